Context: an optimization exercise on an open-source flow, tuned for small area, a short achievable clock period and few clock cycles. The choices shown serve that exercise and are no tape-out recipe.
At most, simulation tests tie the RTL to the original design; equivalence was not proved.
Runs are listed by start time; runs that overlapped did not see each other's results, and the first one shown may already differ from the original design.
Some runs may be left out. An edit can pass the tests and still lose a function that they never use.
For runs 3 to 5, 7, 9 and 15, only the layout was checked, not whether the RTL still works.

--- flow/config.mk ---
export PLATFORM = sky130hd
export DESIGN_NAME = mat_trans
export DESIGN_NICKNAME = mat_trans
export VERILOG_FILES = /design/flow/design.v
export SDC_FILE = /design/flow/constraint.sdc
export NUM_CORES = 4
export LEC_CHECK = 0
export CAP_MARGIN = 20
export CORE_MARGIN = 2
export CORE_UTILIZATION = 40
export PLACE_DENSITY = 0.6
export SLEW_MARGIN = 20
--- flow/constraint.sdc ---
create_clock -name core_clock -period 6.0 [get_ports {clk}]
set_input_delay 1.2000 -clock core_clock [delete_from_list [all_inputs] [get_ports {clk}]]
set_output_delay 1.2000 -clock core_clock [all_outputs]
set_load 0.01 [all_outputs]
--- flow/design.v ---
module spram (
    input clk,
    input en,
    input wire [31:0] din,
    output wire [31:0] dout
);
reg [31:0] w [0:7];
integer i;
always @(posedge clk) begin
    if (en) begin
        for (i = 0; i < 7; i = i + 1) w[i] <= w[i+1];
        w[7] <= din;
    end
end
assign dout = w[0];
endmodule
module mat_trans (
    input clk,
    input rstn,
    input in_req,
    input in_vld,
    input out_ack,
    input wire [31:0] in_data,
    output in_ack,
    output reg out_req,
    output reg out_vld,
    output reg [31:0] out_data
);
reg vq;
reg [31:0] dq;
always @(posedge clk or negedge rstn) begin
    if (!rstn) vq <= 1'b0;
    else vq <= in_vld;
end
always @(posedge clk) dq <= in_data;
reg in_ack_q;
reg fr_on;           
reg fr_in;           
reg fr_out;          
reg st_full;         
reg mode;
reg [6:0] c;         
reg o_on;            
reg [6:0] o_n;       
reg in_done;         
reg [5:0] icnt;      
reg [7:0] sel;       
assign in_ack = in_ack_q;
wire in_grant  = in_req & in_ack_q;
wire out_grant = out_req & out_ack;
wire [6:0] lead = o_n - c;
wire can_ld = mode ? (lead[6:3] == 4'd0) : ((lead == 7'd0) | (o_n[2:0] == 3'd0));
wire ld     = o_on & fr_on & fr_out & can_ld;
wire ld_g   = out_grant & fr_on & fr_out & (c == 7'd0);
wire c0     = (c == 7'd0);
wire fstep  = c0 ? (!in_grant & fr_out & o_on & (lead != 7'd0) & !ld)
                 : ((lead != 7'd0) | ld);
wire step   = fr_on & (fr_in ? vq : fstep);
wire fr_last = step & (c == 7'd63);
reg fr_on_n, fr_in_n, fr_out_n, st_full_n, mode_n, pend_n, in_done_n;
reg [6:0] c_n;
always @(*) begin
    fr_on_n = fr_on; fr_in_n = fr_in; fr_out_n = fr_out;
    st_full_n = st_full; mode_n = mode; c_n = c; in_done_n = in_done;
    if (ld && o_n == 7'd63) fr_out_n = 1'b0;
    if (step) c_n = c + 7'd1;
    if (fr_last) fr_on_n = 1'b0;
    if (in_vld && icnt == 6'd63) in_done_n = 1'b1;
    if ((fr_last | !fr_on) & (st_full | in_grant)) begin
        fr_on_n = 1'b1;
        fr_in_n = in_grant;
        fr_out_n = st_full;
        st_full_n = in_grant;
        mode_n = ~mode;
        c_n = 7'd0;
    end else if (in_grant) begin
        fr_in_n = 1'b1;
        st_full_n = 1'b1;
    end
    if (in_grant) in_done_n = 1'b0;
    pend_n = in_grant ? 1'b1 : (out_grant ? 1'b0 : out_req);
end
wire [2:0] sidx = mode_n ? c_n[2:0] : c_n[5:3];
always @(posedge clk or negedge rstn) begin
    if (!rstn) begin
        fr_on <= 1'b0; fr_in <= 1'b0; fr_out <= 1'b0; st_full <= 1'b0;
        mode <= 1'b0; c <= 7'd0; out_req <= 1'b0; in_ack_q <= 1'b0;
        o_on <= 1'b0; o_n <= 7'd0; out_vld <= 1'b0; sel <= 8'd1;
        in_done <= 1'b0; icnt <= 6'd0;
    end else begin
        fr_on <= fr_on_n; fr_in <= fr_in_n; fr_out <= fr_out_n;
        st_full <= st_full_n; mode <= mode_n; c <= c_n;
        in_done <= in_done_n;
        out_req <= pend_n;
        in_ack_q <= !pend_n & (!fr_on_n | (fr_in_n ? in_done_n : c_n == 7'd0));
        sel <= 8'd1 << sidx;
        out_vld <= ld | ld_g;
        if (in_grant) icnt <= 6'd0;
        else if (in_vld) icnt <= icnt + 6'd1;
        if (out_grant) begin
            o_on <= 1'b1; o_n <= {6'd0, ld_g};
        end else if (ld) begin
            o_n <= o_n + 7'd1;
            if (o_n == 7'd63) o_on <= 1'b0;
        end
    end
end
wire [31:0] head [0:7];
genvar k;
generate for (k = 0; k < 8; k = k + 1) begin : g_ch
    spram u_ch (.clk(clk), .en(step & sel[k]), .din(dq), .dout(head[k]));
end endgenerate
wire [2:0] osel = mode ? o_n[2:0] : o_n[5:3];
always @(posedge clk) out_data <= head[osel];
endmodule
--- flow/run.sh ---
#!/bin/bash
# synth_recipe.tcl (not shown) runs the flow's synth.tcl, then flattens the netlist and writes it again
# the make line also repeats each setting of config.mk as NAME=value (left out here)
make -C /OpenROAD-flow-scripts/flow DESIGN_CONFIG=/design/flow/config.mk WORK_HOME=/design/flow/orfs CLKGATE_MAP_FILE= SYNTH_SCRIPT=/design/flow/synth_recipe.tcl finish
==> impl_metrics.env, run 1 <==
export IMPL_ys_dominant_reg_cell="edfxtp_1"
export IMPL_timing_rr_end="g_ch[6].u_ch.w[7][14]$_DFFE_PP_"
export IMPL_firstDrtPassIters=5
export IMPL_initial_core_util=0.4029
export IMPL_max_slew_margin_rel=0.2487
export IMPL_min_from="g_ch[3].u_ch.w[1][19]$_DFFE_PP_"
export IMPL_drt_iter0_markers=2810
export IMPL_netlist_instances=2847
export IMPL_wl_per_cell_um=19.00
export IMPL_r2r_slack_ns=1.98
export IMPL_nFillCells=13570
export IMPL_syn2layout_area_growth_pct=15.94
export IMPL_maxSlewViolCount=0
export IMPL_grt_max_degree=97
export IMPL_yosysWarnings=3
export IMPL_grt_pass1_vias=25200
export IMPL_synthTopCellsByArea="edfxtp_1 (91%), dfxtp_1 (1.9%), dfrtp_1 (1.4%)"
export IMPL_drc_errors=0
export IMPL_ys_seq_area_frac=0.9452
export IMPL_io_pins=72
export IMPL_cts_tree="built"
export IMPL_nets=3182
export IMPL_ctsHtreeMaxLevel=4
export IMPL_status="complete, no violations"
export IMPL_min_to="g_ch[3].u_ch.w[0][19]$_DFFE_PP_"
export IMPL_reg2reg_from="c[2]$_DFF_PN0_"
export IMPL_cts_hold_buffers=0
export IMPL_crit_path_start_kind="input port"
export IMPL_cts_root_buf="clkbuf_16"
export IMPL_tns_ns=0
export IMPL_antenna_found_initial=7
export IMPL_skew_ns=0.02607
export IMPL_die_area_um2=171900
export IMPL_ys_ff_latch=2151
export IMPL_grt_pass1_wl_mm=156.8
export IMPL_worstPathRequired_ns=6.47
export IMPL_clk_pin_slew_ns=0.06
export IMPL_reg2reg_depth=9
export IMPL_ant_nets=0
export IMPL_hold_viol_final=0
export IMPL_finalSetupViolations=0
export IMPL_cts_max_path_buffers=3
export IMPL_synthesis_area_um2=67450
export IMPL_synth_distinct_cells=69
export IMPL_vias=25700
export IMPL_io_buffer_count=71
export IMPL_hp_class="flip-flop to flip-flop"
export IMPL_synthArstFlopShare=0.01813
export IMPL_wl_mm=104.8
export IMPL_cts_buffers=201
export IMPL_clock_latency_ns=0.81
export IMPL_yosysTopAreaCell="edfxtp_1"
export IMPL_drive_gt1_frac=0.1116
export IMPL_syn_nets=2895
export IMPL_maxCapViolCount=0
export IMPL_syn_area_per_cell_um2=23.69
export IMPL_tightestPinTransition_ns=1.123
export IMPL_cts_setup_buffers=0
export IMPL_fp_coreArea_um2=167400
export IMPL_dp_hpwl_mm=58.60
export IMPL_synth_edf_count=2048
export IMPL_synth_top_area_share=0.9117
export IMPL_worstPathMaxFanout=51
export IMPL_placementRows=150
export IMPL_cts_sinks=2151
export IMPL_fp_dieW_um=414.7
export IMPL_grt_usage=0.1214
export IMPL_period_needed_ns=4.080
export IMPL_hold_path_depth=0
export IMPL_die_y_um=414.7
export IMPL_critPathKind="input port to flip-flop"
export IMPL_gp_congestion=0.7950
export IMPL_period_share=0.6801
export IMPL_grt_overflow=0
export IMPL_critical_path_arrival_ns=4.55
export IMPL_cts_resized=0
export IMPL_clock_fmax_ghz=0.2451
export IMPL_critPathCaptureType="flip-flop"
export IMPL_rsz0062_at_grt="false"
export IMPL_vias_per_cell=4.660
-- placed cells by master (no fill, tap or decap), types with 6 or more instances in the layout --
master           count
a21oi_1             41
a22oi_1              8
a2bb2oi_1            6
a31oi_1              8
and2_4               9
buf_12              30
buf_4               30
bufinv_16           23
clkbuf_1            44
clkbuf_16          204
clkbuf_8             6
clkdlybuf4s50_1     70
clkinv_1            49
clkinv_2            28
clkinvlp_4           6
dfrtp_1             38
dfxtp_1             64
edfxtp_1          2048
ha_1                11
inv_1               16
inv_6                8
mux2i_1              9
nand2_1            211
nand3_1            105
nand4_1             12
nor2_1              47
nor3_1              12
o211ai_1             6
o21ai_0             34
o22ai_1             11
xnor2_1             15
-- cells in the mapped netlist, types with 15 or more instances --
library cell,count
a21oi_1,41
clkbuf_1,37
dfrtp_1,38
dfxtp_1,64
edfxtp_1,2048
inv_1,16
nand2_1,211
nand3_1,105
nor2_1,47
o21ai_0,34
xnor2_1,15
-- worst max-delay path by stage --
stage               slack, ns  cells past startpoint                         endpoint            from
global placement         1.10                      8  g_ch[6].u_ch.w[7][10]$_DFFE_PP_          in_req
floorplan                0.06                      6   g_ch[0].u_ch.w[0][0]$_DFFE_PP_          in_req
finish                   1.92                      8  g_ch[6].u_ch.w[7][14]$_DFFE_PP_          in_req
detailed placement       1.14                      8  g_ch[6].u_ch.w[7][21]$_DFFE_PP_          in_req
CTS                      1.99                      9  g_ch[6].u_ch.w[7][21]$_DFFE_PP_  c[2]$_DFF_PN0_
global route             1.74                      9   g_ch[6].u_ch.w[2][3]$_DFFE_PP_  c[2]$_DFF_PN0_
-- final cells by class --
type | count | area, um2 | area share
Sequential cell | 2151 | 63760 | 0.8153
Inverter | 16 | 60.06 | 0.0007680
Antenna cell | 5 | 12.51 | 0.0001600
Multi-Input combinational cell | 633 | 3520 | 0.04501
Clock inverter | 120 | 1212 | 0.01550
Tap cell | 2204 | 2758 | 0.03526
Clock buffer | 254 | 5353 | 0.06844
Timing Repair Buffer | 131 | 1531 | 0.01958
-- worst max-delay path, cell delays in order --
cell	delay [ns]
clkdlybuf4s50_1	0.41
and2_0	0.39
a211o_1	0.32
a21o_1	0.20
and2_4	0.18
a211oi_4	0.56
and2_4	0.87
buf_12	0.34
-- stage by stage --
stage | cells | area, um2 | util | setup slack (ns) | hold WS (ns)
after floorplan | 2847 | 67450 | - | 0.05716 | 0.4003
after CTS | 5509 | 78190 | 0.4671 | 1.988 | 0.3968
after detailed placement | 5135 | 71630 | 0.4278 | 1.137 | 0.4045
after global routing | 5510 | 78190 | 0.4671 | 1.739 | 0.4072
after global placement | 5135 | 71630 | 0.4278 | 1.103 | 0.4000
final | 5514 | 78200 | 0.4671 | 1.920 | 0.4024
-- logic make-up after synthesis --
kind of cell,count (synthesis),synth area share
buffers and inverters,63,0.003524
adders and majority gates,11,0.002040
xor gates and xnor gates,18,0.002337
AOI/OAI and AO/OA,156,0.01547
and+or+nand+nor,435,0.02946
DFF,2151,0.9452
muxes,13,0.001966
-- state kept, by name, summed over array words and instances, names as in the netlist --
signal,count
out_data,32
g_ch.u_ch.w,2048
st_full,1
o_on,1
fr_in,1
in_done,1
out_req,1
sel,8
o_n,7
dq,32
vq,1
icnt,6
out_vld,1
c,7
fr_on,1
in_ack_q,1
fr_out,1
mode,1
-- routing by layer --
layer | share of wire | vias to the layer above | global-route usage
met3 | 0.047 | 195 | 0.02594
met4 | 0.027 | 0 | 0.04380
met5 | 0 | - | 0
li1 | - | 11860 | -
met1 | 0.45 | 13050 | 0.1693
met2 | 0.48 | 598 | 0.1896
Testbench counts, summed over its fixed seeds: cycles 21,800.
Power of run 1 is not shown: the default activity estimate is doubtful for this run.
==> run 2: changes to the inputs <==
==> flow/design.v (replaced) <==
module spram (
    input clk,
    input en,
    input wire [31:0] din,
    output wire [31:0] dout
);
reg [31:0] w [0:7];
integer i;
always @(posedge clk) begin
    if (en) begin
        for (i = 0; i < 7; i = i + 1) w[i] <= w[i+1];
        w[7] <= din;
    end
end
assign dout = w[0];
endmodule
module mat_trans (
    input clk,
    input rstn,
    input in_req,
    input in_vld,
    input out_ack,
    input wire [31:0] in_data,
    output in_ack,
    output reg out_req,
    output reg out_vld,
    output reg [31:0] out_data
);
reg in_ack_q;
reg fr_on;           
reg fr_in;           
reg fr_out;          
reg st_full;         
reg mode;
reg [6:0] c;         
reg o_on;            
reg [6:0] o_n;       
reg can_q;           
reg fl_q;            
reg [7:0] en_in;     
reg [7:0] en_fl;     
assign in_ack = in_ack_q;
wire in_grant  = in_req & in_ack_q;
wire out_grant = out_req & out_ack;
wire c_is0     = (c == 7'd0);
wire ld      = o_on & fr_on & fr_out & can_q;
wire ld_g    = out_grant & fr_on & fr_out & c_is0 & !o_on;
wire step    = (in_vld & fr_in) | fl_q;
wire fr_last = step & (c == 7'd63);
reg fr_on_n, fr_in_n, fr_out_n, st_full_n, mode_n, pend_n, o_on_n, fl_n, can_n;
reg [6:0] c_n, o_n_n, lead_n;
reg [7:0] sel_n;
always @(*) begin
    fr_on_n = fr_on; fr_in_n = fr_in; fr_out_n = fr_out;
    st_full_n = st_full; mode_n = mode; c_n = c;
    if (ld && o_n == 7'd63) fr_out_n = 1'b0;
    if (step) c_n = c + 7'd1;
    if (fr_last) fr_on_n = 1'b0;
    if ((fr_last | !fr_on) & (st_full | in_grant)) begin
        fr_on_n = 1'b1;
        fr_in_n = in_grant;
        fr_out_n = st_full;
        st_full_n = in_grant;
        mode_n = ~mode;
        c_n = 7'd0;
    end else if (in_grant) begin
        fr_in_n = 1'b1;
        st_full_n = 1'b1;
    end
    pend_n = in_grant ? 1'b1 : (out_grant ? 1'b0 : out_req);
    o_on_n = o_on; o_n_n = o_n;
    if (out_grant) begin
        o_on_n = 1'b1; o_n_n = {6'd0, ld_g};
    end else if (ld) begin
        o_n_n = o_n + 7'd1;
        if (o_n == 7'd63) o_on_n = 1'b0;
    end
    fl_n = fr_on_n & !fr_in_n &
           ((c_n != 7'd0) | (o_on_n & fr_out_n & (mode_n ? (o_n_n[6:3] != 4'd0) : (o_n_n != 7'd0))));
    lead_n = o_n_n - c_n;
    can_n = mode_n ? (lead_n[6:3] == 4'd0) : ((lead_n == 7'd0) | (o_n_n[2:0] == 3'd0));
    sel_n = 8'd1 << (mode_n ? c_n[2:0] : c_n[5:3]);
end
always @(posedge clk or negedge rstn) begin
    if (!rstn) begin
        fr_on <= 1'b0; fr_in <= 1'b0; fr_out <= 1'b0; st_full <= 1'b0;
        mode <= 1'b0; c <= 7'd0; out_req <= 1'b0; in_ack_q <= 1'b0;
        o_on <= 1'b0; o_n <= 7'd0; out_vld <= 1'b0; can_q <= 1'b0;
        fl_q <= 1'b0; en_in <= 8'd0; en_fl <= 8'd0;
    end else begin
        fr_on <= fr_on_n; fr_in <= fr_in_n; fr_out <= fr_out_n;
        st_full <= st_full_n; mode <= mode_n; c <= c_n;
        out_req <= pend_n;
        in_ack_q <= !pend_n & (!fr_on_n | (!fr_in_n & (c_n == 7'd0) & !fl_n));
        o_on <= o_on_n; o_n <= o_n_n; can_q <= can_n;
        out_vld <= ld | ld_g;
        fl_q <= fl_n;
        en_in <= (fr_on_n & fr_in_n) ? sel_n : 8'd0;
        en_fl <= fl_n ? sel_n : 8'd0;
    end
end
wire [31:0] head [0:7];
genvar k;
generate for (k = 0; k < 8; k = k + 1) begin : g_ch
    spram u_ch (.clk(clk), .en((in_vld & en_in[k]) | en_fl[k]), .din(in_data), .dout(head[k]));
end endgenerate
wire [2:0] osel = mode ? o_n[2:0] : o_n[5:3];
always @(posedge clk) out_data <= head[osel];
endmodule
==> impl_metrics.env, run 2 <==
export IMPL_status="complete, no violations"
export IMPL_rsz0062_at_grt="false"
export IMPL_cts_hold_buffers=0
export IMPL_placementRows=149
export IMPL_clk_pin_slew_ns=0.06
export IMPL_ant_nets=0
export IMPL_nets=3047
export IMPL_synth_top_area_share=0.9231
export IMPL_yosys_area_share_simple=0.01933
export IMPL_synthTopCellsByArea="edfxtp_1 (92%), dfrtp_1 (1.5%), dfxtp_1 (0.96%)"
export IMPL_wl_mm=97.84
export IMPL_synthTopCellsByCount="edfxtp_1 (2048), nand2_1 (149), nor2_1 (61)"
export IMPL_maxSlewViolCount=0
export IMPL_syn2layout_area_growth_pct=15.44
export IMPL_tightestPinTransition_ns=1.076
export IMPL_drt_iter0_markers=1955
export IMPL_clock_fmax_ghz=0.2343
export IMPL_drive_gt1_frac=0.1137
export IMPL_biggestRegsByFlops="g_ch.u_ch.w x2048, out_data x32"
export IMPL_maxCapViolCount=0
export IMPL_finalSetupViolations=0
export IMPL_hold_viol_final=0
export IMPL_cts_sinks=2121
export IMPL_grt_pass1_vias=25310
export IMPL_crit_chain="clkdlybuf4s50_1 -> buf_4 -> a21oi_1 -> buf_4 -> nor3_1 -> a21boi_2 -> nand2b_1 -> ha_1 -> nor2b_1 -> o21a_1 -> or4_1 -> a32oi_1 -> or3b_2 -> o311ai_2"
export IMPL_ys_dominant_reg_cell="edfxtp_1"
export IMPL_cts_buffers=195
export IMPL_ctsHtreeMaxLevel=4
export IMPL_worstPathRequired_ns=6.70
export IMPL_synth_compound_area_frac=0.02299
export IMPL_final_cells=5356
export IMPL_fp_coreArea_um2=165200
export IMPL_synth_edf_count=2048
export IMPL_firstDrtPassIters=6
export IMPL_critPathKind="input port to flip-flop"
export IMPL_die_area_um2=169800
export IMPL_grt_pass1_wl_mm=150.2
export IMPL_pre_cts_slack_ns=0.9828
export IMPL_critPathCaptureType="flip-flop"
export IMPL_vias=24790
export IMPL_ys_ff_latch=2121
export IMPL_largest_reg_flops=2048
export IMPL_fp_dieW_um=412.1
export IMPL_period_share=0.7112
export IMPL_cts_max_path_buffers=3
export IMPL_worst_path_max_delay_cell="clkdlybuf4s50_1"
export IMPL_muxShareOfSynthArea=0.001765
export IMPL_syn_area_per_cell_um2=24.38
export IMPL_yosysWarnings=3
export IMPL_skew_ns=0.02953
export IMPL_dp_hpwl_mm=50.22
export IMPL_worstPathMaxFanout=12
export IMPL_hp_class="flip-flop to flip-flop"
export IMPL_dp_cells=4990
export IMPL_period_needed_ns=4.267
export IMPL_setup_ws_ns=1.733
export IMPL_drc_errors=0
export IMPL_io_pins=72
export IMPL_grt_usage=0.1158
export IMPL_wl_per_cell_um=18.27
export IMPL_cts_setup_buffers=0
export IMPL_cts_resized=0
export IMPL_ys_seq_area_frac=0.9481
export IMPL_cts_tree="built"
export IMPL_netlist_instances=2733
export IMPL_antenna_found_initial=5
export IMPL_synth_fa_ha_area_frac=0.001690
export IMPL_synth_most_common_cell="edfxtp_1"
export IMPL_crit_top_cell="buf_4"
export IMPL_synth_top_family_by_area="compound AO/OA/AOI/OAI gates"
export IMPL_grt_overflow=0
export IMPL_gp_congestion=0.7259
export IMPL_vias_per_cell=4.628
export IMPL_grt_max_degree=145
export IMPL_crit_path_start_kind="input port"
export IMPL_synth_distinct_cells=75
export IMPL_io_buffer_count=71
export IMPL_synthesis_area_um2=66620
export IMPL_clock_latency_ns=0.80
export IMPL_yosys_area_share_xor_xnor=0.001972
export IMPL_max_slew_margin_rel=0.2825
export IMPL_syn_nets=2779
export IMPL_initial_core_util=0.4033
export IMPL_final_common_cell="edfxtp_1"
export IMPL_die_y_um=412.1
export IMPL_insertedDiodeCount=0
export IMPL_mostFrequentLayoutCells="edfxtp_1 (2048), clkbuf_16 (199), nand2_1 (149)"
export IMPL_synthArstFlopShare=0.01933
export IMPL_yosysTopAreaCell="edfxtp_1"
export IMPL_cts_root_buf="clkbuf_16"
export IMPL_critical_path_arrival_ns=4.97
export IMPL_critical_path_max_stage_delay_ns=0.50
export IMPL_largest_register="g_ch.u_ch.w"
run 2: cell count changes after synthesis, moves of 9 or more:
cell and change:
a21o_1 +9, a21oi_1 +14, a22oi_1 +17, a31oi_1 +9, buf_2 +12, clkbuf_1 -9, dfxtp_1 -32, nand2_1 -62
nand3_1 -61, nand4_1 -10, nor2_1 +14, o21ai_0 -13
run 2: worst paths after layout:
kind	startpoint	end	slack [ns]	cells after the start
setup / recovery	in_vld	can_q$_DFF_PN0_	1.73	14
hold / removal	g_ch[7].u_ch.w[5][16]$_DFFE_PP_	g_ch[7].u_ch.w[4][16]$_DFFE_PP_	0.39	0
setup reg to reg	in_ack_q$_DFF_PN0_	can_q$_DFF_PN0_	2.24	11
hold reg to reg	g_ch[7].u_ch.w[5][16]$_DFFE_PP_	g_ch[7].u_ch.w[4][16]$_DFFE_PP_	0.39	0
max in group asynchronous	rstn	c[3]$_DFF_PN0_	4.88	1
min in group asynchronous	rstn	in_ack_q$_DFF_PN0_	0.53	1
run 2: routing by layer:
layer / share of wire / GRT usage / vias up / wire length (um)
li1: - / - / 11470 / -
met1: 0.47 / 0.1626 / 12610 / 45940
met2: 0.46 / 0.1790 / 507 / 45210
met3: 0.045 / 0.02693 / 193 / 4440
met4: 0.023 / 0.03945 / 6 / 2212
met5: 0.00035 / 0 / - / 34
run 2: worst max-delay path, delay by kind of cell:
kind                       cells  cell delay (ns)
and+or+nand+nor                5             1.65
buffers and inverters          3             0.92
adders and majority gates      1             0.27
AOI/OAI and AO/OA              5             0.90
run 2: area by class of cell:
type | instances | area, um2
clock buffer | 266 | 5351
fill | 13380 | 88270
inverter | 13 | 48.80
tap | 2189 | 2739
multi-input combinational | 547 | 3287
timing repair buffer | 123 | 1456
clock inverter | 97 | 860.8
sequential | 2121 | 63170
run 2: cells by family (layout without fill, tap and decap cells):
family | Yosys count | after routing
compound gates | 218 | 218
xor+xnor | 15 | 15
fa+ha+maj | 9 | 9
buf+inv | 65 | 499
flops | 2121 | 2121
mux | 11 | 11
simple gates | 294 | 294
run 2: metrics by stage:
| step | hold WS, ns | util | TNS [ns] | area [um2] |
|---|---|---|---|---|
| floorplan | 0.4003 | - | -569.39 | 66630 |
| global placement | 0.4000 | 0.4275 | 0 | 70610 |
| detailed placement | 0.4045 | 0.4275 | 0 | 70610 |
| CTS | 0.4024 | 0.4651 | 0 | 76830 |
| global route | 0.4107 | 0.4656 | 0 | 76910 |
| finish | 0.3945 | 0.4656 | 0 | 76910 |
Testbench counts for the RTL of run 2, summed over its fixed seeds: cycles 21,640.
Power of run 2 is not shown: the default activity estimate is doubtful for this run.
==> run 3: changes to the inputs <==
==> flow/design.v (replaced) <==
module spram (
    input clk,
    input en,
    input wire [31:0] din,
    output wire [31:0] dout
);
reg [31:0] w [0:7];
integer i;
always @(posedge clk) begin
    if (en) begin
        for (i = 0; i < 7; i = i + 1) w[i] <= w[i+1];
        w[7] <= din;
    end
end
assign dout = w[0];
endmodule
module mat_trans (
    input clk,
    input rstn,
    input in_req,
    input in_vld,
    input out_ack,
    input wire [31:0] in_data,
    output in_ack,
    output reg out_req,
    output reg out_vld,
    output reg [31:0] out_data
);
reg in_ack_q;
reg fr_on;           
reg fr_in;           
reg fr_out;          
reg st_full;         
reg mode;
reg [5:0] c;         
reg c0_q, c63_q;     
reg o_on;            
reg [5:0] o_n;       
reg [3:0] lead;      
reg can_q;           
reg fl_q;            
reg [7:0] en_in;     
reg [7:0] en_fl;     
reg [7:0] osel;      
assign in_ack = in_ack_q;
wire in_grant  = in_req & in_ack_q;
wire out_grant = out_req & out_ack;
wire ld      = o_on & fr_on & fr_out & can_q;
wire ld_g    = out_grant & fr_on & fr_out & c0_q & !o_on;
wire step    = (in_vld & fr_in) | fl_q;
wire fr_last = step & c63_q;
wire open    = (fr_last | !fr_on) & (st_full | in_grant);
wire o_last  = (o_n == 6'd63);
reg fr_on_n, fr_in_n, fr_out_n, st_full_n, mode_n, pend_n, o_on_n, fl_n, can_n;
reg c0_n, c63_n;
reg [5:0] c_n, o_n_n;
reg [3:0] lead_n;
always @(*) begin
    fr_on_n   = open | (fr_on & !fr_last);
    fr_in_n   = open ? in_grant : (fr_in | in_grant);
    fr_out_n  = open ? st_full : (fr_out & !(ld & o_last));
    st_full_n = open ? in_grant : (st_full | in_grant);
    mode_n    = mode ^ open;
    c_n       = open ? 6'd0 : (step ? c + 6'd1 : c);
    c0_n      = open | (c0_q & !step);
    c63_n     = !open & (step ? (c == 6'd62) : c63_q);
    pend_n    = in_grant | (out_req & !out_grant);
    o_on_n = o_on; o_n_n = o_n;
    if (out_grant) begin
        o_on_n = 1'b1; o_n_n = {5'd0, ld_g};
    end else if (ld) begin
        o_n_n = o_n + 6'd1;
        if (o_last) o_on_n = 1'b0;
    end
    if (open | out_grant) lead_n = {3'd0, ld_g};
    else lead_n = lead + {3'd0, ld} - {3'd0, step};
    can_n = mode_n ? !lead_n[3] : ((lead_n == 4'd0) | (o_n_n[2:0] == 3'd0));
    fl_n = fr_on_n & !fr_in_n &
           ((fl_q & !open) | (o_on_n & fr_out_n & (mode_n ? lead_n[3] : (lead_n != 4'd0))));
end
always @(posedge clk or negedge rstn) begin
    if (!rstn) begin
        fr_on <= 1'b0; fr_in <= 1'b0; fr_out <= 1'b0; st_full <= 1'b0;
        mode <= 1'b0; c <= 6'd0; c0_q <= 1'b1; c63_q <= 1'b0;
        out_req <= 1'b0; in_ack_q <= 1'b0;
        o_on <= 1'b0; o_n <= 6'd0; lead <= 4'd0; out_vld <= 1'b0; can_q <= 1'b0;
        fl_q <= 1'b0; en_in <= 8'd0; en_fl <= 8'd0; osel <= 8'd1;
    end else begin
        fr_on <= fr_on_n; fr_in <= fr_in_n; fr_out <= fr_out_n;
        st_full <= st_full_n; mode <= mode_n; c <= c_n;
        c0_q <= c0_n; c63_q <= c63_n;
        out_req <= pend_n;
        in_ack_q <= !pend_n & (!fr_on_n | (!fr_in_n & c0_n & !fl_n));
        o_on <= o_on_n; o_n <= o_n_n; lead <= lead_n; can_q <= can_n;
        out_vld <= ld | ld_g;
        fl_q <= fl_n;
        en_in <= (fr_on_n & fr_in_n) ? (8'd1 << (mode_n ? c_n[2:0] : c_n[5:3])) : 8'd0;
        en_fl <= fl_n ? (8'd1 << (mode_n ? c_n[2:0] : c_n[5:3])) : 8'd0;
        osel <= 8'd1 << (mode_n ? o_n_n[2:0] : o_n_n[5:3]);
    end
end
wire [31:0] head [0:7];
genvar k;
generate for (k = 0; k < 8; k = k + 1) begin : g_ch
    spram u_ch (.clk(clk), .en((in_vld & en_in[k]) | en_fl[k]), .din(in_data), .dout(head[k]));
end endgenerate
reg [31:0] omux;
integer j;
always @(*) begin
    omux = 32'd0;
    for (j = 0; j < 8; j = j + 1) omux = omux | (head[j] & {32{osel[j]}});
end
always @(posedge clk) out_data <= omux;
endmodule
--- a/flow/config.mk
+++ b/flow/config.mk
@@ -10,3 +10,4 @@
 export CORE_UTILIZATION = 40
 export PLACE_DENSITY = 0.6
+export SETUP_SLACK_MARGIN = 3.5
 export SLEW_MARGIN = 20
==> impl_metrics.env, run 3 <==
export IMPL_status="complete, no violations"
export IMPL_drc_errors=0
export IMPL_clk_pin_slew_ns=0.06
export IMPL_ctsHtreeMaxLevel=4
export IMPL_tightestPinTransition_ns=1.159
export IMPL_critPathKind="input port to flip-flop"
export IMPL_critical_path_arrival_ns=3.40
export IMPL_crit_end="en_fl[1]$_DFF_PN0_"
export IMPL_dp_hpwl_mm=52.22
export IMPL_syn_nets=2549
export IMPL_vias=23920
export IMPL_maxCapViolCount=0
export IMPL_firstDrtPassIters=5
export IMPL_reg2reg_depth=11
export IMPL_r2r_slack_ns=3.32
export IMPL_clock_fmax_ghz=0.3665
export IMPL_period_share=0.4548
export IMPL_wl_mm=99.97
export IMPL_yosysWarnings=3
export IMPL_synth_top_area_share=0.9324
export IMPL_largest_reg_flops=2048
export IMPL_clock_latency_ns=0.80
export IMPL_crit_path_start_kind="input port"
export IMPL_io_buffer_count=71
export IMPL_die_area_um2=168100
export IMPL_skew_ns=0.03250
export IMPL_fp_coreArea_um2=164400
export IMPL_syn_area_per_cell_um2=26.33
export IMPL_placementRows=149
export IMPL_wl_per_cell_um=19.43
export IMPL_synth_edf_count=2048
export IMPL_grt_usage=0.1188
export IMPL_hp_class="flip-flop to flip-flop"
export IMPL_ys_dominant_reg_cell="edfxtp_1"
export IMPL_regArea_um2=63530
export IMPL_timing_rr_end="en_fl[1]$_DFF_PN0_"
export IMPL_cts_hold_buffers=0
export IMPL_cts_max_path_buffers=3
export IMPL_largest_register="g_ch.u_ch.w"
export IMPL_synthTopCellsByCount="edfxtp_1 (2048), a22oi_1 (128), dfrtp_1 (51)"
export IMPL_maxSlewViolCount=0
export IMPL_cp_startpoint="in_vld"
export IMPL_period_needed_ns=2.729
export IMPL_ys_ff_latch=2133
export IMPL_final_common_cell="edfxtp_1"
export IMPL_gp_congestion=0.7881
export IMPL_rsz0062_at_grt="true"
export IMPL_io_pins=72
export IMPL_tns_ns=0
export IMPL_syn2layout_area_growth_pct=15.57
export IMPL_synthTopCellsByArea="edfxtp_1 (93%), dfrtp_1 (1.9%), a22oi_1 (1.5%)"
export IMPL_worstPathRequired_ns=6.67
export IMPL_ys_seq_area_frac=0.9623
export IMPL_mostFrequentLayoutCells="edfxtp_1 (2048), clkbuf_16 (196), a22oi_1 (128)"
export IMPL_grt_pass1_wl_mm=151.0
export IMPL_finalSetupViolations=0
export IMPL_hold_viol_final=0
export IMPL_netlist_instances=2505
export IMPL_critPathCaptureType="flip-flop"
export IMPL_synthesis_area_um2=65950
export IMPL_multi_input_area_um2=2497
export IMPL_nFillCells=13170
export IMPL_biggestRegsByFlops="g_ch.u_ch.w x2048, out_data x32"
export IMPL_grt_max_degree=162
export IMPL_antenna_found_initial=7
export IMPL_fp_dieW_um=410.1
export IMPL_cts_buffers=192
export IMPL_ant_nets=0
export IMPL_reg2reg_from="o_on$_DFF_PN0_"
export IMPL_cts_root_buf="clkbuf_16"
export IMPL_worstPathMaxFanout=4
export IMPL_die_y_um=410.1
export IMPL_vias_per_cell=4.649
export IMPL_grt_overflow=0
export IMPL_synthArstFlopShare=0.02485
export IMPL_drt_iter0_markers=2441
export IMPL_yosysTopAreaCell="edfxtp_1"
export IMPL_initial_core_util=0.4011
export IMPL_synth_most_common_cell="edfxtp_1"
export IMPL_cts_tree="built"
export IMPL_min_from="g_ch[3].u_ch.w[3][1]$_DFFE_PP_"
export IMPL_max_slew_margin_rel=0.2276
export IMPL_nets=2837
export IMPL_grt_pass1_vias=24600
export IMPL_synth_distinct_cells=56
export IMPL_drive_gt1_frac=0.1419
export IMPL_cts_sinks=2133
[run 3: worst min-delay path by stage]
stage / endpoint / depth (start not counted)
after global placement: g_ch[2].u_ch.w[5][18]$_DFFE_PP_ / 0
after global routing: g_ch[0].u_ch.w[6][10]$_DFFE_PP_ / 0
final: g_ch[3].u_ch.w[2][1]$_DFFE_PP_ / 0
after CTS: g_ch[2].u_ch.w[6][15]$_DFFE_PP_ / 0
after floorplan: g_ch[0].u_ch.w[0][0]$_DFFE_PP_ / 0
after detailed placement: g_ch[0].u_ch.w[2][13]$_DFFE_PP_ / 0
[run 3: critical path: stages]
cell,delay [ns]
buf_12,0.11
a21oi_4,0.18
xnor2_2,0.14
ha_2,0.22
fa_2,0.45
nor2_2,0.12
a21o_1,0.13
a22oi_2,0.06
a21o_1,0.20
a41oi_4,0.31
clkbuf_16,0.21
nor3_2,0.05
[run 3: cells by family (layout without fill, tap and decap cells)]
logic type               Yosys count  count (layout)  share of synthesized area
buffers and inverters             39             486                   0.002485
adder cells (fa/ha/maj)            7               7                   0.001442
AND/OR/NAND/NOR                  133             133                    0.01091
multiplexers                       5               5                  0.0007968
XOR/XNOR                          11              11                   0.001745
flip-flops                      2133            2133                     0.9623
other                              0               4                          0
AO/OA/AOI/OAI                    177             177                    0.02032
[run 3: per-layer routing]
layer  GRT usage  share of wire  vias up
li1            -              -    10790
met1      0.1639           0.44    12380
met2      0.1848           0.48      538
met3     0.02567          0.050      213
met4     0.04779          0.028        4
met5           0        0.00024        -
[run 3: through the flow]
step | cell area [um2] | utilization | hold WS [ns] | std cells | setup WS (ns)
final | 76230 | 0.4636 | 0.3922 | 5145 | 3.271
after floorplan | 66020 | - | 0.4003 | 2505 | 2.555
after global placement | 69810 | 0.4245 | 0.4002 | 4765 | 1.250
after CTS | 76100 | 0.4628 | 0.3882 | 5133 | 3.357
after global routing | 76220 | 0.4635 | 0.3946 | 5141 | 3.262
after detailed placement | 69810 | 0.4245 | 0.4045 | 4765 | 1.069
[run 3: cell type report]
| class | count | area share |
|---|---|---|
| timing repair buffer | 123 | 0.01761 |
| inverter | 10 | 0.0004924 |
| sequential | 2133 | 0.8334 |
| multi-input combinational | 333 | 0.03276 |
| clock inverter | 97 | 0.01160 |
| antenna | 4 | 0.0001313 |
| tap | 2189 | 0.03593 |
| clock buffer | 256 | 0.06807 |
[run 3: repair_timing]
item                                    in CTS  in global routing
gates cloned                                 0                  1
setup buffers                               15                  7
pin swaps                                    5                 10
endpoints found under the setup margin    1787                 27
resized for setup                          215                  6
Power of run 3 is not shown: the default activity estimate is doubtful for this run.
==> run 4: changes to the inputs <==
--- a/flow/config.mk
+++ b/flow/config.mk
@@ -6,8 +6,9 @@
 export NUM_CORES = 4
 export LEC_CHECK = 0
+export ABC_CLOCK_PERIOD_IN_PS = 2500
 export CAP_MARGIN = 20
 export CORE_MARGIN = 2
-export CORE_UTILIZATION = 40
-export PLACE_DENSITY = 0.6
+export CORE_UTILIZATION = 65
+export PLACE_DENSITY = 0.75
 export SETUP_SLACK_MARGIN = 3.5
 export SLEW_MARGIN = 20
==> impl_metrics.env, run 4 <==
export IMPL_status="complete, no violations"
export IMPL_syn2layout_area_growth_pct=13.41
export IMPL_drt_iter0_markers=3048
export IMPL_ys_dominant_reg_cell="edfxtp_1"
export IMPL_grt_overflow=0
export IMPL_fp_coreArea_um2=100300
export IMPL_critPathKind="input port to flip-flop"
export IMPL_crit_chain="buf_12 -> a21oi_4 -> xnor2_2 -> ha_2 -> fa_1 -> nor2_2 -> a21o_1 -> a22oi_2 -> a21o_1 -> a41oi_4 -> buf_12 -> nor3_1"
export IMPL_vias_per_cell=5.821
export IMPL_synth_edf_count=2048
export IMPL_synthesis_area_um2=65950
export IMPL_clock_latency_ns=0.77
export IMPL_final_common_cell="edfxtp_1"
export IMPL_initial_core_util=0.6576
export IMPL_insertedDiodeCount=0
export IMPL_period_share=0.4474
export IMPL_nets=2836
export IMPL_setup_ws_ns=3.315
export IMPL_grt_usage=0.2300
export IMPL_pre_cts_slack_ns=1.189
export IMPL_nFillCells=4974
export IMPL_ant_nets=0
export IMPL_worstPathMaxFanout=9
export IMPL_rsz0062_at_grt="true"
export IMPL_die_y_um=322.5
export IMPL_wl_per_cell_um=27.14
export IMPL_finalSetupViolations=0
export IMPL_wl_mm=116.7
export IMPL_hp_class="flip-flop to flip-flop"
export IMPL_die_area_um2=104000
export IMPL_worstPathRequired_ns=6.68
export IMPL_grt_pass1_wl_mm=170.8
export IMPL_crit_path_start_kind="input port"
export IMPL_netlist_instances=2505
export IMPL_synth_distinct_cells=56
export IMPL_cts_buffers=186
export IMPL_ys_seq_area_frac=0.9623
export IMPL_synthArstFlopShare=0.02485
export IMPL_biggestRegsByFlops="g_ch.u_ch.w x2048, out_data x32"
export IMPL_tns_ns=0
export IMPL_gp_congestion=0.8071
export IMPL_cts_tree="built"
export IMPL_tightestPinTransition_ns=1.155
export IMPL_grt_pass1_vias=25800
export IMPL_regArea_um2=63500
export IMPL_maxCapViolCount=0
export IMPL_cts_max_path_buffers=3
export IMPL_clk_pin_slew_ns=0.06
export IMPL_clock_fmax_ghz=0.3725
export IMPL_yosysWarnings=3
export IMPL_io_buffer_count=71
export IMPL_critical_path_arrival_ns=3.36
export IMPL_synth_top_area_share=0.9324
export IMPL_largest_register="g_ch.u_ch.w"
export IMPL_maxSlewViolCount=0
export IMPL_drc_errors=0
export IMPL_period_needed_ns=2.685
export IMPL_largest_reg_flops=2048
export IMPL_cts_root_buf="clkbuf_16"
export IMPL_ys_ff_latch=2133
export IMPL_antenna_found_initial=7
export IMPL_worst_path_max_delay_cell="fa_1"
export IMPL_critPathCaptureType="flip-flop"
export IMPL_skew_ns=0.03200
export IMPL_synthTopCellsByArea="edfxtp_1 (93%), dfrtp_1 (1.9%), a22oi_1 (1.5%)"
export IMPL_dp_hpwl_mm=53.12
export IMPL_firstDrtPassIters=7
export IMPL_synthTopCellsByCount="edfxtp_1 (2048), a22oi_1 (128), dfrtp_1 (51)"
export IMPL_syn_area_per_cell_um2=26.33
export IMPL_synth_most_common_cell="edfxtp_1"
export IMPL_syn_nets=2549
export IMPL_cts_sinks=2133
export IMPL_multi_input_area_um2=2472
export IMPL_ctsHtreeMaxLevel=4
export IMPL_io_pins=72
export IMPL_fp_dieW_um=322.5
export IMPL_vias=25040
export IMPL_yosysTopAreaCell="edfxtp_1"
export IMPL_placementRows=116
export IMPL_grt_max_degree=137
export IMPL_critical_path_max_stage_delay_ns=0.52
export IMPL_hold_viol_final=0
export IMPL_mostFrequentLayoutCells="edfxtp_1 (2048), clkbuf_16 (189), a22oi_1 (128)"
export IMPL_max_slew_margin_rel=0.2301
export IMPL_drive_gt1_frac=0.1351
-- run 4: cell counts after synthesis --
Identical to the previous run, type by type.
-- run 4: logic make-up after synthesis --
group	after synthesis	synth area share
DFF	2133	0.9623
buffers and inverters	39	0.002485
AOI/OAI and AO/OA	177	0.02032
adders and majority gates	7	0.001442
muxes	5	0.0007968
and+or+nand+nor	133	0.01091
xor gates and xnor gates	11	0.001745
-- run 4: timing repair --
| item | in CTS | in global routing |
|---|---|---|
| buffers inserted | 16 | 6 |
| resized for setup | 187 | 6 |
| cloned | 0 | 2 |
| endpoints found under the setup margin | 2050 | 172 |
| pin swaps | 4 | 3 |
| hold buffers | 0 | 0 |
-- run 4: worst max-delay path, delay by kind of cell --
family,cells,cell delay (ns)
AOI/OAI and AO/OA,5,0.81
adders and majority gates,2,0.72
buffers and inverters,2,0.28
and+or+nand+nor,2,0.26
xor gates and xnor gates,1,0.09
-- run 4: final timing paths --
kind                                            startpoint                              end  slack, ns  cells after the start
max in group asynchronous                             rstn                osel[2]$_DFF_PN0_       4.95                      2
setup / recovery                                    in_vld               en_fl[6]$_DFF_PN0_       3.32                     12
min in group asynchronous                             rstn                   c[5]$_DFF_PN0_       0.55                      2
hold / removal             g_ch[0].u_ch.w[2][25]$_DFFE_PP_  g_ch[0].u_ch.w[1][25]$_DFFE_PP_       0.40                      0
setup reg to reg                            o_on$_DFF_PN0_               en_fl[6]$_DFF_PN0_       3.37                     11
hold reg to reg            g_ch[0].u_ch.w[2][25]$_DFFE_PP_  g_ch[0].u_ch.w[1][25]$_DFFE_PP_       0.40                      0
-- run 4: layer usage --
metal	part of all wire	GRT usage	vias up
met5	0.00046	0	-
met4	0.026	0.07435	8
met3	0.071	0.04539	209
met2	0.51	0.3707	1089
met1	0.39	0.3254	12960
li1	-	-	10770
-- run 4: final cells by class --
type,instances,share of cell area
sequential,2133,0.8490
inverter,10,0.0005018
timing repair buffer,126,0.01658
clock buffer,238,0.06609
multi-input combinational,335,0.03305
tap,1357,0.02270
clock inverter,103,0.01211
-- run 4: per-stage QoR --
stage | instances | hold WS [ns] | cell area (um2) | utilization
floorplan | 2505 | 0.4003 | 66020 | -
finish | 4302 | 0.4007 | 74800 | 0.7458
global placement | 3936 | 0.4001 | 68720 | 0.6852
detailed placement | 3936 | 0.4045 | 68720 | 0.6852
global route | 4302 | 0.4084 | 74800 | 0.7458
CTS | 4293 | 0.4017 | 74690 | 0.7447
Power of run 4 is not shown: the default activity estimate is doubtful for this run.
==> run 5: changes to the inputs <==
--- a/flow/config.mk
+++ b/flow/config.mk
@@ -9,6 +9,7 @@
 export CAP_MARGIN = 20
 export CORE_MARGIN = 2
-export CORE_UTILIZATION = 65
-export PLACE_DENSITY = 0.75
+export CORE_UTILIZATION = 75
+export CTS_CLUSTER_SIZE = 30
+export PLACE_DENSITY = 0.85
 export SETUP_SLACK_MARGIN = 3.5
 export SLEW_MARGIN = 20
==> impl_metrics.env, run 5 <==
export IMPL_status="aborted with a tool error"
export IMPL_lastStage="clock tree synthesis (4_1_cts)"
export IMPL_toolErrorMsg="[ERROR DPL-0033] detailed placement checks failed during check placement."
export IMPL_cts_hold_buffers=0
export IMPL_synth_distinct_cells=56
export IMPL_ys_ff_latch=2133
export IMPL_synthesis_area_um2=65950
export IMPL_syn_area_per_cell_um2=26.33
export IMPL_io_buffer_count=71
export IMPL_synth_compound_area_frac=0.02032
export IMPL_syn_nets=2549
export IMPL_yosysWarnings=3
export IMPL_synthTopCellsByCount="edfxtp_1 (2048), a22oi_1 (128), dfrtp_1 (51)"
export IMPL_yosys_area_share_simple=0.01091
export IMPL_synth_top_area_share=0.9324
export IMPL_yosys_area_share_xor_xnor=0.001745
export IMPL_cts_setup_buffers=25
export IMPL_cts_resized=207
export IMPL_ctsHtreeMaxLevel=4
export IMPL_synth_edf_count=2048
export IMPL_cts_max_path_buffers=3
export IMPL_io_pins=72
export IMPL_synth_top_family_by_area="compound AO/OA/AOI/OAI gates"
export IMPL_synthArstFlopShare=0.02485
export IMPL_muxShareOfSynthArea=0.0007968
export IMPL_ys_seq_area_frac=0.9623
export IMPL_gp_congestion=0.8306
export IMPL_fp_dieW_um=300.5
export IMPL_dp_hpwl_mm=55.08
export IMPL_placementRows=108
export IMPL_yosysTopAreaCell="edfxtp_1"
export IMPL_die_y_um=300.5
export IMPL_synth_fa_ha_area_frac=0.001442
export IMPL_ys_dominant_reg_cell="edfxtp_1"
export IMPL_synth_most_common_cell="edfxtp_1"
export IMPL_netlist_instances=2505
export IMPL_synthTopCellsByArea="edfxtp_1 (93%), dfrtp_1 (1.9%), a22oi_1 (1.5%)"
export IMPL_initial_core_util=0.7579
export IMPL_cts_buffers=185
export IMPL_cts_root_buf="clkbuf_16"
export IMPL_cts_sinks=2133
[run 5: cell counts after synthesis]
Identical to the previous run, type by type.
[run 5: worst max path at each step]
| stage | start | end | slack, ns | cells past startpoint |
|---|---|---|---|---|
| floorplan | in_vld | g_ch[0].u_ch.w[0][0]$_DFFE_PP_ | 2.56 | 2 |
| global placement | in_vld | en_fl[0]$_DFF_PN0_ | 1.42 | 11 |
| detailed placement | in_vld | en_fl[0]$_DFF_PN0_ | 1.10 | 11 |
[run 5: metrics by stage]
| stage | worst slack (ns) | util | std cells | cell area (um2) |
|---|---|---|---|---|
| after global placement | 1.419 | 0.7867 | 3729 | 68460 |
| after floorplan | 2.555 | - | 2505 | 66020 |
| after detailed placement | 1.105 | 0.7867 | 3729 | 68460 |
[run 5: logic make-up after synthesis]
| kind of cell | Yosys count |
|---|---|
| AOI/OAI and AO/OA | 177 |
| xor gates and xnor gates | 11 |
| adders and majority gates | 7 |
| buffers and inverters | 39 |
| DFF | 2133 |
| muxes | 5 |
| and+or+nand+nor | 133 |
==> run 6: changes to the inputs <==
==> flow/design.v (replaced) <==
module spram (
    input clk,
    input en,
    input hold,
    input wire [31:0] din,
    output wire [31:0] dout
);
reg [31:0] w [0:7];
integer i;
always @(posedge clk) begin
    for (i = 0; i < 7; i = i + 1)
        w[i] <= (w[i+1] & {32{en}}) | (w[i] & {32{hold}});
    w[7] <= (din & {32{en}}) | (w[7] & {32{hold}});
end
assign dout = w[0];
endmodule
module mat_trans (
    input clk,
    input rstn,
    input in_req,
    input in_vld,
    input out_ack,
    input wire [31:0] in_data,
    output in_ack,
    output reg out_req,
    output reg out_vld,
    output reg [31:0] out_data
);
reg in_ack_q;
reg fr_on;           
reg fr_in;           
reg fr_out;          
reg st_full;         
reg mode;
reg [5:0] c;         
reg c0_q, c63_q;     
reg [7:0] sel;       
reg o_on;            
reg [5:0] o_n;       
reg [7:0] osel;      
reg [7:0] lt;        
reg can_q;           
reg fl_q;            
reg [7:0] en_in;     
reg [7:0] en_fl;     
reg [7:0] hd_in;     
reg [7:0] hd_fl;     
assign in_ack = in_ack_q;
wire in_grant  = in_req & in_ack_q;
wire out_grant = out_req & out_ack;
wire ld      = o_on & fr_on & fr_out & can_q;
wire ld_g    = out_grant & fr_on & fr_out & c0_q & !o_on;
wire step    = (in_vld & fr_in) | fl_q;
wire fr_last = step & c63_q;
wire open    = (fr_last | !fr_on) & (st_full | in_grant);
wire o_last  = (o_n == 6'd63);
wire [7:0] sel_inc  = (mode | (c[2:0] == 3'd7)) ? {sel[6:0], sel[7]} : sel;
wire [7:0] osel_inc = (mode | (o_n[2:0] == 3'd7)) ? {osel[6:0], osel[7]} : osel;
wire c62 = (c == 6'd62);
wire fr_on_n   = open | (fr_on & !fr_last);
wire fr_in_n   = open ? in_grant : (fr_in | in_grant);
wire fr_out_n  = open ? st_full : (fr_out & !(ld & o_last));
wire st_full_n = open ? in_grant : (st_full | in_grant);
wire mode_n    = mode ^ open;
wire [5:0] c_n = open ? 6'd0 : (step ? c + 6'd1 : c);
wire c0_n      = open | (c0_q & !step);
wire c63_n     = !open & (step ? c62 : c63_q);
wire [7:0] sel_n = open ? 8'd1 : (step ? sel_inc : sel);
wire pend_n    = in_grant | (out_req & !out_grant);
wire o_on_n    = out_grant | (o_on & !(ld & o_last));
wire [5:0] o_n_n = out_grant ? {5'd0, ld_g} : (ld ? o_n + 6'd1 : o_n);
wire [7:0] osel_n = open ? 8'd1 :
                    out_grant ? ((ld_g & mode) ? 8'd2 : 8'd1) :
                    ld ? osel_inc : osel;
wire on_low0_n = out_grant ? !ld_g : (ld ? (o_n[2:0] == 3'd7) : (o_n[2:0] == 3'd0));
wire [7:0] lt_n = (open | out_grant) ? {7'd0, ld_g} :
                  (ld & !step) ? {lt[6:0], 1'b1} :
                  (step & !ld) ? {1'b0, lt[7:1]} : lt;
wire can_n = mode_n ? !lt_n[7] : (!lt_n[0] | on_low0_n);
wire fl_n = fr_on_n & !fr_in_n &
            ((fl_q & !open) | (o_on_n & fr_out_n & (mode_n ? lt_n[7] : lt_n[0])));
always @(posedge clk or negedge rstn) begin
    if (!rstn) begin
        fr_on <= 1'b0; fr_in <= 1'b0; fr_out <= 1'b0; st_full <= 1'b0;
        mode <= 1'b0; c <= 6'd0; c0_q <= 1'b1; c63_q <= 1'b0; sel <= 8'd1;
        out_req <= 1'b0; in_ack_q <= 1'b0;
        o_on <= 1'b0; o_n <= 6'd0; osel <= 8'd1; lt <= 8'd0; can_q <= 1'b0;
        out_vld <= 1'b0; fl_q <= 1'b0; en_in <= 8'd0; en_fl <= 8'd0;
        hd_in <= 8'hff; hd_fl <= 8'hff;
    end else begin
        fr_on <= fr_on_n; fr_in <= fr_in_n; fr_out <= fr_out_n;
        st_full <= st_full_n; mode <= mode_n; c <= c_n;
        c0_q <= c0_n; c63_q <= c63_n; sel <= sel_n;
        out_req <= pend_n;
        in_ack_q <= !pend_n & (!fr_on_n | (!fr_in_n & c0_n & !fl_n));
        o_on <= o_on_n; o_n <= o_n_n; osel <= osel_n; lt <= lt_n; can_q <= can_n;
        out_vld <= ld | ld_g;
        fl_q <= fl_n;
        en_in <= sel_n & {8{fr_on_n & fr_in_n}};
        en_fl <= sel_n & {8{fl_n}};
        hd_in <= ~(sel_n & {8{fr_on_n & fr_in_n}});
        hd_fl <= ~(sel_n & {8{fl_n}});
    end
end
wire [31:0] head [0:7];
genvar k;
generate for (k = 0; k < 8; k = k + 1) begin : g_ch
    spram u_ch (.clk(clk), .en((in_vld & en_in[k]) | en_fl[k]),
                .hold((!in_vld | hd_in[k]) & hd_fl[k]), .din(in_data), .dout(head[k]));
end endgenerate
reg [31:0] omux;
integer j;
always @(*) begin
    omux = 32'd0;
    for (j = 0; j < 8; j = j + 1) omux = omux | (head[j] & {32{osel[j]}});
end
always @(posedge clk) out_data <= omux;
endmodule
--- a/flow/config.mk
+++ b/flow/config.mk
@@ -9,7 +9,8 @@
 export CAP_MARGIN = 20
 export CORE_MARGIN = 2
-export CORE_UTILIZATION = 75
-export CTS_CLUSTER_SIZE = 30
-export PLACE_DENSITY = 0.85
+export CORE_UTILIZATION = 65
+export CTS_CLUSTER_DIAMETER = 80
+export CTS_CLUSTER_SIZE = 25
+export PLACE_DENSITY = 0.75
 export SETUP_SLACK_MARGIN = 3.5
 export SLEW_MARGIN = 20
==> impl_metrics.env, run 6 <==
export IMPL_status="complete, no violations"
export IMPL_critical_path_max_stage_delay_ns=0.29
export IMPL_synthesis_area_um2=66110
export IMPL_critPathCaptureType="flip-flop"
export IMPL_wl_mm=130.9
export IMPL_ctsHtreeMaxLevel=3
export IMPL_wl_per_cell_um=21.10
export IMPL_syn2layout_area_growth_pct=5.963
export IMPL_grt_overflow=0
export IMPL_routed_wl_met2_mm=55.25
export IMPL_io_buffer_count=71
export IMPL_ys_ff_latch=2161
export IMPL_grt_pass1_wl_mm=206.1
export IMPL_period_share=0.4177
export IMPL_vias_per_cell=6.348
export IMPL_synthTopCellsByArea="dfxtp_1 (63%), a22o_1 (27%), clkbuf_1 (2.6%)"
export IMPL_clock_latency_ns=0.70
export IMPL_placementRows=116
export IMPL_cts_root_buf="clkbuf_16"
export IMPL_cts_max_path_buffers=3
export IMPL_syn_nets=5166
export IMPL_dp_hpwl_mm=73.26
export IMPL_drt_iter0_markers=3206
export IMPL_final_util=0.6975
export IMPL_cts_sinks=2161
export IMPL_antenna_found_initial=7
export IMPL_grt_usage=0.2449
export IMPL_synth_distinct_cells=51
export IMPL_largest_reg_flops=2048
export IMPL_synthArstFlopShare=0.03748
export IMPL_drive_gt1_frac=0.05840
export IMPL_synth_top_area_share=0.6298
export IMPL_maxSlewViolCount=0
export IMPL_biggestRegsByFlops="g_ch.u_ch.w x2048, out_data x32"
export IMPL_crit_family="compound AO/OA/AOI/OAI gates"
export IMPL_synth_edf_count=0
export IMPL_mostFrequentLayoutCells="dfxtp_1 (2059), a22o_1 (2048), a22oi_1 (129)"
export IMPL_worst_path_max_delay_cell="xnor2_4"
export IMPL_maxCapViolCount=0
export IMPL_critPathKind="input port to flip-flop"
export IMPL_yosysWarnings=3
export IMPL_crit_chain="buf_4 -> buf_8 -> a21o_4 -> xnor2_4 -> a21o_1 -> a211oi_4 -> o31ai_4 -> buf_12 -> inv_4 -> nand2_1"
export IMPL_top_layer="met5"
export IMPL_clock_fmax_ghz=0.3991
export IMPL_cts_tree="built"
export IMPL_final_common_cell="dfxtp_1"
export IMPL_cts_buffers=96
export IMPL_rsz0062_at_grt="true"
export IMPL_skew_ns=0.02035
export IMPL_drc_errors=0
export IMPL_hold_viol_final=0
export IMPL_io_pins=72
export IMPL_die_area_um2=104300
export IMPL_grt_max_degree=217
export IMPL_largest_register="g_ch.u_ch.w"
export IMPL_insertedDiodeCount=0
export IMPL_met1_length_mm=67.31
export IMPL_grt_pass1_vias=36130
export IMPL_ys_dominant_reg_cell="dfxtp_1"
export IMPL_dr_wl_met3_mm=5.869
export IMPL_syn_area_per_cell_um2=12.90
export IMPL_tightestPinTransition_ns=1.136
export IMPL_tns_ns=0
export IMPL_vias=39370
export IMPL_ant_nets=0
export IMPL_fp_coreArea_um2=100400
export IMPL_netlist_instances=5123
export IMPL_gp_congestion=0.7879
export IMPL_critPathBufInv=4
export IMPL_cts_hold_buffers=0
export IMPL_fp_dieW_um=322.9
export IMPL_worstPathMaxFanout=12
export IMPL_clk_pin_slew_ns=0.10
export IMPL_hp_class="flip-flop to flip-flop"
export IMPL_synth_most_common_cell="dfxtp_1"
export IMPL_critical_path_arrival_ns=3.15
export IMPL_firstDrtPassIters=7
export IMPL_worstPathRequired_ns=6.64
export IMPL_ys_seq_area_frac=0.6609
export IMPL_synthTopCellsByCount="dfxtp_1 (2080), a22o_1 (2048), clkbuf_1 (460)"
export IMPL_die_y_um=322.9
export IMPL_period_needed_ns=2.506
export IMPL_finalSetupViolations=0
export IMPL_crit_path_start_kind="input port"
export IMPL_yosysTopAreaCell="dfxtp_1"
export IMPL_max_slew_margin_rel=0.2425
export IMPL_nets=4875
export IMPL_initial_core_util=0.6582
[run 6: changes by cell type after synthesis, moves of 6 or more]
cell      previous run  this run
a21oi_1             10        16
clkbuf_1            25       460
dfrtp_1             51        62
inv_1               10        25
a21boi_1             0         8
buf_1                0        57
dfxtp_1             32      2080
nand2_1             31        61
edfxtp_1          2048         0
dfstp_2              2        19
a22o_1               0      2048
a222oi_1             0         6
xnor2_1              9         2
[run 6: cells by family after synthesis]
logic type	share of synthesized area
buffers and inverters	0.03140
xor gates and xnor gates	0.001344
and+or+nand+nor	0.01113
AOI/OAI and AO/OA	0.2929
DFF	0.6609
adders and majority gates	0.001136
muxes	0.001211
[run 6: layout make-up]
class | count | area, um2
inverters | 26 | 100.1
clock inverters | 4 | 42.54
flip-flops and latches | 2161 | 43760
fillers | 7213 | 30380
well taps | 1357 | 1698
clock buffers | 108 | 2511
multi-input cells | 2418 | 20590
repair buffers | 129 | 1346
[run 6: worst reg2reg max path, delay by kind of cell (launching register included)]
family / cells / cell delay [ns]
compound gates: 2 / 1.05
buf+inv: 2 / 0.64
flops: 1 / 0.52
[run 6: metrics by stage]
| stage | worst slack (ns) | instance area (um2) | hold slack [ns] | cells |
|---|---|---|---|---|
| 6_report | 3.494 | 70050 | 0.4562 | 6203 |
| 5_1_grt | 3.465 | 70050 | 0.4728 | 6203 |
| 4_1_cts | 3.472 | 69980 | 0.4595 | 6196 |
| 3_5_place_dp | 1.734 | 67380 | 0.4519 | 6080 |
| 3_3_place_gp | 1.765 | 67380 | 0.4488 | 6080 |
| 2_1_floorplan | 3.315 | 66420 | 0.4426 | 5123 |
[run 6: timing repair]
item / in CTS / in global routing
pin swaps: 2 / 5
resized for setup: 181 / 16
buffers inserted: 3 / 5
setup endpoints to repair: 2124 / 252
gates cloned: 1 / 2
[run 6: worst paths after layout]
| check | start | endpoint | slack [ns] | cells past startpoint |
|---|---|---|---|---|
| worst max-delay path | in_vld | hd_fl[6]$_DFF_PN1_ | 3.49 | 10 |
| worst min-delay path | g_ch[3].u_ch.w[3][10]$_DFF_P_ | g_ch[3].u_ch.w[2][10]$_DFF_P_ | 0.46 | 1 |
| worst max register to register | hd_in[4]$_DFF_PN1_ | g_ch[4].u_ch.w[0][25]$_DFF_P_ | 3.71 | 4 |
| worst min register to register | g_ch[3].u_ch.w[3][10]$_DFF_P_ | g_ch[3].u_ch.w[2][10]$_DFF_P_ | 0.46 | 1 |
| max in group asynchronous | rstn | osel[6]$_DFFE_PN0P_ | 4.68 | 1 |
| min in group asynchronous | rstn | o_n[5]$_DFFE_PN0P_ | 0.64 | 1 |
[run 6: metal layers]
| layer | global-route usage | up-vias |
|---|---|---|
| met1 | 0.3836 | 19450 |
| met3 | 0.02774 | 152 |
| li1 | - | 18960 |
| met2 | 0.3663 | 815 |
| met4 | 0.04899 | 2 |
| met5 | 0 | - |
Testbench counts for the RTL of run 6, summed over its fixed seeds: cycles 21,640.
Power of run 6 is not shown: the default activity estimate is doubtful for this run.
==> run 7: changes to the inputs <==
--- a/flow/design.v
+++ b/flow/design.v
@@ -4,12 +4,12 @@
     input hold,
     input wire [31:0] din,
-    output wire [31:0] dout
+    output wire [32:0] dout
 );
-reg [31:0] w [0:7];
+reg [32:0] w [0:7];
 integer i;
 always @(posedge clk) begin
     for (i = 0; i < 7; i = i + 1)
-        w[i] <= (w[i+1] & {32{en}}) | (w[i] & {32{hold}});
-    w[7] <= (din & {32{en}}) | (w[7] & {32{hold}});
+        w[i] <= ~((w[i] | {33{en}}) & (w[i+1] | {33{hold}}));
+    w[7] <= ~((w[7] | {33{en}}) & ({1'b0, din} | {33{hold}}));
 end
 assign dout = w[0];
@@ -78,6 +78,9 @@
                   (step & !ld) ? {1'b0, lt[7:1]} : lt;
 wire can_n = mode_n ? !lt_n[7] : (!lt_n[0] | on_low0_n);
-wire fl_n = fr_on_n & !fr_in_n &
-            ((fl_q & !open) | (o_on_n & fr_out_n & (mode_n ? lt_n[7] : lt_n[0])));
+wire [7:0] lt_f = out_grant ? {7'd0, ld_g} :
+                  (ld & !fl_q) ? {lt[6:0], 1'b1} :
+                  (fl_q & !ld) ? {1'b0, lt[7:1]} : lt;
+wire fl_n = fr_on & !fr_in & !in_grant & !(fl_q & c63_q) &
+            (fl_q | (o_on_n & fr_out_n & (mode ? lt_f[7] : lt_f[0])));
 always @(posedge clk or negedge rstn) begin
     if (!rstn) begin
@@ -103,5 +106,5 @@
     end
 end
-wire [31:0] head [0:7];
+wire [32:0] head [0:7];
 genvar k;
 generate for (k = 0; k < 8; k = k + 1) begin : g_ch
@@ -109,10 +112,10 @@
                 .hold((!in_vld | hd_in[k]) & hd_fl[k]), .din(in_data), .dout(head[k]));
 end endgenerate
-reg [31:0] omux;
+reg [32:0] omux;
 integer j;
 always @(*) begin
-    omux = 32'd0;
-    for (j = 0; j < 8; j = j + 1) omux = omux | (head[j] & {32{osel[j]}});
+    omux = 33'd0;
+    for (j = 0; j < 8; j = j + 1) omux = omux | (head[j] & {33{osel[j]}});
 end
-always @(posedge clk) out_data <= omux;
+always @(posedge clk) out_data <= omux[31:0] ^ {32{omux[32]}};
 endmodule
==> impl_metrics.env, run 7 <==
export IMPL_die_area_um2=99790
export IMPL_stdcell_area_um2=67190
export IMPL_synthTopCellsByCount="dfxtp_1 (2144), o22ai_1 (2104), clkbuf_1 (349)"
export IMPL_fp_dieW_um=315.9
export IMPL_dpl_cell_area_um2=64170
export IMPL_finalSetupViolations=0
export IMPL_tightestPinTransition_ns=1.137
export IMPL_nets=5071
export IMPL_largest_reg_flops=2112
export IMPL_critPathKind="input port to flip-flop"
export IMPL_ctsHtreeMaxLevel=3
export IMPL_syn_area_per_cell_um2=11.89
export IMPL_antenna_found_initial=9
export IMPL_synth_distinct_cells=51
export IMPL_synth_top_area_share=0.6788
export IMPL_drt_iter0_markers=3279
export IMPL_clk_pin_slew_ns=0.09
export IMPL_final_common_cell="dfxtp_1"
export IMPL_period_needed_ns=2.554
export IMPL_drc_errors=0
export IMPL_placementRows=114
export IMPL_cts_hold_buffers=0
export IMPL_maxSlewViolCount=0
export IMPL_io_pins=72
export IMPL_vias=41890
export IMPL_drive_gt1_frac=0.05852
export IMPL_grt_max_degree=265
export IMPL_synthArstFlopShare=0.03640
export IMPL_largest_register="g_ch.u_ch.w"
export IMPL_firstDrtPassIters=6
export IMPL_io_buffer_count=71
export IMPL_ys_seq_area_frac=0.7112
export IMPL_maxCapViolCount=0
export IMPL_synthesis_area_um2=63230
export IMPL_crit_path_start_kind="input port"
export IMPL_hold_viol_final=0
export IMPL_die_y_um=315.9
export IMPL_r2r_slack_ns=3.52
export IMPL_cts_buffers=99
export IMPL_reg2reg_from="osel[1]$_DFFE_PN0P_"
export IMPL_dp_hpwl_mm=74.99
export IMPL_worstPathMaxFanout=136
export IMPL_rsz0062_at_grt="true"
export IMPL_vias_per_cell=6.629
export IMPL_ys_ff_latch=2225
export IMPL_synth_most_common_cell="dfxtp_1"
export IMPL_critical_path_max_stage_delay_ns=0.42
export IMPL_hold_path_depth=1
export IMPL_synthTopCellsByArea="dfxtp_1 (68%), o22ai_1 (21%), dfrtp_1 (2.5%)"
export IMPL_synth_edf_count=0
export IMPL_fp_coreArea_um2=96570
export IMPL_wl_mm=141.0
export IMPL_clock_latency_ns=0.71
export IMPL_grt_usage=0.2729
export IMPL_initial_core_util=0.6548
export IMPL_netlist_instances=5316
export IMPL_ant_nets=0
export IMPL_cts_root_buf="clkbuf_16"
export IMPL_clock_fmax_ghz=0.3915
export IMPL_cts_sinks=2225
export IMPL_mostFrequentLayoutCells="dfxtp_1 (2137), o22ai_1 (2104), a22oi_1 (135)"
export IMPL_reg2reg_depth=5
export IMPL_worstPathRequired_ns=6.55
export IMPL_cts_max_path_buffers=3
export IMPL_yosysWarnings=3
export IMPL_max_slew_margin_rel=0.2423
export IMPL_critPathCaptureType="flip-flop"
export IMPL_hp_class="flip-flop to flip-flop"
export IMPL_skew_ns=0.03577
export IMPL_timing_rr_end="out_data[30]$_DFF_P_"
export IMPL_min_to="g_ch[2].u_ch.w[4][27]$_DFF_P_"
export IMPL_cts_tree="built"
export IMPL_crit_chain="dlygate4sd2_1 -> buf_12 -> a21o_4 -> buf_16 -> o22ai_1"
export IMPL_tns_ns=0
export IMPL_gp_congestion=0.7482
export IMPL_grt_overflow=0
export IMPL_critical_path_arrival_ns=3.11
export IMPL_syn2layout_area_growth_pct=6.259
export IMPL_grt_pass1_vias=39240
export IMPL_wl_per_cell_um=22.31
export IMPL_grt_pass1_wl_mm=216.6
export IMPL_ys_dominant_reg_cell="dfxtp_1"
export IMPL_status="complete, no violations"
export IMPL_min_from="g_ch[2].u_ch.w[4][27]$_DFF_P_"
export IMPL_dp_cells=6173
export IMPL_worst_path_max_delay_cell="a21o_4"
export IMPL_biggestRegsByFlops="g_ch.u_ch.w x2112, out_data x32"
export IMPL_final_cells=6320
export IMPL_period_share=0.4257
export IMPL_yosysTopAreaCell="dfxtp_1"
export IMPL_syn_nets=5359
run 7: kinds of logic (layout without fill, tap and decap cells):
logic type,after synthesis,after routing,share of synthesized area
simple gates,166,166,0.01314
mux,2,2,0.0004154
other cells,0,3,0
buf+inv,559,270,0.03532
flops,2225,2225,0.7112
fa+ha+maj,6,6,0.001187
compound gates,2318,2332,0.2330
xor+xnor,40,40,0.005778
run 7: critical path: cells and delay by family:
| kind | cells | cell delay, ns |
|---|---|---|
| buffers and inverters | 3 | 0.98 |
| AOI/OAI and AO/OA | 2 | 0.61 |
run 7: layer usage:
| layer | GRT usage | routed length, um |
|---|---|---|
| met3 | 0.03739 | 7066 |
| met5 | 0 | 39 |
| met4 | 0.09683 | 5180 |
| met1 | 0.3785 | 64140 |
| met2 | 0.4414 | 64570 |
run 7: how the worst max path moves through the flow:
| stage | start | endpoint | slack [ns] | depth (start not counted) |
|---|---|---|---|---|
| floorplan | in_vld | g_ch[6].u_ch.w[1][0]$_DFF_P_ | 3.46 | 6 |
| global placement | in_vld | g_ch[0].u_ch.w[7][1]$_DFF_P_ | 2.20 | 5 |
| detailed placement | in_vld | g_ch[5].u_ch.w[2][22]$_DFF_P_ | 2.16 | 5 |
| CTS | in_vld | g_ch[1].u_ch.w[3][27]$_DFF_P_ | 3.45 | 5 |
| global route | in_vld | g_ch[6].u_ch.w[4][6]$_DFF_P_ | 3.43 | 5 |
| finish | in_vld | g_ch[6].u_ch.w[4][6]$_DFF_P_ | 3.45 | 5 |
run 7: timing repair:
| action | 4_1_cts | 5_1_grt |
|---|---|---|
| buffers inserted | 9 | 3 |
| resized for setup | 136 | 38 |
| pin swaps | 7 | 2 |
| cloned | 13 | 4 |
| setup endpoints to repair | 2028 | 786 |
run 7: layout make-up:
cell class,instances,area (um2)
antenna,3,7.507
clock buffer,108,2575
clock inverter,6,88.84
fill,6852,29370
inverter,15,56.30
multi-input combinational,2546,16330
sequential,2225,44990
tap,1276,1597
timing repair buffer,141,1548
run 7: through the flow:
step / setup WS (ns) / utilization / hold slack (ns)
after floorplan: 3.465 / - / 0.4116
final: 3.446 / 0.6958 / 0.4360
after global routing: 3.433 / 0.6958 / 0.4486
after global placement: 2.202 / 0.6645 / 0.4171
after detailed placement: 2.159 / 0.6645 / 0.4266
after CTS: 3.448 / 0.6953 / 0.4409
Power of run 7 is not shown: the default activity estimate is doubtful for this run.
==> run 8: changes to the inputs <==
--- a/flow/design.v
+++ b/flow/design.v
@@ -4,12 +4,12 @@
     input hold,
     input wire [31:0] din,
-    output wire [32:0] dout
+    output wire [31:0] dout
 );
-reg [32:0] w [0:7];
+reg [31:0] w [0:7];
 integer i;
 always @(posedge clk) begin
     for (i = 0; i < 7; i = i + 1)
-        w[i] <= ~((w[i] | {33{en}}) & (w[i+1] | {33{hold}}));
-    w[7] <= ~((w[7] | {33{en}}) & ({1'b0, din} | {33{hold}}));
+        w[i] <= ~((w[i] | {32{en}}) & (w[i+1] | {32{hold}}));
+    w[7] <= ~((w[7] | {32{en}}) & (din | {32{hold}}));
 end
 assign dout = w[0];
@@ -46,4 +46,5 @@
 reg [7:0] hd_in;     
 reg [7:0] hd_fl;     
+reg par;             
 assign in_ack = in_ack_q;
 wire in_grant  = in_req & in_ack_q;
@@ -90,5 +91,5 @@
         o_on <= 1'b0; o_n <= 6'd0; osel <= 8'd1; lt <= 8'd0; can_q <= 1'b0;
         out_vld <= 1'b0; fl_q <= 1'b0; en_in <= 8'd0; en_fl <= 8'd0;
-        hd_in <= 8'hff; hd_fl <= 8'hff;
+        hd_in <= 8'hff; hd_fl <= 8'hff; par <= 1'b0;
     end else begin
         fr_on <= fr_on_n; fr_in <= fr_in_n; fr_out <= fr_out_n;
@@ -104,18 +105,19 @@
         hd_in <= ~(sel_n & {8{fr_on_n & fr_in_n}});
         hd_fl <= ~(sel_n & {8{fl_n}});
+        par <= ~par;
     end
 end
-wire [32:0] head [0:7];
+wire [31:0] head [0:7];
 genvar k;
 generate for (k = 0; k < 8; k = k + 1) begin : g_ch
     spram u_ch (.clk(clk), .en((in_vld & en_in[k]) | en_fl[k]),
-                .hold((!in_vld | hd_in[k]) & hd_fl[k]), .din(in_data), .dout(head[k]));
+                .hold((!in_vld | hd_in[k]) & hd_fl[k]), .din(in_data ^ {32{par}}), .dout(head[k]));
 end endgenerate
-reg [32:0] omux;
+reg [31:0] omux;
 integer j;
 always @(*) begin
-    omux = 33'd0;
-    for (j = 0; j < 8; j = j + 1) omux = omux | (head[j] & {33{osel[j]}});
+    omux = 32'd0;
+    for (j = 0; j < 8; j = j + 1) omux = omux | (head[j] & {32{osel[j]}});
 end
-always @(posedge clk) out_data <= omux[31:0] ^ {32{omux[32]}};
+always @(posedge clk) out_data <= omux ^ {32{par}};
 endmodule
==> impl_metrics.env, run 8 <==
export IMPL_status="complete, no violations"
export IMPL_critPathKind="flip-flop to flip-flop"
export IMPL_cts_max_path_buffers=3
export IMPL_clk_pin_slew_ns=0.10
export IMPL_cp_startpoint="par$_DFF_PN0_"
export IMPL_synth_distinct_cells=55
export IMPL_nFillCells=6829
export IMPL_ant_nets=0
export IMPL_die_y_um=312.4
export IMPL_crit_chain="buf_4 -> inv_2 -> buf_4 -> xnor2_1"
export IMPL_grt_pass1_wl_mm=205.5
export IMPL_cts_tree="built"
export IMPL_synth_compound_area_frac=0.2317
export IMPL_grt_overflow=0
export IMPL_biggestRegsByFlops="g_ch.u_ch.w x2048, out_data x32"
export IMPL_worstPathRequired_ns=6.52
export IMPL_firstDrtPassIters=5
export IMPL_ys_dominant_reg_cell="dfxtp_1"
export IMPL_maxCapViolCount=0
export IMPL_drc_errors=0
export IMPL_hp_class="input port to async pin"
export IMPL_synth_edf_count=0
export IMPL_hold_viol_final=0
export IMPL_worstPathMaxFanout=31
export IMPL_period_share=0.4221
export IMPL_tightestPinTransition_ns=1.098
export IMPL_maxSlewViolCount=0
export IMPL_drive_gt1_frac=0.06110
export IMPL_ys_seq_area_frac=0.7072
export IMPL_wl_mm=130.6
export IMPL_clock_latency_ns=0.69
export IMPL_reg2reg_from="par$_DFF_PN0_"
export IMPL_clock_fmax_ghz=0.3949
export IMPL_worst_path_max_delay_cell="dfrtp_2"
export IMPL_io_pins=72
export IMPL_fp_coreArea_um2=94590
export IMPL_critical_path_max_stage_delay_ns=0.74
export IMPL_syn_nets=5216
export IMPL_largest_reg_flops=2048
export IMPL_skew_ns=0.02189
export IMPL_ctsHtreeMaxLevel=3
export IMPL_final_common_cell="dfxtp_1"
export IMPL_muxShareOfSynthArea=0.0004250
export IMPL_critical_path_arrival_ns=3.05
export IMPL_initial_core_util=0.6536
export IMPL_max_slew_margin_rel=0.2657
export IMPL_period_needed_ns=2.533
export IMPL_synth_most_common_cell="dfxtp_1"
export IMPL_largest_register="g_ch.u_ch.w"
export IMPL_dp_hpwl_mm=73.75
export IMPL_placementRows=113
export IMPL_yosys_area_share_simple=0.01350
export IMPL_yosysWarnings=3
export IMPL_synthTopCellsByArea="dfxtp_1 (67%), o22ai_1 (21%), dfrtp_1 (2.6%)"
export IMPL_synthTopCellsByCount="dfxtp_1 (2080), o22ai_1 (2048), clkbuf_1 (250)"
export IMPL_syn_area_per_cell_um2=11.95
export IMPL_ys_ff_latch=2162
export IMPL_synth_top_family_by_area="compound AO/OA/AOI/OAI gates"
export IMPL_grt_pass1_vias=37550
export IMPL_antenna_found_initial=1
export IMPL_gp_congestion=0.7792
export IMPL_fp_dieW_um=312.4
export IMPL_crit_path_start_kind="flip-flop"
export IMPL_syn2layout_area_growth_pct=6.422
export IMPL_drt_iter0_markers=3142
export IMPL_netlist_instances=5173
export IMPL_grt_usage=0.2597
export IMPL_synthArstFlopShare=0.03793
export IMPL_synth_fa_ha_area_frac=0.001214
export IMPL_die_area_um2=97590
export IMPL_yosysTopAreaCell="dfxtp_1"
export IMPL_crit_top_cell="buf_4"
export IMPL_mostFrequentLayoutCells="dfxtp_1 (2071), o22ai_1 (2048), a22oi_1 (131)"
export IMPL_cts_root_buf="clkbuf_16"
export IMPL_tns_ns=0
export IMPL_yosys_area_share_xor_xnor=0.01044
export IMPL_grt_max_degree=210
export IMPL_vias=40810
export IMPL_nets=4970
export IMPL_finalSetupViolations=0
export IMPL_wl_per_cell_um=21.04
export IMPL_rsz0062_at_grt="true"
export IMPL_io_buffer_count=71
export IMPL_cts_buffers=96
export IMPL_synthesis_area_um2=61820
export IMPL_synth_top_area_share=0.6736
export IMPL_cts_sinks=2162
export IMPL_critPathCaptureType="flip-flop"
export IMPL_vias_per_cell=6.573
==> run 8: routing by layer <==
layer	part of all wire	vias up	wire length (um)	global-route usage
li1	-	19520	-	-
met1	0.47	20190	60750	0.3752
met2	0.46	955	60650	0.4245
met3	0.051	157	6642	0.02741
met4	0.020	0	2595	0.05933
met5	0	-	0	0
==> run 8: worst paths after layout <==
kind	to	slack (ns)	depth (start not counted)
hold reg to reg	g_ch[7].u_ch.w[2][3]$_DFF_P_	0.44	1
hold / removal	o_n[4]$_DFFE_PN0P_	0.39	1
setup / recovery	out_data[7]$_DFF_P_	3.47	4
min in group core_clock	g_ch[7].u_ch.w[2][3]$_DFF_P_	0.44	1
max in group asynchronous	hd_fl[5]$_DFF_PN1_	4.98	2
setup reg to reg	out_data[7]$_DFF_P_	3.47	4
==> run 8: cell type report <==
type,instances,area [um2],share of cell area
flip-flops and latches,2162,43750,0.6651
clock inverters,4,35.03,0.0005325
multi-input cells,2497,16140,0.2453
clock buffers,110,2550,0.03876
repair buffers,154,1664,0.02529
well taps,1265,1583,0.02406
inverters,16,60.06,0.0009129
diodes,1,2.502,0.00003804
==> run 8: critical path: cells and delay by family (launching register included) <==
family                 cells  cell delay (ns)
buffers and inverters      3             0.95
XOR/XNOR                   1             0.57
flip-flops                 1             0.74
==> run 8: what timing repair did <==
item	CTS	global route
hold buffers	0	0
cloned	4	0
buffers inserted	5	0
endpoints found under the setup margin	2154	27
gates resized for setup	113	22
pin swaps	2	0
==> run 8: logic make-up (layout without fill, tap and decap cells) <==
| kind of cell | count (synthesis) | count (layout) |
|---|---|---|
| adders and majority gates | 6 | 6 |
| muxes | 2 | 2 |
| AOI/OAI and AO/OA | 2250 | 2252 |
| other | 0 | 1 |
| DFF | 2162 | 2162 |
| buffers and inverters | 516 | 284 |
| and+or+nand+nor | 165 | 165 |
| xor gates and xnor gates | 72 | 72 |
==> run 8: per-stage QoR <==
stage	area [um2]	hold WS (ns)	utilization	worst slack, ns	std cells
global placement	63040	0.4169	0.6664	1.881	6084
finish	65790	0.3860	0.6955	3.468	6209
CTS	65760	0.4404	0.6953	3.502	6207
floorplan	61820	0.4116	-	3.488	5173
global route	65790	0.3806	0.6955	3.481	6208
detailed placement	63040	0.4276	0.6664	1.836	6084
Testbench counts for the RTL of run 8, summed over its fixed seeds: cycles 21,640.
Power of run 8 is not shown: the default activity estimate is doubtful for this run.
==> run 9: changes to the inputs <==
--- a/flow/design.v
+++ b/flow/design.v
@@ -46,5 +46,6 @@
 reg [7:0] hd_in;     
 reg [7:0] hd_fl;     
-reg par;             
+reg [3:0] par_i;
+reg [3:0] par_o;
 assign in_ack = in_ack_q;
 wire in_grant  = in_req & in_ack_q;
@@ -91,5 +92,5 @@
         o_on <= 1'b0; o_n <= 6'd0; osel <= 8'd1; lt <= 8'd0; can_q <= 1'b0;
         out_vld <= 1'b0; fl_q <= 1'b0; en_in <= 8'd0; en_fl <= 8'd0;
-        hd_in <= 8'hff; hd_fl <= 8'hff; par <= 1'b0;
+        hd_in <= 8'hff; hd_fl <= 8'hff; par_i <= 4'd0; par_o <= 4'd0;
     end else begin
         fr_on <= fr_on_n; fr_in <= fr_in_n; fr_out <= fr_out_n;
@@ -105,5 +106,6 @@
         hd_in <= ~(sel_n & {8{fr_on_n & fr_in_n}});
         hd_fl <= ~(sel_n & {8{fl_n}});
-        par <= ~par;
+        par_i <= ~par_i;
+        par_o <= ~par_o;
     end
 end
@@ -112,5 +114,5 @@
 generate for (k = 0; k < 8; k = k + 1) begin : g_ch
     spram u_ch (.clk(clk), .en((in_vld & en_in[k]) | en_fl[k]),
-                .hold((!in_vld | hd_in[k]) & hd_fl[k]), .din(in_data ^ {32{par}}), .dout(head[k]));
+                .hold((!in_vld | hd_in[k]) & hd_fl[k]), .din(in_data ^ {{8{par_i[3]}}, {8{par_i[2]}}, {8{par_i[1]}}, {8{par_i[0]}}}), .dout(head[k]));
 end endgenerate
 reg [31:0] omux;
@@ -120,4 +122,4 @@
     for (j = 0; j < 8; j = j + 1) omux = omux | (head[j] & {32{osel[j]}});
 end
-always @(posedge clk) out_data <= omux ^ {32{par}};
+always @(posedge clk) out_data <= omux ^ {{8{par_o[3]}}, {8{par_o[2]}}, {8{par_o[1]}}, {8{par_o[0]}}};
 endmodule
==> impl_metrics.env, run 9 <==
export IMPL_maxSlewViolCount=0
export IMPL_vias=41300
export IMPL_netlist_instances=5184
export IMPL_multi_input_area_um2=16250
export IMPL_worstPathMaxFanout=57
export IMPL_die_y_um=312.9
export IMPL_hold_viol_final=0
export IMPL_synthTopCellsByArea="dfxtp_1 (67%), o22ai_1 (21%), dfrtp_1 (2.8%)"
export IMPL_reg2reg_from="osel[2]$_DFFE_PN0P_"
export IMPL_synthTopCellsByCount="dfxtp_1 (2080), o22ai_1 (2048), clkbuf_1 (237)"
export IMPL_grt_pass1_wl_mm=209.8
export IMPL_critPathCaptureType="flip-flop"
export IMPL_cts_tree="built"
export IMPL_drive_gt1_frac=0.06878
export IMPL_period_needed_ns=2.545
export IMPL_firstDrtPassIters=6
export IMPL_drt_iter0_markers=3360
export IMPL_synth_edf_count=0
export IMPL_r2r_slack_ns=3.56
export IMPL_cts_buffers=97
export IMPL_fp_dieW_um=312.9
export IMPL_nFillCells=6760
export IMPL_grt_overflow=0
export IMPL_cts_max_path_buffers=3
export IMPL_grt_pass1_vias=38240
export IMPL_period_share=0.4241
export IMPL_hp_class="input port to async pin"
export IMPL_ctsHtreeMaxLevel=3
export IMPL_max_slew_margin_rel=0.2341
export IMPL_mostFrequentLayoutCells="dfxtp_1 (2070), o22ai_1 (2048), a22oi_1 (131)"
export IMPL_cts_sinks=2169
export IMPL_grt_max_degree=191
export IMPL_cts_root_buf="clkbuf_16"
export IMPL_die_area_um2=97910
export IMPL_nets=5009
export IMPL_status="complete, no violations"
export IMPL_ant_nets=0
export IMPL_crit_path_start_kind="input port"
export IMPL_critical_path_arrival_ns=3.10
export IMPL_syn_nets=5227
export IMPL_tightestPinTransition_ns=1.145
export IMPL_skew_ns=0.02993
export IMPL_regArea_um2=43930
export IMPL_clk_pin_slew_ns=0.10
export IMPL_dpl_cell_area_um2=63440
export IMPL_placementRows=113
export IMPL_insertedDiodeCount=0
export IMPL_largest_register="g_ch.u_ch.w"
export IMPL_rsz0062_at_grt="true"
export IMPL_synthesis_area_um2=62020
export IMPL_ys_ff_latch=2169
export IMPL_muxShareOfSynthArea=0.0004236
export IMPL_maxCapViolCount=0
export IMPL_critPathKind="input port to flip-flop"
export IMPL_largest_reg_flops=2048
export IMPL_io_buffer_count=71
export IMPL_stdcell_area_um2=66390
export IMPL_synth_top_family_by_area="compound AO/OA/AOI/OAI gates"
export IMPL_finalSetupViolations=0
export IMPL_holdWs_ns=0.4303
export IMPL_final_common_cell="dfxtp_1"
export IMPL_synth_most_common_cell="dfxtp_1"
export IMPL_synth_top_area_share=0.6713
export IMPL_worstPathRequired_ns=6.56
export IMPL_grt_usage=0.2657
export IMPL_initial_core_util=0.6548
export IMPL_io_pins=72
export IMPL_synth_fa_ha_area_frac=0.001210
export IMPL_wl_mm=134.2
export IMPL_wl_per_cell_um=21.47
export IMPL_syn2layout_area_growth_pct=7.044
export IMPL_yosysTopAreaCell="dfxtp_1"
export IMPL_dp_hpwl_mm=75.80
export IMPL_synth_compound_area_frac=0.2309
export IMPL_antenna_found_initial=2
export IMPL_tns_ns=0
export IMPL_ys_seq_area_frac=0.7076
export IMPL_gp_congestion=0.7809
export IMPL_syn_area_per_cell_um2=11.96
export IMPL_drc_errors=0
export IMPL_timing_rr_end="out_data[13]$_DFF_P_"
export IMPL_fp_coreArea_um2=94730
export IMPL_synthArstFlopShare=0.04103
export IMPL_clock_fmax_ghz=0.3930
export IMPL_biggestRegsByFlops="g_ch.u_ch.w x2048, out_data x32"
export IMPL_synth_distinct_cells=55
export IMPL_vias_per_cell=6.606
export IMPL_yosys_area_share_simple=0.01346
export IMPL_ys_dominant_reg_cell="dfxtp_1"
export IMPL_yosysWarnings=3
export IMPL_clock_latency_ns=0.70
export IMPL_yosys_area_share_xor_xnor=0.01041
export IMPL_reg2reg_depth=4
run 9: repair_timing:
action	in CTS	in global routing
endpoints found under the hold margin	0	0
setup endpoints to repair	2142	724
pin swaps	8	5
gates resized for setup	122	22
hold buffers	0	0
buffers inserted	6	12
cloned	8	1
run 9: through the flow:
step	utilization	setup slack [ns]	std cells
after floorplan	-	3.488	5184
after global placement	0.6696	2.017	6105
after detailed placement	0.6697	1.965	6105
after CTS	0.6997	3.436	6239
after global routing	0.7009	3.400	6252
final	0.7009	3.455	6252
run 9: how the worst max path moves through the flow:
stage,from,to,slack [ns],depth (start not counted)
5_1_grt,in_vld,g_ch[2].u_ch.w[0][15]$_DFF_P_,3.40,5
2_1_floorplan,in_vld,g_ch[7].u_ch.w[0][0]$_DFF_P_,3.49,6
6_report,in_vld,g_ch[2].u_ch.w[0][15]$_DFF_P_,3.46,5
3_5_place_dp,in_vld,g_ch[5].u_ch.w[7][5]$_DFF_P_,1.96,5
4_1_cts,in_vld,g_ch[5].u_ch.w[3][28]$_DFF_P_,3.44,5
3_3_place_gp,in_vld,g_ch[5].u_ch.w[7][5]$_DFF_P_,2.02,5
run 9: layer usage:
metal | up-vias | track usage | wire length, um
met1 | 20490 | 0.3767 | 61420
met5 | - | 0 | 0
met3 | 220 | 0.03050 | 6426
li1 | 19620 | - | -
met2 | 976 | 0.4338 | 62550
met4 | 0 | 0.07623 | 3839
run 9: kinds of logic (layout without fill, tap and decap cells):
family | count (synthesis) | after routing
muxes | 2 | 2
and+or+nand+nor | 165 | 165
buffers and inverters | 520 | 315
adders and majority gates | 6 | 6
AOI/OAI and AO/OA | 2250 | 2258
xor gates and xnor gates | 72 | 72
DFF | 2169 | 2169
run 9: layout make-up:
type / count / share of cell area
multi-input cells: 2503 / 0.2448
repair buffers: 172 / 0.02831
inverters: 23 / 0.001300
clock inverters: 5 / 0.001300
clock buffers: 115 / 0.03886
well taps: 1265 / 0.02384
flip-flops and latches: 2169 / 0.6616
run 9: critical path: stages:
cell and delay, ns:
clkdlybuf4s15_2 0.40, buf_8 0.31, a21o_4 0.62, buf_12 0.33
o22ai_1 0.13
Power of run 9 is not shown: the default activity estimate is doubtful for this run.
==> run 10: changes to the inputs <==
--- a/flow/design.v
+++ b/flow/design.v
@@ -27,4 +27,6 @@
     output reg [31:0] out_data
 );
+reg vq;
+reg [31:0] dq;
 reg in_ack_q;
 reg fr_on;           
@@ -42,8 +44,6 @@
 reg can_q;           
 reg fl_q;            
-reg [7:0] en_in;     
-reg [7:0] en_fl;     
-reg [7:0] hd_in;     
-reg [7:0] hd_fl;     
+reg [7:0] en_q;      
+reg [7:0] hd_q;      
 reg [3:0] par_i;
 reg [3:0] par_o;
@@ -53,5 +53,5 @@
 wire ld      = o_on & fr_on & fr_out & can_q;
 wire ld_g    = out_grant & fr_on & fr_out & c0_q & !o_on;
-wire step    = (in_vld & fr_in) | fl_q;
+wire step    = (vq & fr_in) | fl_q;
 wire fr_last = step & c63_q;
 wire open    = (fr_last | !fr_on) & (st_full | in_grant);
@@ -91,6 +91,6 @@
         out_req <= 1'b0; in_ack_q <= 1'b0;
         o_on <= 1'b0; o_n <= 6'd0; osel <= 8'd1; lt <= 8'd0; can_q <= 1'b0;
-        out_vld <= 1'b0; fl_q <= 1'b0; en_in <= 8'd0; en_fl <= 8'd0;
-        hd_in <= 8'hff; hd_fl <= 8'hff; par_i <= 4'd0; par_o <= 4'd0;
+        out_vld <= 1'b0; fl_q <= 1'b0; en_q <= 8'd0; hd_q <= 8'hff;
+        par_i <= 4'd0; par_o <= 4'd0; vq <= 1'b0;
     end else begin
         fr_on <= fr_on_n; fr_in <= fr_in_n; fr_out <= fr_out_n;
@@ -98,21 +98,21 @@
         c0_q <= c0_n; c63_q <= c63_n; sel <= sel_n;
         out_req <= pend_n;
-        in_ack_q <= !pend_n & (!fr_on_n | (!fr_in_n & c0_n & !fl_n));
+        in_ack_q <= !pend_n & (!fr_on_n | (!fr_in_n & c0_n & !fl_n) |
+                               (fr_in_n & c63_n & in_vld));
         o_on <= o_on_n; o_n <= o_n_n; osel <= osel_n; lt <= lt_n; can_q <= can_n;
         out_vld <= ld | ld_g;
         fl_q <= fl_n;
-        en_in <= sel_n & {8{fr_on_n & fr_in_n}};
-        en_fl <= sel_n & {8{fl_n}};
-        hd_in <= ~(sel_n & {8{fr_on_n & fr_in_n}});
-        hd_fl <= ~(sel_n & {8{fl_n}});
+        vq <= in_vld;
+        en_q <= sel_n & {8{(in_vld & fr_on_n & fr_in_n) | fl_n}};
+        hd_q <= ~(sel_n & {8{(in_vld & fr_on_n & fr_in_n) | fl_n}});
         par_i <= ~par_i;
         par_o <= ~par_o;
     end
 end
+always @(posedge clk) dq <= in_data;
 wire [31:0] head [0:7];
 genvar k;
 generate for (k = 0; k < 8; k = k + 1) begin : g_ch
-    spram u_ch (.clk(clk), .en((in_vld & en_in[k]) | en_fl[k]),
-                .hold((!in_vld | hd_in[k]) & hd_fl[k]), .din(in_data ^ {{8{par_i[3]}}, {8{par_i[2]}}, {8{par_i[1]}}, {8{par_i[0]}}}), .dout(head[k]));
+    spram u_ch (.clk(clk), .en(en_q[k]), .hold(hd_q[k]), .din(dq ^ {{8{par_i[3]}}, {8{par_i[2]}}, {8{par_i[1]}}, {8{par_i[0]}}}), .dout(head[k]));
 end endgenerate
 reg [31:0] omux;
--- a/flow/config.mk
+++ b/flow/config.mk
@@ -11,6 +11,6 @@
 export CORE_UTILIZATION = 65
 export CTS_CLUSTER_DIAMETER = 80
-export CTS_CLUSTER_SIZE = 25
+export CTS_CLUSTER_SIZE = 30
 export PLACE_DENSITY = 0.75
-export SETUP_SLACK_MARGIN = 3.5
+export SETUP_SLACK_MARGIN = 3.6
 export SLEW_MARGIN = 20
==> impl_metrics.env, run 10 <==
export IMPL_synthesis_area_um2=61790
export IMPL_cts_sinks=2186
export IMPL_finalSetupViolations=0
export IMPL_critical_path_arrival_ns=3.01
export IMPL_hp_class="flip-flop to flip-flop"
export IMPL_biggestRegsByFlops="g_ch.u_ch.w x2048, dq x32, out_data x32"
export IMPL_cts_tree="built"
export IMPL_syn_area_per_cell_um2=11.99
export IMPL_critPathKind="flip-flop to flip-flop"
export IMPL_cts_max_path_buffers=3
export IMPL_critical_path_max_stage_delay_ns=0.59
export IMPL_drc_errors=0
export IMPL_ys_ff_latch=2186
export IMPL_cts_buffers=83
export IMPL_fp_coreArea_um2=94590
export IMPL_ctsHtreeMaxLevel=3
export IMPL_vias=39470
export IMPL_cts_root_buf="clkbuf_16"
export IMPL_crit_chain="buf_4 -> a22oi_1 -> nand4_1 -> xnor2_1"
export IMPL_syn_nets=5196
export IMPL_grt_overflow=0
export IMPL_rsz0062_at_grt="true"
export IMPL_io_buffer_count=71
export IMPL_worst_path_max_delay_cell="xnor2_1"
export IMPL_ys_dominant_reg_cell="dfxtp_1"
export IMPL_placementRows=113
export IMPL_die_y_um=312.3
export IMPL_final_util=0.6903
export IMPL_maxSlewViolCount=0
export IMPL_wl_per_cell_um=20.51
export IMPL_max_slew_margin_rel=0.2307
export IMPL_yosysWarnings=3
export IMPL_firstDrtPassIters=5
export IMPL_drt_iter0_markers=2825
export IMPL_fp_dieW_um=312.3
export IMPL_skew_ns=0.02227
export IMPL_antenna_found_initial=4
export IMPL_final_common_cell="dfxtp_1"
export IMPL_crit_path_start_kind="flip-flop"
export IMPL_yosysTopAreaCell="dfxtp_1"
export IMPL_netlist_instances=5153
export IMPL_clock_fmax_ghz=0.4003
export IMPL_ys_seq_area_frac=0.7145
export IMPL_nFillCells=6963
export IMPL_tightestPinTransition_ns=1.150
export IMPL_grt_pass1_wl_mm=198.6
export IMPL_synth_edf_count=0
export IMPL_synth_distinct_cells=53
export IMPL_period_share=0.4163
export IMPL_status="complete, no violations"
export IMPL_worstPathMaxFanout=26
export IMPL_synthArstFlopShare=0.03385
export IMPL_reg2reg_depth=4
export IMPL_wl_mm=126.3
export IMPL_clock_latency_ns=0.69
export IMPL_dp_hpwl_mm=68.91
export IMPL_mostFrequentLayoutCells="dfxtp_1 (2107), o22ai_1 (2050), a22oi_1 (130)"
export IMPL_largest_register="g_ch.u_ch.w"
export IMPL_synthTopCellsByCount="dfxtp_1 (2112), o22ai_1 (2050), clkbuf_1 (446)"
export IMPL_tns_ns=0
export IMPL_initial_core_util=0.6532
export IMPL_grt_pass1_vias=36030
export IMPL_syn2layout_area_growth_pct=5.684
export IMPL_gp_congestion=0.7652
export IMPL_vias_per_cell=6.410
export IMPL_grt_usage=0.2518
export IMPL_drive_gt1_frac=0.05273
export IMPL_synth_top_area_share=0.6843
export IMPL_die_area_um2=97540
export IMPL_largest_reg_flops=2048
export IMPL_synthTopCellsByArea="dfxtp_1 (68%), o22ai_1 (21%), clkbuf_1 (2.7%)"
export IMPL_critPathCaptureType="flip-flop"
export IMPL_hold_viol_final=0
export IMPL_grt_max_degree=257
export IMPL_hold_path_depth=1
export IMPL_insertedDiodeCount=0
export IMPL_synth_most_common_cell="dfxtp_1"
export IMPL_maxCapViolCount=0
export IMPL_ant_nets=0
export IMPL_clk_pin_slew_ns=0.11
export IMPL_nets=4918
export IMPL_period_needed_ns=2.498
export IMPL_io_pins=72
export IMPL_worstPathRequired_ns=6.52
-- run 10: cell count changes after synthesis, sizes merged, moves of 7 or more --
cell | previous run | this run
clkbuf | 238 | 446
dfstp | 19 | 11
dfrtp | 70 | 63
and3 | 1 | 9
a21o | 11 | 2
and2 | 17 | 1
mux2i | 0 | 9
buf | 259 | 47
nand2 | 66 | 35
dfxtp | 2080 | 2112
a21oi | 24 | 17
-- run 10: metal layers --
metal	GRT usage	routed length [um]
met1	0.3748	61640
met2	0.3856	54800
met3	0.04227	7521
met4	0.06152	2336
met5	0	0
-- run 10: logic make-up after synthesis --
logic type      count (synthesis)  synth area share
buf+inv                       512           0.03137
xor+xnor                       71           0.01006
fa+ha+maj                       6          0.001215
simple gates                  137           0.01177
mux                            11          0.001883
compound gates               2230            0.2292
flops                        2186            0.7145
-- run 10: cell type report --
cell class | instances | area [um2] | area share
sequential | 2186 | 44220 | 0.6773
clock inverter | 5 | 50.05 | 0.0007665
clock buffer | 98 | 2218 | 0.03397
tap | 1265 | 1583 | 0.02424
inverter | 19 | 71.32 | 0.001092
multi-input combinational | 2455 | 15830 | 0.2424
timing repair buffer | 130 | 1319 | 0.02020
-- run 10: critical path: cells and delay by family (launching register included) --
kind / cells / cell delay [ns]
AO/OA/AOI/OAI: 1 / 0.55
XOR/XNOR: 1 / 0.59
buffers and inverters: 1 / 0.41
flip-flops: 1 / 0.55
AND/OR/NAND/NOR: 1 / 0.18
-- run 10: path summary, 6_finish.rpt --
check | startpoint | endpoint | slack (ns)
setup / recovery | osel[4]$_DFFE_PN0P_ | out_data[12]$_DFF_P_ | 3.50
hold / removal | g_ch[5].u_ch.w[4][1]$_DFF_P_ | g_ch[5].u_ch.w[3][1]$_DFF_P_ | 0.44
max in group asynchronous | rstn | en_q[3]$_DFF_PN0_ | 4.84
setup reg to reg | osel[4]$_DFFE_PN0P_ | out_data[12]$_DFF_P_ | 3.50
min in group asynchronous | rstn | out_req$_DFF_PN0_ | 0.54
hold reg to reg | g_ch[5].u_ch.w[4][1]$_DFF_P_ | g_ch[5].u_ch.w[3][1]$_DFF_P_ | 0.44
-- run 10: timing repair --
item / in CTS / in global routing
setup buffers: 6 / 7
setup endpoints to repair: 311 / 278
hold endpoints to repair: 0 / 0
hold buffers: 0 / 0
pin swaps: 1 / 7
gates resized for setup: 149 / 13
-- run 10: through the flow --
step	area, um2	worst slack (ns)	hold slack (ns)	cells
5_1_grt	65300	3.544	0.4520	6158
3_5_place_dp	62800	2.686	0.4299	6039
3_3_place_gp	62800	2.544	0.4175	6039
2_1_floorplan	61800	3.615	0.4118	5153
4_1_cts	65040	3.457	0.4365	6148
6_report	65300	3.502	0.4389	6158
Testbench counts for the RTL of run 10, summed over its fixed seeds: cycles 21,800.
Power of run 10 is not shown: the default activity estimate is doubtful for this run.
==> run 11: changes to the inputs <==
--- a/flow/config.mk
+++ b/flow/config.mk
@@ -11,6 +11,6 @@
 export CORE_UTILIZATION = 65
 export CTS_CLUSTER_DIAMETER = 80
-export CTS_CLUSTER_SIZE = 30
+export CTS_CLUSTER_SIZE = 25
 export PLACE_DENSITY = 0.75
-export SETUP_SLACK_MARGIN = 3.6
+export SETUP_SLACK_MARGIN = 3.5
 export SLEW_MARGIN = 20
==> impl_metrics.env, run 11 <==
export IMPL_grt_pass1_vias=36050
export IMPL_skew_ns=0.02671
export IMPL_hp_class="flip-flop to flip-flop"
export IMPL_cts_sinks=2186
export IMPL_initial_core_util=0.6532
export IMPL_cts_root_buf="clkbuf_16"
export IMPL_vias=39740
export IMPL_synthTopCellsByCount="dfxtp_1 (2112), o22ai_1 (2050), clkbuf_1 (446)"
export IMPL_yosysTopAreaCell="dfxtp_1"
export IMPL_synth_distinct_cells=53
export IMPL_drc_errors=0
export IMPL_syn_nets=5196
export IMPL_hold_viol_final=0
export IMPL_worstPathMaxFanout=1
export IMPL_critical_path_arrival_ns=1.38
export IMPL_yosysWarnings=3
export IMPL_crit_path_start_kind="flip-flop"
export IMPL_fp_coreArea_um2=94590
export IMPL_critPathBufInv=1
export IMPL_ys_ff_latch=2186
export IMPL_period_share=0.4297
export IMPL_critical_path_max_stage_delay_ns=0.42
export IMPL_ctsHtreeMaxLevel=3
export IMPL_rsz0062_at_grt="true"
export IMPL_die_y_um=312.3
export IMPL_synth_most_common_cell="dfxtp_1"
export IMPL_period_needed_ns=2.578
export IMPL_tns_ns=0
export IMPL_finalSetupViolations=0
export IMPL_vias_per_cell=6.444
export IMPL_syn_area_per_cell_um2=11.99
export IMPL_critPathKind="flip-flop to output pin"
export IMPL_fp_dieW_um=312.3
export IMPL_tightestPinTransition_ns=1.147
export IMPL_holdWs_ns=0.4289
export IMPL_drive_gt1_frac=0.05186
export IMPL_clk_pin_slew_ns=0.09
export IMPL_ant_nets=0
export IMPL_grt_overflow=0
export IMPL_critPathCaptureType="output pin"
export IMPL_clock_fmax_ghz=0.3879
export IMPL_clock_latency_ns=0.70
export IMPL_placementRows=113
export IMPL_cts_max_path_buffers=3
export IMPL_syn2layout_area_growth_pct=5.984
export IMPL_cts_buffers=97
export IMPL_worst_path_max_delay_cell="dfxtp_4"
export IMPL_maxCapViolCount=0
export IMPL_io_pins=72
export IMPL_status="complete, no violations"
export IMPL_die_area_um2=97540
export IMPL_dp_hpwl_mm=69.02
export IMPL_grt_pass1_wl_mm=197.5
export IMPL_nets=4921
export IMPL_largest_register="g_ch.u_ch.w"
export IMPL_drt_iter0_markers=2678
export IMPL_io_buffer_count=71
export IMPL_ys_seq_area_frac=0.7145
export IMPL_gp_congestion=0.8196
export IMPL_ys_dominant_reg_cell="dfxtp_1"
export IMPL_antenna_found_initial=4
export IMPL_mostFrequentLayoutCells="dfxtp_1 (2104), o22ai_1 (2050), a22oi_1 (130)"
export IMPL_grt_usage=0.2489
export IMPL_max_slew_margin_rel=0.2324
export IMPL_crit_chain="clkdlybuf4s15_1"
export IMPL_wl_per_cell_um=20.19
export IMPL_final_common_cell="dfxtp_1"
export IMPL_synth_top_area_share=0.6843
export IMPL_crit_family="flip-flops"
export IMPL_nFillCells=6936
export IMPL_largest_reg_flops=2048
export IMPL_grt_max_degree=257
export IMPL_firstDrtPassIters=7
export IMPL_synthesis_area_um2=61790
export IMPL_worstPathRequired_ns=4.80
export IMPL_synth_edf_count=0
export IMPL_netlist_instances=5153
export IMPL_cts_tree="built"
export IMPL_maxSlewViolCount=0
export IMPL_wl_mm=124.5
export IMPL_synthTopCellsByArea="dfxtp_1 (68%), o22ai_1 (21%), clkbuf_1 (2.7%)"
export IMPL_biggestRegsByFlops="g_ch.u_ch.w x2048, dq x32, out_data x32"
export IMPL_synthArstFlopShare=0.03385
## run 11: cell families after synthesis
| logic type | share of synthesized area |
|---|---|
| adders and majority gates | 0.001215 |
| and+or+nand+nor | 0.01177 |
| muxes | 0.001883 |
| buffers and inverters | 0.03137 |
| DFF | 0.7145 |
| AOI/OAI and AO/OA | 0.2292 |
| xor gates and xnor gates | 0.01006 |
## run 11: final timing paths
| path | startpoint | endpoint | slack [ns] | depth (start not counted) |
|---|---|---|---|---|
| max | out_data[5]$_DFF_P_ | out_data[5] | 3.42 | 1 |
| min | g_ch[4].u_ch.w[1][0]$_DFF_P_ | g_ch[4].u_ch.w[0][0]$_DFF_P_ | 0.43 | 1 |
| max reg2reg | osel[5]$_DFFE_PN0P_ | out_data[3]$_DFF_P_ | 3.58 | 4 |
| min reg2reg | g_ch[4].u_ch.w[1][0]$_DFF_P_ | g_ch[4].u_ch.w[0][0]$_DFF_P_ | 0.43 | 1 |
| max in group asynchronous | rstn | en_q[5]$_DFF_PN0_ | 4.55 | 1 |
| min in group asynchronous | rstn | st_full$_DFF_PN0_ | 0.68 | 1 |
## run 11: what timing repair did
action	4_1_cts	5_1_grt
buffers inserted	3	1
hold buffers	0	0
gates resized for setup	125	15
setup endpoints to repair	54	119
pin swaps	1	0
gates cloned	0	0
## run 11: per-layer routing
metal | wire length, um | GRT usage | share of wire
met3 | 6571 | 0.02999 | 0.053
met4 | 2270 | 0.06326 | 0.018
met5 | 0 | 0 | 0
met2 | 55150 | 0.3860 | 0.44
met1 | 60530 | 0.3729 | 0.49
## run 11: area by class of cell
type                    instances  area, um2  share of cell area
diodes                          3      7.507           0.0001146
clock buffers                 111       2522             0.03852
repair buffers                119       1201             0.01834
multi-input cells            2455      15760              0.2407
inverters                      19      71.32            0.001089
clock inverters                 8      90.09            0.001376
well taps                    1265       1583             0.02417
flip-flops and latches       2186      44250              0.6757
## run 11: stage by stage
stage                     cell area, um2  setup slack, ns  cells  utilization
final                              65480            3.422   6166       0.6923
after global routing               65480            3.379   6163       0.6922
after CTS                          65400            3.368   6160       0.6914
after detailed placement           62780            2.583   6038       0.6638
after global placement             62750            2.635   6038       0.6634
after floorplan                    61790            3.519   5153            -
Power of run 11 is not shown: the default activity estimate is doubtful for this run.
==> run 12: changes to the inputs <==
--- a/flow/config.mk
+++ b/flow/config.mk
@@ -11,6 +11,6 @@
 export CORE_UTILIZATION = 65
 export CTS_CLUSTER_DIAMETER = 80
-export CTS_CLUSTER_SIZE = 25
+export CTS_CLUSTER_SIZE = 30
 export PLACE_DENSITY = 0.75
-export SETUP_SLACK_MARGIN = 3.5
+export SETUP_SLACK_MARGIN = 4.0
 export SLEW_MARGIN = 20
==> impl_metrics.env, run 12 <==
export IMPL_hold_viol_final=0
export IMPL_worst_path_max_delay_cell="dfxtp_4"
export IMPL_die_y_um=312.3
export IMPL_yosys_area_share_xor_xnor=0.01006
export IMPL_synthTopCellsByCount="dfxtp_1 (2112), o22ai_1 (2050), clkbuf_1 (446)"
export IMPL_worstPathMaxFanout=1
export IMPL_critical_path_max_stage_delay_ns=0.45
export IMPL_multi_input_area_um2=16050
export IMPL_period_needed_ns=2.479
export IMPL_critPathBufInv=1
export IMPL_crit_chain="buf_6"
export IMPL_syn_nets=5196
export IMPL_fp_coreArea_um2=94590
export IMPL_clock_fmax_ghz=0.4034
export IMPL_yosysTopAreaCell="dfxtp_1"
export IMPL_placementRows=113
export IMPL_finalSetupViolations=0
export IMPL_ys_seq_area_frac=0.7145
export IMPL_yosysWarnings=3
export IMPL_wl_mm=139.4
export IMPL_firstDrtPassIters=6
export IMPL_syn_area_per_cell_um2=11.99
export IMPL_grt_pass1_wl_mm=211.8
export IMPL_regArea_um2=44280
export IMPL_io_pins=72
export IMPL_ant_nets=0
export IMPL_syn2layout_area_growth_pct=7.653
export IMPL_grt_max_degree=231
export IMPL_reg2reg_depth=4
export IMPL_period_share=0.4132
export IMPL_cts_max_path_buffers=3
export IMPL_grt_overflow=0
export IMPL_grt_usage=0.2723
export IMPL_holdWs_ns=0.4313
export IMPL_biggestRegsByFlops="g_ch.u_ch.w x2048, dq x32, out_data x32"
export IMPL_maxCapViolCount=0
export IMPL_synthTopCellsByArea="dfxtp_1 (68%), o22ai_1 (21%), clkbuf_1 (2.7%)"
export IMPL_critPathCaptureType="output pin"
export IMPL_synth_fa_ha_area_frac=0.001215
export IMPL_skew_ns=0.02711
export IMPL_worstPathRequired_ns=4.80
export IMPL_ys_ff_latch=2186
export IMPL_io_buffer_count=71
export IMPL_rsz0062_at_grt="true"
export IMPL_grt_pass1_vias=37260
export IMPL_wl_per_cell_um=22.46
export IMPL_synth_compound_area_frac=0.2292
export IMPL_largest_reg_flops=2048
export IMPL_tightestPinTransition_ns=1.027
export IMPL_antenna_found_initial=1
export IMPL_max_slew_margin_rel=0.3148
export IMPL_netlist_instances=5153
export IMPL_initial_core_util=0.6532
export IMPL_dp_hpwl_mm=70.02
export IMPL_clk_pin_slew_ns=0.10
export IMPL_gp_congestion=0.7693
export IMPL_maxSlewViolCount=0
export IMPL_cts_tree="built"
export IMPL_mostFrequentLayoutCells="dfxtp_1 (2086), o22ai_1 (2050), a22oi_1 (129)"
export IMPL_muxShareOfSynthArea=0.001883
export IMPL_hp_class="flip-flop to flip-flop"
export IMPL_worst_path_stages=1
export IMPL_crit_path_start_kind="flip-flop"
export IMPL_critPathKind="flip-flop to output pin"
export IMPL_status="complete, no violations"
export IMPL_final_common_cell="dfxtp_1"
export IMPL_ctsHtreeMaxLevel=3
export IMPL_synthesis_area_um2=61790
export IMPL_synth_edf_count=0
export IMPL_hold_path_depth=1
export IMPL_cts_hold_buffers=0
export IMPL_r2r_slack_ns=3.96
export IMPL_cts_root_buf="clkbuf_16"
export IMPL_nFillCells=6712
export IMPL_die_area_um2=97540
export IMPL_clock_latency_ns=0.70
export IMPL_cts_sinks=2186
export IMPL_vias_per_cell=6.569
export IMPL_synth_distinct_cells=53
export IMPL_final_util=0.7032
export IMPL_synthArstFlopShare=0.03385
export IMPL_fp_dieW_um=312.3
export IMPL_drive_gt1_frac=0.07124
export IMPL_synth_most_common_cell="dfxtp_1"
export IMPL_largest_register="g_ch.u_ch.w"
export IMPL_drt_iter0_markers=3328
export IMPL_synth_top_area_share=0.6843
export IMPL_cts_buffers=83
export IMPL_drc_errors=0
export IMPL_crit_family="flip-flops"
export IMPL_tns_ns=0
export IMPL_ys_dominant_reg_cell="dfxtp_1"
export IMPL_nets=4964
export IMPL_vias=40780
export IMPL_synth_top_family_by_area="compound AO/OA/AOI/OAI gates"
export IMPL_critical_path_arrival_ns=1.28
export IMPL_yosys_area_share_simple=0.01177
## run 12: cell types whose count changed in the layout (fill, tap and decap cells not counted), sizes merged, moves of 2 or more
| cell | previous run | this run |
|---|---|---|
| clkinvlp | 2 | 0 |
| clkdlybuf4s50 | 35 | 33 |
| bufbuf | 0 | 2 |
| buf | 66 | 135 |
| clkbuf | 116 | 103 |
| inv | 22 | 24 |
| clkdlybuf4s15 | 13 | 0 |
## run 12: stage by stage
stage / setup WS [ns] / cells / cell area [um2]
finish: 3.521 / 6208 / 66510
CTS: 3.499 / 6183 / 65990
global route: 3.492 / 6206 / 66510
floorplan: 3.664 / 5153 / 61860
global placement: 2.783 / 6041 / 62860
detailed placement: 2.769 / 6041 / 62860
## run 12: final cells by class
type,instances,area share
inverters,19,0.001072
multi-input cells,2456,0.2414
clock buffers,98,0.03350
repair buffers,175,0.03320
flip-flops and latches,2186,0.6657
clock inverters,7,0.001317
well taps,1265,0.02380
diodes,2,0.00007524
## run 12: what timing repair did
action,in CTS,in global routing
pin swaps,7,11
endpoints found under the setup margin,1642,975
setup buffers,34,20
cloned,3,3
gates resized for setup,242,49
## run 12: final timing paths
| path | from | end |
|---|---|---|
| setup / recovery | out_data[3]$_DFF_P_ | out_data[3] |
| hold / removal | g_ch[0].u_ch.w[3][13]$_DFF_P_ | g_ch[0].u_ch.w[2][13]$_DFF_P_ |
| setup reg to reg | osel[1]$_DFFE_PN0P_ | out_data[29]$_DFF_P_ |
| hold reg to reg | g_ch[0].u_ch.w[3][13]$_DFF_P_ | g_ch[0].u_ch.w[2][13]$_DFF_P_ |
| max in group asynchronous | rstn | osel[6]$_DFFE_PN0P_ |
| min in group asynchronous | rstn | o_n[4]$_DFFE_PN0P_ |
## run 12: routing by layer
metal  vias to the layer above  global-route usage  wire (um)
met5                         -                   0          0
met4                         0             0.07201       3199
met3                       201             0.04492       9128
met2                      1107              0.4177      61640
met1                     19980              0.4027      65470
li1                      19500                   -          -
## run 12: cells by family after synthesis
family	Yosys count
muxes	11
AOI/OAI and AO/OA	2230
adders and majority gates	6
DFF	2186
buffers and inverters	512
and+or+nand+nor	137
xor gates and xnor gates	71
Power of run 12 is not shown: the default activity estimate is doubtful for this run.
==> run 13: changes to the inputs <==
--- a/flow/config.mk
+++ b/flow/config.mk
@@ -6,11 +6,11 @@
 export NUM_CORES = 4
 export LEC_CHECK = 0
-export ABC_CLOCK_PERIOD_IN_PS = 2500
+export ABC_CLOCK_PERIOD_IN_PS = 1500
 export CAP_MARGIN = 20
 export CORE_MARGIN = 2
-export CORE_UTILIZATION = 65
+export CORE_UTILIZATION = 72
 export CTS_CLUSTER_DIAMETER = 80
 export CTS_CLUSTER_SIZE = 30
-export PLACE_DENSITY = 0.75
+export PLACE_DENSITY = 0.82
 export SETUP_SLACK_MARGIN = 4.0
 export SLEW_MARGIN = 20
==> impl_metrics.env, run 13 <==
export IMPL_status="complete, no violations"
export IMPL_syn_area_per_cell_um2=11.99
export IMPL_grt_usage=0.3075
export IMPL_cts_tree="built"
export IMPL_worst_path_max_delay_cell="dfxtp_4"
export IMPL_cts_max_path_buffers=3
export IMPL_period_share=0.4124
export IMPL_grt_pass1_vias=38960
export IMPL_synthArstFlopShare=0.03385
export IMPL_largest_register="g_ch.u_ch.w"
export IMPL_nets=4958
export IMPL_ys_dominant_reg_cell="dfxtp_1"
export IMPL_grt_pass1_wl_mm=218.7
export IMPL_synthTopCellsByCount="dfxtp_1 (2112), o22ai_1 (2050), clkbuf_1 (446)"
export IMPL_worstPathMaxFanout=1
export IMPL_ys_seq_area_frac=0.7145
export IMPL_grt_overflow=0
export IMPL_synth_most_common_cell="dfxtp_1"
export IMPL_cts_root_buf="clkbuf_16"
export IMPL_initial_core_util=0.7256
export IMPL_crit_family="flip-flops"
export IMPL_maxSlewViolCount=0
export IMPL_netlist_instances=5153
export IMPL_yosysWarnings=3
export IMPL_synth_edf_count=0
export IMPL_rsz0062_at_grt="true"
export IMPL_final_common_cell="dfxtp_1"
export IMPL_fp_coreArea_um2=85150
export IMPL_synth_top_area_share=0.6843
export IMPL_vias_per_cell=6.932
export IMPL_drc_errors=0
export IMPL_worstPathRequired_ns=4.80
export IMPL_clk_pin_slew_ns=0.11
export IMPL_mostFrequentLayoutCells="dfxtp_1 (2090), o22ai_1 (2050), a22oi_1 (130)"
export IMPL_maxCapViolCount=0
export IMPL_grt_max_degree=225
export IMPL_synth_distinct_cells=53
export IMPL_critical_path_arrival_ns=1.27
export IMPL_hp_class="flip-flop to flip-flop"
export IMPL_critPathCaptureType="output pin"
export IMPL_yosysTopAreaCell="dfxtp_1"
export IMPL_die_y_um=296.9
export IMPL_critical_path_max_stage_delay_ns=0.45
export IMPL_ant_nets=0
export IMPL_dp_hpwl_mm=70.17
export IMPL_firstDrtPassIters=7
export IMPL_drive_gt1_frac=0.06769
export IMPL_ys_ff_latch=2186
export IMPL_cts_sinks=2186
export IMPL_finalSetupViolations=0
export IMPL_biggestRegsByFlops="g_ch.u_ch.w x2048, dq x32, out_data x32"
export IMPL_syn2layout_area_growth_pct=7.136
export IMPL_wl_per_cell_um=23.90
export IMPL_largest_reg_flops=2048
export IMPL_placementRows=107
export IMPL_period_needed_ns=2.475
export IMPL_max_slew_margin_rel=0.2498
export IMPL_wl_mm=145.3
export IMPL_skew_ns=0.03964
export IMPL_synthesis_area_um2=61790
export IMPL_hold_viol_final=0
export IMPL_critPathBufInv=1
export IMPL_syn_nets=5196
export IMPL_critPathKind="flip-flop to output pin"
export IMPL_antenna_found_initial=2
export IMPL_tightestPinTransition_ns=1.122
export IMPL_die_area_um2=88170
export IMPL_crit_path_start_kind="flip-flop"
export IMPL_ctsHtreeMaxLevel=3
export IMPL_vias=42140
export IMPL_io_pins=72
export IMPL_crit_chain="buf_6"
export IMPL_clock_fmax_ghz=0.4041
export IMPL_drt_iter0_markers=4113
export IMPL_fp_dieW_um=296.9
export IMPL_cts_buffers=83
export IMPL_tns_ns=0
export IMPL_synthTopCellsByArea="dfxtp_1 (68%), o22ai_1 (21%), clkbuf_1 (2.7%)"
export IMPL_gp_congestion=0.7785
export IMPL_io_buffer_count=71
export IMPL_clock_latency_ns=0.69
-- run 13: final timing paths --
| path | start | endpoint | slack (ns) | cells after the start |
|---|---|---|---|---|
| min reg2reg | g_ch[4].u_ch.w[1][30]$_DFF_P_ | g_ch[4].u_ch.w[0][30]$_DFF_P_ | 0.43 | 1 |
| max | out_data[3]$_DFF_P_ | out_data[3] | 3.53 | 1 |
| max reg2reg | osel[4]$_DFFE_PN0P_ | out_data[6]$_DFF_P_ | 3.94 | 4 |
| min | g_ch[4].u_ch.w[1][30]$_DFF_P_ | g_ch[4].u_ch.w[0][30]$_DFF_P_ | 0.43 | 1 |
| min in group asynchronous | rstn | st_full$_DFF_PN0_ | 0.56 | 1 |
| max in group asynchronous | rstn | osel[7]$_DFFE_PN0P_ | 4.85 | 1 |
-- run 13: what timing repair did --
action	in CTS	in global routing
buffers inserted	31	20
hold buffers	0	0
cloned	6	4
pin swaps	6	7
gates resized for setup	232	36
endpoints found under the setup margin	1457	686
-- run 13: worst register-to-register path, delay by kind of cell (launching register included) --
family	cells	cell delay, ns
AND/OR/NAND/NOR	1	0.30
XOR/XNOR	1	0.45
buffers and inverters	1	0.30
AO/OA/AOI/OAI	1	0.20
flip-flops	1	0.64
-- run 13: cell type report --
type	count	area, um2
Antenna cell	1	2.502
Clock buffer	97	2193
Clock inverter	7	97.59
Fill cell	5258	18950
Inverter	19	71.32
Multi-Input combinational cell	2455	15990
Sequential cell	2186	44270
Tap cell	1144	1431
Timing Repair Buffer	170	2131
-- run 13: stage by stage --
| stage | hold slack (ns) | setup slack [ns] | area [um2] | instances | utilization |
|---|---|---|---|---|---|
| after detailed placement | 0.4268 | 2.774 | 62660 | 5913 | 0.7359 |
| final | 0.4256 | 3.525 | 66190 | 6079 | 0.7774 |
| after global placement | 0.4175 | 2.794 | 62660 | 5913 | 0.7359 |
| after global routing | 0.4418 | 3.520 | 66190 | 6078 | 0.7774 |
| after CTS | 0.4288 | 3.529 | 65750 | 6054 | 0.7721 |
| after floorplan | 0.4118 | 3.664 | 61860 | 5153 | - |
-- run 13: logic make-up (layout without fill, tap and decap cells) --
| logic type | Yosys count | after routing | synth area share |
|---|---|---|---|
| other cells | 0 | 1 | 0 |
| simple gates | 137 | 137 | 0.01177 |
| buf+inv | 512 | 293 | 0.03137 |
| xor+xnor | 71 | 71 | 0.01006 |
| mux | 11 | 11 | 0.001883 |
| flops | 2186 | 2186 | 0.7145 |
| fa+ha+maj | 6 | 6 | 0.001215 |
| compound gates | 2230 | 2230 | 0.2292 |
-- run 13: routing by layer --
metal,up-vias,global-route usage,share of wire
li1,19450,-,-
met1,20700,0.4489,0.44
met2,1720,0.4826,0.46
met3,279,0.04133,0.081
met4,0,0.09187,0.028
met5,-,0,0
Power of run 13 is not shown: the default activity estimate is doubtful for this run.
==> run 14: changes to the inputs <==
==> flow/config.mk (replaced) <==
export PLATFORM = sky130hd
export DESIGN_NAME = mat_trans
export DESIGN_NICKNAME = mat_trans
export VERILOG_FILES = /design/flow/design.v
export SDC_FILE = /design/flow/constraint.sdc
export NUM_CORES = 4
export LEC_CHECK = 0
export ABC_CLOCK_PERIOD_IN_PS = 2000
export CAP_MARGIN = 20
export CORE_MARGIN = 2
export CORE_UTILIZATION = 68
export CTS_CLUSTER_DIAMETER = 80
export CTS_CLUSTER_SIZE = 30
export PLACE_DENSITY = 0.8
export SETUP_SLACK_MARGIN = 3.8
export SLEW_MARGIN = 20
==> impl_metrics.env, run 14 <==
export IMPL_die_y_um=305.4
export IMPL_synthArstFlopShare=0.03385
export IMPL_crit_chain="buf_6"
export IMPL_cts_buffers=83
export IMPL_largest_register="g_ch.u_ch.w"
export IMPL_drive_gt1_frac=0.05510
export IMPL_critical_path_arrival_ns=1.22
export IMPL_synthesis_area_um2=61790
export IMPL_cp_startpoint="out_req$_DFF_PN0_"
export IMPL_nets=4907
export IMPL_hp_class="flip-flop to flip-flop"
export IMPL_worstPathMaxFanout=2
export IMPL_worstPathRequired_ns=4.80
export IMPL_die_area_um2=93290
export IMPL_fp_dieW_um=305.4
export IMPL_netlist_instances=5153
export IMPL_syn2layout_area_growth_pct=5.891
export IMPL_ys_dominant_reg_cell="dfxtp_1"
export IMPL_tns_ns=0
export IMPL_clk_pin_slew_ns=0.11
export IMPL_cts_sinks=2186
export IMPL_synth_distinct_cells=53
export IMPL_vias=40660
export IMPL_yosysWarnings=3
export IMPL_drt_iter0_markers=3444
export IMPL_wl_per_cell_um=21.83
export IMPL_rsz0062_at_grt="true"
export IMPL_cts_root_buf="clkbuf_16"
export IMPL_r2r_slack_ns=3.80
export IMPL_ant_nets=0
export IMPL_io_pins=72
export IMPL_ys_seq_area_frac=0.7145
export IMPL_reg2reg_depth=3
export IMPL_critPathCaptureType="output pin"
export IMPL_gp_congestion=0.7955
export IMPL_finalSetupViolations=0
export IMPL_largest_reg_flops=2048
export IMPL_mostFrequentLayoutCells="dfxtp_1 (2087), o22ai_1 (2050), a22oi_1 (130)"
export IMPL_clock_fmax_ghz=0.4138
export IMPL_clock_latency_ns=0.68
export IMPL_synth_edf_count=0
export IMPL_ctsHtreeMaxLevel=3
export IMPL_grt_pass1_wl_mm=201.9
export IMPL_wl_mm=132.3
export IMPL_synthTopCellsByArea="dfxtp_1 (68%), o22ai_1 (21%), clkbuf_1 (2.7%)"
export IMPL_antenna_found_initial=5
export IMPL_cts_hold_buffers=0
export IMPL_crit_family="flip-flops"
export IMPL_ys_ff_latch=2186
export IMPL_grt_pass1_vias=37180
export IMPL_placementRows=110
export IMPL_crit_end="out_req"
export IMPL_io_buffer_count=71
export IMPL_grt_usage=0.2653
export IMPL_worst_path_stages=1
export IMPL_critical_path_max_stage_delay_ns=0.43
export IMPL_skew_ns=0.03008
export IMPL_grt_overflow=0
export IMPL_dp_hpwl_mm=67.15
export IMPL_crit_path_start_kind="flip-flop"
export IMPL_worst_path_max_delay_cell="dfrtp_2"
export IMPL_yosysTopAreaCell="dfxtp_1"
export IMPL_period_share=0.4028
export IMPL_synth_most_common_cell="dfxtp_1"
export IMPL_final_util=0.7269
export IMPL_period_needed_ns=2.417
export IMPL_timing_rr_end="out_data[6]$_DFF_P_"
export IMPL_status="complete, no violations"
export IMPL_grt_max_degree=257
export IMPL_holdWs_ns=0.4311
export IMPL_syn_nets=5196
export IMPL_reg2reg_from="osel[0]$_DFFE_PN1P_"
export IMPL_maxSlewViolCount=0
export IMPL_vias_per_cell=6.710
export IMPL_tightestPinTransition_ns=1.142
export IMPL_hold_viol_final=0
export IMPL_critPathBufInv=1
export IMPL_initial_core_util=0.6864
export IMPL_cts_max_path_buffers=3
export IMPL_fp_coreArea_um2=90010
export IMPL_maxCapViolCount=0
export IMPL_synth_top_area_share=0.6843
export IMPL_cts_tree="built"
export IMPL_critPathKind="flip-flop to output pin"
export IMPL_syn_area_per_cell_um2=11.99
export IMPL_firstDrtPassIters=5
export IMPL_biggestRegsByFlops="g_ch.u_ch.w x2048, dq x32, out_data x32"
export IMPL_final_common_cell="dfxtp_1"
export IMPL_drc_errors=0
export IMPL_max_slew_margin_rel=0.2358
export IMPL_synthTopCellsByCount="dfxtp_1 (2112), o22ai_1 (2050), clkbuf_1 (446)"
## run 14: what timing repair did
action,CTS,global route
setup buffers,6,5
endpoints found under the setup margin,289,1099
pin swaps,2,1
resized for setup,214,24
gates cloned,0,4
## run 14: worst reg2reg max path: cells and delay by family (launching register included)
| kind | cells | cell delay, ns |
|---|---|---|
| simple gates | 1 | 0.26 |
| flops | 1 | 1.24 |
| compound gates | 1 | 0.31 |
| xor+xnor | 1 | 0.25 |
## run 14: worst min path at each step
stage / startpoint / endpoint / slack, ns / cells past startpoint
after floorplan: g_ch[0].u_ch.w[1][30]$_DFF_P_ / g_ch[0].u_ch.w[0][30]$_DFF_P_ / 0.41 / 1
after global placement: g_ch[5].u_ch.w[1][30]$_DFF_P_ / g_ch[5].u_ch.w[0][30]$_DFF_P_ / 0.42 / 1
after detailed placement: g_ch[7].u_ch.w[2][27]$_DFF_P_ / g_ch[7].u_ch.w[1][27]$_DFF_P_ / 0.43 / 1
after CTS: g_ch[4].u_ch.w[7][30]$_DFF_P_ / g_ch[4].u_ch.w[6][30]$_DFF_P_ / 0.43 / 1
after global routing: g_ch[2].u_ch.w[6][31]$_DFF_P_ / g_ch[2].u_ch.w[5][31]$_DFF_P_ / 0.45 / 1
final: g_ch[4].u_ch.w[3][26]$_DFF_P_ / g_ch[4].u_ch.w[2][26]$_DFF_P_ / 0.43 / 1
## run 14: layout make-up
class,count,area [um2]
Inverter,19,71.32
Tap cell,1176,1471
Clock buffer,98,2218
Multi-Input combinational cell,2455,15850
Antenna cell,1,2.502
Timing Repair Buffer,119,1495
Sequential cell,2186,44270
Clock inverter,5,50.05
Fill cell,6119,24590
## run 14: cell families (layout without fill, tap and decap cells)
family | after synthesis | count (layout) | synth area share
muxes | 11 | 11 | 0.001883
adders and majority gates | 6 | 6 | 0.001215
DFF | 2186 | 2186 | 0.7145
AOI/OAI and AO/OA | 2230 | 2230 | 0.2292
xor gates and xnor gates | 71 | 71 | 0.01006
other | 0 | 1 | 0
and+or+nand+nor | 137 | 137 | 0.01177
buffers and inverters | 512 | 241 | 0.03137
## run 14: per-layer routing
metal,vias to the layer above,wire [um],GRT usage
met5,-,0,0
met4,0,2839,0.06370
met3,188,8357,0.03023
met2,1135,58880,0.4180
met1,19930,62180,0.3949
li1,19400,-,-
## run 14: metrics by stage
| step | setup slack [ns] | cell area [um2] | instances |
|---|---|---|---|
| detailed placement | 2.621 | 62640 | 5939 |
| CTS | 3.545 | 65060 | 6048 |
| global route | 3.544 | 65420 | 6058 |
| floorplan | 3.664 | 61830 | 5153 |
| finish | 3.583 | 65430 | 6059 |
| global placement | 2.645 | 62640 | 5939 |
Power of run 14 is not shown: the default activity estimate is doubtful for this run.
==> run 15: changes to the inputs <==
==> flow/design.v: back to that of run 9 <==
--- a/flow/config.mk
+++ b/flow/config.mk
@@ -9,5 +9,5 @@
 export CAP_MARGIN = 20
 export CORE_MARGIN = 2
-export CORE_UTILIZATION = 68
+export CORE_UTILIZATION = 70
 export CTS_CLUSTER_DIAMETER = 80
 export CTS_CLUSTER_SIZE = 30
==> impl_metrics.env, run 15 <==
export IMPL_status="complete, no violations"
export IMPL_synth_top_area_share=0.6713
export IMPL_period_share=0.4054
export IMPL_clock_latency_ns=0.68
export IMPL_worstPathMaxFanout=2
export IMPL_die_area_um2=91000
export IMPL_largest_reg_flops=2048
export IMPL_drive_gt1_frac=0.07720
export IMPL_antenna_found_initial=6
export IMPL_drc_errors=0
export IMPL_io_pins=72
export IMPL_period_needed_ns=2.432
export IMPL_ys_dominant_reg_cell="dfxtp_1"
export IMPL_holdWs_ns=0.4392
export IMPL_skew_ns=0.03074
export IMPL_dpl_cell_area_um2=63040
export IMPL_cts_buffers=82
export IMPL_cts_sinks=2169
export IMPL_hp_class="flip-flop to flip-flop"
export IMPL_synthArstFlopShare=0.04103
export IMPL_clk_pin_slew_ns=0.11
export IMPL_maxCapViolCount=0
export IMPL_vias_per_cell=6.856
export IMPL_biggestRegsByFlops="g_ch.u_ch.w x2048, out_data x32"
export IMPL_cts_tree="built"
export IMPL_critPathCaptureType="output pin"
export IMPL_drt_iter0_markers=3883
export IMPL_finalSetupViolations=0
export IMPL_cts_root_buf="clkbuf_16"
export IMPL_maxSlewViolCount=0
export IMPL_initial_core_util=0.7040
export IMPL_synth_most_common_cell="dfxtp_1"
export IMPL_final_common_cell="dfxtp_1"
export IMPL_rsz0062_at_grt="true"
export IMPL_max_slew_margin_rel=0.3100
export IMPL_dp_hpwl_mm=75.10
export IMPL_tightestPinTransition_ns=1.031
export IMPL_grt_max_degree=194
export IMPL_grt_overflow=0
export IMPL_die_y_um=301.7
export IMPL_critPathBufInv=1
export IMPL_tns_ns=0
export IMPL_synthTopCellsByArea="dfxtp_1 (67%), o22ai_1 (21%), dfrtp_1 (2.8%)"
export IMPL_nets=5026
export IMPL_mostFrequentLayoutCells="dfxtp_1 (2062), o22ai_1 (2048), a22oi_1 (131)"
export IMPL_yosysTopAreaCell="dfxtp_1"
export IMPL_ys_seq_area_frac=0.7076
export IMPL_grt_pass1_vias=37840
export IMPL_io_buffer_count=71
export IMPL_fp_dieW_um=301.7
export IMPL_synthesis_area_um2=62020
export IMPL_dp_cells=5991
export IMPL_cts_max_path_buffers=3
export IMPL_critical_path_max_stage_delay_ns=0.44
export IMPL_crit_family="flip-flops"
export IMPL_syn_nets=5227
export IMPL_crit_path_start_kind="flip-flop"
export IMPL_wl_per_cell_um=23.26
export IMPL_firstDrtPassIters=6
export IMPL_ys_ff_latch=2169
export IMPL_final_cells=6166
export IMPL_crit_chain="buf_6"
export IMPL_worstPathRequired_ns=4.80
export IMPL_syn2layout_area_growth_pct=7.192
export IMPL_ctsHtreeMaxLevel=3
export IMPL_fp_coreArea_um2=88100
export IMPL_wl_mm=143.4
export IMPL_gp_congestion=0.7768
export IMPL_synth_distinct_cells=55
export IMPL_grt_pass1_wl_mm=211.2
export IMPL_yosysWarnings=3
export IMPL_placementRows=109
export IMPL_synthTopCellsByCount="dfxtp_1 (2080), o22ai_1 (2048), clkbuf_1 (237)"
export IMPL_critPathKind="flip-flop to output pin"
export IMPL_grt_usage=0.2912
export IMPL_synth_edf_count=0
export IMPL_syn_area_per_cell_um2=11.96
export IMPL_netlist_instances=5184
export IMPL_critical_path_arrival_ns=1.23
export IMPL_largest_register="g_ch.u_ch.w"
export IMPL_hold_viol_final=0
export IMPL_ant_nets=0
export IMPL_clock_fmax_ghz=0.4111
export IMPL_vias=42270
export IMPL_stdcell_area_um2=66490
export IMPL_worst_path_max_delay_cell="dfrtp_2"
[run 15: layout make-up]
cell class / instances / area (um2)
inverters: 23 / 86.33
clock inverters: 4 / 47.55
repair buffers: 192 / 2255
flip-flops and latches: 2169 / 43930
well taps: 1165 / 1458
clock buffers: 97 / 2193
diodes: 1 / 2.502
fillers: 5641 / 21620
multi-input cells: 2515 / 16510
[run 15: metal layers]
metal  GRT usage  vias up  part of all wire
met5           0        -          0.000049
met4     0.08793        2             0.028
met3     0.03739      220             0.072
met2      0.4599     1509              0.46
met1      0.4224    20860              0.44
li1            -    19680                 -
[run 15: path summary, 6_finish.rpt]
kind	endpoint	slack, ns	cells past startpoint	start
worst max register to register	out_data[6]$_DFF_P_	3.74	4	osel[5]$_DFFE_PN0P_
max in group asynchronous	osel[2]$_DFFE_PN0P_	4.15	2	rstn
worst min-delay path	g_ch[2].u_ch.w[4][14]$_DFF_P_	0.44	1	g_ch[2].u_ch.w[4][14]$_DFF_P_
worst min register to register	g_ch[2].u_ch.w[4][14]$_DFF_P_	0.44	1	g_ch[2].u_ch.w[4][14]$_DFF_P_
min in group asynchronous	par_i[0]$_DFF_PN0_	0.54	1	rstn
worst max-delay path	out_req	3.57	1	out_req$_DFF_PN0_
[run 15: cell families (layout without fill, tap and decap cells)]
kind of cell	Yosys count	count (layout)	share of synthesized area
AOI/OAI and AO/OA	2250	2270	0.2309
DFF	2169	2169	0.7076
buffers and inverters	520	316	0.03597
and+or+nand+nor	165	165	0.01346
xor gates and xnor gates	72	72	0.01041
adders and majority gates	6	6	0.001210
muxes	2	2	0.0004235
other	0	1	0
[run 15: repair_timing]
action / 4_1_cts / 5_1_grt
endpoints found under the hold margin: 0 / 0
cloned: 20 / 12
endpoints found under the setup margin: 2157 / 877
setup buffers: 19 / 22
hold buffers: 0 / 0
gates resized for setup: 228 / 63
pin swaps: 12 / 8
[run 15: stage by stage]
| step | utilization | worst slack (ns) |
|---|---|---|
| detailed placement | 0.7156 | 1.966 |
| global placement | 0.7155 | 2.001 |
| global route | 0.7546 | 3.541 |
| floorplan | - | 3.700 |
| finish | 0.7546 | 3.568 |
| CTS | 0.7479 | 3.554 |
Power of run 15 is not shown: the default activity estimate is doubtful for this run.
==> run 16: changes to the inputs <==
==> flow/design.v: back to that of run 10 <==
--- a/flow/config.mk
+++ b/flow/config.mk
@@ -9,7 +9,7 @@
 export CAP_MARGIN = 20
 export CORE_MARGIN = 2
-export CORE_UTILIZATION = 70
-export CTS_CLUSTER_DIAMETER = 80
-export CTS_CLUSTER_SIZE = 30
+export CORE_UTILIZATION = 68
+export CTS_CLUSTER_DIAMETER = 70
+export CTS_CLUSTER_SIZE = 36
 export PLACE_DENSITY = 0.8
 export SETUP_SLACK_MARGIN = 3.8
==> impl_metrics.env, run 16 <==
export IMPL_hp_class="flip-flop to flip-flop"
export IMPL_multi_input_area_um2=15840
export IMPL_min_from="g_ch[4].u_ch.w[5][2]$_DFF_P_"
export IMPL_drive_gt1_frac=0.05903
export IMPL_tns_ns=0
export IMPL_tightestPinTransition_ns=1.162
export IMPL_cts_tree="built"
export IMPL_maxCapViolCount=0
export IMPL_wl_mm=133.4
export IMPL_hold_path_depth=1
export IMPL_antenna_found_initial=5
export IMPL_synth_distinct_cells=53
export IMPL_grt_max_degree=257
export IMPL_vias_per_cell=6.706
export IMPL_biggestRegsByFlops="g_ch.u_ch.w x2048, dq x32, out_data x32"
export IMPL_reg2reg_from="osel[4]$_DFFE_PN0P_"
export IMPL_crit_path_start_kind="flip-flop"
export IMPL_grt_usage=0.2670
export IMPL_cts_max_path_buffers=3
export IMPL_crit_family="flip-flops"
export IMPL_ys_seq_area_frac=0.7145
export IMPL_drt_iter0_markers=3579
export IMPL_rsz0062_at_grt="true"
export IMPL_die_y_um=305.4
export IMPL_largest_register="g_ch.u_ch.w"
export IMPL_r2r_slack_ns=3.78
export IMPL_timing_rr_end="out_data[1]$_DFF_P_"
export IMPL_clk_pin_slew_ns=0.12
export IMPL_drc_errors=0
export IMPL_critical_path_max_stage_delay_ns=0.43
export IMPL_ctsHtreeMaxLevel=3
export IMPL_critPathKind="flip-flop to output pin"
export IMPL_syn2layout_area_growth_pct=6.112
export IMPL_critPathCaptureType="output pin"
export IMPL_final_common_cell="dfxtp_1"
export IMPL_io_buffer_count=71
export IMPL_grt_pass1_vias=37290
export IMPL_gp_congestion=0.7955
export IMPL_die_area_um2=93290
export IMPL_syn_area_per_cell_um2=11.99
export IMPL_critPathBufInv=1
export IMPL_wl_per_cell_um=21.96
export IMPL_synthTopCellsByArea="dfxtp_1 (68%), o22ai_1 (21%), clkbuf_1 (2.7%)"
export IMPL_clock_latency_ns=0.69
export IMPL_synth_most_common_cell="dfxtp_1"
export IMPL_netlist_instances=5153
export IMPL_max_slew_margin_rel=0.2229
export IMPL_initial_core_util=0.6864
export IMPL_fp_dieW_um=305.4
export IMPL_io_pins=72
export IMPL_maxSlewViolCount=0
export IMPL_firstDrtPassIters=7
export IMPL_grt_pass1_wl_mm=202.5
export IMPL_synth_top_area_share=0.6843
export IMPL_min_to="g_ch[4].u_ch.w[4][2]$_DFF_P_"
export IMPL_largest_reg_flops=2048
export IMPL_hold_viol_final=0
export IMPL_syn_nets=5196
export IMPL_stdcell_area_um2=65560
export IMPL_fp_coreArea_um2=90010
export IMPL_cts_hold_buffers=0
export IMPL_cts_root_buf="clkbuf_16"
export IMPL_ys_ff_latch=2186
export IMPL_ys_dominant_reg_cell="dfxtp_1"
export IMPL_clock_fmax_ghz=0.4107
export IMPL_yosysTopAreaCell="dfxtp_1"
export IMPL_finalSetupViolations=0
export IMPL_dpl_cell_area_um2=62640
export IMPL_synthesis_area_um2=61790
export IMPL_yosysWarnings=3
export IMPL_status="complete, no violations"
export IMPL_period_share=0.4058
export IMPL_skew_ns=0.03209
export IMPL_worst_path_max_delay_cell="dfrtp_2"
export IMPL_cts_sinks=2186
export IMPL_reg2reg_depth=4
export IMPL_grt_overflow=0
export IMPL_ant_nets=0
export IMPL_synthTopCellsByCount="dfxtp_1 (2112), o22ai_1 (2050), clkbuf_1 (446)"
export IMPL_vias=40720
export IMPL_dp_hpwl_mm=67.15
export IMPL_nets=4901
export IMPL_regArea_um2=44270
export IMPL_worstPathRequired_ns=4.80
export IMPL_mostFrequentLayoutCells="dfxtp_1 (2087), o22ai_1 (2050), a22oi_1 (130)"
export IMPL_placementRows=110
export IMPL_nFillCells=6076
export IMPL_worstPathMaxFanout=2
export IMPL_crit_chain="buf_6"
export IMPL_critical_path_arrival_ns=1.23
export IMPL_synthArstFlopShare=0.03385
export IMPL_cts_buffers=77
export IMPL_synth_edf_count=0
export IMPL_period_needed_ns=2.435
==> run 16: cell count changes after synthesis, moves of 8 or more <==
cell,change
mux2i_1,+9
buf_2,-206
nand2_1,-31
dfstp_2,-8
and2_1,-9
dfxtp_1,+32
a21o_1,-9
clkbuf_1,+209
a21boi_1,-8
==> run 16: kinds of logic after synthesis <==
family,Yosys count,synth area share
adder cells (fa/ha/maj),6,0.001215
AO/OA/AOI/OAI,2230,0.2292
XOR/XNOR,71,0.01006
flip-flops,2186,0.7145
buffers and inverters,512,0.03137
AND/OR/NAND/NOR,137,0.01177
multiplexers,11,0.001883
==> run 16: final cells by class <==
type	count	area share
Sequential cell	2186	0.6753
Multi-Input combinational cell	2455	0.2417
Clock buffer	88	0.03128
Timing Repair Buffer	119	0.02288
Tap cell	1176	0.02244
Clock inverter	29	0.005344
Inverter	19	0.001088
Antenna cell	1	0.00003817
==> run 16: worst max-delay path by stage <==
| stage | from | to | slack [ns] | cells after the start |
|---|---|---|---|---|
| 2_1_floorplan | out_ack | en_q[4]$_DFF_PN0_ | 3.66 | 7 |
| 3_3_place_gp | in_req | en_q[1]$_DFF_PN0_ | 2.65 | 5 |
| 3_5_place_dp | in_req | en_q[2]$_DFF_PN0_ | 2.62 | 5 |
| 4_1_cts | out_req$_DFF_PN0_ | out_req | 3.53 | 1 |
| 5_1_grt | out_req$_DFF_PN0_ | out_req | 3.54 | 1 |
| 6_report | out_req$_DFF_PN0_ | out_req | 3.57 | 1 |
==> run 16: what timing repair did <==
item                                    CTS  global route
buffers inserted                          6             4
cloned                                    0             5
endpoints found under the setup margin  308          1068
resized for setup                       212            27
pin swaps                                 2             1
==> run 16: metrics by stage <==
step	setup WS, ns	hold slack (ns)	utilization	instances
after floorplan	3.664	0.4118	-	5153
after global placement	2.645	0.4195	0.6959	5939
after detailed placement	2.621	0.4305	0.6959	5939
after CTS	3.534	0.4372	0.7243	6062
after global routing	3.542	0.4495	0.7283	6072
final	3.565	0.4334	0.7284	6073
==> run 16: per-layer routing <==
metal  GRT usage  up-vias  share of wire
li1            -    19400              -
met1      0.3952    19920           0.47
met2      0.4202     1241           0.44
met3     0.03356      163          0.074
met4     0.06587        0          0.019
met5           0        -              0
Testbench counts for the RTL of run 16, summed over its fixed seeds: cycles 21,800.
Power of run 16 is not shown: the default activity estimate is doubtful for this run.
==> run 17: changes to the inputs <==
--- a/flow/config.mk
+++ b/flow/config.mk
@@ -7,10 +7,10 @@
 export LEC_CHECK = 0
 export ABC_CLOCK_PERIOD_IN_PS = 2000
-export CAP_MARGIN = 20
+export CAP_MARGIN = 5
 export CORE_MARGIN = 2
 export CORE_UTILIZATION = 68
-export CTS_CLUSTER_DIAMETER = 70
-export CTS_CLUSTER_SIZE = 36
+export CTS_CLUSTER_DIAMETER = 80
+export CTS_CLUSTER_SIZE = 30
 export PLACE_DENSITY = 0.8
 export SETUP_SLACK_MARGIN = 3.8
-export SLEW_MARGIN = 20
+export SLEW_MARGIN = 5
==> impl_metrics.env, run 17 <==
export IMPL_synthTopCellsByArea="dfxtp_1 (68%), o22ai_1 (21%), clkbuf_1 (2.7%)"
export IMPL_cts_root_buf="clkbuf_16"
export IMPL_io_buffer_count=71
export IMPL_setup_ws_ns=3.584
export IMPL_hold_viol_final=0
export IMPL_vias=40610
export IMPL_synthArstFlopShare=0.03385
export IMPL_grt_max_degree=257
export IMPL_dpl_cell_area_um2=62640
export IMPL_critPathBufInv=1
export IMPL_vias_per_cell=6.704
export IMPL_critPathCaptureType="output pin"
export IMPL_holdWs_ns=0.4261
export IMPL_drt_iter0_markers=3283
export IMPL_synth_edf_count=0
export IMPL_drive_gt1_frac=0.05470
export IMPL_clock_fmax_ghz=0.4138
export IMPL_nets=4906
export IMPL_syn_area_per_cell_um2=11.99
export IMPL_final_common_cell="dfxtp_1"
export IMPL_critical_path_max_stage_delay_ns=0.43
export IMPL_biggestRegsByFlops="g_ch.u_ch.w x2048, dq x32, out_data x32"
export IMPL_cts_tree="built"
export IMPL_antenna_found_initial=5
export IMPL_cts_buffers=83
export IMPL_nFillCells=6127
export IMPL_finalSetupViolations=0
export IMPL_tns_ns=0
export IMPL_ys_dominant_reg_cell="dfxtp_1"
export IMPL_yosysTopAreaCell="dfxtp_1"
export IMPL_wl_mm=132.2
export IMPL_rsz0062_at_grt="true"
export IMPL_crit_chain="buf_6"
export IMPL_yosysWarnings=3
export IMPL_syn2layout_area_growth_pct=5.824
export IMPL_placementRows=110
export IMPL_fp_coreArea_um2=90010
export IMPL_mostFrequentLayoutCells="dfxtp_1 (2087), o22ai_1 (2050), a22oi_1 (130)"
export IMPL_worstPathMaxFanout=2
export IMPL_worst_path_max_delay_cell="dfrtp_2"
export IMPL_hp_class="flip-flop to flip-flop"
export IMPL_grt_overflow=0
export IMPL_clock_latency_ns=0.68
export IMPL_firstDrtPassIters=8
export IMPL_critical_path_arrival_ns=1.22
export IMPL_maxSlewViolCount=0
export IMPL_maxCapViolCount=0
export IMPL_gp_congestion=0.7955
export IMPL_synth_top_area_share=0.6843
export IMPL_ys_ff_latch=2186
export IMPL_period_needed_ns=2.416
export IMPL_grt_pass1_wl_mm=201.9
export IMPL_period_share=0.4027
export IMPL_ant_nets=0
export IMPL_synth_most_common_cell="dfxtp_1"
export IMPL_initial_core_util=0.6864
export IMPL_synthTopCellsByCount="dfxtp_1 (2112), o22ai_1 (2050), clkbuf_1 (446)"
export IMPL_worst_path_stages=1
export IMPL_synth_distinct_cells=53
export IMPL_grt_usage=0.2653
export IMPL_cts_max_path_buffers=3
export IMPL_cts_sinks=2186
export IMPL_synthesis_area_um2=61790
export IMPL_stdcell_area_um2=65380
export IMPL_die_y_um=305.4
export IMPL_critPathKind="flip-flop to output pin"
export IMPL_netlist_instances=5153
export IMPL_reg2reg_depth=4
export IMPL_crit_path_start_kind="flip-flop"
export IMPL_ys_seq_area_frac=0.7145
export IMPL_wl_per_cell_um=21.83
export IMPL_skew_ns=0.02705
export IMPL_ctsHtreeMaxLevel=3
export IMPL_tightestPinTransition_ns=1.229
export IMPL_crit_family="flip-flops"
export IMPL_die_area_um2=93290
export IMPL_largest_reg_flops=2048
export IMPL_drc_errors=0
export IMPL_grt_pass1_vias=37180
export IMPL_syn_nets=5196
export IMPL_insertedDiodeCount=0
export IMPL_max_slew_margin_rel=0.1805
export IMPL_fp_dieW_um=305.4
export IMPL_io_pins=72
export IMPL_clk_pin_slew_ns=0.12
export IMPL_cts_hold_buffers=0
export IMPL_hold_path_depth=1
export IMPL_worstPathRequired_ns=4.80
export IMPL_pre_cts_slack_ns=2.621
export IMPL_status="complete, no violations"
export IMPL_largest_register="g_ch.u_ch.w"
export IMPL_dp_hpwl_mm=67.15
-- run 17: cell count changes in the layout (fill, tap and decap cells not counted), sizes merged --
cell,delta
clkinvlp,-1
diode,-1
clkinv,-6
clkbuf,+9
inv,-17
-- run 17: area by class of cell --
cell class | instances | area [um2] | share of cell area
flip-flops and latches | 2186 | 44270 | 0.6771
clock inverters | 5 | 50.05 | 0.0007654
well taps | 1176 | 1471 | 0.02250
repair buffers | 118 | 1464 | 0.02239
multi-input cells | 2455 | 15840 | 0.2422
inverters | 19 | 71.32 | 0.001091
clock buffers | 98 | 2218 | 0.03393
-- run 17: worst paths after layout --
kind,from,end,slack (ns)
worst min-delay path,g_ch[4].u_ch.w[7][30]$_DFF_P_,g_ch[4].u_ch.w[6][30]$_DFF_P_,0.43
max in group asynchronous,rstn,en_q[1]$_DFF_PN0_,4.48
worst min register to register,g_ch[4].u_ch.w[7][30]$_DFF_P_,g_ch[4].u_ch.w[6][30]$_DFF_P_,0.43
worst max register to register,osel[4]$_DFFE_PN0P_,out_data[1]$_DFF_P_,3.78
worst max-delay path,out_req$_DFF_PN0_,out_req,3.58
min in group asynchronous,rstn,par_o[2]$_DFF_PN0_,0.68
-- run 17: per-stage QoR --
step | util | cells
after floorplan | - | 5153
after global placement | 0.6959 | 5939
after detailed placement | 0.6959 | 5939
after CTS | 0.7228 | 6048
after global routing | 0.7264 | 6057
final | 0.7264 | 6057
-- run 17: what timing repair did --
| action | 4_1_cts | 5_1_grt |
|---|---|---|
| gates cloned | 0 | 4 |
| endpoints found under the setup margin | 289 | 1123 |
| pin swaps | 2 | 1 |
| buffers inserted | 6 | 5 |
| resized for setup | 214 | 24 |
-- run 17: metal layers --
metal	global-route usage	routed length [um]
met1	0.3949	61910
met2	0.4180	58550
met3	0.03023	8832
met4	0.06370	2947
met5	0	0
-- run 17: cells by family after synthesis --
| kind of cell | count (synthesis) | synth area share |
|---|---|---|
| compound gates | 2230 | 0.2292 |
| simple gates | 137 | 0.01177 |
| flops | 2186 | 0.7145 |
| mux | 11 | 0.001883 |
| fa+ha+maj | 6 | 0.001215 |
| buf+inv | 512 | 0.03137 |
| xor+xnor | 71 | 0.01006 |
-- run 17: worst register-to-register path, cell delays in order (launching register included) --
cell and delay (ns):
dfrtp_4 0.71, buf_4 0.39, a22oi_1 0.27, nand4_1 0.14
xnor2_1 0.54
Power of run 17 is not shown: the default activity estimate is doubtful for this run.
==> run 18: changes to the inputs <==
--- a/flow/design.v
+++ b/flow/design.v
@@ -69,5 +69,6 @@
 wire c63_n     = !open & (step ? c62 : c63_q);
 wire [7:0] sel_n = open ? 8'd1 : (step ? sel_inc : sel);
-wire pend_n    = in_grant | (out_req & !out_grant);
+wire in_last   = in_vld & fr_in & c63_n;
+wire pend_n    = in_last | (out_req & !out_grant);
 wire o_on_n    = out_grant | (o_on & !(ld & o_last));
 wire [5:0] o_n_n = out_grant ? {5'd0, ld_g} : (ld ? o_n + 6'd1 : o_n);
@@ -98,6 +99,5 @@
         c0_q <= c0_n; c63_q <= c63_n; sel <= sel_n;
         out_req <= pend_n;
-        in_ack_q <= !pend_n & (!fr_on_n | (!fr_in_n & c0_n & !fl_n) |
-                               (fr_in_n & c63_n & in_vld));
+        in_ack_q <= !pend_n & (!fr_on_n | (!fr_in_n & c0_n & !fl_n));
         o_on <= o_on_n; o_n <= o_n_n; osel <= osel_n; lt <= lt_n; can_q <= can_n;
         out_vld <= ld | ld_g;
--- a/flow/config.mk
+++ b/flow/config.mk
@@ -7,5 +7,5 @@
 export LEC_CHECK = 0
 export ABC_CLOCK_PERIOD_IN_PS = 2000
-export CAP_MARGIN = 5
+export CAP_MARGIN = 20
 export CORE_MARGIN = 2
 export CORE_UTILIZATION = 68
@@ -14,3 +14,3 @@
 export PLACE_DENSITY = 0.8
 export SETUP_SLACK_MARGIN = 3.8
-export SLEW_MARGIN = 5
+export SLEW_MARGIN = 20
==> impl_metrics.env, run 18 <==
export IMPL_placementRows=110
export IMPL_cts_root_buf="clkbuf_16"
export IMPL_hp_class="flip-flop to flip-flop"
export IMPL_critPathKind="flip-flop to output pin"
export IMPL_synth_edf_count=0
export IMPL_period_share=0.4046
export IMPL_largest_register="g_ch.u_ch.w"
export IMPL_initial_core_util=0.6859
export IMPL_io_pins=72
export IMPL_clock_latency_ns=0.68
export IMPL_grt_pass1_wl_mm=199.8
export IMPL_routed_wl_met2_mm=57.93
export IMPL_maxSlewViolCount=0
export IMPL_dp_cells=5952
export IMPL_syn2layout_area_growth_pct=6.009
export IMPL_cts_tree="built"
export IMPL_synthArstFlopShare=0.03385
export IMPL_mostFrequentLayoutCells="dfxtp_1 (2088), o22ai_1 (2049), a22oi_1 (130)"
export IMPL_dr_wl_met3_mm=7.547
export IMPL_tns_ns=0
export IMPL_clk_pin_slew_ns=0.11
export IMPL_synthTopCellsByArea="dfxtp_1 (68%), o22ai_1 (21%), clkbuf_1 (2.7%)"
export IMPL_insertedDiodeCount=0
export IMPL_cts_sinks=2186
export IMPL_synthesis_area_um2=61740
export IMPL_period_needed_ns=2.428
export IMPL_hold_viol_final=0
export IMPL_ys_ff_latch=2186
export IMPL_grt_max_degree=257
export IMPL_vias=40520
export IMPL_die_y_um=305.3
export IMPL_worst_path_max_delay_cell="dfrtp_1"
export IMPL_critical_path_max_stage_delay_ns=0.41
export IMPL_syn_nets=5193
export IMPL_final_common_cell="dfxtp_1"
export IMPL_wl_per_cell_um=21.08
export IMPL_synth_most_common_cell="dfxtp_1"
export IMPL_drc_errors=0
export IMPL_fp_dieW_um=305.3
export IMPL_ys_dominant_reg_cell="dfxtp_1"
export IMPL_ant_nets=0
export IMPL_top_layer="met4"
export IMPL_gp_congestion=0.7568
export IMPL_skew_ns=0.02404
export IMPL_crit_chain="buf_2"
export IMPL_worstPathRequired_ns=4.80
export IMPL_biggestRegsByFlops="g_ch.u_ch.w x2048, dq x32, out_data x32"
export IMPL_grt_usage=0.2617
export IMPL_drive_gt1_frac=0.05749
export IMPL_final_cells=6081
export IMPL_nFillCells=6228
export IMPL_cts_hold_buffers=0
export IMPL_die_area_um2=93210
export IMPL_tightestPinTransition_ns=1.196
export IMPL_vias_per_cell=6.663
export IMPL_critPathBufInv=1
export IMPL_synthTopCellsByCount="dfxtp_1 (2112), o22ai_1 (2049), clkbuf_1 (452)"
export IMPL_fp_coreArea_um2=90010
export IMPL_firstDrtPassIters=5
export IMPL_synth_distinct_cells=49
export IMPL_clock_fmax_ghz=0.4119
export IMPL_met1_length_mm=60.30
export IMPL_ctsHtreeMaxLevel=3
export IMPL_syn_area_per_cell_um2=11.99
export IMPL_finalSetupViolations=0
export IMPL_wl_mm=128.2
export IMPL_grt_overflow=0
export IMPL_cts_buffers=83
export IMPL_synth_top_area_share=0.6849
export IMPL_max_slew_margin_rel=0.2000
export IMPL_io_buffer_count=71
export IMPL_grt_pass1_vias=37070
export IMPL_crit_path_start_kind="flip-flop"
export IMPL_status="complete, no violations"
export IMPL_largest_reg_flops=2048
export IMPL_ys_seq_area_frac=0.7151
export IMPL_rsz0062_at_grt="true"
export IMPL_yosysTopAreaCell="dfxtp_1"
export IMPL_crit_family="flip-flops"
export IMPL_critical_path_arrival_ns=1.23
export IMPL_nets=4928
export IMPL_drt_iter0_markers=3257
export IMPL_netlist_instances=5150
export IMPL_critPathCaptureType="output pin"
export IMPL_cts_max_path_buffers=3
export IMPL_dp_hpwl_mm=71.00
export IMPL_maxCapViolCount=0
export IMPL_antenna_found_initial=1
export IMPL_yosysWarnings=3
export IMPL_worstPathMaxFanout=2
run 18: cell types whose count changed in the layout (fill, tap and decap cells not counted), moves of 6 or more:
cell       before  now
clkbuf_16      91   84
dfxtp_2        24   18
buf_6          30   39
xor2_1         36   28
dfrtp_4        14    8
buf_4          20   34
and3_2          7    0
nand3_1        11    4
nor3_1          1   10
nand2b_1        0   10
run 18: final cells by class:
cell class	instances	area [um2]	area share
Clock buffer	96	2147	0.03281
Inverter	17	63.81	0.0009750
Multi-Input combinational cell	2453	15790	0.2413
Sequential cell	2186	44270	0.6764
Tap cell	1176	1471	0.02248
Timing Repair Buffer	144	1607	0.02455
Clock inverter	9	101.3	0.001549
run 18: stage by stage:
step,utilization,area (um2),setup slack [ns],hold slack [ns]
after global routing,0.7271,65450,3.535,0.4439
after floorplan,-,61790,3.589,0.4118
after global placement,0.6958,62630,2.553,0.4171
after CTS,0.7230,65080,3.563,0.4323
final,0.7271,65450,3.572,0.4287
after detailed placement,0.6959,62640,2.555,0.4237
run 18: repair_timing:
action	in CTS	in global routing
buffers inserted	8	14
resized for setup	209	36
gates cloned	1	0
setup endpoints to repair	756	1071
pin swaps	2	0
run 18: logic make-up (layout without fill, tap and decap cells):
kind of cell | Yosys count | after routing | share of synthesized area
compound gates | 2227 | 2227 | 0.2291
flops | 2186 | 2186 | 0.7151
buf+inv | 511 | 266 | 0.03127
simple gates | 140 | 140 | 0.01180
xor+xnor | 71 | 71 | 0.01007
mux | 9 | 9 | 0.001500
fa+ha+maj | 6 | 6 | 0.001216
run 18: metal layers:
metal  GRT usage  vias to the layer above
li1            -                    19370
met1      0.3880                    19960
met2      0.4138                     1026
met3     0.03217                      163
met4     0.05957                        0
met5           0                        -
run 18: path summary, 6_finish.rpt:
| check | cells past startpoint | to | from | slack [ns] |
|---|---|---|---|---|
| worst max-delay path | 1 | in_ack | in_ack_q$_DFF_PN0_ | 3.57 |
| worst min-delay path | 1 | g_ch[5].u_ch.w[5][12]$_DFF_P_ | g_ch[5].u_ch.w[6][12]$_DFF_P_ | 0.43 |
| worst max register to register | 4 | out_data[15]$_DFF_P_ | osel[7]$_DFFE_PN0P_ | 3.81 |
| worst min register to register | 1 | g_ch[5].u_ch.w[5][12]$_DFF_P_ | g_ch[5].u_ch.w[6][12]$_DFF_P_ | 0.43 |
| max in group asynchronous | 1 | en_q[6]$_DFF_PN0_ | rstn | 4.82 |
| min in group asynchronous | 1 | par_o[3]$_DFF_PN0_ | rstn | 0.53 |
Testbench counts for the RTL of run 18, summed over its fixed seeds: cycles 21,960.
Power of run 18 is not shown: the default activity estimate is doubtful for this run.
==> run 19: changes to the inputs <==
--- a/flow/config.mk
+++ b/flow/config.mk
@@ -7,5 +7,5 @@
 export LEC_CHECK = 0
 export ABC_CLOCK_PERIOD_IN_PS = 2000
-export CAP_MARGIN = 20
+export CAP_MARGIN = 5
 export CORE_MARGIN = 2
 export CORE_UTILIZATION = 68
@@ -14,3 +14,3 @@
 export PLACE_DENSITY = 0.8
 export SETUP_SLACK_MARGIN = 3.8
-export SLEW_MARGIN = 20
+export SLEW_MARGIN = 5
==> impl_metrics.env, run 19 <==
export IMPL_status="complete, no violations"
export IMPL_gp_congestion=0.7568
export IMPL_synth_distinct_cells=49
export IMPL_drc_errors=0
export IMPL_largest_reg_flops=2048
export IMPL_ys_ff_latch=2186
export IMPL_syn_nets=5193
export IMPL_grt_pass1_wl_mm=198.0
export IMPL_antenna_found_initial=1
export IMPL_maxSlewViolCount=0
export IMPL_maxCapViolCount=0
export IMPL_initial_core_util=0.6859
export IMPL_finalSetupViolations=0
export IMPL_dp_hpwl_mm=70.96
export IMPL_synthTopCellsByArea="dfxtp_1 (68%), o22ai_1 (21%), clkbuf_1 (2.7%)"
export IMPL_min_to="g_ch[3].u_ch.w[2][19]$_DFF_P_"
export IMPL_worstPathMaxFanout=1
export IMPL_synth_edf_count=0
export IMPL_grt_max_degree=257
export IMPL_vias=40240
export IMPL_io_buffer_count=71
export IMPL_critPathBufInv=1
export IMPL_reg2reg_depth=6
export IMPL_reg2reg_from="fr_out$_DFF_PN0_"
export IMPL_biggestRegsByFlops="g_ch.u_ch.w x2048, dq x32, out_data x32"
export IMPL_wl_mm=128.4
export IMPL_firstDrtPassIters=6
export IMPL_synthesis_area_um2=61740
export IMPL_grt_pass1_vias=36900
export IMPL_cts_max_path_buffers=3
export IMPL_setup_ws_ns=3.577
export IMPL_io_pins=72
export IMPL_period_share=0.4038
export IMPL_period_needed_ns=2.423
export IMPL_ctsHtreeMaxLevel=3
export IMPL_rsz0062_at_grt="true"
export IMPL_grt_usage=0.2605
export IMPL_clk_pin_slew_ns=0.10
export IMPL_fp_coreArea_um2=90010
export IMPL_skew_ns=0.02047
export IMPL_wl_per_cell_um=21.13
export IMPL_critical_path_arrival_ns=1.22
export IMPL_drt_iter0_markers=3251
export IMPL_crit_family="flip-flops"
export IMPL_crit_path_start_kind="flip-flop"
export IMPL_tns_ns=0
export IMPL_mostFrequentLayoutCells="dfxtp_1 (2088), o22ai_1 (2049), a22oi_1 (130)"
export IMPL_ant_nets=0
export IMPL_placementRows=110
export IMPL_vias_per_cell=6.619
export IMPL_syn2layout_area_growth_pct=5.938
export IMPL_worstPathRequired_ns=4.80
export IMPL_cts_root_buf="clkbuf_16"
export IMPL_netlist_instances=5150
export IMPL_ys_dominant_reg_cell="dfxtp_1"
export IMPL_synth_most_common_cell="dfxtp_1"
export IMPL_r2r_slack_ns=3.86
export IMPL_synthArstFlopShare=0.03385
export IMPL_hold_viol_final=0
export IMPL_cts_tree="built"
export IMPL_die_y_um=305.3
export IMPL_hold_path_depth=1
export IMPL_critical_path_max_stage_delay_ns=0.42
export IMPL_hp_class="flip-flop to flip-flop"
export IMPL_cts_buffers=83
export IMPL_largest_register="g_ch.u_ch.w"
export IMPL_final_common_cell="dfxtp_1"
export IMPL_grt_overflow=0
export IMPL_synth_top_area_share=0.6849
export IMPL_critPathKind="flip-flop to output pin"
export IMPL_clock_latency_ns=0.67
export IMPL_worst_path_max_delay_cell="dfxtp_4"
export IMPL_yosysTopAreaCell="dfxtp_1"
export IMPL_min_from="g_ch[3].u_ch.w[3][19]$_DFF_P_"
export IMPL_clock_fmax_ghz=0.4127
export IMPL_drive_gt1_frac=0.05731
export IMPL_critPathCaptureType="output pin"
export IMPL_nets=4927
export IMPL_syn_area_per_cell_um2=11.99
export IMPL_die_area_um2=93210
export IMPL_crit_chain="buf_6"
export IMPL_cts_hold_buffers=0
export IMPL_pre_cts_slack_ns=2.529
export IMPL_max_slew_margin_rel=0.1043
export IMPL_insertedDiodeCount=0
export IMPL_cts_sinks=2186
export IMPL_timing_rr_end="en_q[2]$_DFF_PN0_"
export IMPL_fp_dieW_um=305.3
export IMPL_synthTopCellsByCount="dfxtp_1 (2112), o22ai_1 (2049), clkbuf_1 (452)"
export IMPL_yosysWarnings=3
export IMPL_ys_seq_area_frac=0.7151
export IMPL_nFillCells=6206
export IMPL_tightestPinTransition_ns=1.339
==> run 19: cell types whose count changed in the layout (fill, tap and decap cells not counted), sizes merged <==
cell    before  now
bufinv       0    1
inv         24   22
buf        109  108
==> run 19: timing repair <==
item / CTS / global route
hold endpoints to repair: 0 / 0
cloned: 1 / 0
endpoints found under the setup margin: 718 / 1019
resized for setup: 206 / 36
buffers inserted: 9 / 13
pin swaps: 2 / 0
==> run 19: layer usage <==
metal  global-route usage  wire length, um
met5                    0                0
met4              0.07332             2795
met3              0.03716             8212
met2               0.4021            57530
met1               0.3859            59910
==> run 19: cell type report <==
type	instances	area (um2)	area share
multi-input cells	2453	15790	0.2414
inverters	17	63.81	0.0009757
repair buffers	143	1560	0.02386
clock buffers	96	2168	0.03315
clock inverters	8	85.08	0.001301
flip-flops and latches	2186	44260	0.6768
well taps	1176	1471	0.02250
==> run 19: worst max-delay path by stage <==
stage	startpoint	cells after the start	slack (ns)	endpoint
3_3_place_gp	in_req	7	2.55	hd_q[1]$_DFF_PN1_
3_5_place_dp	in_req	7	2.53	en_q[3]$_DFF_PN0_
5_1_grt	in_ack_q$_DFF_PN0_	1	3.55	in_ack
4_1_cts	out_data[1]$_DFF_P_	1	3.56	out_data[1]
2_1_floorplan	out_ack	7	3.59	en_q[1]$_DFF_PN0_
6_report	out_data[1]$_DFF_P_	1	3.58	out_data[1]
==> run 19: logic make-up (layout without fill, tap and decap cells) <==
kind of cell / after synthesis / after routing / share of synthesized area
flip-flops: 2186 / 2186 / 0.7151
XOR/XNOR: 71 / 71 / 0.01007
AND/OR/NAND/NOR: 140 / 140 / 0.01180
multiplexers: 9 / 9 / 0.001500
buffers and inverters: 511 / 264 / 0.03127
AO/OA/AOI/OAI: 2227 / 2227 / 0.2291
adder cells (fa/ha/maj): 6 / 6 / 0.001216
==> run 19: through the flow <==
step	hold WS, ns	std cells	area (um2)	util
after floorplan	0.4118	5150	61790	-
after CTS	0.4358	6066	65070	0.7229
final	0.4308	6079	65400	0.7266
after global routing	0.4406	6079	65400	0.7266
after global placement	0.4171	5952	62630	0.6958
after detailed placement	0.4250	5952	62630	0.6958
Power of run 19 is not shown: the default activity estimate is doubtful for this run.
==> run 20: changes to the inputs <==
--- a/flow/config.mk
+++ b/flow/config.mk
@@ -7,10 +7,10 @@
 export LEC_CHECK = 0
 export ABC_CLOCK_PERIOD_IN_PS = 2000
-export CAP_MARGIN = 5
+export CAP_MARGIN = 20
 export CORE_MARGIN = 2
-export CORE_UTILIZATION = 68
+export CORE_UTILIZATION = 70
 export CTS_CLUSTER_DIAMETER = 80
 export CTS_CLUSTER_SIZE = 30
 export PLACE_DENSITY = 0.8
 export SETUP_SLACK_MARGIN = 3.8
-export SLEW_MARGIN = 5
+export SLEW_MARGIN = 20
==> impl_metrics.env, run 20 <==
export IMPL_yosys_area_share_simple=0.01180
export IMPL_synthTopCellsByArea="dfxtp_1 (68%), o22ai_1 (21%), clkbuf_1 (2.7%)"
export IMPL_drt_iter0_markers=3114
export IMPL_synthesis_area_um2=61740
export IMPL_min_from="g_ch[3].u_ch.w[3][3]$_DFF_P_"
export IMPL_r2r_slack_ns=3.72
export IMPL_regArea_um2=44260
export IMPL_clock_fmax_ghz=0.4183
export IMPL_yosysTopAreaCell="dfxtp_1"
export IMPL_synth_most_common_cell="dfxtp_1"
export IMPL_critPathKind="flip-flop to output pin"
export IMPL_muxShareOfSynthArea=0.001500
export IMPL_io_pins=72
export IMPL_vias_per_cell=6.712
export IMPL_gp_congestion=0.7918
export IMPL_reg2reg_from="osel[4]$_DFFE_PN0P_"
export IMPL_cts_hold_buffers=0
export IMPL_antenna_found_initial=2
export IMPL_firstDrtPassIters=5
export IMPL_synth_top_family_by_area="compound AO/OA/AOI/OAI gates"
export IMPL_biggestRegsByFlops="g_ch.u_ch.w x2048, dq x32, out_data x32"
export IMPL_grt_max_degree=217
export IMPL_timing_rr_end="out_data[6]$_DFF_P_"
export IMPL_reg2reg_depth=4
export IMPL_maxSlewViolCount=0
export IMPL_ant_nets=0
export IMPL_critPathBufInv=1
export IMPL_critical_path_arrival_ns=1.19
export IMPL_maxCapViolCount=0
export IMPL_die_area_um2=90590
export IMPL_syn_nets=5193
export IMPL_wl_mm=132.1
export IMPL_tns_ns=0
export IMPL_largest_register="g_ch.u_ch.w"
export IMPL_yosysWarnings=3
export IMPL_critPathCaptureType="output pin"
export IMPL_cts_sinks=2186
export IMPL_ys_dominant_reg_cell="dfxtp_1"
export IMPL_worstPathRequired_ns=4.80
export IMPL_drive_gt1_frac=0.05702
export IMPL_nets=4920
export IMPL_period_share=0.3984
export IMPL_period_needed_ns=2.391
export IMPL_fp_coreArea_um2=87020
export IMPL_cts_tree="built"
export IMPL_dp_hpwl_mm=69.21
export IMPL_synth_edf_count=0
export IMPL_hp_class="flip-flop to flip-flop"
export IMPL_worst_path_max_delay_cell="dfrtp_1"
export IMPL_grt_pass1_wl_mm=200.4
export IMPL_ys_ff_latch=2186
export IMPL_worstPathMaxFanout=1
export IMPL_initial_core_util=0.7094
export IMPL_clock_latency_ns=0.68
export IMPL_finalSetupViolations=0
export IMPL_netlist_instances=5150
export IMPL_min_to="g_ch[3].u_ch.w[2][3]$_DFF_P_"
export IMPL_cts_max_path_buffers=3
export IMPL_synthTopCellsByCount="dfxtp_1 (2112), o22ai_1 (2049), clkbuf_1 (452)"
export IMPL_status="complete, no violations"
export IMPL_synth_fa_ha_area_frac=0.001216
export IMPL_fp_dieW_um=301.0
export IMPL_mostFrequentLayoutCells="dfxtp_1 (2088), o22ai_1 (2049), a22oi_1 (130)"
export IMPL_synth_distinct_cells=49
export IMPL_yosys_area_share_xor_xnor=0.01007
export IMPL_drc_errors=0
export IMPL_critical_path_max_stage_delay_ns=0.40
export IMPL_io_buffer_count=71
export IMPL_rsz0062_at_grt="true"
export IMPL_skew_ns=0.02779
export IMPL_crit_path_start_kind="flip-flop"
export IMPL_synth_compound_area_frac=0.2291
export IMPL_largest_reg_flops=2048
export IMPL_vias=40600
export IMPL_syn2layout_area_growth_pct=5.940
export IMPL_crit_chain="buf_6"
export IMPL_crit_family="flip-flops"
export IMPL_placementRows=108
export IMPL_wl_per_cell_um=21.84
export IMPL_synthArstFlopShare=0.03385
export IMPL_hold_viol_final=0
export IMPL_insertedDiodeCount=0
export IMPL_tightestPinTransition_ns=1.256
export IMPL_ctsHtreeMaxLevel=3
export IMPL_ys_seq_area_frac=0.7151
export IMPL_cts_buffers=83
export IMPL_grt_usage=0.2746
export IMPL_synth_top_area_share=0.6849
export IMPL_syn_area_per_cell_um2=11.99
export IMPL_final_common_cell="dfxtp_1"
export IMPL_clk_pin_slew_ns=0.11
export IMPL_nFillCells=5801
export IMPL_grt_pass1_vias=37030
export IMPL_die_y_um=301.0
export IMPL_multi_input_area_um2=15820
export IMPL_hold_path_depth=1
export IMPL_cts_root_buf="clkbuf_16"
export IMPL_grt_overflow=0
export IMPL_max_slew_margin_rel=0.1597
==> run 20: cell counts after synthesis <==
Identical to the previous run, type by type.
==> run 20: cell families after synthesis <==
kind of cell	count (synthesis)
flops	2186
compound gates	2227
buf+inv	511
fa+ha+maj	6
mux	9
simple gates	140
xor+xnor	71
==> run 20: layout make-up <==
| cell class | count | area share |
|---|---|---|
| Sequential cell | 2186 | 0.6767 |
| Multi-Input combinational cell | 2453 | 0.2419 |
| Clock buffer | 94 | 0.03304 |
| Tap cell | 1155 | 0.02210 |
| Timing Repair Buffer | 136 | 0.02433 |
| Clock inverter | 7 | 0.0009565 |
| Inverter | 17 | 0.0009757 |
==> run 20: routing by layer <==
layer / vias up / track usage / routed length (um)
met4: 0 / 0.07901 / 3583
li1: 19370 / - / -
met2: 1040 / 0.4271 / 58200
met3: 215 / 0.04726 / 8515
met1: 19980 / 0.3980 / 61790
met5: - / 0 / 0
==> run 20: worst max path at each step <==
| stage | start | end | slack (ns) | cells past startpoint |
|---|---|---|---|---|
| floorplan | out_ack | en_q[1]$_DFF_PN0_ | 3.59 | 7 |
| global placement | in_req | hd_q[7]$_DFF_PN1_ | 2.60 | 7 |
| detailed placement | in_req | en_q[2]$_DFF_PN0_ | 2.53 | 7 |
| CTS | out_vld$_DFF_PN0_ | out_vld | 3.58 | 1 |
| global route | in_ack_q$_DFF_PN0_ | in_ack | 3.56 | 1 |
| finish | out_vld$_DFF_PN0_ | out_vld | 3.61 | 1 |
==> run 20: timing repair <==
item,4_1_cts,5_1_grt
hold endpoints to repair,0,0
setup buffers,9,16
endpoints found under the setup margin,280,1098
gates resized for setup,206,28
gates cloned,1,4
pin swaps,2,5
==> run 20: per-stage QoR <==
| step | std cells | instance area [um2] | util | hold slack, ns | setup WS [ns] |
|---|---|---|---|---|---|
| floorplan | 5150 | 61790 | - | 0.4118 | 3.589 |
| global placement | 5917 | 62570 | 0.7190 | 0.4174 | 2.600 |
| detailed placement | 5917 | 62580 | 0.7191 | 0.4293 | 2.531 |
| CTS | 6028 | 64950 | 0.7464 | 0.4410 | 3.576 |
| global route | 6048 | 65400 | 0.7516 | 0.4499 | 3.560 |
| finish | 6048 | 65400 | 0.7516 | 0.4392 | 3.609 |
Power of run 20 is not shown: the default activity estimate is doubtful for this run.
==> run 21: changes to the inputs <==
--- a/flow/config.mk
+++ b/flow/config.mk
@@ -9,8 +9,8 @@
 export CAP_MARGIN = 20
 export CORE_MARGIN = 2
-export CORE_UTILIZATION = 70
+export CORE_UTILIZATION = 71
 export CTS_CLUSTER_DIAMETER = 80
 export CTS_CLUSTER_SIZE = 30
-export PLACE_DENSITY = 0.8
-export SETUP_SLACK_MARGIN = 3.8
+export PLACE_DENSITY = 0.81
+export SETUP_SLACK_MARGIN = 3.9
 export SLEW_MARGIN = 20
==> impl_metrics.env, run 21 <==
export IMPL_status="complete, no violations"
export IMPL_synth_most_common_cell="dfxtp_1"
export IMPL_placementRows=108
export IMPL_skew_ns=0.03013
export IMPL_io_pins=72
export IMPL_largest_register="g_ch.u_ch.w"
export IMPL_cts_root_buf="clkbuf_16"
export IMPL_biggestRegsByFlops="g_ch.u_ch.w x2048, dq x32, out_data x32"
export IMPL_timing_rr_end="out_data[23]$_DFF_P_"
export IMPL_grt_usage=0.2954
export IMPL_syn2layout_area_growth_pct=6.810
export IMPL_yosysWarnings=3
export IMPL_worstPathRequired_ns=4.80
export IMPL_final_common_cell="dfxtp_1"
export IMPL_grt_pass1_vias=38090
export IMPL_gp_congestion=0.8036
export IMPL_initial_core_util=0.7138
export IMPL_crit_family="flip-flops"
export IMPL_hold_path_depth=1
export IMPL_clock_fmax_ghz=0.4082
export IMPL_grt_pass1_wl_mm=212.3
export IMPL_drive_gt1_frac=0.06520
export IMPL_firstDrtPassIters=6
export IMPL_min_to="g_ch[7].u_ch.w[5][5]$_DFF_P_"
export IMPL_cts_buffers=83
export IMPL_drc_errors=0
export IMPL_grt_max_degree=224
export IMPL_synthArstFlopShare=0.03385
export IMPL_max_slew_margin_rel=0.2444
export IMPL_worstPathMaxFanout=1
export IMPL_synth_edf_count=0
export IMPL_yosysTopAreaCell="dfxtp_1"
export IMPL_maxCapViolCount=0
export IMPL_synthTopCellsByCount="dfxtp_1 (2112), o22ai_1 (2049), clkbuf_1 (452)"
export IMPL_ctsHtreeMaxLevel=3
export IMPL_nets=4949
export IMPL_cts_sinks=2186
export IMPL_nFillCells=5539
export IMPL_maxSlewViolCount=0
export IMPL_crit_path_start_kind="flip-flop"
export IMPL_mostFrequentLayoutCells="dfxtp_1 (2089), o22ai_1 (2049), a22oi_1 (130)"
export IMPL_ys_ff_latch=2186
export IMPL_crit_chain="buf_6"
export IMPL_fp_coreArea_um2=86480
export IMPL_io_buffer_count=71
export IMPL_wl_mm=141.7
export IMPL_wl_per_cell_um=23.31
export IMPL_worst_path_stages=1
export IMPL_fp_dieW_um=298.9
export IMPL_dp_hpwl_mm=71.72
export IMPL_netlist_instances=5150
export IMPL_reg2reg_depth=4
export IMPL_largest_reg_flops=2048
export IMPL_stdcell_area_um2=65940
export IMPL_critical_path_arrival_ns=1.25
export IMPL_cts_max_path_buffers=3
export IMPL_clk_pin_slew_ns=0.11
export IMPL_cts_tree="built"
export IMPL_vias_per_cell=6.864
export IMPL_ys_dominant_reg_cell="dfxtp_1"
export IMPL_grt_overflow=0
export IMPL_finalSetupViolations=0
export IMPL_dpl_cell_area_um2=62640
export IMPL_critPathKind="flip-flop to output pin"
export IMPL_critPathBufInv=1
export IMPL_die_y_um=298.9
export IMPL_synth_distinct_cells=49
export IMPL_antenna_found_initial=3
export IMPL_die_area_um2=89330
export IMPL_ant_nets=0
export IMPL_pre_cts_slack_ns=2.574
export IMPL_tns_ns=0
export IMPL_setup_ws_ns=3.550
export IMPL_tightestPinTransition_ns=1.130
export IMPL_r2r_slack_ns=3.86
export IMPL_cts_hold_buffers=0
export IMPL_reg2reg_from="osel[2]$_DFFE_PN0P_"
export IMPL_hp_class="flip-flop to flip-flop"
export IMPL_critical_path_max_stage_delay_ns=0.45
export IMPL_syn_nets=5193
export IMPL_hold_viol_final=0
export IMPL_period_share=0.4083
export IMPL_syn_area_per_cell_um2=11.99
export IMPL_synthTopCellsByArea="dfxtp_1 (68%), o22ai_1 (21%), clkbuf_1 (2.7%)"
export IMPL_clock_latency_ns=0.68
export IMPL_ys_seq_area_frac=0.7151
export IMPL_synthesis_area_um2=61740
export IMPL_vias=41730
export IMPL_min_from="g_ch[7].u_ch.w[6][5]$_DFF_P_"
export IMPL_synth_top_area_share=0.6849
export IMPL_period_needed_ns=2.450
export IMPL_worst_path_max_delay_cell="dfxtp_4"
export IMPL_critPathCaptureType="output pin"
export IMPL_rsz0062_at_grt="true"
export IMPL_drt_iter0_markers=3903
==> run 21: worst max-delay path by stage <==
stage                              startpoint                 to  slack [ns]
after floorplan                       out_ack  en_q[1]$_DFF_PN0_        3.59
after global placement                 in_req  en_q[2]$_DFF_PN0_        2.56
after detailed placement               in_req  en_q[2]$_DFF_PN0_        2.57
after CTS                 out_data[6]$_DFF_P_        out_data[6]        3.54
after global routing      out_data[6]$_DFF_P_        out_data[6]        3.53
final                     out_data[6]$_DFF_P_        out_data[6]        3.55
==> run 21: routing by layer <==
metal,share of wire,vias up,track usage
met3,0.075,262,0.03388
met4,0.028,0,0.07964
met2,0.46,1542,0.4718
li1,-,19420,-
met1,0.44,20510,0.4315
met5,0,-,0
==> run 21: cell type report <==
cell class	count	area [um2]	area share
Sequential cell	2186	44270	0.6714
Multi-Input combinational cell	2453	15940	0.2417
Clock buffer	96	2178	0.03304
Timing Repair Buffer	165	1978	0.03000
Tap cell	1155	1445	0.02192
Inverter	17	63.81	0.0009677
Clock inverter	6	60.06	0.0009108
Antenna cell	1	2.502	0.00003795
==> run 21: cell families (layout without fill, tap and decap cells) <==
| group | count (synthesis) | count (layout) | share of synthesized area |
|---|---|---|---|
| AOI/OAI and AO/OA | 2227 | 2227 | 0.2291 |
| other | 0 | 1 | 0 |
| muxes | 9 | 9 | 0.001500 |
| xor gates and xnor gates | 71 | 71 | 0.01007 |
| adders and majority gates | 6 | 6 | 0.001216 |
| buffers and inverters | 511 | 284 | 0.03127 |
| DFF | 2186 | 2186 | 0.7151 |
| and+or+nand+nor | 140 | 140 | 0.01180 |
==> run 21: timing repair <==
action,CTS,global route
endpoints found under the setup margin,1336,1323
pin swaps,4,11
setup buffers,28,15
gates resized for setup,214,45
cloned,3,4
==> run 21: metrics by stage <==
step / util / cells / hold WS, ns
floorplan: - / 5150 / 0.4118
global placement: 0.7243 / 5926 / 0.4172
detailed placement: 0.7243 / 5926 / 0.4285
CTS: 0.7563 / 6059 / 0.4396
global route: 0.7624 / 6078 / 0.4493
finish: 0.7625 / 6079 / 0.4381
Power of run 21 is not shown: the default activity estimate is doubtful for this run.
==> run 22: changes to the inputs <==
==> flow/config.mk (replaced) <==
export PLATFORM = sky130hd
export DESIGN_NAME = mat_trans
export DESIGN_NICKNAME = mat_trans
export VERILOG_FILES = /design/flow/design.v
export SDC_FILE = /design/flow/constraint.sdc
export NUM_CORES = 4
export LEC_CHECK = 0
export ABC_CLOCK_PERIOD_IN_PS = 2000
export CAP_MARGIN = 10
export CORE_MARGIN = 2
export CORE_UTILIZATION = 70
export CTS_CLUSTER_DIAMETER = 75
export CTS_CLUSTER_SIZE = 28
export PLACE_DENSITY = 0.8
export SETUP_SLACK_MARGIN = 3.8
export SLEW_MARGIN = 10
==> impl_metrics.env, run 22 <==
export IMPL_status="complete, no violations"
export IMPL_finalSetupViolations=0
export IMPL_synthTopCellsByArea="dfxtp_1 (68%), o22ai_1 (21%), clkbuf_1 (2.7%)"
export IMPL_cts_sinks=2186
export IMPL_hold_viol_final=0
export IMPL_largest_reg_flops=2048
export IMPL_worstPathMaxFanout=1
export IMPL_cts_buffers=88
export IMPL_gp_congestion=0.7918
export IMPL_vias=40820
export IMPL_period_share=0.3997
export IMPL_yosys_area_share_xor_xnor=0.01007
export IMPL_cts_hold_buffers=0
export IMPL_tightestPinTransition_ns=1.268
export IMPL_grt_max_degree=217
export IMPL_grt_pass1_wl_mm=203.4
export IMPL_final_common_cell="dfxtp_1"
export IMPL_netlist_instances=5150
export IMPL_clk_pin_slew_ns=0.10
export IMPL_wl_per_cell_um=21.94
export IMPL_r2r_slack_ns=3.77
export IMPL_synth_edf_count=0
export IMPL_critPathKind="flip-flop to output pin"
export IMPL_critPathCaptureType="output pin"
export IMPL_grt_overflow=0
export IMPL_dp_hpwl_mm=69.22
export IMPL_synth_distinct_cells=49
export IMPL_synthArstFlopShare=0.03385
export IMPL_synth_top_area_share=0.6849
export IMPL_max_slew_margin_rel=0.1517
export IMPL_die_y_um=301.0
export IMPL_yosysWarnings=3
export IMPL_syn2layout_area_growth_pct=6.123
export IMPL_mostFrequentLayoutCells="dfxtp_1 (2088), o22ai_1 (2049), a22oi_1 (130)"
export IMPL_crit_family="flip-flops"
export IMPL_hp_class="flip-flop to flip-flop"
export IMPL_crit_chain="buf_6"
export IMPL_synth_fa_ha_area_frac=0.001216
export IMPL_synth_compound_area_frac=0.2291
export IMPL_grt_usage=0.2774
export IMPL_synth_most_common_cell="dfxtp_1"
export IMPL_crit_path_start_kind="flip-flop"
export IMPL_tns_ns=0
export IMPL_rsz0062_at_grt="true"
export IMPL_syn_area_per_cell_um2=11.99
export IMPL_biggestRegsByFlops="g_ch.u_ch.w x2048, dq x32, out_data x32"
export IMPL_synth_top_family_by_area="compound AO/OA/AOI/OAI gates"
export IMPL_muxShareOfSynthArea=0.001500
export IMPL_maxSlewViolCount=0
export IMPL_yosys_area_share_simple=0.01180
export IMPL_io_buffer_count=71
export IMPL_placementRows=108
export IMPL_ctsHtreeMaxLevel=3
export IMPL_grt_pass1_vias=37460
export IMPL_critical_path_max_stage_delay_ns=0.40
export IMPL_drt_iter0_markers=2888
export IMPL_ys_dominant_reg_cell="dfxtp_1"
export IMPL_ys_seq_area_frac=0.7151
export IMPL_critical_path_arrival_ns=1.20
export IMPL_synthTopCellsByCount="dfxtp_1 (2112), o22ai_1 (2049), clkbuf_1 (452)"
export IMPL_drc_errors=0
export IMPL_yosysTopAreaCell="dfxtp_1"
export IMPL_die_area_um2=90590
export IMPL_synthesis_area_um2=61740
export IMPL_ys_ff_latch=2186
export IMPL_nets=4923
export IMPL_largest_register="g_ch.u_ch.w"
export IMPL_ant_nets=0
export IMPL_dpl_cell_area_um2=62570
export IMPL_cts_max_path_buffers=3
export IMPL_cts_root_buf="clkbuf_16"
export IMPL_initial_core_util=0.7094
export IMPL_clock_latency_ns=0.68
export IMPL_cts_tree="built"
export IMPL_worst_path_max_delay_cell="dfrtp_1"
export IMPL_clock_fmax_ghz=0.4170
export IMPL_antenna_found_initial=0
export IMPL_period_needed_ns=2.398
export IMPL_maxCapViolCount=0
export IMPL_wl_mm=132.8
export IMPL_fp_coreArea_um2=87020
export IMPL_stdcell_area_um2=65520
export IMPL_io_pins=72
export IMPL_critPathBufInv=1
export IMPL_skew_ns=0.04410
export IMPL_fp_dieW_um=301.0
export IMPL_syn_nets=5193
export IMPL_drive_gt1_frac=0.05637
export IMPL_firstDrtPassIters=6
export IMPL_vias_per_cell=6.744
export IMPL_worstPathRequired_ns=4.80
==> run 22: path summary, 6_finish.rpt <==
check	end	startpoint	depth (start not counted)
min in group asynchronous	en_q[0]$_DFF_PN0_	rstn	1
worst max register to register	out_data[4]$_DFF_P_	osel[6]$_DFFE_PN0P_	4
worst max-delay path	out_vld	out_vld$_DFF_PN0_	1
worst min register to register	g_ch[3].u_ch.w[0][16]$_DFF_P_	g_ch[3].u_ch.w[1][16]$_DFF_P_	1
worst min-delay path	g_ch[3].u_ch.w[0][16]$_DFF_P_	g_ch[3].u_ch.w[1][16]$_DFF_P_	1
max in group asynchronous	osel[2]$_DFFE_PN0P_	rstn	1
==> run 22: kinds of logic after synthesis <==
logic type,after synthesis
flip-flops,2186
AO/OA/AOI/OAI,2227
multiplexers,9
AND/OR/NAND/NOR,140
buffers and inverters,511
XOR/XNOR,71
adder cells (fa/ha/maj),6
==> run 22: metal layers <==
layer / routed length, um / GRT usage / vias up
met1: 62000 / 0.4140 / 20010
met2: 58670 / 0.4329 / 1207
met4: 3245 / 0.07119 / 0
li1: - / - / 19390
met5: 0 / 0 / -
met3: 8876 / 0.03348 / 214
==> run 22: layout make-up <==
cell class	count	area (um2)
diodes	1	2.502
inverters	17	63.81
well taps	1155	1445
clock buffers	100	2311
clock inverters	6	70.07
flip-flops and latches	2186	44260
repair buffers	134	1573
fillers	5806	21510
multi-input cells	2453	15790
==> run 22: repair_timing <==
item,in CTS,in global routing
buffers inserted,15,7
gates cloned,2,4
pin swaps,3,4
setup endpoints to repair,325,1198
gates resized for setup,204,31
==> run 22: per-stage QoR <==
stage                     utilization  instances  setup slack [ns]  hold slack (ns)
final                          0.7528       6052             3.602           0.4280
after global routing           0.7528       6051             3.581           0.4502
after CTS                      0.7488       6040             3.580           0.4302
after detailed placement       0.7190       5917             2.542           0.4260
after global placement         0.7190       5917             2.600           0.4174
after floorplan                     -       5150             3.589           0.4118
Power of run 22 is not shown: the default activity estimate is doubtful for this run.

[separate check: timing with driven ports]
No port has a modelled driver above. Below, the same layouts with a new extraction and two added sets of constraints. Step 1: set_driving_cell puts a clkbuf_16 on clk and a buf_2 on each other input, an assumption about the parent block. Step 2 times the ports against the registers' clock, not the clock port: input delays grow and output delays shrink by t, the midpoint of the rising clock arrivals with the driver on. a / b / c = ideal / step 1 / step 2; a / b = the first two.
| run | t (ns) | setup slack, ns | worst hold slack (ns) | worst register clock-pin slew, ns |
|---|---|---|---|---|
| run 1 | 0.875 | 1.920 / 1.972 / 1.097 | 0.402 / 0.402 / 0.402 | 0.07 / 0.07 |
| run 2 | 0.860 | 1.733 / 1.777 / 0.917 | 0.395 / 0.395 / 0.395 | 0.07 / 0.07 |
| run 3 | 0.859 | 3.271 / 3.284 / 2.425 | 0.392 / 0.392 / 0.392 | 0.07 / 0.07 |
| run 4 | 0.831 | 3.315 / 3.335 / 2.504 | 0.401 / 0.401 / 0.401 | 0.08 / 0.08 |
| run 6 | 0.766 | 3.494 / 3.436 / 2.770 | 0.456 / 0.456 / 0.456 | 0.10 / 0.10 |
| run 7 | 0.762 | 3.446 / 3.462 / 2.726 | 0.436 / 0.436 / 0.436 | 0.10 / 0.10 |
| run 8 | 0.749 | 3.468 / 3.468 / 2.889 | 0.386 / 0.347 / 0.436 | 0.10 / 0.10 |
| run 9 | 0.760 | 3.455 / 3.463 / 2.747 | 0.430 / 0.382 / 0.437 | 0.10 / 0.10 |
| run 10 | 0.748 | 3.502 / 3.502 / 2.940 | 0.439 / 0.439 / 0.439 | 0.11 / 0.11 |
| run 11 | 0.763 | 3.422 / 3.352 / 2.801 | 0.429 / 0.429 / 0.429 | 0.10 / 0.10 |
| run 12 | 0.758 | 3.521 / 3.448 / 3.306 | 0.431 / 0.431 / 0.431 | 0.11 / 0.11 |
| run 13 | 0.740 | 3.525 / 3.453 / 3.351 | 0.426 / 0.426 / 0.426 | 0.11 / 0.11 |
| run 14 | 0.736 | 3.583 / 3.514 / 3.181 | 0.431 / 0.431 / 0.431 | 0.12 / 0.12 |
| run 15 | 0.732 | 3.568 / 3.500 / 3.056 | 0.439 / 0.439 / 0.439 | 0.11 / 0.11 |
| run 16 | 0.745 | 3.565 / 3.496 / 3.176 | 0.433 / 0.433 / 0.433 | 0.12 / 0.12 |
| run 17 | 0.737 | 3.584 / 3.514 / 3.179 | 0.426 / 0.426 / 0.426 | 0.12 / 0.12 |
| run 18 | 0.738 | 3.572 / 3.502 / 3.184 | 0.429 / 0.429 / 0.429 | 0.11 / 0.11 |
| run 19 | 0.732 | 3.577 / 3.507 / 3.175 | 0.431 / 0.431 / 0.431 | 0.11 / 0.11 |
| run 20 | 0.722 | 3.609 / 3.546 / 3.092 | 0.439 / 0.439 / 0.439 | 0.12 / 0.12 |
| run 21 | 0.734 | 3.550 / 3.480 / 3.225 | 0.438 / 0.438 / 0.438 | 0.12 / 0.12 |
| run 22 | 0.726 | 3.602 / 3.537 / 3.105 | 0.428 / 0.428 / 0.428 | 0.11 / 0.11 |
After both steps every run listed still meets setup and hold. The setup slack of run 3, which loses most, moves by +0.013 ns with the drivers and by -0.846 ns with both steps.
